Context: an optimization exercise on an open-source flow, tuned for small area. The choices shown serve that exercise and are no tape-out recipe. RTL that was checked went through simulation tests only; none was proved equivalent to the original. Order is by start time. A run may have started before the one above it ended, and the first run may already hold edits. The series may have gaps, and a smaller design here may also do less where the tests do not look. The RTL of runs 3 and 4 was laid out without a check of its function. No driver is modelled on the clock port, so clock power and skew are understated where the tree is cut down; a real chip needs a root buffer or a tree. Power figures rest on the tool's default switching activity, not on a simulated workload.

==> design/flow/design.v <==
module smoothing (clk, reset, data, smooth);
	input logic clk, reset;
	input logic [11:0] data;
	output logic [11:0] smooth;
	logic [1535:0] hist;
	logic [6:0] count;
	logic full;
	logic [18:0] sum;
	logic [11:0] oldest;
	assign oldest = full ? hist[1535:1524] : 12'd0;
	assign smooth = sum[18:7];
	always_ff @(posedge clk) begin
		hist <= {hist[1523:0], data};
	end
	always_ff @(posedge clk) begin
		if (reset) begin
			count <= 0;
			full <= 0;
			sum <= 0;
		end
		else begin
			count <= count + 1'b1;
			if (&count) full <= 1'b1;
			sum <= sum + {7'd0, data} - {7'd0, oldest};
		end
	end
endmodule
==> design/flow/run.sh <==
#!/bin/bash
# synth_recipe.tcl (not shown) runs the flow's synth.tcl, then flattens the netlist and writes it again
# the make line also repeats each setting of config.mk as NAME=value (left out here)
make -C /OpenROAD-flow-scripts/flow DESIGN_CONFIG=/design/flow/config.mk WORK_HOME=/design/flow/orfs CLKGATE_MAP_FILE= SYNTH_SCRIPT=/design/flow/synth_recipe.tcl finish
==> design/flow/config.mk <==
export PLATFORM = sky130hd
export DESIGN_NAME = smoothing
export DESIGN_NICKNAME = smoothing
export VERILOG_FILES = /design/flow/design.v
export SDC_FILE = /design/flow/constraint.sdc
export NUM_CORES = 4
export LEC_CHECK = 0
export ABC_AREA = 1
export CAP_MARGIN = 20
export CORE_MARGIN = 2
export CORE_UTILIZATION = 25
export SLEW_MARGIN = 20
==> design/flow/constraint.sdc <==
create_clock -name core_clock -period 20.0 [get_ports {clk}]
set_input_delay 4.0000 -clock core_clock [delete_from_list [all_inputs] [get_ports {clk}]]
set_output_delay 4.0000 -clock core_clock [all_outputs]
set_load 0.01 [all_outputs]
==> metrics.csv, run 1 <==
stage,metric,value,unit
clocking,Max clock buf depth,3,
worst_setup_path,CP Data Required Time,16.00,ns
sta,Slew HR,58.8,%
drt,Residual DRC,0,
layout,Nets,2107,
layout,layout cells sized above 1,11.1,%
clocking,# Post-CTS Setup Buffers,0,
drt,Antenna Nets Post-Route,0,
floorplan,FP Rows,133,
clocking,H-Tree Level Count,4,
worst_hold_path,Worst Hold Class,flop to flop,
place,Detail Placement HPWL,17300,µm
place,RD Place Congestion,0.694,
synth,"Seq/Total Area, Yosys",94.2,%
sta,Final setup viols,0,
sta,final worst path period share,29.3,%
drt,drt pass-1 iters,4,
global_routing,total global-route track usage,5.36,%
synth,cell area after synthesis,33200,µm²
global_routing,initial antenna violation count,0,
worst_setup_path,worst-path cell chain,clkdlybuf4s50_1,
power_and_ir_drop,leakage power,0.0164,µW
worst_setup_path,crit-path max FO,3,
power_and_ir_drop,total chip power,6140,µW
drt,DR vias/cell,3.06,
floorplan,die area,136000,µm²
synth,Mean Syn Cell Area,17.3,µm²
power_and_ir_drop,pwr dens,153,nW/µm²
worst_setup_path,Crit. End Element,output port,
power_and_ir_drop,Peak VDD IR,115,µV
drt,routed len/inst,8.92,µm
worst_setup_path,top cell family by delay on the critical path,buffers and inverters,
floorplan,Die X,369,µm
clocking,TritonCTS clock tree,yes,
sta,Fin Clk Skew,0.0184,ns
synth,YS warnings,1,
synth,Yosys reg bits,1563,
global_routing,first-pass GRT wire length,59400,µm
worst_setup_path,Worst Setup Start Kind,flop,
drt,DR iter-0 viols,485,
place,Port-buffer cells,25,
worst_setup_path,slowest CP cell,clkdlybuf4s50_1,
layout,Syn-to-layout area delta,21.0,%
drt,via count,12000,
worst_setup_path,CP Buf/Inv Count,1,
global_routing,gr ovfl total,0,
worst_setup_path,largest stage delay on the critical path,0.77,ns
sta,Fin Setup TNS,0,ns
sta,Fin. Hold Viols,0,
synth,Syn Nets,1961,
layout,Antenna diodes,0,
sta,unrepaired setup endpoints after global routing,false,
sta,Worst-Margin Slew,0.617,ns
floorplan,core region area,132000,µm²
worst_setup_path,crit path DAT,1.85,ns
clocking,cts-stage hold buffer count,0,
clocking,Worst-path clk slew,0.07,ns
job,maxcap violations,0,
synth,"Distinct cells, synth",24,
sta,Slew Limit Fails,0,
status,status,finished clean,
sta,post-route worst setup slack,14.15,ns
global_routing,largest net degree at the start of global routing,19,
clocking,CTS Buf Count,134,
sta,final critical-path required period,5.85,ns
worst_setup_path,critical path type,flop to output port,
clocking,post-cts gate resize count,0,
clocking,total clock sinks,1563,
place,Place WS,13.55,ns
clocking,CTS root buffer,clkbuf_16,
synth,Post-Synthesis Cells,1915,
drt,Final Routed Wirelength,35000,µm
sta,Worst Hold Margin,0.308,ns
floorplan,Die Y,369,µm
global_routing,vias in the first global route,12000,
floorplan,Initial Utilization,25.2,%
clocking,"Clk Latency, worst-skew pair",0.70,ns
floorplan,Ports,26,
sta,Peak Freq,171,MHz
[cell type report]
type | count | area [µm²]
inverters | 105 | 394
clock buffers | 189 | 3930
fillers | 12800 | 91400
multi-input cells | 232 | 1430
well taps | 1755 | 2200
repair buffers | 25 | 250
flip-flops and latches | 1563 | 31300
clock inverters | 53 | 712
[metrics by stage]
step | std cells | utilization [%] | instance area (µm²)
floorplan | 1915 | - | 33200
global placement | 3680 | 27.0 | 35600
detailed placement | 3680 | 27.0 | 35600
CTS | 3922 | 30.5 | 40200
global route | 3922 | 30.5 | 40200
finish | 3922 | 30.5 | 40200
[state kept, by name (all words and copies together), names as in the netlist]
signal / cells
full: 1
sum: 19
hist: 1536
count: 7
[metal layers]
| metal | global-route usage (%) | part of all wire, % | routed length (µm) | up-vias |
|---|---|---|---|---|
| met2 | 6.78 | 36 | 12700 | 191 |
| met5 | 0 | 0 | 0 | - |
| met4 | 2.93 | 3.0 | 1050 | 0 |
| met3 | 2.00 | 5.2 | 1820 | 87 |
| met1 | 7.70 | 56 | 19400 | 5552 |
| li1 | - | - | - | 6165 |
[worst paths after layout]
kind	start	to	slack, ns	cells after the start
max	sum[12]	smooth[5]	14.15	1
min reg2reg	hist[1156]	hist[1168]	0.31	0
min	hist[1156]	hist[1168]	0.31	0
max reg2reg	full	sum[14]	17.46	13
[cells in the mapped netlist]
| library cell | n | area, µm² |
|---|---|---|
| buf_4 | 12 | 90.1 |
| buf_2 | 1 | 5.00 |
| clkbuf_1 | 1 | 3.75 |
| a21oi_1 | 30 | 150 |
| nor3_1 | 3 | 15.0 |
| buf_6 | 1 | 11.3 |
| fa_1 | 12 | 240 |
| o22ai_1 | 1 | 6.26 |
| a21oi_2 | 2 | 17.5 |
| o21bai_1 | 1 | 7.51 |
| nand2_2 | 8 | 50.1 |
| nor3_2 | 1 | 10.0 |
| nor2_1 | 34 | 128 |
| dfxtp_1 | 1563 | 31300 |
| nand2_1 | 85 | 319 |
| inv_1 | 105 | 394 |
| and2_1 | 2 | 12.5 |
| xor2_1 | 1 | 8.76 |
| nor2_2 | 2 | 12.5 |
| nand3_2 | 8 | 80.1 |
| o21a_1 | 3 | 22.5 |
| ha_1 | 20 | 250 |
| nand3_1 | 10 | 50.1 |
| o21ai_0 | 9 | 45.0 |
[placed cells by master, fill, tap and decap left out, types with 3 or more instances in the layout]
| cell | instances |
|---|---|
| dfxtp_1 | 1563 |
| clkbuf_16 | 138 |
| inv_1 | 105 |
| nand2_1 | 85 |
| nor2_1 | 34 |
| a21oi_1 | 30 |
| clkbuf_8 | 28 |
| clkdlybuf4s50_1 | 25 |
| clkbuf_1 | 23 |
| clkinv_2 | 22 |
| ha_1 | 20 |
| bufinv_16 | 14 |
| fa_1 | 12 |
| nand3_1 | 10 |
| o21ai_0 | 9 |
| nand3_2 | 8 |
| nand2_2 | 8 |
| inv_6 | 6 |
| clkinv_8 | 5 |
| clkinvlp_4 | 4 |
| o21a_1 | 3 |
| nor3_1 | 3 |
[cells by family (layout without fill, tap and decap cells)]
group | after synthesis | count (layout) | share of synthesized area (%)
AND/OR/NAND/NOR | 153 | 153 | 2.04
adder cells (fa/ha/maj) | 32 | 32 | 1.48
flip-flops | 1563 | 1563 | 94.2
AO/OA/AOI/OAI | 46 | 46 | 0.750
XOR/XNOR | 1 | 1 | 0.0264
buffers and inverters | 120 | 372 | 1.52
[where the power goes]
group	total, µW	leakage (µW)	switching, µW	internal, µW
logic	300	0.00131	189	111
clock network	2620	0.00228	1060	1560
registers	3220	0.0128	26.2	3190
==> run 2, diff against run 1 <==
--- a/design/flow/config.mk
+++ b/design/flow/config.mk
@@ -8,5 +8,5 @@
 export ABC_AREA = 1
 export CAP_MARGIN = 20
 export CORE_MARGIN = 2
-export CORE_UTILIZATION = 25
+export CORE_UTILIZATION = 70
 export SLEW_MARGIN = 20
==> metrics.csv, run 2 <==
stage,metric,value,unit,change
worst_setup_path,CP Buf/Inv Count,4,,was 1
global_routing,gr ovfl total,0,,unchanged
sta,post-route worst setup slack,14.11,ns,was 14.15 ns
drt,Final Routed Wirelength,52700,µm,was 35000 µm
layout,filler cell count,1987,,was 12800
worst_setup_path,critical path type,primary input to flop,,was flop to output port
sta,Worst-Margin Slew,0.702,ns,was 0.617 ns
power_and_ir_drop,total chip power,6190,µW,was 6140 µW
synth,Synth Flop Type,dfxtp_1,,unchanged
clocking,H-Tree Level Count,4,,unchanged
clocking,total clock sinks,1563,,unchanged
layout,Final Non-Filler Cells,2770,,was 3922
synth,largest area contributor in the netlist,dfxtp_1,,unchanged
synth,Syn Nets,1961,,unchanged
worst_setup_path,top cell family by delay on the critical path,adder cells,,was buffers and inverters
synth,Yosys reg bits,1563,,unchanged
worst_setup_path,slowest CP cell,fa_1,,was clkdlybuf4s50_1
clocking,CTS root buffer,clkbuf_16,,unchanged
worst_setup_path,FF-to-FF Start,full,,unchanged
layout,max reg flops,1536,,unchanged
layout,Largest regs,"hist (1536), sum (19), count (7)",,unchanged
worst_setup_path,crit-path max FO,5,,was 3
floorplan,core region area,46700,µm²,was 132000 µm²
place,RD Place Congestion,0.755,,was 0.694
synth,"count leader, synth",dfxtp_1,,unchanged
clocking,CTS Buf Count,133,,was 134
power_and_ir_drop,leakage power,0.0164,µW,about the same
place,Detail Placement HPWL,18400,µm,was 17300 µm
place,dpl cells,2532,,was 3680
synth,Post-Synthesis Cells,1915,,unchanged
synth,YS warnings,1,,unchanged
power_and_ir_drop,pwr dens,160,nW/µm²,was 153 nW/µm²
floorplan,die area,49200,µm²,was 136000 µm²
sta,Fin Setup TNS,0,ns,unchanged
global_routing,initial antenna violation count,1,,was 0
sta,Fin Clk Skew,0.0395,ns,was 0.0184 ns
worst_setup_path,R2R Setup Slk,17.19,ns,was 17.46 ns
clocking,Worst-path clk slew,0.10,ns,was 0.07 ns
synth,Mean Syn Cell Area,17.3,µm²,unchanged
worst_setup_path,Crit. End Element,flop,,was output port
sta,final critical-path required period,5.89,ns,was 5.85 ns
drt,Residual DRC,0,,unchanged
floorplan,FP Rows,79,,was 133
layout,Nets,2106,,was 2107
sta,Peak Freq,170,MHz,was 171 MHz
sta,unrepaired setup endpoints after global routing,false,,unchanged
floorplan,Die Y,222,µm,was 369 µm
clocking,post-cts gate resize count,0,,unchanged
sta,Fin. Hold Viols,0,,unchanged
layout,most frequent cells in the layout,"dfxtp_1, clkbuf_16, inv_1",,unchanged
clocking,"Clk Latency, worst-skew pair",0.73,ns,was 0.70 ns
drt,via count,12700,,was 12000
sta,Slew HR,53.2,%,was 58.8%
drt,drt pass-1 iters,4,,unchanged
worst_hold_path,Worst Hold Class,flop to flop,,unchanged
worst_hold_path,hold path start,hist[662],,was hist[1156]
global_routing,first-pass GRT wire length,84500,µm,was 59400 µm
worst_setup_path,Worst Setup SP,data[4],,was sum[12]
place,Place WS,13.55,ns,about the same
global_routing,total global-route track usage,22.9,%,was 5.36%
drt,Antenna Nets Post-Route,0,,unchanged
clocking,Max clock buf depth,3,,unchanged
synth,top post-synthesis cells by area,"dfxtp_1, inv_1, nand2_1, ha_1, fa_1",,unchanged
floorplan,Die X,222,µm,was 369 µm
worst_setup_path,Worst Setup Start Kind,primary input,,was flop
synth,"Async S/R FF share, synth",0,%,unchanged
layout,layout cells sized above 1,10.7,%,was 11.1%
clocking,cts-stage hold buffer count,0,,unchanged
sta,Final setup viols,0,,unchanged
worst_setup_path,CP Data Required Time,20.59,ns,was 16.00 ns
floorplan,Ports,26,,unchanged
global_routing,vias in the first global route,14600,,was 12000
worst_setup_path,"most used cell, CP",nand2_1,,
status,status,finished clean,,unchanged
layout,Antenna diodes,0,,unchanged
drt,routed len/inst,19.0,µm,was 8.92 µm
synth,"Seq/Total Area, Yosys",94.2,%,unchanged
layout,Syn-to-layout area delta,16.4,%,was 21.0%
synth,cell area after synthesis,33200,µm²,unchanged
global_routing,largest net degree at the start of global routing,19,,unchanged
layout,"commonest non-fill, non-tap cell in the layout",dfxtp_1,,unchanged
sta,final worst path period share,29.4,%,was 29.3%
power_and_ir_drop,Peak VDD IR,151,µV,was 115 µV
job,maxcap violations,0,,unchanged
synth,"Distinct cells, synth",24,,unchanged
place,Port-buffer cells,25,,unchanged
clocking,# Post-CTS Setup Buffers,0,,unchanged
synth,Synth top cells by count,"dfxtp_1, inv_1, nand2_1",,unchanged
worst_setup_path,largest stage delay on the critical path,0.58,ns,was 0.77 ns
worst_setup_path,worst-path cell chain,"clkdlybuf4s50_1, inv_1, fa_1, inv_1, ha_1, nand2_1, inv_1, nand2_1, nand2_1, nand2_1, nand3_2, nand2_2, nand3_2, nand2_1, nor2_1",,was clkdlybuf4s50_1
synth,Yosys top cell area share,94.2,%,unchanged
clocking,TritonCTS clock tree,yes,,unchanged
layout,"Most flops, register",hist,,unchanged
sta,Slew Limit Fails,0,,unchanged
worst_setup_path,crit path DAT,6.48,ns,was 1.85 ns
drt,DR vias/cell,4.57,,was 3.06
floorplan,Initial Utilization,71.2,%,was 25.2%
drt,DR iter-0 viols,731,,was 485
synth,Post-synth EDFFs,0,,unchanged
-- run 2: cell counts after synthesis --
Identical to the previous run, type by type.
-- run 2: report_power, final --
part	internal (µW)	switching (µW)	leakage (µW)
logic	114	197	0.00131
registers	3190	36.4	0.0128
clock network	1520	1130	0.00223
total	4820	1370	0.0164
-- run 2: path summary, 6_finish.rpt --
| kind | to | cells after the start |
|---|---|---|
| setup / recovery | sum[18] | 15 |
| hold / removal | hist[674] | 0 |
| setup reg to reg | sum[18] | 15 |
| hold reg to reg | hist[674] | 0 |
-- run 2: worst register-to-register path, delay by kind of cell (launching register included) --
family | cells | cell delay (ns)
buf+inv | 3 | 0.31
flops | 1 | 0.63
simple gates | 10 | 0.97
fa+ha+maj | 2 | 0.77
-- run 2: per-layer routing --
layer	track usage [%]	vias to the layer above	wire length, µm
met2	38.6	238	26600
met3	4.89	109	1690
met5	0	-	0
met1	28.7	6158	23000
met4	10.0	0	1410
li1	-	6154	-
-- run 2: stage by stage --
| stage | hold slack (ns) | instance area [µm²] | util [%] |
|---|---|---|---|
| global placement | 0.310 | 34100 | 73.1 |
| CTS | 0.293 | 38700 | 82.9 |
| finish | 0.293 | 38700 | 82.9 |
| floorplan | 0.310 | 33200 | - |
| detailed placement | 0.312 | 34100 | 73.1 |
| global route | 0.300 | 38700 | 82.9 |
-- run 2: logic make-up after synthesis --
| logic type | synth area share (%) |
|---|---|
| flops | 94.2 |
| compound gates | 0.750 |
| xor+xnor | 0.0264 |
| simple gates | 2.04 |
| buf+inv | 1.52 |
| fa+ha+maj | 1.48 |
-- run 2: layout make-up --
class	instances	area, µm²	area share [%]
clock inverter	33	420	1.09
clock buffer	205	4120	10.7
timing repair buffer	25	250	0.647
tap	607	759	1.96
sequential	1563	31300	80.9
inverter	105	394	1.02
multi-input combinational	232	1430	3.69
==> run 3, diff against run 2 <==
==> design/flow/design.v (replaced) <==
module smoothing (clk, reset, data, smooth);
	input logic clk, reset;
	input logic [11:0] data;
	output logic [11:0] smooth;
	logic [1523:0] hist;
	logic [11:0] nold;
	logic [6:0] count;
	logic full;
	logic full_next;
	logic [18:0] sum;
	assign smooth = sum[18:7];
	logic [7:0] cc;
	logic [6:0] count_inc;
	assign cc[0] = 1'b1;
	genvar g;
	generate
		for (g = 0; g < 7; g++) begin : inc
			assign count_inc[g] = count[g] ^ cc[g];
			assign cc[g+1] = count[g] & cc[g];
		end
	endgenerate
	assign full_next = ~reset & (full | cc[7]);
	logic [11:0] cs_s;
	logic [12:0] cs_c;
	logic [12:0] rc;
	logic [11:0] lo;
	assign cs_c[0] = 1'b1;
	assign rc[0] = 1'b0;
	generate
		for (g = 0; g < 12; g++) begin : csa
			assign cs_s[g] = sum[g] ^ data[g] ^ nold[g];
			assign cs_c[g+1] = (sum[g] & data[g]) | (sum[g] & nold[g]) | (data[g] & nold[g]);
			assign lo[g] = cs_s[g] ^ cs_c[g] ^ rc[g];
			assign rc[g+1] = (cs_s[g] & cs_c[g]) | (cs_s[g] & rc[g]) | (cs_c[g] & rc[g]);
		end
	endgenerate
	logic up, down;
	logic [7:0] uc;
	logic [6:0] hi;
	assign up = cs_c[12] & rc[12];
	assign down = ~(cs_c[12] | rc[12]);
	assign uc[0] = up;
	generate
		for (g = 0; g < 7; g++) begin : upd
			assign hi[g] = sum[12+g] ^ down ^ uc[g];
			assign uc[g+1] = (sum[12+g] & down) | (sum[12+g] & uc[g]) | (down & uc[g]);
		end
	endgenerate
	always_ff @(posedge clk) begin
		hist <= {hist[1511:0], data};
		nold <= ~(hist[1523:1512] & {12{full_next}});
		full <= full_next;
		if (reset) begin
			count <= 0;
			sum <= 0;
		end
		else begin
			count <= count_inc;
			sum <= {hi, lo};
		end
	end
endmodule
==> design/flow/flow/run.sh (new file) <==
#!/bin/bash
# Standard layout, with the clock tree built without dummy loads and with
# smaller port buffers. Each make step's log is under orfs/logs; make's own
# output goes to make.log here.
set -euo pipefail
export CTS_ARGS="-sink_clustering_enable -repair_clock_nets -dont_use_dummy_load -root_buf sky130_fd_sc_hd__clkbuf_16 -buf_list {sky130_fd_sc_hd__clkbuf_8 sky130_fd_sc_hd__clkbuf_16} -sink_clustering_size 20 -sink_clustering_max_diameter 50"
export BUFFER_PORTS_ARGS="-buffer_cell sky130_fd_sc_hd__buf_1"
bash standard.sh > make.log 2>&1
==> design/flow/standard.sh (new file) <==
#!/bin/bash
# synth_recipe.tcl (not shown) runs the flow's synth.tcl, then flattens the netlist and writes it again
# the make line also repeats each setting of config.mk as NAME=value (left out here)
make -C /OpenROAD-flow-scripts/flow DESIGN_CONFIG=/design/flow/config.mk WORK_HOME=/design/flow/orfs CLKGATE_MAP_FILE= SYNTH_SCRIPT=/design/flow/synth_recipe.tcl "${@:-finish}"
--- a/design/flow/config.mk
+++ b/design/flow/config.mk
@@ -8,5 +8,5 @@
 export ABC_AREA = 1
 export CAP_MARGIN = 20
 export CORE_MARGIN = 2
-export CORE_UTILIZATION = 70
+export CORE_UTILIZATION = 50
 export SLEW_MARGIN = 20
removed: design/flow/run.sh
==> metrics.csv, run 3 <==
stage,metric,value,unit,change
clocking,Max clock buf depth,3,,unchanged
floorplan,Initial Utilization,50.5,%,was 71.2%
global_routing,gr ovfl total,0,,unchanged
synth,Yosys top cell area share,96.4,%,was 94.2%
synth,largest area contributor in the netlist,dfxtp_1,,unchanged
drt,DR iter-0 viols,469,,was 731
layout,Antenna diodes,0,,unchanged
global_routing,first-pass GRT wire length,54600,µm,was 84500 µm
status,status,finished clean,,unchanged
synth,Synth top cells by count,"dfxtp_1, inv_1, nor2_1",,"was dfxtp_1, inv_1, nand2_1"
layout,layout cells sized above 1,6.31,%,was 10.7%
synth,"count leader, synth",dfxtp_1,,unchanged
clocking,cts-stage hold buffer count,0,,unchanged
clocking,H-Tree Level Count,3,,was 4
worst_setup_path,largest stage delay on the critical path,0.46,ns,was 0.58 ns
layout,max reg flops,1524,,was 1536
floorplan,Die Y,259,µm,was 222 µm
floorplan,Die X,259,µm,was 222 µm
worst_setup_path,Crit. End Element,flop,,unchanged
layout,Syn-to-layout area delta,11.2,%,was 16.4%
power_and_ir_drop,pwr dens,142,nW/µm²,was 160 nW/µm²
floorplan,FP Rows,93,,was 79
sta,Slew HR,41.3,%,was 53.2%
floorplan,core region area,64300,µm²,was 46700 µm²
drt,Final Routed Wirelength,31200,µm,was 52700 µm
clocking,CTS root buffer,clkbuf_16,,unchanged
global_routing,total global-route track usage,9.93,%,was 22.9%
drt,Antenna Nets Post-Route,0,,unchanged
synth,"Async S/R FF share, synth",0,%,unchanged
synth,Mean Syn Cell Area,18.8,µm²,was 17.3 µm²
sta,Fin. Hold Viols,0,,unchanged
synth,top post-synthesis cells by area,"dfxtp_1, fa_1, inv_1, nor2_1, buf_4",,"was dfxtp_1, inv_1, nand2_1, ha_1, fa_1"
clocking,TritonCTS clock tree,yes,,unchanged
place,Detail Placement HPWL,14700,µm,was 18400 µm
sta,Worst-Margin Slew,0.877,ns,was 0.702 ns
worst_setup_path,slowest CP cell,fa_1,,unchanged
sta,Final setup viols,0,,unchanged
place,Port-buffer cells,25,,unchanged
worst_setup_path,crit-path max FO,9,,was 5
synth,YS warnings,1,,unchanged
sta,Slew Limit Fails,0,,unchanged
layout,Nets,1882,,was 2106
synth,Synth Flop Type,dfxtp_1,,unchanged
layout,"Most flops, register",hist,,unchanged
sta,final worst path period share,48.9,%,was 29.4%
synth,Post-synth EDFFs,0,,unchanged
sta,Peak Freq,102,MHz,was 170 MHz
synth,Yosys reg bits,1563,,unchanged
layout,Largest regs,"hist (1524), sum (19), nold (12)",,"was hist (1536), sum (19), count (7)"
synth,"Seq/Total Area, Yosys",96.4,%,was 94.2%
drt,routed len/inst,11.6,µm,was 19.0 µm
synth,"Distinct cells, synth",22,,was 24
drt,Residual DRC,0,,unchanged
clocking,# Post-CTS Setup Buffers,0,,unchanged
sta,Fin Clk Skew,0.0540,ns,was 0.0395 ns
synth,cell area after synthesis,32500,µm²,was 33200 µm²
worst_setup_path,CP Data Required Time,20.50,ns,was 20.59 ns
floorplan,Ports,26,,unchanged
worst_setup_path,crit path DAT,10.29,ns,was 6.48 ns
synth,Post-Synthesis Cells,1724,,was 1915
place,Post-DP Area,33500,µm²,was 34100 µm²
power_and_ir_drop,leakage power,0.0147,µW,was 0.0164 µW
place,RD Place Congestion,0.722,,was 0.755
drt,DR vias/cell,3.94,,was 4.57
clocking,"Clk Latency, worst-skew pair",0.64,ns,was 0.73 ns
sta,unrepaired setup endpoints after global routing,false,,unchanged
clocking,post-cts gate resize count,0,,unchanged
job,maxcap violations,0,,unchanged
sta,Fin Setup TNS,0,ns,unchanged
floorplan,die area,67000,µm²,was 49200 µm²
global_routing,largest net degree at the start of global routing,24,,was 19
worst_setup_path,CP Buf/Inv Count,4,,unchanged
worst_hold_path,Worst Hold Class,flop to flop,,unchanged
power_and_ir_drop,Peak VDD IR,80.5,µV,was 151 µV
drt,drt pass-1 iters,4,,unchanged
worst_setup_path,critical path type,primary input to flop,,unchanged
layout,most frequent cells in the layout,"dfxtp_1, clkbuf_16, inv_1",,unchanged
layout,post-route cell area,36100,µm²,was 38700 µm²
clocking,CTS Buf Count,102,,was 133
global_routing,vias in the first global route,10900,,was 14600
sta,final critical-path required period,9.79,ns,was 5.89 ns
layout,"commonest non-fill, non-tap cell in the layout",dfxtp_1,,unchanged
clocking,Worst-path clk slew,0.07,ns,was 0.10 ns
worst_setup_path,"most used cell, CP",fa_1,,was nand2_1
clocking,total clock sinks,1563,,unchanged
synth,Syn Nets,1767,,was 1961
drt,via count,10600,,was 12700
global_routing,initial antenna violation count,0,,was 1
worst_setup_path,Worst Setup Start Kind,primary input,,unchanged
worst_setup_path,top cell family by delay on the critical path,adder cells,,unchanged
## run 3: kinds of logic after synthesis
kind of cell | after synthesis | share of synthesized area [%]
flip-flops | 1563 | 96.4
AND/OR/NAND/NOR | 66 | 0.990
adder cells (fa/ha/maj) | 29 | 1.65
AO/OA/AOI/OAI | 11 | 0.173
buffers and inverters | 53 | 0.752
XOR/XNOR | 2 | 0.0540
## run 3: report_power, final
group          leakage, µW  internal (µW)  total [µW]  switching, µW
combinational     0.000592           46.2         114           68.1
clock              0.00126            897        1780            884
sequential          0.0128           3190        3220           26.0
## run 3: per-stage QoR
stage / power (µW) / worst slack [ns] / std cells / hold slack [ns] / util (%)
2_1_floorplan: 3380 / 10.23 / 1724 / 0.310 / -
3_3_place_gp: 3390 / 9.69 / 2590 / 0.310 / 52.1
3_5_place_dp: 3400 / 9.56 / 2590 / 0.312 / 52.1
4_1_cts: 5190 / 10.21 / 2692 / 0.288 / 56.1
5_1_grt: 5330 / 9.88 / 2692 / 0.287 / 56.1
6_report: 5110 / 10.21 / 2692 / 0.287 / 56.1
## run 3: area by class of cell
| type | count | area [µm²] |
|---|---|---|
| multi-input combinational | 108 | 931 |
| sequential | 1563 | 31300 |
| timing repair buffer | 26 | 101 |
| tap | 855 | 1070 |
| fill | 4865 | 28300 |
| inverter | 38 | 143 |
| clock buffer | 102 | 2550 |
## run 3: metal layers
layer | part of all wire, % | vias up | global-route usage, %
li1 | - | 5398 | -
met1 | 56 | 4982 | 15.4
met2 | 36 | 149 | 12.3
met3 | 4.8 | 89 | 3.22
met4 | 3.7 | 0 | 4.51
met5 | 0 | - | 0
## run 3: path summary, 6_finish.rpt
path,depth (start not counted),slack [ns],endpoint,start
max reg2reg,26,13.55,sum[18],nold[0]
min,0,0.29,hist[1241],hist[1229]
max,27,10.21,sum[18],data[1]
min reg2reg,0,0.29,hist[1241],hist[1229]
==> run 4, diff against run 3 <==
==> design/flow/flow/run.sh (replaced) <==
#!/bin/bash
# Standard layout, with the clock tree built without dummy loads and with
# smaller port buffers. Each make step's log is under orfs/logs; make's own
# output goes to make.log here.
set -euo pipefail
export CTS_ARGS="-sink_clustering_enable -repair_clock_nets -dont_use_dummy_load -buf_list {sky130_fd_sc_hd__clkbuf_16} -sink_clustering_size 30 -sink_clustering_max_diameter 60"
export BUFFER_PORTS_ARGS="-buffer_cell sky130_fd_sc_hd__buf_1"
bash standard.sh > make.log 2>&1
==> metrics.csv, run 4 <==
stage,metric,value,unit,change
worst_hold_path,Hold EP,hist[1202],,was hist[1241]
sta,Slew HR,42.6,%,was 41.3%
layout,"Most flops, register",hist,,unchanged
clocking,Worst-path clk slew,0.10,ns,was 0.07 ns
floorplan,Die Y,259,µm,unchanged
floorplan,Initial Utilization,50.5,%,unchanged
sta,Final setup viols,0,,unchanged
worst_setup_path,Critical R2R Capture,sum[18],,unchanged
global_routing,largest net degree at the start of global routing,31,,was 24
power_and_ir_drop,combinational power share,2.4,%,was 2.2%
layout,most frequent cells in the layout,"dfxtp_1, clkbuf_16, inv_1",,unchanged
layout,final core occ,54.7,%,was 56.1%
worst_setup_path,FF-to-FF Start,nold[0],,unchanged
power_and_ir_drop,leakage power,0.0142,µW,was 0.0147 µW
floorplan,FP Rows,93,,unchanged
synth,Post-Synthesis Cells,1724,,unchanged
drt,routed len/inst,11.5,µm,was 11.6 µm
drt,Antenna Nets Post-Route,0,,unchanged
worst_setup_path,R2R cell count,26,,unchanged
synth,Synth top cells by count,"dfxtp_1, inv_1, nor2_1",,unchanged
layout,Nets,1846,,was 1882
global_routing,initial antenna violation count,0,,unchanged
synth,top post-synthesis cells by area,"dfxtp_1, fa_1, inv_1, nor2_1, buf_4",,unchanged
global_routing,total global-route track usage,9.69,%,was 9.93%
synth,Yosys top cell area share,96.4,%,unchanged
power_and_ir_drop,pwr dens,135,nW/µm²,was 142 nW/µm²
clocking,Max clock buf depth,3,,unchanged
sta,Fin. Hold Viols,0,,unchanged
worst_setup_path,R2R Setup Slk,13.59,ns,was 13.55 ns
synth,largest area contributor in the netlist,dfxtp_1,,unchanged
drt,via count,10400,,was 10600
synth,Syn Nets,1767,,unchanged
clocking,H-Tree Level Count,3,,unchanged
layout,Antenna diodes,0,,unchanged
worst_hold_path,Worst Hold Class,flop to flop,,unchanged
synth,"Distinct cells, synth",22,,unchanged
floorplan,Ports,26,,unchanged
clocking,post-cts gate resize count,0,,unchanged
clocking,TritonCTS clock tree,yes,,unchanged
synth,cell area after synthesis,32500,µm²,unchanged
layout,layout cells sized above 1,4.44,%,was 6.31%
drt,Final Routed Wirelength,30600,µm,was 31200 µm
sta,Peak Freq,102,MHz,about the same
sta,final worst path period share,48.9,%,about the same
worst_setup_path,crit-path max FO,9,,unchanged
sta,Fin Setup TNS,0,ns,unchanged
job,maxcap violations,0,,unchanged
clocking,CTS root buffer,clkbuf_16,,unchanged
synth,"Async S/R FF share, synth",0,%,unchanged
drt,DR vias/cell,3.92,,was 3.94
place,Detail Placement HPWL,14700,µm,unchanged
sta,Slew Limit Fails,0,,unchanged
power_and_ir_drop,Seq pwr share,67.7,%,was 62.9%
synth,"count leader, synth",dfxtp_1,,unchanged
power_and_ir_drop,Peak VDD IR,72.6,µV,was 80.5 µV
sta,Fin Clk Skew,0.0425,ns,was 0.0540 ns
global_routing,first-pass GRT wire length,53400,µm,was 54600 µm
layout,Syn-to-layout area delta,8.38,%,was 11.2%
drt,drt pass-1 iters,4,,unchanged
worst_setup_path,CP Data Required Time,20.48,ns,was 20.50 ns
worst_setup_path,Crit. End Element,flop,,unchanged
worst_hold_path,Hold Path Depth,0,,unchanged
power_and_ir_drop,Clock power frac,29.9,%,was 34.8%
floorplan,die area,67000,µm²,unchanged
status,status,finished clean,,unchanged
worst_hold_path,hold path start,hist[1190],,was hist[1229]
power_and_ir_drop,Int Pwr,3830,µW,was 4130 µW
place,RD Place Congestion,0.722,,unchanged
clocking,CTS Buf Count,66,,was 102
drt,DR iter-0 viols,521,,was 469
sta,final critical-path required period,9.78,ns,was 9.79 ns
clocking,"Clk Latency, worst-skew pair",0.61,ns,was 0.64 ns
clocking,# Post-CTS Setup Buffers,0,,unchanged
worst_setup_path,critical path type,primary input to flop,,unchanged
sta,Worst-Margin Slew,0.858,ns,was 0.877 ns
global_routing,vias in the first global route,10600,,was 10900
worst_setup_path,Worst Setup Start Kind,primary input,,unchanged
layout,Largest regs,"hist (1524), sum (19), nold (12)",,unchanged
layout,"commonest non-fill, non-tap cell in the layout",dfxtp_1,,unchanged
place,Port-buffer cells,25,,unchanged
synth,YS warnings,1,,unchanged
synth,"Seq/Total Area, Yosys",96.4,%,unchanged
power_and_ir_drop,Net Sw Frac,19.3,%,was 19.1%
synth,Yosys reg bits,1563,,unchanged
floorplan,Die X,259,µm,unchanged
power_and_ir_drop,Switch Pwr,918,µW,was 978 µW
synth,Mean Syn Cell Area,18.8,µm²,unchanged
global_routing,gr ovfl total,0,,unchanged
synth,Post-synth EDFFs,0,,unchanged
worst_setup_path,crit path DAT,10.26,ns,was 10.29 ns
drt,Residual DRC,0,,unchanged
clocking,cts-stage hold buffer count,0,,unchanged
layout,max reg flops,1524,,unchanged
sta,unrepaired setup endpoints after global routing,false,,unchanged
synth,Synth Flop Type,dfxtp_1,,unchanged
floorplan,core region area,64300,µm²,unchanged
clocking,total clock sinks,1563,,unchanged
-- run 4: cell families after synthesis --
logic type | Yosys count | share of synthesized area (%)
DFF | 1563 | 96.4
and+or+nand+nor | 66 | 0.990
buffers and inverters | 53 | 0.752
adders and majority gates | 29 | 1.65
AOI/OAI and AO/OA | 11 | 0.173
xor gates and xnor gates | 2 | 0.0540
-- run 4: per-stage QoR --
step	std cells	total power, µW	worst slack [ns]	hold slack (ns)	instance area (µm²)
floorplan	1724	3380	10.23	0.310	32500
global placement	2590	3390	9.69	0.310	33500
detailed placement	2590	3400	9.56	0.312	33500
CTS	2656	4820	10.19	0.293	35200
global route	2656	4950	9.85	0.285	35200
finish	2656	4750	10.22	0.282	35200
-- run 4: layout make-up --
type / count / area [µm²]
clock buffers: 66 / 1650
repair buffers: 26 / 101
fillers: 4942 / 29200
inverters: 38 / 143
flip-flops and latches: 1563 / 31300
well taps: 855 / 1070
multi-input cells: 108 / 931
-- run 4: worst max path at each step --
stage	startpoint	endpoint	depth (start not counted)
finish	data[1]	sum[18]	27
detailed placement	data[1]	sum[18]	27
floorplan	data[0]	sum[18]	26
global placement	data[1]	sum[18]	27
CTS	data[1]	sum[18]	27
global route	data[0]	sum[18]	25
-- run 4: worst max-delay path, stage by stage --
cell and delay (ns):
buf_1 0.33, fa_1 0.46, inv_1 0.08, fa_1 0.20, fa_1 0.17, inv_1 0.05, fa_1 0.44, fa_1 0.46
fa_1 0.46, fa_1 0.42, fa_1 0.39, fa_1 0.39, fa_1 0.38, fa_1 0.39, fa_1 0.47, nor2_4 0.24
inv_2 0.12, nand2_2 0.09, nand3_2 0.09, nand2_4 0.09, nand2_4 0.06, nand2_4 0.07, nand2_4 0.05, nand2_4 0.06
nand2_2 0.06, a21oi_1 0.15, nor2_1 0.07
-- run 4: power groups by stage --
stage / registers, µW / logic [µW] / clock network (µW)
finish: 3220 / 114 / 1420
global route: 3230 / 136 / 1590
CTS: 3220 / 117 / 1480
detailed placement: 3290 / 116 / 0
global placement: 3290 / 106 / 0
floorplan: 3280 / 101 / 0
-- run 4: routing by layer --
metal / vias up / track usage (%) / wire length [µm]
li1: 5328 / - / -
met1: 4892 / 15.4 / 17600
met2: 129 / 12.0 / 10700
met3: 72 / 2.43 / 1340
met4: 0 / 4.70 / 993
met5: - / 0 / 0
==> run 5, diff against run 4 <==
--- a/design/flow/design.v
+++ b/design/flow/design.v
@@ -20,26 +20,25 @@
 		end
 	endgenerate
 	assign full_next = ~reset & (full | cc[7]);
-	logic [11:0] cs_s;
-	logic [12:0] cs_c;
+	logic [12:0] tc;
+	logic [11:0] t;
 	logic [12:0] rc;
 	logic [11:0] lo;
-	assign cs_c[0] = 1'b1;
+	assign tc[0] = 1'b1;
 	assign rc[0] = 1'b0;
 	generate
-		for (g = 0; g < 12; g++) begin : csa
-			assign cs_s[g] = sum[g] ^ data[g] ^ nold[g];
-			assign cs_c[g+1] = (sum[g] & data[g]) | (sum[g] & nold[g]) | (data[g] & nold[g]);
-			assign lo[g] = cs_s[g] ^ cs_c[g] ^ rc[g];
-			assign rc[g+1] = (cs_s[g] & cs_c[g]) | (cs_s[g] & rc[g]) | (cs_c[g] & rc[g]);
+		for (g = 0; g < 12; g++) begin : sub
+			assign t[g] = data[g] ^ nold[g] ^ tc[g];
+			assign tc[g+1] = (data[g] & nold[g]) | (data[g] & tc[g]) | (nold[g] & tc[g]);
+			assign lo[g] = sum[g] ^ t[g] ^ rc[g];
+			assign rc[g+1] = (sum[g] & t[g]) | (sum[g] & rc[g]) | (t[g] & rc[g]);
 		end
 	endgenerate
-	logic up, down;
+	logic down;
 	logic [7:0] uc;
 	logic [6:0] hi;
-	assign up = cs_c[12] & rc[12];
-	assign down = ~(cs_c[12] | rc[12]);
-	assign uc[0] = up;
+	assign down = ~tc[12];
+	assign uc[0] = rc[12];
 	generate
 		for (g = 0; g < 7; g++) begin : upd
 			assign hi[g] = sum[12+g] ^ down ^ uc[g];
==> design/flow/flow/run.sh (replaced) <==
#!/bin/bash
# Standard layout, with the clock tree built without dummy loads and with
# smaller port buffers. Each make step's log is under orfs/logs; make's own
# output goes to make.log here.
set -euo pipefail
export CTS_ARGS="-sink_clustering_enable -repair_clock_nets -dont_use_dummy_load -buf_list {sky130_fd_sc_hd__clkbuf_16} -sink_clustering_size 40 -sink_clustering_max_diameter 50"
export BUFFER_PORTS_ARGS="-buffer_cell sky130_fd_sc_hd__buf_1"
bash standard.sh > make.log 2>&1
--- a/design/flow/config.mk
+++ b/design/flow/config.mk
@@ -8,5 +8,5 @@
 export ABC_AREA = 1
 export CAP_MARGIN = 20
 export CORE_MARGIN = 2
-export CORE_UTILIZATION = 50
+export CORE_UTILIZATION = 60
 export SLEW_MARGIN = 20
==> metrics.csv, run 5 <==
stage,metric,value,unit,change
synth,Yosys reg bits,1563,,unchanged
synth,YS warnings,1,,unchanged
worst_setup_path,FF-to-FF Start,nold[0],,unchanged
layout,"commonest non-fill, non-tap cell in the layout",dfxtp_1,,unchanged
layout,Largest regs,"hist (1524), sum (19), nold (12)",,unchanged
worst_setup_path,crit-path max FO,2,,was 9
layout,Antenna diodes,0,,unchanged
drt,DR vias/cell,4.12,,was 3.92
power_and_ir_drop,Net Sw Frac,18.5,%,was 19.3%
clocking,post-cts gate resize count,0,,unchanged
status,status,finished clean,,unchanged
place,RD Place Congestion,0.705,,was 0.722
drt,Final Routed Wirelength,30700,µm,was 30600 µm
sta,Worst Hold Margin,0.273,ns,was 0.282 ns
worst_setup_path,Worst Setup SP,data[0],,was data[1]
floorplan,Die X,236,µm,was 259 µm
power_and_ir_drop,total chip power,4810,µW,was 4750 µW
drt,routed len/inst,12.4,µm,was 11.5 µm
sta,Final setup viols,0,,unchanged
clocking,Worst-path clk slew,0.11,ns,was 0.10 ns
clocking,Max clock buf depth,3,,unchanged
synth,"count leader, synth",dfxtp_1,,unchanged
layout,Nets,1833,,was 1846
layout,max reg flops,1524,,unchanged
sta,post-route worst setup slack,8.55,ns,was 10.22 ns
clocking,CTS root buffer,clkbuf_16,,unchanged
power_and_ir_drop,pwr dens,136,nW/µm²,was 135 nW/µm²
layout,most frequent cells in the layout,"dfxtp_1, clkbuf_16, inv_1",,unchanged
place,Port-buffer cells,25,,unchanged
worst_setup_path,Crit. End Element,flop,,unchanged
drt,DR top layer,met4,,unchanged
layout,layout cells sized above 1,4.60,%,was 4.44%
floorplan,core region area,53600,µm²,was 64300 µm²
global_routing,largest net degree at the start of global routing,34,,was 31
synth,largest area contributor in the netlist,dfxtp_1,,unchanged
global_routing,total global-route track usage,11.7,%,was 9.69%
job,maxcap violations,0,,unchanged
floorplan,FP Rows,85,,was 93
floorplan,Initial Utilization,60.4,%,was 50.5%
synth,"Distinct cells, synth",12,,was 22
power_and_ir_drop,leakage power,0.0143,µW,was 0.0142 µW
worst_setup_path,R2R Setup Slk,11.74,ns,was 13.59 ns
clocking,# Post-CTS Setup Buffers,0,,unchanged
synth,Yosys top cell area share,96.7,%,was 96.4%
synth,Synth Flop Type,dfxtp_1,,unchanged
clocking,cts-stage hold buffer count,0,,unchanged
synth,"Seq/Total Area, Yosys",96.7,%,was 96.4%
worst_setup_path,critical path type,primary input to flop,,unchanged
sta,Peak Freq,87.3,MHz,was 102 MHz
synth,Post-Synthesis Cells,1691,,was 1724
drt,met3 wire length,1280,µm,was 1340 µm
layout,Syn-to-layout area delta,8.81,%,was 8.38%
synth,"Async S/R FF share, synth",0,%,unchanged
sta,Fin. Hold Viols,0,,unchanged
global_routing,initial antenna violation count,0,,unchanged
power_and_ir_drop,combinational power share,0.9,%,was 2.4%
sta,Fin Setup TNS,0,ns,unchanged
power_and_ir_drop,Clock power frac,32.3,%,was 29.9%
floorplan,die area,55800,µm²,was 67000 µm²
sta,Slew HR,74.1,%,was 42.6%
clocking,H-Tree Level Count,3,,unchanged
drt,drt pass-1 iters,4,,unchanged
drt,Residual DRC,0,,unchanged
layout,filler cell count,3759,,was 4942
global_routing,first-pass GRT wire length,52300,µm,was 53400 µm
place,Place WS,7.81,ns,was 9.56 ns
drt,Antenna Nets Post-Route,0,,unchanged
clocking,TritonCTS clock tree,yes,,unchanged
clocking,total clock sinks,1563,,unchanged
power_and_ir_drop,Switch Pwr,891,µW,was 918 µW
sta,unrepaired setup endpoints after global routing,false,,unchanged
clocking,"Clk Latency, worst-skew pair",0.62,ns,was 0.61 ns
synth,cell area after synthesis,32400,µm²,was 32500 µm²
global_routing,vias in the first global route,10200,,was 10600
layout,Final Non-Filler Cells,2477,,was 2656
sta,final worst path period share,57.3,%,was 48.9%
worst_setup_path,Critical R2R Capture,sum[18],,unchanged
sta,final critical-path required period,11.45,ns,was 9.78 ns
synth,Post-synth EDFFs,0,,unchanged
synth,Mean Syn Cell Area,19.1,µm²,was 18.8 µm²
worst_setup_path,R2R cell count,25,,was 26
global_routing,gr ovfl total,0,,unchanged
drt,via count,10200,,was 10400
sta,Fin Clk Skew,0.0530,ns,was 0.0425 ns
sta,Slew Limit Fails,0,,unchanged
worst_setup_path,Setup crit end,sum[18],,unchanged
place,dpl cells,2397,,was 2590
clocking,CTS Buf Count,80,,was 66
power_and_ir_drop,Int Pwr,3920,µW,was 3830 µW
sta,Worst-Margin Slew,0.390,ns,was 0.858 ns
drt,length of routed met2 wiring,10900,µm,was 10700 µm
floorplan,Die Y,236,µm,was 259 µm
drt,DR iter-0 viols,411,,was 521
synth,Synth top cells by count,"dfxtp_1, inv_1, fa_1",,"was dfxtp_1, inv_1, nor2_1"
worst_setup_path,Worst Setup Start Kind,primary input,,unchanged
worst_hold_path,Worst Hold Class,flop to flop,,unchanged
power_and_ir_drop,Seq pwr share,66.8,%,was 67.7%
synth,top post-synthesis cells by area,"dfxtp_1, fa_1, inv_1, nor2_1, ha_1",,"was dfxtp_1, fa_1, inv_1, nor2_1, buf_4"
worst_setup_path,CP Data Required Time,20.51,ns,was 20.48 ns
place,Detail Placement HPWL,15000,µm,was 14700 µm
layout,"Most flops, register",hist,,unchanged
drt,Post-Route M1 WL,17500,µm,was 17600 µm
synth,Syn Nets,1741,,was 1767
floorplan,Ports,26,,unchanged
power_and_ir_drop,Peak VDD IR,98.3,µV,was 72.6 µV
worst_setup_path,crit path DAT,11.96,ns,was 10.26 ns
-- run 5: cell types whose count changed after synthesis, moves of 4 or more --
cell	previous run	this run
fa_1	23	28
inv_1	36	31
nand2_4	5	0
nor2_1	33	27
a21oi_1	6	1
o21ai_1	4	0
-- run 5: worst min-delay path by stage --
stage                     startpoint         end  slack (ns)  cells after the start
final                     hist[1079]  hist[1091]        0.27                      0
after global routing      hist[1079]  hist[1091]        0.27                      0
after CTS                 hist[1079]  hist[1091]        0.28                      0
after detailed placement  hist[1109]  hist[1121]        0.31                      0
after global placement     hist[690]   hist[702]        0.31                      0
after floorplan            hist[988]  hist[1000]        0.31                      0
-- run 5: kinds of logic (layout without fill, tap and decap cells) --
logic type	after synthesis	after routing	synth area share, %
compound gates	1	1	0.0154
simple gates	44	44	0.537
buf+inv	47	137	0.738
flops	1563	1563	96.7
fa+ha+maj	36	36	2.04
-- run 5: per-layer routing --
| metal | vias to the layer above | track usage [%] |
|---|---|---|
| met5 | - | 0 |
| met4 | 0 | 5.64 |
| met3 | 78 | 2.93 |
| met2 | 112 | 14.6 |
| met1 | 4778 | 18.7 |
| li1 | 5248 | - |
-- run 5: critical path, cell delays in order --
cell	delay, ns
buf_1	0.09
inv_1	0.05
ha_1	0.20
inv_1	0.07
fa_1	0.43
fa_1	0.41
fa_1	0.43
fa_1	0.41
fa_1	0.45
fa_1	0.40
fa_1	0.39
fa_1	0.39
fa_1	0.40
fa_1	0.38
fa_1	0.38
fa_1	0.39
fa_1	0.39
fa_1	0.39
fa_1	0.39
fa_1	0.40
fa_1	0.39
fa_1	0.39
inv_1	0.06
nand2_1	0.06
a21oi_1	0.16
nor2_1	0.06
-- run 5: layout make-up --
type,instances,area [µm²],share of cell area [%]
Sequential cell,1563,31300,88.8
Clock buffer,80,2000,5.68
Tap cell,696,871,2.47
Multi-Input combinational cell,81,840,2.38
Inverter,31,116,0.330
Timing Repair Buffer,26,101,0.288
-- run 5: through the flow --
| step | instance area, µm² | util (%) |
|---|---|---|
| 2_1_floorplan | 32400 | - |
| 3_3_place_gp | 33200 | 62.0 |
| 3_5_place_dp | 33200 | 62.0 |
| 4_1_cts | 35200 | 65.7 |
| 5_1_grt | 35200 | 65.7 |
| 6_report | 35200 | 65.7 |
-- run 5: power by group through the flow --
stage	combinational (µW)	sequential, µW	clock, µW
CTS	45.3	3210	1610
detailed placement	45.2	3280	0
global placement	42.8	3280	0
floorplan	37.7	3270	0
global route	51.8	3220	1730
finish	43.2	3210	1550
==> run 6, diff against run 5 <==
==> design/flow/flow/run.sh (replaced) <==
#!/bin/bash
# Standard layout, with the clock tree built without dummy loads and with
# smaller port buffers. Each make step's log is under orfs/logs; make's own
# output goes to make.log here.
set -euo pipefail
export CTS_ARGS="-sink_clustering_enable -repair_clock_nets -dont_use_dummy_load -buf_list {sky130_fd_sc_hd__clkbuf_16} -sink_clustering_size 36 -sink_clustering_max_diameter 60"
export BUFFER_PORTS_ARGS="-buffer_cell sky130_fd_sc_hd__buf_1"
bash standard.sh > make.log 2>&1
--- a/design/flow/config.mk
+++ b/design/flow/config.mk
@@ -8,5 +8,5 @@
 export ABC_AREA = 1
 export CAP_MARGIN = 20
 export CORE_MARGIN = 2
-export CORE_UTILIZATION = 60
+export CORE_UTILIZATION = 50
 export SLEW_MARGIN = 20
==> metrics.csv, run 6 <==
stage,metric,value,unit,change
status,status,finished clean,,unchanged
synth,largest area contributor in the netlist,dfxtp_1,,unchanged
worst_setup_path,Worst Setup SP,data[0],,unchanged
layout,max reg flops,1524,,unchanged
clocking,TritonCTS clock tree,yes,,unchanged
drt,routed len/inst,11.6,µm,was 12.4 µm
worst_setup_path,R2R Setup Slk,11.68,ns,was 11.74 ns
worst_setup_path,crit-path max FO,2,,unchanged
synth,Yosys top cell area share,96.7,%,unchanged
power_and_ir_drop,leakage power,0.0141,µW,was 0.0143 µW
clocking,CTS Buf Count,58,,was 80
global_routing,gr ovfl total,0,,unchanged
worst_setup_path,CP Data Required Time,20.50,ns,was 20.51 ns
sta,unrepaired setup endpoints after global routing,false,,unchanged
global_routing,total global-route track usage,9.38,%,was 11.7%
drt,DR vias/cell,3.87,,was 4.12
drt,Antenna Nets Post-Route,0,,unchanged
clocking,# Post-CTS Setup Buffers,0,,unchanged
sta,post-route worst setup slack,8.50,ns,was 8.55 ns
layout,area of the multi-input gates,840,µm²,unchanged
layout,FF/Latch Area,31300,µm²,unchanged
floorplan,core region area,64200,µm²,was 53600 µm²
layout,Syn-to-layout area delta,7.72,%,was 8.81%
floorplan,Die Y,258,µm,was 236 µm
sta,Slew HR,74.9,%,was 74.1%
global_routing,initial antenna violation count,0,,unchanged
layout,"Most flops, register",hist,,unchanged
drt,via count,10100,,was 10200
synth,cell area after synthesis,32400,µm²,unchanged
drt,Residual DRC,0,,unchanged
sta,Worst-Margin Slew,0.376,ns,was 0.390 ns
synth,Post-synth EDFFs,0,,unchanged
sta,final worst path period share,57.5,%,was 57.3%
worst_setup_path,Critical R2R Capture,sum[18],,unchanged
layout,Antenna diodes,0,,unchanged
floorplan,Ports,26,,unchanged
power_and_ir_drop,pwr dens,131,nW/µm²,was 136 nW/µm²
worst_setup_path,Setup crit end,sum[18],,unchanged
worst_setup_path,crit path DAT,11.99,ns,was 11.96 ns
layout,Nets,1811,,was 1833
layout,layout cells sized above 1,3.41,%,was 4.60%
synth,Synth top cells by count,"dfxtp_1, inv_1, fa_1",,unchanged
place,RD Place Congestion,0.687,,was 0.705
global_routing,largest net degree at the start of global routing,37,,was 34
sta,Slew Limit Fails,0,,unchanged
synth,Mean Syn Cell Area,19.1,µm²,unchanged
worst_setup_path,critical path type,primary input to flop,,unchanged
sta,Fin Setup TNS,0,ns,unchanged
clocking,"Clk Latency, worst-skew pair",0.63,ns,was 0.62 ns
worst_setup_path,R2R cell count,25,,unchanged
clocking,cts-stage hold buffer count,0,,unchanged
clocking,Max clock buf depth,3,,unchanged
synth,Synth Flop Type,dfxtp_1,,unchanged
power_and_ir_drop,Peak VDD IR,88.5,µV,was 98.3 µV
floorplan,Die X,258,µm,was 236 µm
place,Place WS,7.81,ns,about the same
worst_hold_path,Worst Hold Class,flop to flop,,unchanged
global_routing,first-pass GRT wire length,51500,µm,was 52300 µm
layout,Largest regs,"hist (1524), sum (19), nold (12)",,unchanged
clocking,CTS root buffer,clkbuf_16,,unchanged
layout,"commonest non-fill, non-tap cell in the layout",dfxtp_1,,unchanged
place,Detail Placement HPWL,14400,µm,was 15000 µm
synth,"Async S/R FF share, synth",0,%,unchanged
synth,Yosys reg bits,1563,,unchanged
floorplan,Initial Utilization,50.4,%,was 60.4%
synth,Post-Synthesis Cells,1691,,unchanged
layout,most frequent cells in the layout,"dfxtp_1, clkbuf_16, inv_1",,unchanged
synth,"count leader, synth",dfxtp_1,,unchanged
drt,Final Routed Wirelength,30300,µm,was 30700 µm
job,maxcap violations,0,,unchanged
drt,DR iter-0 viols,428,,was 411
place,dpl cells,2556,,was 2397
floorplan,die area,66800,µm²,was 55800 µm²
sta,Peak Freq,87.0,MHz,was 87.3 MHz
synth,"Seq/Total Area, Yosys",96.7,%,unchanged
sta,Final setup viols,0,,unchanged
synth,top post-synthesis cells by area,"dfxtp_1, fa_1, inv_1, nor2_1, ha_1",,unchanged
floorplan,FP Rows,93,,was 85
layout,Final Non-Filler Cells,2614,,was 2477
sta,final critical-path required period,11.50,ns,was 11.45 ns
worst_setup_path,FF-to-FF Start,nold[0],,unchanged
drt,drt pass-1 iters,3,,was 4
sta,Fin. Hold Viols,0,,unchanged
synth,Syn Nets,1741,,unchanged
clocking,H-Tree Level Count,2,,was 3
clocking,total clock sinks,1563,,unchanged
synth,YS warnings,1,,unchanged
sta,Fin Clk Skew,0.0550,ns,was 0.0530 ns
worst_setup_path,Worst Setup Start Kind,primary input,,unchanged
layout,filler cell count,5014,,was 3759
clocking,Worst-path clk slew,0.10,ns,was 0.11 ns
global_routing,vias in the first global route,10100,,was 10200
clocking,post-cts gate resize count,0,,unchanged
place,Port-buffer cells,25,,unchanged
worst_setup_path,Crit. End Element,flop,,unchanged
synth,"Distinct cells, synth",12,,unchanged
[run 6: critical path, cell delays in order]
cell and delay, ns:
buf_1 0.09, inv_1 0.05, ha_1 0.18, inv_1 0.07
fa_1 0.42, fa_1 0.40, fa_1 0.44, fa_1 0.47
fa_1 0.42, fa_1 0.40, fa_1 0.40, fa_1 0.39
fa_1 0.39, fa_1 0.39, fa_1 0.39, fa_1 0.39
fa_1 0.39, fa_1 0.39, fa_1 0.41, fa_1 0.40
fa_1 0.39, fa_1 0.39, inv_1 0.06, nand2_1 0.06
a21oi_1 0.15, nor2_1 0.06
[run 6: per-stage QoR]
step	hold slack [ns]	area [µm²]	power, µW	util (%)
after floorplan	0.310	32400	3310	-
after global placement	0.310	33400	3320	52.0
after detailed placement	0.312	33400	3330	52.0
after CTS	0.269	34900	4650	54.3
after global routing	0.263	34900	4760	54.3
final	0.267	34900	4580	54.3
[run 6: layout make-up]
class / count / area share [%]
sequential: 1563 / 89.7
tap: 855 / 3.07
timing repair buffer: 26 / 0.291
inverter: 31 / 0.334
clock buffer: 58 / 4.16
multi-input combinational: 81 / 2.41
[run 6: report_power, final]
group          total (µW)  switching [µW]  internal, µW
clock                1330             813           521
combinational        42.9            24.5          18.4
sequential           3210            22.1          3190
[run 6: worst min path at each step]
stage	from	end	depth (start not counted)
floorplan	hist[988]	hist[1000]	0
global placement	hist[12]	hist[24]	0
detailed placement	hist[1001]	hist[1013]	0
CTS	hist[843]	hist[855]	0
global route	hist[843]	hist[855]	0
finish	hist[843]	hist[855]	0
[run 6: cell families (layout without fill, tap and decap cells)]
kind of cell    count (synthesis)  after routing  share of synthesized area [%]
compound gates                  1              1                         0.0154
fa+ha+maj                      36             36                           2.04
buf+inv                        47            115                          0.738
flops                        1563           1563                           96.7
simple gates                   44             44                          0.537
[run 6: per-layer routing]
layer  part of all wire [%]  GRT usage, %  wire length (µm)  up-vias
met1                     58          15.0             17400     4752
met3                    4.3          2.57              1300       69
met2                     35          11.8             10600       91
met5                      0             0                 0        -
met4                    3.1          3.73               931        0
li1                       -             -                 -     5209
==> run 7, diff against run 6 <==
==> design/flow/flow/run.sh (replaced) <==
#!/bin/bash
# Standard layout, with the clock tree built without dummy loads, leaf clock
# buffers downsized where slew allows (post_cts.tcl), power recovery sizing
# down non-critical gates, and smaller port buffers. Each make step's log is
# under orfs/logs; make's own output goes to make.log here.
set -euo pipefail
here=$(cd "$(dirname "$0")" && pwd)
export CTS_ARGS="-sink_clustering_enable -repair_clock_nets -dont_use_dummy_load -buf_list {sky130_fd_sc_hd__clkbuf_16} -sink_clustering_size 36 -sink_clustering_max_diameter 60"
export POST_CTS_TCL="$here/post_cts.tcl"
export BUFFER_PORTS_ARGS="-buffer_cell sky130_fd_sc_hd__buf_1"
export RECOVER_POWER=100
bash standard.sh > make.log 2>&1
==> design/flow/flow/post_cts.tcl (new file) <==
set limit 0.114
set max_sinks 44
set sizes {sky130_fd_sc_hd__clkbuf_2 sky130_fd_sc_hd__clkbuf_4 sky130_fd_sc_hd__clkbuf_8}
set block [ord::get_db_block]

proc net_sink_slew {net} {
  set worst 0
  foreach p [get_pins -of_objects $net -filter "direction==input"] {
    set s [get_property $p slew_max]
    if {$s > $worst} { set worst $s }
  }
  return $worst
}
proc leaf_nets {} {
  set r {}
  foreach n [[ord::get_db_block] getNets] {
    if {[string match "clknet_leaf*" [$n getName]]} { lappend r $n }
  }
  return $r
}
proc sinks_of {dbnet} {
  set r {}
  foreach it [$dbnet getITerms] { if {[$it isInputSignal]} { lappend r $it } }
  return $r
}
proc driver_inst {dbnet} {
  foreach it [$dbnet getITerms] { if {[$it isOutputSignal]} { return [$it getInst] } }
  return ""
}
proc inst_xy {inst} {
  set b [$inst getBBox]
  return [list [expr {([$b xMin] + [$b xMax]) / 2}] [expr {([$b yMin] + [$b yMax]) / 2}]]
}

estimate_parasitics -placement
set merged 0
set changed 1
while {$changed} {
  set changed 0
  # smallest leaf first
  set leaves {}
  foreach n [leaf_nets] { lappend leaves [list [llength [sinks_of $n]] [$n getName]] }
  set leaves [lsort -integer -index 0 $leaves]
  foreach entry $leaves {
    lassign $entry cnt name
    set net [$block findNet $name]
    if {$net eq "NULL" || $net eq ""} continue
    set drv [driver_inst $net]
    lassign [inst_xy $drv] x y
    # candidate targets by distance
    set cands {}
    foreach n2 [leaf_nets] {
      if {[$n2 getName] eq $name} continue
      set c2 [llength [sinks_of $n2]]
      if {$c2 + $cnt > $::max_sinks} continue
      lassign [inst_xy [driver_inst $n2]] x2 y2
      lappend cands [list [expr {abs($x2 - $x) + abs($y2 - $y)}] [$n2 getName]]
    }
    set cands [lsort -integer -index 0 $cands]
    foreach c [lrange $cands 0 2] {
      set target [$block findNet [lindex $c 1]]
      set moved [sinks_of $net]
      foreach it $moved { $it disconnect; $it connect $target }
      estimate_parasitics -placement
      set s [net_sink_slew [get_nets [$target getName]]]
      if {$s <= $limit} {
        puts "post_cts: merged $name ($cnt sinks) into [$target getName], slew [format %.3f $s]"
        set inpin [$drv findITerm A]
        $inpin disconnect
        odb::dbInst_destroy $drv
        odb::dbNet_destroy $net
        incr merged
        set changed 1
        break
      }
      foreach it $moved { $it disconnect; $it connect $net }
    }
    if {$changed} break
  }
}
estimate_parasitics -placement
puts "post_cts: merged $merged leaf clusters"

set saved 0
foreach net [leaf_nets] {
  set inst [driver_inst $net]
  set master [[$inst getMaster] getName]
  set sinst [get_cells [$inst getName]]
  foreach cand $sizes {
    replace_cell $sinst $cand
    if {[net_sink_slew [get_nets [$net getName]]] <= $limit} {
      puts "post_cts: [$inst getName] $master -> $cand ([llength [sinks_of $net]] sinks)"
      incr saved
      break
    }
    replace_cell $sinst $master
  }
}
puts "post_cts: downsized $saved leaf clock buffers"
detailed_placement
check_placement -verbose
estimate_parasitics -placement
report_clock_skew
==> metrics.csv, run 7 <==
stage,metric,value,unit,change
place,Detail Placement HPWL,14400,µm,unchanged
synth,Yosys top cell area share,96.7,%,unchanged
status,Stopped at,clock tree synthesis (4_1_cts),,
synth,Yosys reg bits,1563,,unchanged
status,status,did not finish,,was finished clean
place,Place WS,7.81,ns,unchanged
floorplan,Die Y,258,µm,unchanged
place,RD Place Congestion,0.687,,unchanged
synth,Post-Synthesis Cells,1691,,unchanged
synth,cell area after synthesis,32400,µm²,unchanged
synth,Mean Syn Cell Area,19.1,µm²,unchanged
synth,Post-synth EDFFs,0,,unchanged
synth,Synth Flop Type,dfxtp_1,,unchanged
synth,"Seq/Total Area, Yosys",96.7,%,unchanged
synth,Syn Nets,1741,,unchanged
synth,Synth top cells by count,"dfxtp_1, inv_1, fa_1",,unchanged
place,Port-buffer cells,25,,unchanged
synth,"Distinct cells, synth",12,,unchanged
synth,"count leader, synth",dfxtp_1,,unchanged
floorplan,Initial Utilization,50.4,%,unchanged
synth,top post-synthesis cells by area,"dfxtp_1, fa_1, inv_1, nor2_1, ha_1",,unchanged
floorplan,FP Rows,93,,unchanged
synth,"Async S/R FF share, synth",0,%,unchanged
status,stop err,"Error: cts.tcl, 90 can't read ""::max_sinks"": no such variable",,
clocking,total clock sinks,1563,,unchanged
floorplan,Die X,258,µm,unchanged
synth,YS warnings,1,,unchanged
floorplan,Ports,26,,unchanged
synth,largest area contributor in the netlist,dfxtp_1,,unchanged
[run 7: cell counts after synthesis]
No cell type changed its count.
[run 7: power by group through the flow]
stage                     Combinational [µW]  Sequential (µW)  Clock, µW
after floorplan                         37.7             3270          0
after global placement                  41.0             3280          0
after detailed placement                44.6             3280          0
[run 7: logic make-up after synthesis]
family                     Yosys count  share of synthesized area [%]
DFF                               1563                           96.7
AOI/OAI and AO/OA                    1                         0.0154
buffers and inverters               47                          0.738
and+or+nand+nor                     44                          0.537
adders and majority gates           36                           2.04
[run 7: worst max path at each step]
| stage | start | to |
|---|---|---|
| after floorplan | data[0] | sum[18] |
| after global placement | data[0] | sum[18] |
| after detailed placement | data[0] | sum[18] |
[run 7: per-stage QoR]
step | area (µm²) | std cells
after floorplan | 32400 | 1691
after global placement | 33400 | 2556
after detailed placement | 33400 | 2556
==> run 8, diff against run 7 <==
--- a/design/flow/flow/run.sh
+++ b/design/flow/flow/run.sh
@@ -5,7 +5,7 @@
 # under orfs/logs; make's own output goes to make.log here.
 set -euo pipefail
 here=$(cd "$(dirname "$0")" && pwd)
-export CTS_ARGS="-sink_clustering_enable -repair_clock_nets -dont_use_dummy_load -buf_list {sky130_fd_sc_hd__clkbuf_16} -sink_clustering_size 36 -sink_clustering_max_diameter 60"
+export CTS_ARGS="-sink_clustering_enable -repair_clock_nets -dont_use_dummy_load -buf_list {sky130_fd_sc_hd__clkbuf_16} -sink_clustering_size 36 -sink_clustering_max_diameter 50"
 export POST_CTS_TCL="$here/post_cts.tcl"
 export BUFFER_PORTS_ARGS="-buffer_cell sky130_fd_sc_hd__buf_1"
 export RECOVER_POWER=100
==> design/flow/flow/post_cts.tcl (replaced) <==
set limit 0.120
set max_sinks 44
set sizes {sky130_fd_sc_hd__clkbuf_2 sky130_fd_sc_hd__clkbuf_4 sky130_fd_sc_hd__clkbuf_8}
set block [ord::get_db_block]

proc net_sink_slew {net} {
  set worst 0
  foreach p [get_pins -of_objects $net -filter "direction==input"] {
    set s [get_property $p slew_max]
    if {$s > $worst} { set worst $s }
  }
  return $worst
}
proc leaf_nets {} {
  set r {}
  foreach n [[ord::get_db_block] getNets] {
    if {[string match "clknet_leaf*" [$n getName]]} { lappend r $n }
  }
  return $r
}
proc sinks_of {dbnet} {
  set r {}
  foreach it [$dbnet getITerms] { if {[$it isInputSignal]} { lappend r $it } }
  return $r
}
proc driver_inst {dbnet} {
  foreach it [$dbnet getITerms] { if {[$it isOutputSignal]} { return [$it getInst] } }
  return ""
}
proc inst_xy {inst} {
  set b [$inst getBBox]
  return [list [expr {([$b xMin] + [$b xMax]) / 2}] [expr {([$b yMin] + [$b yMax]) / 2}]]
}

estimate_parasitics -placement
# Dissolve leaf clusters, smallest first: hand each of its flip-flops to the
# nearest other leaf buffer that has room, and keep the change only if every
# leaf that took some stays under the slew limit.
set merged 0
set tried {}
while {1} {
  set leaves {}
  foreach n [leaf_nets] {
    if {[lsearch -exact $tried [$n getName]] >= 0} continue
    lappend leaves [list [llength [sinks_of $n]] [$n getName]]
  }
  if {[llength $leaves] == 0} break
  set leaves [lsort -integer -index 0 $leaves]
  lassign [lindex $leaves 0] cnt name
  lappend tried $name
  set net [$block findNet $name]
  set drv [driver_inst $net]
  set others {}
  foreach n2 [leaf_nets] {
    if {[$n2 getName] eq $name} continue
    lassign [inst_xy [driver_inst $n2]] x2 y2
    dict set others [$n2 getName] [list $x2 $y2 [llength [sinks_of $n2]]]
  }
  set moves {}
  set ok 1
  foreach it [sinks_of $net] {
    lassign [inst_xy [$it getInst]] x y
    set best ""; set bd 1e18
    dict for {n2 v} $others {
      lassign $v x2 y2 c2
      if {$c2 >= $max_sinks} continue
      set d [expr {abs($x2 - $x) + abs($y2 - $y)}]
      if {$d < $bd} { set bd $d; set best $n2 }
    }
    if {$best eq ""} { set ok 0; break }
    set v [dict get $others $best]
    dict set others $best [list [lindex $v 0] [lindex $v 1] [expr {[lindex $v 2] + 1}]]
    lappend moves [list $it $best]
  }
  if {!$ok} continue
  set touched {}
  foreach m $moves {
    lassign $m it t
    $it disconnect
    $it connect [$block findNet $t]
    if {[lsearch -exact $touched $t] < 0} { lappend touched $t }
  }
  estimate_parasitics -placement
  set worst 0
  foreach t $touched {
    set s [net_sink_slew [get_nets $t]]
    if {$s > $worst} { set worst $s }
  }
  if {$worst <= $limit} {
    puts "post_cts: dissolved $name ($cnt sinks) into [llength $touched] leaves, slew [format %.3f $worst]"
    set inpin [$drv findITerm A]
    $inpin disconnect
    odb::dbInst_destroy $drv
    odb::dbNet_destroy $net
    incr merged
    set tried {}
  } else {
    foreach m $moves {
      lassign $m it t
      $it disconnect
      $it connect $net
    }
    estimate_parasitics -placement
  }
}
estimate_parasitics -placement
puts "post_cts: merged $merged leaf clusters"

set saved 0
foreach net [leaf_nets] {
  set inst [driver_inst $net]
  set master [[$inst getMaster] getName]
  set sinst [get_cells [$inst getName]]
  foreach cand $sizes {
    replace_cell $sinst $cand
    if {[net_sink_slew [get_nets [$net getName]]] <= $limit} {
      puts "post_cts: [$inst getName] $master -> $cand ([llength [sinks_of $net]] sinks)"
      incr saved
      break
    }
    replace_cell $sinst $master
  }
}
puts "post_cts: downsized $saved leaf clock buffers"
detailed_placement
check_placement -verbose
estimate_parasitics -placement
report_clock_skew
--- a/design/flow/config.mk
+++ b/design/flow/config.mk
@@ -9,4 +9,5 @@
 export CAP_MARGIN = 20
 export CORE_MARGIN = 2
 export CORE_UTILIZATION = 50
+export PLACE_DENSITY = 0.85
 export SLEW_MARGIN = 20
==> metrics.csv, run 8 <==
stage,metric,value,unit,change
status,status,finished clean,,was did not finish
synth,Synth Flop Type,dfxtp_1,,unchanged
global_routing,largest net degree at the start of global routing,38,,
sta,Peak Freq,84.9,MHz,
drt,drt pass-1 iters,4,,
sta,Slew Limit Fails,0,,
sta,final critical-path required period,11.78,ns,
synth,Post-synth EDFFs,0,,unchanged
sta,Fin. Hold Viols,0,,
floorplan,FP Rows,93,,unchanged
global_routing,first-pass GRT wire length,61300,µm,
floorplan,die area,66800,µm²,
worst_setup_path,crit path DAT,12.29,ns,
worst_setup_path,crit-path max FO,2,,
drt,DR vias/cell,3.92,,
synth,Synth top cells by count,"dfxtp_1, inv_1, fa_1",,unchanged
drt,via count,10300,,
global_routing,gr ovfl total,0,,
power_and_ir_drop,Int Pwr,3720,µW,
power_and_ir_drop,leakage power,0.0140,µW,
worst_setup_path,Crit. End Element,flop,,
worst_setup_path,slowest CP cell,fa_1,,
worst_setup_path,critical path type,primary input to flop,,
synth,cell area after synthesis,32400,µm²,unchanged
layout,max reg flops,1524,,
worst_setup_path,R2R cell count,25,,
worst_hold_path,Hold Path Depth,0,,
synth,"count leader, synth",dfxtp_1,,unchanged
worst_setup_path,FF-to-FF Start,nold[0],,
synth,YS warnings,1,,unchanged
layout,Largest regs,"hist (1524), sum (19), nold (12)",,
synth,top post-synthesis cells by area,"dfxtp_1, fa_1, inv_1, nor2_1, ha_1",,unchanged
worst_setup_path,"most used cell, CP",fa_1,,
synth,"Distinct cells, synth",12,,unchanged
floorplan,Initial Utilization,50.4,%,unchanged
sta,Slew HR,4.33,%,
drt,DR iter-0 viols,514,,
drt,Final Routed Wirelength,37400,µm,
drt,routed len/inst,14.3,µm,
worst_setup_path,CP Data Required Time,20.50,ns,
layout,layout cells sized above 1,3.46,%,
clocking,total clock sinks,1563,,unchanged
layout,most frequent cells in the layout,"dfxtp_1, clkbuf_16, inv_1",,
sta,Fin Setup TNS,0,ns,
sta,Final setup viols,0,,
global_routing,vias in the first global route,11100,,
worst_setup_path,WP depth,26,,
power_and_ir_drop,total chip power,4610,µW,
power_and_ir_drop,pwr dens,132,nW/µm²,
worst_setup_path,Worst Setup Start Kind,primary input,,
power_and_ir_drop,Net Sw Frac,19.2,%,
worst_hold_path,Hold EP,hist[36],,
clocking,Worst-path clk slew,0.11,ns,
sta,Worst-Margin Slew,1.44,ns,
synth,"Seq/Total Area, Yosys",96.7,%,unchanged
power_and_ir_drop,Clock power frac,29.2,%,
sta,Fin Clk Skew,0.0436,ns,
sta,final worst path period share,58.9,%,
power_and_ir_drop,Seq pwr share,69.7,%,
floorplan,Die X,258,µm,unchanged
place,RD Place Congestion,0.719,,was 0.687
layout,Nets,1814,,
job,maxcap violations,0,,
synth,"Async S/R FF share, synth",0,%,unchanged
worst_setup_path,top cell family by delay on the critical path,adder cells,,
worst_setup_path,largest stage delay on the critical path,0.56,ns,
clocking,"Clk Latency, worst-skew pair",0.61,ns,
synth,Post-Synthesis Cells,1691,,unchanged
worst_setup_path,CP Buf/Inv Count,4,,
synth,Mean Syn Cell Area,19.1,µm²,unchanged
layout,"commonest non-fill, non-tap cell in the layout",dfxtp_1,,
floorplan,core region area,64200,µm²,
synth,Syn Nets,1741,,unchanged
layout,Antenna diodes,0,,
worst_setup_path,Critical R2R Capture,sum[18],,
layout,Syn-to-layout area delta,7.62,%,
synth,Yosys reg bits,1563,,unchanged
worst_hold_path,Worst Hold Class,flop to flop,,
drt,Antenna Nets Post-Route,0,,
synth,largest area contributor in the netlist,dfxtp_1,,unchanged
power_and_ir_drop,Peak VDD IR,92.8,µV,
synth,Yosys top cell area share,96.7,%,unchanged
global_routing,initial antenna violation count,0,,
drt,Residual DRC,0,,
global_routing,total global-route track usage,11.7,%,
place,Detail Placement HPWL,17400,µm,was 14400 µm
floorplan,Ports,26,,unchanged
layout,filler cell count,4718,,
worst_hold_path,hold path start,hist[24],,
worst_setup_path,R2R Setup Slk,11.48,ns,
sta,unrepaired setup endpoints after global routing,false,,
place,Port-buffer cells,25,,unchanged
power_and_ir_drop,Switch Pwr,883,µW,
power_and_ir_drop,combinational power share,1.1,%,
floorplan,Die Y,258,µm,unchanged
layout,"Most flops, register",hist,,
-- run 8: cell counts after synthesis --
Identical to the previous run, type by type.
-- run 8: power by group through the flow --
stage	logic [µW]	registers (µW)	clock network (µW)
detailed placement	46.8	3280	0
floorplan	37.7	3270	0
global placement	40.0	3280	0
finish	49.2	3210	1350
global route	55.1	3220	1480
-- run 8: kinds of logic (layout without fill, tap and decap cells) --
kind of cell	count (synthesis)	count (layout)	synth area share, %
compound gates	1	1	0.0154
fa+ha+maj	36	36	2.04
buf+inv	47	118	0.738
flops	1563	1563	96.7
simple gates	44	44	0.537
-- run 8: layout make-up --
type	instances	area (µm²)	share of cell area, %
flip-flops and latches	1563	31300	89.8
clock buffers	61	1430	4.11
well taps	855	1070	3.07
multi-input cells	81	832	2.39
inverters	31	116	0.334
repair buffers	26	97.6	0.280
-- run 8: per-stage QoR --
| step | instances | utilization, % | worst slack [ns] | hold slack (ns) | cell area, µm² |
|---|---|---|---|---|---|
| 6_report | 2617 | 54.2 | 8.22 | 0.294 | 34800 |
| 5_1_grt | 2617 | 54.2 | 7.96 | 0.285 | 34800 |
| 2_1_floorplan | 1691 | - | 8.40 | 0.310 | 32400 |
| 3_3_place_gp | 2556 | 52.0 | 7.93 | 0.311 | 33400 |
| 3_5_place_dp | 2556 | 52.0 | 7.69 | 0.312 | 33400 |
-- run 8: routing by layer --
metal | vias to the layer above | share of wire, % | wire length (µm) | global-route usage [%]
met1 | 4861 | 49 | 18300 | 16.0
li1 | 5205 | - | - | -
met2 | 119 | 45 | 16800 | 18.1
met4 | 0 | 2.7 | 1000 | 4.72
met5 | - | 0 | 0 | 0
met3 | 72 | 3.6 | 1350 | 2.66
-- run 8: worst register-to-register path, delay by kind of cell (launching register included) --
kind	cells	cell delay [ns]
buffers and inverters	3	0.19
adders and majority gates	19	7.68
AOI/OAI and AO/OA	1	0.15
DFF	1	0.32
and+or+nand+nor	2	0.12
-- run 8: how the worst max path moves through the flow --
stage	startpoint	slack, ns	endpoint
6_report	data[0]	8.22	sum[18]
5_1_grt	data[0]	7.96	sum[18]
3_5_place_dp	data[0]	7.69	sum[18]
3_3_place_gp	data[0]	7.93	sum[18]
2_1_floorplan	data[0]	8.40	sum[18]
==> run 9, diff against run 8 <==
--- a/design/flow/flow/run.sh
+++ b/design/flow/flow/run.sh
@@ -5,7 +5,7 @@
 # under orfs/logs; make's own output goes to make.log here.
 set -euo pipefail
 here=$(cd "$(dirname "$0")" && pwd)
-export CTS_ARGS="-sink_clustering_enable -repair_clock_nets -dont_use_dummy_load -buf_list {sky130_fd_sc_hd__clkbuf_16} -sink_clustering_size 36 -sink_clustering_max_diameter 50"
+export CTS_ARGS="-sink_clustering_enable -repair_clock_nets -dont_use_dummy_load -buf_list {sky130_fd_sc_hd__clkbuf_16} -sink_clustering_size 36 -sink_clustering_max_diameter 60"
 export POST_CTS_TCL="$here/post_cts.tcl"
 export BUFFER_PORTS_ARGS="-buffer_cell sky130_fd_sc_hd__buf_1"
 export RECOVER_POWER=100
==> design/flow/flow/post_cts.tcl (replaced) <==
set limit 0.112
set sizes {sky130_fd_sc_hd__clkbuf_2 sky130_fd_sc_hd__clkbuf_4 sky130_fd_sc_hd__clkbuf_8}
estimate_parasitics -placement
proc sink_slew {net} {
  set worst 0
  foreach p [get_pins -of_objects $net -filter "direction==input"] {
    set s [get_property $p slew_max]
    if {$s > $worst} { set worst $s }
  }
  return $worst
}
set saved 0
foreach inst [get_cells -hier *] {
  set master [get_property $inst ref_name]
  if {![string match "sky130_fd_sc_hd__clkbuf_16" $master]} continue
  set out [get_pins -of_objects $inst -filter "direction==output"]
  set net [get_nets -of_objects $out]
  if {![string match "clknet_leaf*" [get_name $net]]} continue
  foreach cand $sizes {
    replace_cell $inst $cand
    if {[sink_slew $net] <= $limit} {
      puts "post_cts: [get_name $inst] $master -> $cand ([llength [get_pins -of_objects $net -filter direction==input]] sinks)"
      incr saved
      break
    }
    replace_cell $inst $master
  }
}
puts "post_cts: downsized $saved leaf clock buffers"
detailed_placement
check_placement -verbose
--- a/design/flow/config.mk
+++ b/design/flow/config.mk
@@ -9,5 +9,4 @@
 export CAP_MARGIN = 20
 export CORE_MARGIN = 2
 export CORE_UTILIZATION = 50
-export PLACE_DENSITY = 0.85
 export SLEW_MARGIN = 20
==> metrics.csv, run 9 <==
stage,metric,value,unit,change
worst_setup_path,WP depth,26,,unchanged
job,maxcap violations,0,,unchanged
global_routing,first-pass GRT wire length,51500,µm,was 61300 µm
synth,top post-synthesis cells by area,"dfxtp_1, fa_1, inv_1, nor2_1, ha_1",,unchanged
layout,filler cell count,5025,,was 4718
sta,post-route worst setup slack,8.53,ns,was 8.22 ns
synth,Syn Nets,1741,,unchanged
drt,Final Routed Wirelength,30200,µm,was 37400 µm
clocking,Worst-path clk slew,0.12,ns,was 0.11 ns
layout,Antenna diodes,0,,unchanged
power_and_ir_drop,leakage power,0.0140,µW,about the same
sta,Fin. Hold Viols,0,,unchanged
synth,cell area after synthesis,32400,µm²,unchanged
layout,max reg flops,1524,,unchanged
floorplan,Ports,26,,unchanged
worst_setup_path,"most used cell, CP",fa_1,,unchanged
synth,largest area contributor in the netlist,dfxtp_1,,unchanged
floorplan,core region area,64200,µm²,unchanged
clocking,total clock sinks,1563,,unchanged
global_routing,met2 Use GR,11.7,%,was 18.1%
worst_setup_path,crit path DAT,12.00,ns,was 12.29 ns
synth,Yosys top cell area share,96.7,%,unchanged
worst_setup_path,largest stage delay on the critical path,0.47,ns,was 0.56 ns
layout,layout cells sized above 1,3.30,%,was 3.46%
drt,Antenna Nets Post-Route,0,,unchanged
clocking,TritonCTS clock tree,yes,,
place,Detail Placement HPWL,14400,µm,was 17400 µm
floorplan,Die X,258,µm,unchanged
floorplan,FP Rows,93,,unchanged
power_and_ir_drop,total chip power,4560,µW,was 4610 µW
worst_setup_path,CP Buf/Inv Count,4,,unchanged
synth,"count leader, synth",dfxtp_1,,unchanged
synth,"Distinct cells, synth",12,,unchanged
global_routing,largest net degree at the start of global routing,37,,was 38
layout,Largest regs,"hist (1524), sum (19), nold (12)",,unchanged
synth,Synth Flop Type,dfxtp_1,,unchanged
sta,Peak Freq,87.1,MHz,was 84.9 MHz
place,RD Place Congestion,0.687,,was 0.719
worst_setup_path,Worst Setup Start Kind,primary input,,unchanged
sta,Slew Limit Fails,0,,unchanged
drt,via count,10100,,was 10300
worst_setup_path,crit-path max FO,2,,unchanged
synth,"Seq/Total Area, Yosys",96.7,%,unchanged
sta,unrepaired setup endpoints after global routing,false,,unchanged
global_routing,total global-route track usage,9.38,%,was 11.7%
global_routing,initial antenna violation count,0,,unchanged
synth,Post-synth EDFFs,0,,unchanged
sta,Fin Clk Skew,0.0320,ns,was 0.0436 ns
layout,Syn-to-layout area delta,7.50,%,was 7.62%
synth,YS warnings,1,,unchanged
power_and_ir_drop,pwr dens,131,nW/µm²,was 132 nW/µm²
worst_hold_path,Worst Hold Class,flop to flop,,unchanged
global_routing,vias in the first global route,10100,,was 11100
global_routing,gr ovfl total,0,,unchanged
worst_setup_path,top cell family by delay on the critical path,adder cells,,unchanged
floorplan,Initial Utilization,50.4,%,unchanged
synth,"Async S/R FF share, synth",0,%,unchanged
layout,most frequent cells in the layout,"dfxtp_1, clkbuf_16, inv_1",,unchanged
sta,Final setup viols,0,,unchanged
synth,Synth top cells by count,"dfxtp_1, inv_1, fa_1",,unchanged
place,Place WS,7.81,ns,was 7.69 ns
global_routing,layer with the highest usage,met1,,was met2
sta,final critical-path required period,11.47,ns,was 11.78 ns
drt,DR iter-0 viols,419,,was 514
floorplan,Die Y,258,µm,unchanged
synth,Mean Syn Cell Area,19.1,µm²,unchanged
sta,Fin Setup TNS,0,ns,unchanged
worst_setup_path,slowest CP cell,fa_1,,unchanged
worst_setup_path,critical path type,primary input to flop,,unchanged
layout,area of the multi-input gates,832,µm²,unchanged
layout,"Most flops, register",hist,,unchanged
sta,final worst path period share,57.4,%,was 58.9%
global_routing,met1 usage,15.0,%,was 16.0%
sta,Worst-Margin Slew,1.28,ns,was 1.44 ns
worst_setup_path,R2R cell count,25,,unchanged
power_and_ir_drop,Peak VDD IR,88.5,µV,was 92.8 µV
clocking,"Clk Latency, worst-skew pair",0.62,ns,was 0.61 ns
drt,DR vias/cell,3.86,,was 3.92
worst_setup_path,CP Data Required Time,20.52,ns,was 20.50 ns
status,status,finished clean,,unchanged
drt,Residual DRC,0,,unchanged
sta,Slew HR,15.0,%,was 4.33%
worst_hold_path,Hold Path Depth,0,,unchanged
place,Port-buffer cells,25,,unchanged
drt,drt pass-1 iters,3,,was 4
global_routing,GR Util met3,2.57,%,was 2.66%
layout,"commonest non-fill, non-tap cell in the layout",dfxtp_1,,unchanged
synth,Post-Synthesis Cells,1691,,unchanged
synth,Yosys reg bits,1563,,unchanged
drt,routed len/inst,11.6,µm,was 14.3 µm
floorplan,die area,66800,µm²,unchanged
worst_setup_path,Crit. End Element,flop,,unchanged
layout,Nets,1811,,was 1814
layout,FF/Latch Area,31300,µm²,unchanged
## run 9: cell types whose count changed in the layout (fill, tap and decap cells not counted), sizes merged
| cell | before | now |
|---|---|---|
| clkbuf | 62 | 61 |
| buf | 25 | 23 |
## run 9: layout make-up
type	count	area share, %
Timing Repair Buffer	26	0.280
Multi-Input combinational cell	81	2.39
Clock buffer	58	3.99
Sequential cell	1563	89.9
Inverter	31	0.334
Tap cell	855	3.07
## run 9: worst reg2reg max path, cell delays in order, from the launching register on
cell	delay [ns]
dfxtp_1	0.33
inv_1	0.04
ha_1	0.16
inv_1	0.07
fa_1	0.42
fa_1	0.40
fa_1	0.44
fa_1	0.47
fa_1	0.42
fa_1	0.40
fa_1	0.40
fa_1	0.39
fa_1	0.39
fa_1	0.39
fa_1	0.39
fa_1	0.39
fa_1	0.39
fa_1	0.39
fa_1	0.41
fa_1	0.40
fa_1	0.39
fa_1	0.39
inv_1	0.06
nand2_1	0.06
a21oi_1	0.15
nor2_1	0.06
## run 9: where the power goes
| part | switching (µW) | leakage (µW) | internal [µW] |
|---|---|---|---|
| registers | 22.1 | 0.0128 | 3190 |
| clock network | 809 | 0.000686 | 498 |
| logic | 24.6 | 0.000513 | 18.3 |
| total | 856 | 0.0140 | 3700 |
## run 9: routing by layer
layer | routed length (µm) | vias up | share of wire [%]
li1 | - | 5206 | -
met1 | 17400 | 4736 | 58
met5 | 0 | - | 0
met3 | 1300 | 69 | 4.3
met2 | 10600 | 91 | 35
met4 | 931 | 0 | 3.1
## run 9: per-stage QoR
| stage | hold slack, ns | cells | instance area [µm²] | utilization [%] |
|---|---|---|---|---|
| 2_1_floorplan | 0.310 | 1691 | 32400 | - |
| 3_3_place_gp | 0.310 | 2556 | 33400 | 52.0 |
| 6_report | 0.305 | 2614 | 34800 | 54.2 |
| 3_5_place_dp | 0.312 | 2556 | 33400 | 52.0 |
| 5_1_grt | 0.307 | 2614 | 34800 | 54.2 |
## run 9: kinds of logic after synthesis
kind of cell               after synthesis  synth area share [%]
DFF                                   1563                  96.7
buffers and inverters                   47                 0.738
and+or+nand+nor                         44                 0.537
adders and majority gates               36                  2.04
AOI/OAI and AO/OA                        1                0.0154
## run 9: path summary, 6_finish.rpt
kind              startpoint    endpoint  slack, ns
setup / recovery     data[0]     sum[18]       8.53
hold / removal    hist[1256]  hist[1268]       0.30
setup reg to reg     nold[0]     sum[18]      11.71
hold reg to reg   hist[1256]  hist[1268]       0.30
==> run 10, diff against run 9 <==
--- a/design/flow/config.mk
+++ b/design/flow/config.mk
@@ -8,5 +8,5 @@
 export ABC_AREA = 1
 export CAP_MARGIN = 20
 export CORE_MARGIN = 2
-export CORE_UTILIZATION = 50
+export CORE_UTILIZATION = 70
 export SLEW_MARGIN = 20
==> metrics.csv, run 10 <==
stage,metric,value,unit,change
status,status,finished clean,,unchanged
sta,post-route worst setup slack,8.55,ns,was 8.53 ns
sta,Fin Clk Skew,0.0342,ns,was 0.0320 ns
synth,YS warnings,1,,unchanged
layout,Largest regs,"hist (1524), sum (19), nold (12)",,unchanged
layout,max reg flops,1524,,unchanged
global_routing,vias in the first global route,10600,,was 10100
global_routing,initial antenna violation count,1,,was 0
power_and_ir_drop,leakage power,0.0140,µW,about the same
floorplan,die area,48000,µm²,was 66800 µm²
synth,Yosys top cell area share,96.7,%,unchanged
clocking,total clock sinks,1563,,unchanged
synth,"Async S/R FF share, synth",0,%,unchanged
synth,"count leader, synth",dfxtp_1,,unchanged
floorplan,Die X,219,µm,was 258 µm
clocking,Worst-path clk slew,0.13,ns,was 0.12 ns
sta,Final setup viols,0,,unchanged
worst_setup_path,R2R Setup Slk,11.76,ns,was 11.71 ns
worst_hold_path,Worst Hold Class,flop to flop,,unchanged
layout,final core occ,75.6,%,was 54.2%
synth,Syn Nets,1741,,unchanged
place,dpl cells,2301,,was 2556
synth,compound-cell area share of the yosys netlist,0.0155,%,unchanged
synth,synthesized-area fraction occupied by adder cells,2.04,%,unchanged
layout,"Most flops, register",hist,,unchanged
global_routing,first-pass GRT wire length,56800,µm,was 51500 µm
synth,Post-synth EDFFs,0,,unchanged
floorplan,Ports,26,,unchanged
power_and_ir_drop,pwr dens,132,nW/µm²,was 131 nW/µm²
power_and_ir_drop,Peak VDD IR,126,µV,was 88.5 µV
synth,"Distinct cells, synth",12,,unchanged
drt,drt pass-1 iters,4,,was 3
sta,Worst-Margin Slew,1.17,ns,was 1.28 ns
layout,Antenna diodes,0,,unchanged
worst_setup_path,crit-path max FO,2,,unchanged
layout,most frequent cells in the layout,"dfxtp_1, clkbuf_16, inv_1",,unchanged
synth,Synth Flop Type,dfxtp_1,,unchanged
synth,"Seq/Total Area, Yosys",96.7,%,unchanged
layout,Final Non-Filler Cells,2354,,was 2614
place,RD Place Congestion,0.714,,was 0.687
drt,Residual DRC,0,,unchanged
place,Port-buffer cells,25,,unchanged
synth,cell area after synthesis,32400,µm²,unchanged
floorplan,Die Y,219,µm,was 258 µm
layout,Nets,1806,,was 1811
layout,"commonest non-fill, non-tap cell in the layout",dfxtp_1,,unchanged
drt,DR iter-0 viols,528,,was 419
place,Detail Placement HPWL,15300,µm,was 14400 µm
global_routing,total global-route track usage,15.2,%,was 9.38%
floorplan,Initial Utilization,71.2,%,was 50.4%
worst_setup_path,CP Data Required Time,20.49,ns,was 20.52 ns
layout,filler cell count,2550,,was 5025
drt,Antenna Nets Post-Route,0,,unchanged
worst_setup_path,Crit. End Element,flop,,unchanged
synth,Synth top cells by count,"dfxtp_1, inv_1, fa_1",,unchanged
sta,Peak Freq,87.3,MHz,was 87.1 MHz
worst_setup_path,Worst Setup Start Kind,primary input,,unchanged
worst_setup_path,crit path DAT,11.95,ns,was 12.00 ns
global_routing,gr ovfl total,0,,unchanged
sta,Slew HR,21.9,%,was 15.0%
place,Place WS,7.93,ns,was 7.81 ns
synth,Post-Synthesis Cells,1691,,unchanged
synth,Mean Syn Cell Area,19.1,µm²,unchanged
synth,simple-gate share of the synthesized area,0.537,%,unchanged
clocking,"Clk Latency, worst-skew pair",0.63,ns,was 0.62 ns
synth,Yosys reg bits,1563,,unchanged
clocking,TritonCTS clock tree,yes,,unchanged
drt,via count,10200,,was 10100
drt,DR vias/cell,4.32,,was 3.86
synth,largest area contributor in the netlist,dfxtp_1,,unchanged
layout,layout cells sized above 1,3.02,%,was 3.30%
worst_setup_path,critical path type,primary input to flop,,unchanged
global_routing,largest net degree at the start of global routing,37,,unchanged
synth,top post-synthesis cells by area,"dfxtp_1, fa_1, inv_1, nor2_1, ha_1",,unchanged
layout,Syn-to-layout area delta,6.23,%,was 7.50%
job,maxcap violations,0,,unchanged
floorplan,core region area,45500,µm²,was 64200 µm²
synth,largest family of logic cells by synthesized area,adder cells,,unchanged
sta,Fin. Hold Viols,0,,unchanged
synth,post-synthesis mux area share,0,%,unchanged
floorplan,FP Rows,78,,was 93
drt,Final Routed Wirelength,34100,µm,was 30200 µm
drt,routed len/inst,14.5,µm,was 11.6 µm
sta,unrepaired setup endpoints after global routing,false,,unchanged
synth,Synth Area in XOR/XNOR,0,%,unchanged
sta,Slew Limit Fails,0,,unchanged
sta,final worst path period share,57.3,%,was 57.4%
sta,Fin Setup TNS,0,ns,unchanged
sta,final critical-path required period,11.45,ns,was 11.47 ns
## run 10: critical path, cell delays in order
cell,delay [ns]
buf_1,0.09
inv_1,0.06
ha_1,0.20
inv_1,0.07
fa_1,0.42
fa_1,0.40
fa_1,0.43
fa_1,0.42
fa_1,0.40
fa_1,0.39
fa_1,0.40
fa_1,0.40
fa_1,0.38
fa_1,0.39
fa_1,0.39
fa_1,0.40
fa_1,0.40
fa_1,0.39
fa_1,0.40
fa_1,0.40
fa_1,0.39
fa_1,0.39
inv_1,0.06
nand2_1,0.06
a21oi_1,0.15
nor2_1,0.06
## run 10: report_power, final
group          internal [µW]  switching, µW
Sequential              3190           25.3
Combinational           18.3           25.9
Clock                    470            813
Total                   3670            865
## run 10: cell type report
class                   count  area [µm²]  area share, %
multi-input cells          81         832           2.42
repair buffers             26        97.6          0.284
flip-flops and latches   1563       31300           91.0
inverters                  31         116          0.338
well taps                 600         751           2.18
clock buffers              53        1300           3.77
## run 10: path summary, 6_finish.rpt
check | startpoint | cells past startpoint | to
worst max register to register | nold[0] | 25 | sum[18]
worst min register to register | hist[445] | 0 | hist[457]
worst min-delay path | hist[445] | 0 | hist[457]
worst max-delay path | data[0] | 26 | sum[18]
## run 10: layer usage
metal / vias up / wire (µm) / part of all wire (%) / track usage (%)
li1: 5196 / - / - / -
met2: 67 / 14000 / 41 / 21.6
met4: 0 / 873 / 2.6 / 4.55
met5: - / 0 / 0 / 0
met1: 4835 / 18100 / 53 / 23.8
met3: 68 / 1100 / 3.2 / 3.08
## run 10: kinds of logic after synthesis
group	Yosys count
buffers and inverters	47
flip-flops	1563
adder cells (fa/ha/maj)	36
AND/OR/NAND/NOR	44
AO/OA/AOI/OAI	1
## run 10: per-stage QoR
stage          hold slack [ns]  total power (µW)  instance area [µm²]
5_1_grt                  0.305              4700                34400
3_5_place_dp             0.312              3330                33100
3_3_place_gp             0.310              3320                33100
2_1_floorplan            0.310              3310                32400
6_report                 0.302              4540                34400
==> run 11, diff against run 10 <==
--- a/design/flow/config.mk
+++ b/design/flow/config.mk
@@ -5,8 +5,8 @@
 export SDC_FILE = /design/flow/constraint.sdc
 export NUM_CORES = 4
 export LEC_CHECK = 0
-export ABC_AREA = 1
+export ABC_AREA = 0
 export CAP_MARGIN = 20
 export CORE_MARGIN = 2
-export CORE_UTILIZATION = 70
+export CORE_UTILIZATION = 50
 export SLEW_MARGIN = 20
==> metrics.csv, run 11 <==
stage,metric,value,unit,change
status,status,finished clean,,unchanged
worst_hold_path,Worst Hold Class,flop to flop,,unchanged
layout,most frequent cells in the layout,"dfxtp_1, clkbuf_16, fa_1",,"was dfxtp_1, clkbuf_16, inv_1"
layout,Nets,1780,,was 1806
floorplan,FP Rows,93,,was 78
synth,"Distinct cells, synth",13,,was 12
sta,Fin Setup TNS,0,ns,unchanged
layout,Syn-to-layout area delta,7.50,%,was 6.23%
drt,Residual DRC,0,,unchanged
clocking,total clock sinks,1563,,unchanged
sta,final critical-path required period,11.53,ns,was 11.45 ns
synth,"Async S/R FF share, synth",0,%,unchanged
job,maxcap violations,0,,unchanged
place,RD Place Congestion,0.675,,was 0.714
worst_setup_path,Worst Setup Start Kind,primary input,,unchanged
global_routing,vias in the first global route,10000,,was 10600
worst_setup_path,Crit. End Element,flop,,unchanged
sta,Worst Hold Margin,0.288,ns,was 0.302 ns
synth,"Seq/Total Area, Yosys",96.8,%,was 96.7%
layout,Largest regs,"hist (1524), sum (19), nold (12)",,unchanged
drt,DR iter-0 viols,417,,was 528
global_routing,total global-route track usage,9.56,%,was 15.2%
synth,Synth Flop Type,dfxtp_1,,unchanged
drt,Final Routed Wirelength,30800,µm,was 34100 µm
clocking,Worst-path clk slew,0.10,ns,was 0.13 ns
synth,Post-Synthesis Cells,1659,,was 1691
synth,Yosys reg bits,1563,,unchanged
sta,Final setup viols,0,,unchanged
layout,Antenna diodes,0,,unchanged
floorplan,Die X,258,µm,was 219 µm
global_routing,largest net degree at the start of global routing,37,,unchanged
synth,Yosys top cell area share,96.8,%,was 96.7%
sta,Peak Freq,86.8,MHz,was 87.3 MHz
drt,DR vias/cell,3.85,,was 4.32
sta,Fin. Hold Viols,0,,unchanged
drt,via count,9936,,was 10200
worst_setup_path,crit path DAT,12.01,ns,was 11.95 ns
drt,routed len/inst,11.9,µm,was 14.5 µm
layout,"Most flops, register",hist,,unchanged
layout,layout cells sized above 1,3.41,%,was 3.02%
global_routing,initial antenna violation count,1,,unchanged
power_and_ir_drop,pwr dens,131,nW/µm²,was 132 nW/µm²
floorplan,Die Y,258,µm,was 219 µm
sta,final worst path period share,57.6,%,was 57.3%
synth,Syn Nets,1709,,was 1741
sta,Worst-Margin Slew,1.11,ns,was 1.17 ns
worst_setup_path,CP Data Required Time,20.48,ns,was 20.49 ns
synth,top post-synthesis cells by area,"dfxtp_1, fa_1, nor2b_1, ha_1, buf_4",,"was dfxtp_1, fa_1, inv_1, nor2_1, ha_1"
synth,Synth top cells by count,"dfxtp_1, fa_1, nor2b_1",,"was dfxtp_1, inv_1, fa_1"
floorplan,core region area,64200,µm²,was 45500 µm²
power_and_ir_drop,leakage power,0.0140,µW,about the same
layout,"commonest non-fill, non-tap cell in the layout",dfxtp_1,,unchanged
global_routing,gr ovfl total,0,,unchanged
global_routing,first-pass GRT wire length,51900,µm,was 56800 µm
synth,YS warnings,1,,unchanged
synth,cell area after synthesis,32300,µm²,was 32400 µm²
clocking,"Clk Latency, worst-skew pair",0.64,ns,was 0.63 ns
worst_setup_path,crit-path max FO,2,,unchanged
sta,Slew Limit Fails,0,,unchanged
synth,"count leader, synth",dfxtp_1,,unchanged
clocking,TritonCTS clock tree,yes,,unchanged
synth,largest area contributor in the netlist,dfxtp_1,,unchanged
worst_setup_path,critical path type,primary input to flop,,unchanged
place,Detail Placement HPWL,15200,µm,was 15300 µm
sta,unrepaired setup endpoints after global routing,false,,unchanged
layout,max reg flops,1524,,unchanged
sta,Slew HR,25.7,%,was 21.9%
drt,Antenna Nets Post-Route,0,,unchanged
drt,drt pass-1 iters,3,,was 4
floorplan,Ports,26,,unchanged
sta,Fin Clk Skew,0.0461,ns,was 0.0342 ns
floorplan,die area,66700,µm²,was 48000 µm²
power_and_ir_drop,Peak VDD IR,77.8,µV,was 126 µV
sta,post-route worst setup slack,8.47,ns,was 8.55 ns
place,Port-buffer cells,25,,unchanged
synth,Mean Syn Cell Area,19.5,µm²,was 19.1 µm²
synth,Post-synth EDFFs,0,,unchanged
floorplan,Initial Utilization,50.3,%,was 71.2%
place,Place WS,7.80,ns,was 7.93 ns
[run 11: cell types whose count changed in the layout (fill, tap and decap cells not counted), sizes merged, moves of 3 or more]
cell    previous run  this run
clkbuf            57        69
nor2              28         2
buf               22        15
nand2             15        12
inv               31         5
and2b              0         6
nor2b              0        18
[run 11: per-stage QoR]
| stage | utilization [%] | cells | power (µW) | area, µm² |
|---|---|---|---|---|
| global route | 54.1 | 2583 | 4730 | 34800 |
| floorplan | - | 1659 | 3300 | 32300 |
| global placement | 52.0 | 2524 | 3320 | 33400 |
| detailed placement | 52.0 | 2524 | 3320 | 33400 |
| finish | 54.1 | 2583 | 4550 | 34800 |
[run 11: critical path: stages]
cell    delay, ns
buf_1        0.09
inv_1        0.07
ha_1         0.20
inv_1        0.07
fa_1         0.42
fa_1         0.40
fa_1         0.45
fa_1         0.42
fa_1         0.39
fa_1         0.39
fa_1         0.38
fa_1         0.39
fa_1         0.39
fa_1         0.39
fa_1         0.39
fa_1         0.42
fa_1         0.39
fa_1         0.39
fa_1         0.40
fa_1         0.39
fa_1         0.39
fa_1         0.37
xor3_1       0.39
nor2_1       0.04
[run 11: worst paths after layout]
| path | slack [ns] | start | cells after the start | end |
|---|---|---|---|---|
| worst max-delay path | 8.47 | data[0] | 24 | sum[18] |
| worst min-delay path | 0.29 | hist[912] | 0 | hist[924] |
| worst max register to register | 11.69 | nold[0] | 23 | sum[18] |
| worst min register to register | 0.29 | hist[912] | 0 | hist[924] |
[run 11: power by group]
group / leakage [µW] / internal [µW] / switching [µW]
combinational: 0.000466 / 19.4 / 21.4
sequential: 0.0128 / 3190 / 21.0
clock: 0.000683 / 494 / 807
total: 0.0140 / 3700 / 849
[run 11: final cells by class]
class / instances / area [µm²]
Clock buffer: 59 / 1380
Tap cell: 855 / 1070
Multi-Input combinational cell: 76 / 905
Sequential cell: 1563 / 31300
Fill cell: 5016 / 29500
Timing Repair Buffer: 25 / 93.8
Inverter: 5 / 18.8
[run 11: logic make-up after synthesis]
| family | Yosys count | synth area share (%) |
|---|---|---|
| AOI/OAI and AO/OA | 1 | 0.0503 |
| DFF | 1563 | 96.8 |
| adders and majority gates | 36 | 2.04 |
| buffers and inverters | 20 | 0.402 |
| and+or+nand+nor | 38 | 0.650 |
| xor gates and xnor gates | 1 | 0.0735 |
[run 11: per-layer routing]
layer  vias up  GRT usage, %  routed length, µm
met5         -             0                  0
met4         0          3.18                805
met3        65          2.80               1420
met2        89          11.7              10500
met1      4644          15.7              18100
li1       5138             -                  -
==> run 12, diff against run 11 <==
--- a/design/flow/flow/run.sh
+++ b/design/flow/flow/run.sh
@@ -1,6 +1,6 @@
 #!/bin/bash
-# Standard layout, with the clock tree built without dummy loads, leaf clock
-# buffers downsized where slew allows (post_cts.tcl), power recovery sizing
+# Standard layout, with the clock tree built without dummy loads, its leaves
+# adjusted to the clock-pin slew limit (post_cts.tcl), power recovery sizing
 # down non-critical gates, and smaller port buffers. Each make step's log is
 # under orfs/logs; make's own output goes to make.log here.
 set -euo pipefail
==> design/flow/flow/post_cts.tcl (replaced) <==
set limit 0.121
set down_limit 0.112
set sizes {sky130_fd_sc_hd__clkbuf_2 sky130_fd_sc_hd__clkbuf_4 sky130_fd_sc_hd__clkbuf_8}
set block [ord::get_db_block]

proc net_sink_slew {net} {
  set worst 0
  foreach p [get_pins -of_objects $net -filter "direction==input"] {
    set s [get_property $p slew_max]
    if {$s > $worst} { set worst $s }
  }
  return $worst
}
proc leaf_nets {} {
  set r {}
  foreach n [[ord::get_db_block] getNets] {
    if {[string match "clknet_leaf*" [$n getName]]} { lappend r $n }
  }
  return $r
}
proc sinks_of {dbnet} {
  set r {}
  foreach it [$dbnet getITerms] { if {[$it isInputSignal]} { lappend r $it } }
  return $r
}
proc driver_inst {dbnet} {
  foreach it [$dbnet getITerms] { if {[$it isOutputSignal]} { return [$it getInst] } }
  return ""
}
proc inst_xy {inst} {
  set b [$inst getBBox]
  return [list [expr {([$b xMin] + [$b xMax]) / 2.0}] [expr {([$b yMin] + [$b yMax]) / 2.0}]]
}

set saved 0
foreach net [leaf_nets] {
  set inst [driver_inst $net]
  set master [[$inst getMaster] getName]
  set sinst [get_cells [$inst getName]]
  foreach cand $sizes {
    replace_cell $sinst $cand
    if {[net_sink_slew [get_nets [$net getName]]] <= $down_limit} {
      puts "post_cts: [$inst getName] $master -> $cand ([llength [sinks_of $net]] sinks)"
      incr saved
      break
    }
    replace_cell $sinst $master
  }
}
puts "post_cts: downsized $saved leaf clock buffers"
detailed_placement
estimate_parasitics -placement
# Offload: while a leaf's worst clock-pin slew is over the limit, hand its
# flip-flop farthest from its buffer to the nearest other leaf buffer whose
# slew stays under the limit with it.
proc leaf_slew {name} { return [net_sink_slew [get_nets $name]] }
set moves 0
set fails 0
set over 1
while {$over && $moves < 400} {
  set over 0
  foreach n [leaf_nets] {
    set name [$n getName]
    if {[leaf_slew $name] <= $limit} continue
    set over 1
    lassign [inst_xy [driver_inst $n]] bx by
    set far ""; set fd -1
    foreach it [sinks_of $n] {
      lassign [inst_xy [$it getInst]] x y
      set d [expr {abs($x - $bx) + abs($y - $by)}]
      if {$d > $fd} { set fd $d; set far $it }
    }
    lassign [inst_xy [$far getInst]] x y
    set cands {}
    foreach n2 [leaf_nets] {
      if {[$n2 getName] eq $name} continue
      lassign [inst_xy [driver_inst $n2]] x2 y2
      lappend cands [list [expr {abs($x2 - $x) + abs($y2 - $y)}] [$n2 getName]]
    }
    set done 0
    foreach c [lrange [lsort -real -index 0 $cands] 0 3] {
      set t [lindex $c 1]
      $far disconnect
      $far connect [$block findNet $t]
      estimate_parasitics -placement
      if {[leaf_slew $t] <= $limit} { set done 1; incr moves; break }
      $far disconnect
      $far connect $n
    }
    if {!$done} { incr fails; estimate_parasitics -placement }
    if {$fails > 50} { set over 0; break }
  }
}
set worst 0
foreach n [leaf_nets] { set s [leaf_slew [$n getName]]; if {$s > $worst} { set worst $s } }
puts "post_cts: moved $moves flip-flops between leaves ($fails failed tries), worst slew [format %.3f $worst]"
check_placement -verbose
--- a/design/flow/config.mk
+++ b/design/flow/config.mk
@@ -5,8 +5,8 @@
 export SDC_FILE = /design/flow/constraint.sdc
 export NUM_CORES = 4
 export LEC_CHECK = 0
-export ABC_AREA = 0
+export ABC_AREA = 1
 export CAP_MARGIN = 20
 export CORE_MARGIN = 2
-export CORE_UTILIZATION = 50
+export CORE_UTILIZATION = 70
 export SLEW_MARGIN = 20
==> metrics.csv, run 12 <==
stage,metric,value,unit,change
worst_setup_path,Worst Setup Start Kind,primary input,,unchanged
synth,"Distinct cells, synth",12,,was 13
layout,Nets,1806,,was 1780
drt,routed len/inst,14.4,µm,was 11.9 µm
worst_hold_path,Worst Hold Class,flop to flop,,unchanged
layout,Largest regs,"hist (1524), sum (19), nold (12)",,unchanged
layout,filler cell count,2550,,was 5016
global_routing,total global-route track usage,15.1,%,was 9.56%
place,RD Place Congestion,0.714,,was 0.675
floorplan,Die X,219,µm,was 258 µm
sta,final critical-path required period,11.45,ns,was 11.53 ns
sta,Worst-Margin Slew,1.17,ns,was 1.11 ns
synth,"Seq/Total Area, Yosys",96.7,%,was 96.8%
synth,Post-synth EDFFs,0,,unchanged
global_routing,vias in the first global route,10600,,was 10000
drt,via count,10200,,was 9936
synth,simple-gate share of the synthesized area,0.537,%,was 0.650%
power_and_ir_drop,total chip power,4540,µW,was 4550 µW
sta,Slew Limit Fails,0,,unchanged
sta,Final setup viols,0,,unchanged
drt,DR iter-0 viols,513,,was 417
status,status,finished clean,,unchanged
worst_setup_path,Crit. End Element,flop,,unchanged
synth,Post-Synthesis Cells,1691,,was 1659
worst_setup_path,CP Buf/Inv Count,4,,was 3
worst_setup_path,crit-path max FO,2,,unchanged
place,Post-DP Area,33100,µm²,was 33400 µm²
layout,FF/Latch Area,31300,µm²,unchanged
clocking,TritonCTS clock tree,yes,,unchanged
synth,YS warnings,1,,unchanged
synth,Yosys top cell area share,96.7,%,was 96.8%
clocking,total clock sinks,1563,,unchanged
layout,"Most flops, register",hist,,unchanged
floorplan,Initial Utilization,71.2,%,was 50.3%
drt,Antenna Nets Post-Route,0,,unchanged
floorplan,Ports,26,,unchanged
worst_setup_path,critical path type,primary input to flop,,unchanged
global_routing,initial antenna violation count,1,,unchanged
layout,area of the multi-input gates,832,µm²,was 905 µm²
drt,Final Routed Wirelength,34000,µm,was 30800 µm
synth,largest area contributor in the netlist,dfxtp_1,,unchanged
sta,Fin Setup TNS,0,ns,unchanged
sta,Peak Freq,87.3,MHz,was 86.8 MHz
drt,DR vias/cell,4.32,,was 3.85
worst_setup_path,crit path DAT,11.95,ns,was 12.01 ns
synth,Mean Syn Cell Area,19.1,µm²,was 19.5 µm²
layout,Antenna diodes,0,,unchanged
synth,compound-cell area share of the yosys netlist,0.0155,%,was 0.0503%
drt,drt pass-1 iters,4,,was 3
worst_setup_path,CP Data Required Time,20.49,ns,was 20.48 ns
worst_setup_path,slowest CP cell,fa_1,,unchanged
synth,cell area after synthesis,32400,µm²,was 32300 µm²
floorplan,core region area,45500,µm²,was 64200 µm²
sta,Fin. Hold Viols,0,,unchanged
layout,"commonest non-fill, non-tap cell in the layout",dfxtp_1,,unchanged
layout,Final Non-Filler Cells,2354,,was 2583
synth,post-synthesis mux area share,0,%,unchanged
sta,Worst Hold Margin,0.303,ns,was 0.288 ns
global_routing,largest net degree at the start of global routing,38,,was 37
sta,Slew HR,21.9,%,was 25.7%
place,dpl cells,2301,,was 2524
clocking,"Clk Latency, worst-skew pair",0.63,ns,was 0.64 ns
layout,max reg flops,1524,,unchanged
floorplan,Die Y,219,µm,was 258 µm
synth,"Async S/R FF share, synth",0,%,unchanged
job,maxcap violations,0,,unchanged
worst_setup_path,"most used cell, CP",fa_1,,unchanged
floorplan,FP Rows,78,,was 93
synth,synthesized-area fraction occupied by adder cells,2.04,%,about the same
synth,largest family of logic cells by synthesized area,adder cells,,unchanged
sta,unrepaired setup endpoints after global routing,false,,unchanged
layout,most frequent cells in the layout,"dfxtp_1, clkbuf_16, inv_1",,"was dfxtp_1, clkbuf_16, fa_1"
synth,Synth top cells by count,"dfxtp_1, inv_1, fa_1",,"was dfxtp_1, fa_1, nor2b_1"
drt,Residual DRC,0,,unchanged
power_and_ir_drop,Peak VDD IR,126,µV,was 77.8 µV
synth,Syn Nets,1741,,was 1709
layout,Syn-to-layout area delta,6.23,%,was 7.50%
worst_setup_path,top cell family by delay on the critical path,adder cells,,unchanged
synth,top post-synthesis cells by area,"dfxtp_1, fa_1, inv_1, nor2_1, ha_1",,"was dfxtp_1, fa_1, nor2b_1, ha_1, buf_4"
synth,Synth Flop Type,dfxtp_1,,unchanged
sta,Fin Clk Skew,0.0313,ns,was 0.0461 ns
synth,"count leader, synth",dfxtp_1,,unchanged
synth,Synth Area in XOR/XNOR,0,%,was 0.0735%
layout,layout cells sized above 1,3.02,%,was 3.41%
global_routing,gr ovfl total,0,,unchanged
synth,Yosys reg bits,1563,,unchanged
global_routing,first-pass GRT wire length,56700,µm,was 51900 µm
power_and_ir_drop,leakage power,0.0140,µW,about the same
clocking,Worst-path clk slew,0.12,ns,was 0.10 ns
sta,final worst path period share,57.3,%,was 57.6%
place,Port-buffer cells,25,,unchanged
worst_setup_path,largest stage delay on the critical path,0.43,ns,was 0.45 ns
power_and_ir_drop,pwr dens,132,nW/µm²,was 131 nW/µm²
floorplan,die area,48000,µm²,was 66700 µm²
layout,post-route cell area,34400,µm²,was 34800 µm²
place,Detail Placement HPWL,15300,µm,was 15200 µm
==> run 12: cell types whose count changed in the layout (fill, tap and decap cells not counted) <==
cell      change
clkbuf_8      -6
nand3_1       +1
nor2b_1      -18
xor3_1        -1
nor2_1       +26
o21ba_1       -1
and2b_1       -6
a21oi_1       +1
inv_1        +26
clkbuf_1      -6
nand2_1       +3
buf_1         +7
==> run 12: final timing paths <==
| check | start | endpoint | slack, ns | cells after the start |
|---|---|---|---|---|
| max | data[0] | sum[18] | 8.55 | 26 |
| max reg2reg | nold[0] | sum[18] | 11.76 | 25 |
| min reg2reg | hist[470] | hist[482] | 0.30 | 0 |
| min | hist[470] | hist[482] | 0.30 | 0 |
==> run 12: area by class of cell <==
class,instances,share of cell area (%)
tap,600,2.18
clock buffer,53,3.77
sequential,1563,91.0
timing repair buffer,26,0.284
multi-input combinational,81,2.42
inverter,31,0.338
==> run 12: through the flow <==
step	utilization [%]	setup slack, ns
after floorplan	-	8.40
after global placement	72.8	8.05
after detailed placement	72.8	7.93
after global routing	75.6	8.25
final	75.6	8.55
==> run 12: layer usage <==
| layer | up-vias | GRT usage (%) | share of wire (%) |
|---|---|---|---|
| met3 | 68 | 3.08 | 3.1 |
| met1 | 4840 | 23.7 | 53 |
| met4 | 0 | 4.55 | 2.6 |
| met5 | - | 0 | 0 |
| met2 | 68 | 21.5 | 41 |
| li1 | 5197 | - | - |
==> run 12: logic make-up after synthesis <==
kind of cell | after synthesis
AO/OA/AOI/OAI | 1
AND/OR/NAND/NOR | 44
flip-flops | 1563
adder cells (fa/ha/maj) | 36
buffers and inverters | 47
==> run 12: report_power, final <==
part / switching (µW) / internal [µW] / total, µW
combinational: 25.9 / 18.3 / 44.2
sequential: 25.3 / 3190 / 3210
clock: 810 / 470 / 1280
total: 862 / 3670 / 4540
==> run 13, diff against run 12 <==
--- a/design/flow/config.mk
+++ b/design/flow/config.mk
@@ -5,8 +5,8 @@
 export SDC_FILE = /design/flow/constraint.sdc
 export NUM_CORES = 4
 export LEC_CHECK = 0
-export ABC_AREA = 1
+export ABC_AREA = 0
 export CAP_MARGIN = 20
 export CORE_MARGIN = 2
-export CORE_UTILIZATION = 70
+export CORE_UTILIZATION = 85
 export SLEW_MARGIN = 20
==> metrics.csv, run 13 <==
stage,metric,value,unit,change
synth,"Seq/Total Area, Yosys",96.8,%,was 96.7%
synth,Yosys reg bits,1563,,unchanged
synth,cell area after synthesis,32300,µm²,was 32400 µm²
synth,Yosys top cell area share,96.8,%,was 96.7%
synth,Mean Syn Cell Area,19.5,µm²,was 19.1 µm²
floorplan,Die Y,199,µm,was 219 µm
synth,Post-Synthesis Cells,1659,,was 1691
floorplan,Die X,199,µm,was 219 µm
synth,YS warnings,1,,unchanged
floorplan,FP Rows,71,,was 78
synth,"Distinct cells, synth",13,,was 12
floorplan,Initial Utilization,86.0,%,was 71.2%
place,Port-buffer cells,25,,unchanged
synth,Synth Flop Type,dfxtp_1,,unchanged
status,stop err,"Error: detail_place.tcl, 38 bad optional access",,
synth,"count leader, synth",dfxtp_1,,unchanged
status,Stopped at,detailed placement (3_5_place_dp),,
status,status,did not finish,,was finished clean
synth,largest area contributor in the netlist,dfxtp_1,,unchanged
synth,"Async S/R FF share, synth",0,%,unchanged
synth,Post-synth EDFFs,0,,unchanged
synth,top post-synthesis cells by area,"dfxtp_1, fa_1, nor2b_1, ha_1, buf_4",,"was dfxtp_1, fa_1, inv_1, nor2_1, ha_1"
place,RD Place Congestion,0.723,,was 0.714
synth,Synth top cells by count,"dfxtp_1, fa_1, nor2b_1",,"was dfxtp_1, inv_1, fa_1"
floorplan,Ports,26,,unchanged
synth,Syn Nets,1709,,was 1741
-- run 13: per-stage QoR --
step              total power [µW]  instance area (µm²)  worst slack (ns)  hold slack, ns
global placement              3320                33000              7.80           0.311
floorplan                     3300                32300              8.31           0.310
-- run 13: how the worst min path moves through the flow --
stage                        from    endpoint  slack (ns)
after global placement   hist[28]    hist[40]        0.31
after floorplan         hist[988]  hist[1000]        0.31
-- run 13: cell families after synthesis --
group                    Yosys count  synth area share, %
flip-flops                      1563                 96.8
buffers and inverters             20                0.402
adder cells (fa/ha/maj)           36                 2.04
AND/OR/NAND/NOR                   38                0.650
AO/OA/AOI/OAI                      1               0.0503
XOR/XNOR                           1               0.0735
-- run 13: power groups by stage --
| stage | sequential (µW) | clock [µW] | combinational [µW] |
|---|---|---|---|
| 3_3_place_gp | 3280 | 0 | 42.5 |
| 2_1_floorplan | 3270 | 0 | 33.3 |
==> run 14, diff against run 13 <==
--- a/design/flow/design.v
+++ b/design/flow/design.v
@@ -4,28 +4,19 @@
 	output logic [11:0] smooth;
 	logic [1523:0] hist;
 	logic [11:0] nold;
-	logic [6:0] count;
-	logic full;
-	logic full_next;
 	logic [18:0] sum;
 	assign smooth = sum[18:7];
-	logic [7:0] cc;
-	logic [6:0] count_inc;
-	assign cc[0] = 1'b1;
-	genvar g;
-	generate
-		for (g = 0; g < 7; g++) begin : inc
-			assign count_inc[g] = count[g] ^ cc[g];
-			assign cc[g+1] = count[g] & cc[g];
-		end
-	endgenerate
-	assign full_next = ~reset & (full | cc[7]);
+	logic [6:0] lfsr;
+	logic late;
+	logic full_next;
+	assign full_next = late & ~reset;
 	logic [12:0] tc;
 	logic [11:0] t;
 	logic [12:0] rc;
 	logic [11:0] lo;
 	assign tc[0] = 1'b1;
 	assign rc[0] = 1'b0;
+	genvar g;
 	generate
 		for (g = 0; g < 12; g++) begin : sub
 			assign t[g] = data[g] ^ nold[g] ^ tc[g];
@@ -48,13 +39,14 @@
 	always_ff @(posedge clk) begin
 		hist <= {hist[1511:0], data};
 		nold <= ~(hist[1523:1512] & {12{full_next}});
-		full <= full_next;
 		if (reset) begin
-			count <= 0;
+			lfsr <= 0;
+			late <= 0;
 			sum <= 0;
 		end
 		else begin
-			count <= count_inc;
+			lfsr <= {lfsr[5:0], ~(lfsr[6] ^ lfsr[5])};
+			if (lfsr == 7'b1000000) late <= 1'b1;
 			sum <= {hi, lo};
 		end
 	end
==> design/flow/flow/run.sh (replaced) <==
#!/bin/bash
# Standard layout, with the clock tree built without dummy loads, its leaves
# adjusted to the clock-pin slew limit (post_cts.tcl), and smaller port
# buffers. Each make step's log is
# under orfs/logs; make's own output goes to make.log here.
set -euo pipefail
here=$(cd "$(dirname "$0")" && pwd)
export CTS_ARGS="-sink_clustering_enable -repair_clock_nets -dont_use_dummy_load -buf_list {sky130_fd_sc_hd__clkbuf_16} -sink_clustering_size 36 -sink_clustering_max_diameter 60"
export POST_CTS_TCL="$here/post_cts.tcl"
export BUFFER_PORTS_ARGS="-buffer_cell sky130_fd_sc_hd__buf_1"
bash standard.sh > make.log 2>&1
--- a/design/flow/config.mk
+++ b/design/flow/config.mk
@@ -8,5 +8,5 @@
 export ABC_AREA = 0
 export CAP_MARGIN = 20
 export CORE_MARGIN = 2
-export CORE_UTILIZATION = 85
+export CORE_UTILIZATION = 70
 export SLEW_MARGIN = 20
==> metrics.csv, run 14 <==
stage,metric,value,unit,change
synth,Synth Flop Type,dfxtp_1,,unchanged
sta,Fin. Hold Viols,0,,
layout,layout cells sized above 1,3.20,%,
power_and_ir_drop,total chip power,4530,µW,
drt,DR top layer,met4,,
place,Detail Placement HPWL,15500,µm,
synth,cell area after synthesis,32300,µm²,about the same
synth,Mean Syn Cell Area,19.5,µm²,about the same
layout,post-route cell area,34300,µm²,
floorplan,die area,47900,µm²,
worst_setup_path,largest stage delay on the critical path,0.43,ns,
power_and_ir_drop,Peak VDD IR,122,µV,
sta,final worst path period share,57.2,%,
synth,Yosys reg bits,1563,,unchanged
sta,unrepaired setup endpoints after global routing,false,,
worst_setup_path,"most used cell, CP",fa_1,,
drt,Antenna Nets Post-Route,0,,
status,status,finished clean,,was did not finish
synth,Synth top cells by count,"dfxtp_1, fa_1, nor2b_1",,unchanged
floorplan,Die Y,219,µm,was 199 µm
global_routing,vias in the first global route,10300,,
place,Post-DP Area,33000,µm²,
worst_setup_path,top cell family by delay on the critical path,adder cells,,
synth,Yosys top cell area share,96.9,%,was 96.8%
drt,via count,9891,,
place,RD Place Congestion,0.728,,was 0.723
global_routing,gr ovfl total,0,,
sta,Worst-Margin Slew,0.341,ns,
worst_setup_path,slowest CP cell,fa_1,,
synth,Post-synth EDFFs,0,,unchanged
worst_setup_path,Crit. End Element,flop,,
drt,met3 wire length,897,µm,
layout,Final Non-Filler Cells,2320,,
sta,Slew HR,77.3,%,
global_routing,initial antenna violation count,0,,
drt,drt pass-1 iters,4,,
worst_setup_path,CP Buf/Inv Count,3,,
synth,"Seq/Total Area, Yosys",96.9,%,was 96.8%
power_and_ir_drop,leakage power,0.0139,µW,
worst_setup_path,Worst Setup Start Kind,primary input,,
clocking,"Clk Latency, worst-skew pair",0.62,ns,
synth,Syn Nets,1702,,was 1709
drt,routed len/inst,14.5,µm,
job,maxcap violations,0,,
layout,filler cell count,2585,,
synth,top post-synthesis cells by area,"dfxtp_1, fa_1, nor2b_1, buf_4, and2b_1",,"was dfxtp_1, fa_1, nor2b_1, ha_1, buf_4"
sta,Final setup viols,0,,
drt,DR vias/cell,4.26,,
synth,"Distinct cells, synth",17,,was 13
global_routing,largest net degree at the start of global routing,37,,
floorplan,Ports,26,,unchanged
layout,Largest regs,"hist (1524), sum (19), nold (12)",,
sta,Fin Setup TNS,0,ns,
drt,DR iter-0 viols,495,,
synth,largest area contributor in the netlist,dfxtp_1,,unchanged
drt,length of routed met2 wiring,13700,µm,
layout,"commonest non-fill, non-tap cell in the layout",dfxtp_1,,
sta,Fin Clk Skew,0.0393,ns,
layout,Syn-to-layout area delta,6.30,%,
layout,"Most flops, register",hist,,
synth,YS warnings,1,,unchanged
layout,Antenna diodes,0,,
sta,Slew Limit Fails,0,,
drt,Post-Route M1 WL,18300,µm,
worst_hold_path,Worst Hold Class,flop to flop,,
floorplan,core region area,45500,µm²,
layout,Nets,1766,,
place,Port-buffer cells,25,,unchanged
floorplan,Die X,219,µm,was 199 µm
worst_setup_path,worst-path cell chain,"buf_1, inv_1, ha_1, inv_1, fa_1, fa_1, fa_1, fa_1, fa_1, fa_1, fa_1, fa_1, fa_1, fa_1, fa_1, fa_1, fa_1, fa_1, fa_1, fa_1, fa_1, fa_1, xor3_1, nor2_1",,
place,dpl cells,2268,,
worst_setup_path,CP Data Required Time,20.47,ns,
synth,"count leader, synth",dfxtp_1,,unchanged
sta,final critical-path required period,11.45,ns,
clocking,TritonCTS clock tree,yes,,
synth,"Async S/R FF share, synth",0,%,unchanged
global_routing,total global-route track usage,14.8,%,
clocking,total clock sinks,1563,,
floorplan,FP Rows,78,,was 71
worst_setup_path,critical path type,primary input to flop,,
clocking,Worst-path clk slew,0.12,ns,
synth,Post-Synthesis Cells,1658,,was 1659
power_and_ir_drop,pwr dens,132,nW/µm²,
layout,most frequent cells in the layout,"dfxtp_1, clkbuf_16, fa_1",,
global_routing,first-pass GRT wire length,55100,µm,
drt,Final Routed Wirelength,33700,µm,
worst_setup_path,crit-path max FO,2,,
sta,Peak Freq,87.3,MHz,
drt,Residual DRC,0,,
layout,max reg flops,1524,,
floorplan,Initial Utilization,71.0,%,was 86.0%
worst_setup_path,crit path DAT,11.92,ns,
[run 14: changes by cell type after synthesis]
cell     delta
nor2b_4     +1
o21ba_4     -1
nor4b_2     +1
ha_1        -6
nor4_1      +1
a21o_1      +1
xor2_1      +1
buf_4       +1
[run 14: path summary, 6_finish.rpt]
path / depth (start not counted) / start / to / slack [ns]
hold / removal: 0 / hist[322] / hist[334] / 0.29
setup / recovery: 24 / data[0] / sum[18] / 8.55
hold reg to reg: 0 / hist[322] / hist[334] / 0.29
setup reg to reg: 23 / nold[0] / sum[18] / 11.76
[run 14: cell families (layout without fill, tap and decap cells)]
| group | Yosys count | after routing | synth area share (%) |
|---|---|---|---|
| flops | 1563 | 1563 | 96.9 |
| buf+inv | 21 | 83 | 0.426 |
| compound gates | 1 | 1 | 0.0233 |
| fa+ha+maj | 30 | 30 | 1.81 |
| xor+xnor | 2 | 2 | 0.101 |
| simple gates | 41 | 41 | 0.759 |
[run 14: where the power goes]
group          internal [µW]  switching [µW]
Combinational           18.7            18.3
Sequential              3190            25.8
Clock                    472             809
[run 14: stage by stage]
stage / hold WS (ns) / setup WS [ns] / util (%)
finish: 0.290 / 8.55 / 75.5
global route: 0.288 / 8.28 / 75.5
detailed placement: 0.312 / 7.92 / 72.6
global placement: 0.310 / 8.01 / 72.6
floorplan: 0.310 / 8.31 / -
[run 14: layout make-up]
type	count	area, µm²	area share [%]
repair buffers	26	101	0.295
inverters	5	18.8	0.0547
well taps	600	751	2.19
multi-input cells	74	871	2.54
clock buffers	52	1300	3.79
flip-flops and latches	1563	31300	91.1
[run 14: per-layer routing]
| metal | global-route usage, % | up-vias |
|---|---|---|
| met3 | 2.66 | 57 |
| met5 | 0 | - |
| li1 | - | 5114 |
| met4 | 5.16 | 0 |
| met2 | 21.2 | 70 |
| met1 | 23.1 | 4650 |
==> run 15, diff against run 14 <==
--- a/design/flow/config.mk
+++ b/design/flow/config.mk
@@ -5,7 +5,7 @@
 export SDC_FILE = /design/flow/constraint.sdc
 export NUM_CORES = 4
 export LEC_CHECK = 0
-export ABC_AREA = 0
+export ABC_AREA = 1
 export CAP_MARGIN = 20
 export CORE_MARGIN = 2
 export CORE_UTILIZATION = 70
==> metrics.csv, run 15 <==
stage,metric,value,unit,change
global_routing,gr ovfl total,0,,unchanged
sta,Slew Limit Fails,0,,unchanged
drt,DR vias/cell,4.30,,was 4.26
drt,Post-Route M1 WL,18200,µm,was 18300 µm
sta,Fin Clk Skew,0.0267,ns,was 0.0393 ns
sta,Slew HR,77.8,%,was 77.3%
worst_setup_path,largest stage delay on the critical path,0.44,ns,was 0.43 ns
place,Place WS,7.83,ns,was 7.92 ns
floorplan,die area,47900,µm²,about the same
clocking,total clock sinks,1563,,unchanged
sta,Final setup viols,0,,unchanged
worst_setup_path,CP Data Required Time,20.51,ns,was 20.47 ns
drt,Residual DRC,0,,unchanged
worst_setup_path,Crit. End Element,flop,,unchanged
drt,DR iter-0 viols,502,,was 495
layout,FF/Latch Area,31300,µm²,unchanged
drt,drt pass-1 iters,4,,unchanged
global_routing,largest net degree at the start of global routing,38,,was 37
layout,Syn-to-layout area delta,6.19,%,was 6.30%
synth,YS warnings,1,,unchanged
synth,"Distinct cells, synth",14,,was 17
place,Port-buffer cells,25,,unchanged
worst_setup_path,Worst Setup Start Kind,primary input,,unchanged
place,dpl cells,2305,,was 2268
synth,Yosys top cell area share,96.8,%,was 96.9%
job,maxcap violations,0,,unchanged
power_and_ir_drop,leakage power,0.0139,µW,about the same
worst_setup_path,crit-path max FO,2,,unchanged
drt,routed len/inst,14.2,µm,was 14.5 µm
floorplan,FP Rows,78,,unchanged
layout,filler cell count,2620,,was 2585
clocking,TritonCTS clock tree,yes,,unchanged
drt,met3 wire length,1090,µm,was 897 µm
synth,largest area contributor in the netlist,dfxtp_1,,unchanged
global_routing,first-pass GRT wire length,55800,µm,was 55100 µm
layout,Nets,1803,,was 1766
global_routing,total global-route track usage,14.9,%,was 14.8%
worst_setup_path,crit path DAT,12.02,ns,was 11.92 ns
sta,Fin. Hold Viols,0,,unchanged
global_routing,initial antenna violation count,1,,was 0
synth,Mean Syn Cell Area,19.1,µm²,was 19.5 µm²
sta,final worst path period share,57.6,%,was 57.2%
layout,max reg flops,1524,,unchanged
drt,Final Routed Wirelength,33600,µm,was 33700 µm
floorplan,Initial Utilization,71.1,%,was 71.0%
drt,DR top layer,met4,,unchanged
sta,Fin Setup TNS,0,ns,unchanged
place,Detail Placement HPWL,15700,µm,was 15500 µm
sta,Worst-Margin Slew,0.332,ns,was 0.341 ns
sta,post-route worst setup slack,8.49,ns,was 8.55 ns
layout,Antenna diodes,0,,unchanged
layout,layout cells sized above 1,3.19,%,was 3.20%
synth,"count leader, synth",dfxtp_1,,unchanged
drt,via count,10100,,was 9891
worst_hold_path,Worst Hold Class,flop to flop,,unchanged
sta,final critical-path required period,11.51,ns,was 11.45 ns
sta,Peak Freq,86.8,MHz,was 87.3 MHz
drt,length of routed met2 wiring,13400,µm,was 13700 µm
floorplan,core region area,45500,µm²,unchanged
layout,"commonest non-fill, non-tap cell in the layout",dfxtp_1,,unchanged
synth,cell area after synthesis,32300,µm²,about the same
sta,unrepaired setup endpoints after global routing,false,,unchanged
synth,Syn Nets,1739,,was 1702
floorplan,Die Y,219,µm,about the same
synth,"Seq/Total Area, Yosys",96.8,%,was 96.9%
worst_setup_path,slowest CP cell,fa_1,,unchanged
power_and_ir_drop,Peak VDD IR,124,µV,was 122 µV
synth,"Async S/R FF share, synth",0,%,unchanged
worst_setup_path,top cell family by delay on the critical path,adder cells,,unchanged
layout,Largest regs,"hist (1524), sum (19), nold (12)",,unchanged
floorplan,Ports,26,,unchanged
power_and_ir_drop,pwr dens,132,nW/µm²,about the same
synth,top post-synthesis cells by area,"dfxtp_1, fa_1, inv_1, nor2_1, buf_4",,"was dfxtp_1, fa_1, nor2b_1, buf_4, and2b_1"
synth,Synth top cells by count,"dfxtp_1, inv_1, nor2_1",,"was dfxtp_1, fa_1, nor2b_1"
global_routing,vias in the first global route,10500,,was 10300
worst_setup_path,"most used cell, CP",fa_1,,unchanged
synth,Yosys reg bits,1563,,unchanged
layout,"Most flops, register",hist,,unchanged
clocking,Worst-path clk slew,0.11,ns,was 0.12 ns
power_and_ir_drop,total chip power,4520,µW,was 4530 µW
drt,Antenna Nets Post-Route,0,,unchanged
layout,Final Non-Filler Cells,2357,,was 2320
synth,Post-synth EDFFs,0,,unchanged
status,status,finished clean,,unchanged
worst_setup_path,CP Buf/Inv Count,4,,was 3
layout,most frequent cells in the layout,"dfxtp_1, clkbuf_16, inv_1",,"was dfxtp_1, clkbuf_16, fa_1"
worst_setup_path,critical path type,primary input to flop,,unchanged
place,RD Place Congestion,0.732,,was 0.728
layout,area of the multi-input gates,791,µm²,was 871 µm²
synth,Post-Synthesis Cells,1695,,was 1658
floorplan,Die X,219,µm,about the same
synth,Synth Flop Type,dfxtp_1,,unchanged
clocking,"Clk Latency, worst-skew pair",0.62,ns,about the same
==> run 15: changes by cell type after synthesis, sizes merged, moves of 2 or more <==
cell   previous run  this run
and2b             6         0
nand2            12        20
nor2              2        30
nor2b            19         0
inv               5        33
nand3             0         2
==> run 15: area by class of cell <==
| class | count | share of cell area (%) |
|---|---|---|
| flip-flops and latches | 1563 | 91.1 |
| repair buffers | 26 | 0.295 |
| inverters | 33 | 0.368 |
| well taps | 600 | 2.19 |
| clock buffers | 52 | 3.71 |
| multi-input cells | 83 | 2.30 |
==> run 15: where the power goes <==
| part | switching [µW] | internal, µW |
|---|---|---|
| Combinational | 25.2 | 18.1 |
| Clock | 805 | 462 |
| Sequential | 26.7 | 3190 |
| Total | 857 | 3670 |
==> run 15: metrics by stage <==
stage	utilization, %	area (µm²)	hold WS (ns)
finish	75.5	34300	0.311
detailed placement	72.7	33100	0.312
global placement	72.7	33100	0.310
global route	75.5	34300	0.310
floorplan	-	32300	0.310
==> run 15: cell families after synthesis <==
group           after synthesis  synth area share (%)
compound gates                1                0.0155
fa+ha+maj                    30                  1.81
buf+inv                      49                 0.770
flops                      1563                  96.8
simple gates                 52                 0.619
==> run 15: worst paths after layout <==
check	slack, ns	start	cells past startpoint	to
max	8.49	data[0]	26	sum[18]
min reg2reg	0.31	hist[662]	0	hist[674]
max reg2reg	11.82	nold[0]	25	sum[18]
min	0.31	hist[662]	0	hist[674]
==> run 15: per-layer routing <==
| layer | vias to the layer above | GRT usage (%) |
|---|---|---|
| met4 | 0 | 4.86 |
| li1 | 5193 | - |
| met5 | - | 0 |
| met2 | 79 | 20.9 |
| met3 | 70 | 3.08 |
| met1 | 4788 | 23.4 |
==> run 16, diff against run 15 <==
--- a/design/flow/flow/post_cts.tcl
+++ b/design/flow/flow/post_cts.tcl
@@ -1,4 +1,5 @@
 set limit 0.121
+set max_sinks 36
 set down_limit 0.112
 set sizes {sky130_fd_sc_hd__clkbuf_2 sky130_fd_sc_hd__clkbuf_4 sky130_fd_sc_hd__clkbuf_8}
 set block [ord::get_db_block]
@@ -30,6 +31,135 @@
 proc inst_xy {inst} {
   set b [$inst getBBox]
   return [list [expr {([$b xMin] + [$b xMax]) / 2.0}] [expr {([$b yMin] + [$b yMax]) / 2.0}]]
+}
+
+proc ckmeans {pts K C iters} {
+  set N [llength $pts]
+  set centres [list [lrange [lindex $pts 0] 0 1]]
+  set dmin [lrepeat $N 1e18]
+  while {[llength $centres] < $K} {
+    lassign [lindex $centres end] cx cy
+    set best -1; set bd -1
+    for {set i 0} {$i < $N} {incr i} {
+      lassign [lindex $pts $i] x y
+      set d [expr {abs($x - $cx) + abs($y - $cy)}]
+      if {$d < [lindex $dmin $i]} { lset dmin $i $d }
+      if {[lindex $dmin $i] > $bd} { set bd [lindex $dmin $i]; set best $i }
+    }
+    lappend centres [lrange [lindex $pts $best] 0 1]
+  }
+  for {set it 0} {$it < $iters} {incr it} {
+    set pairs {}
+    for {set i 0} {$i < $N} {incr i} {
+      lassign [lindex $pts $i] x y
+      for {set k 0} {$k < $K} {incr k} {
+        lassign [lindex $centres $k] cx cy
+        lappend pairs [list [expr {abs($x - $cx) + abs($y - $cy)}] $i $k]
+      }
+    }
+    set pairs [lsort -real -index 0 $pairs]
+    set asg [lrepeat $N -1]
+    set cnt [lrepeat $K 0]
+    set left $N
+    foreach pr $pairs {
+      lassign $pr d i k
+      if {[lindex $asg $i] >= 0} continue
+      if {[lindex $cnt $k] >= $C} continue
+      lset asg $i $k
+      lset cnt $k [expr {[lindex $cnt $k] + 1}]
+      incr left -1
+      if {$left == 0} break
+    }
+    set sx [lrepeat $K 0.0]; set sy [lrepeat $K 0.0]
+    for {set i 0} {$i < $N} {incr i} {
+      set k [lindex $asg $i]
+      lassign [lindex $pts $i] x y
+      lset sx $k [expr {[lindex $sx $k] + $x}]
+      lset sy $k [expr {[lindex $sy $k] + $y}]
+    }
+    set centres {}
+    for {set k 0} {$k < $K} {incr k} {
+      set c [lindex $cnt $k]
+      if {$c == 0} { set c 1 }
+      lappend centres [list [expr {[lindex $sx $k] / $c}] [expr {[lindex $sy $k] / $c}]]
+    }
+  }
+  return [list $centres $asg]
+}
+proc apply {centres asg} {
+  upvar its its bufs bufs
+  set used {}; set chosen {}
+  foreach c $centres {
+    lassign $c cx cy
+    set best ""; set bd 1e18
+    foreach b $bufs {
+      if {[lsearch -exact $used [$b getName]] >= 0} continue
+      lassign [inst_xy $b] x y
+      set d [expr {abs($x - $cx) + abs($y - $cy)}]
+      if {$d < $bd} { set bd $d; set best $b }
+    }
+    lappend used [$best getName]; lappend chosen $best
+    set w [[$best getMaster] getWidth]; set h [[$best getMaster] getHeight]
+    $best setLocation [expr {int($cx - $w / 2)}] [expr {int($cy - $h / 2)}]
+  }
+  set i 0
+  foreach it $its {
+    set net [[[lindex $chosen [lindex $asg $i]] findITerm X] getNet]
+    $it disconnect; $it connect $net; incr i
+  }
+  return $chosen
+}
+proc restore {} {
+  upvar its its orig_net orig_net bufs bufs orig_loc orig_loc
+  set i 0; foreach it $its { $it disconnect; $it connect [lindex $orig_net $i]; incr i }
+  set i 0; foreach b $bufs { lassign [lindex $orig_loc $i] x y; $b setLocation $x $y; incr i }
+}
+estimate_parasitics -placement
+set leaves [leaf_nets]
+set bufs {}
+foreach n $leaves { lappend bufs [driver_inst $n] }
+set pts {}; set its {}
+foreach n $leaves {
+  foreach it [sinks_of $n] {
+    lassign [inst_xy [$it getInst]] x y
+    lappend pts [list $x $y]; lappend its $it
+  }
+}
+set orig_net {}; foreach it $its { lappend orig_net [$it getNet] }
+set orig_loc {}; foreach b $bufs { lappend orig_loc [$b getLocation] }
+set N [llength $pts]
+set chosen ""
+for {set K [expr {($N + $max_sinks - 1) / $max_sinks}]} {$K < [llength $bufs]} {incr K} {
+  lassign [ckmeans $pts $K $max_sinks 15] centres asg
+  set chosen [apply $centres $asg]
+  detailed_placement
+  estimate_parasitics -placement
+  set worst 0
+  foreach b $chosen {
+    set s [net_sink_slew [get_nets [[[$b findITerm X] getNet] getName]]]
+    if {$s > $worst} { set worst $s }
+  }
+  puts "post_cts: $K leaf clusters of at most $max_sinks: worst slew [format %.3f $worst]"
+  if {$worst <= $limit + 0.004} break
+  restore
+  set chosen ""
+  if {$K >= [expr {($N + $max_sinks - 1) / $max_sinks}] + 4} break
+}
+if {$chosen ne ""} {
+  set removed 0
+  foreach b $bufs {
+    if {[lsearch -exact $chosen $b] >= 0} continue
+    set net [[$b findITerm X] getNet]
+    [$b findITerm A] disconnect
+    [$b findITerm X] disconnect
+    odb::dbInst_destroy $b
+    if {$net ne "NULL"} { odb::dbNet_destroy $net }
+    incr removed
+  }
+  puts "post_cts: removed $removed leaf buffers"
+} else {
+  detailed_placement
+  puts "post_cts: kept CTS's leaves"
 }
 
 set saved 0
==> metrics.csv, run 16 <==
stage,metric,value,unit,change
layout,"Most flops, register",hist,,unchanged
sta,Worst-Margin Slew,0.330,ns,was 0.332 ns
layout,max reg flops,1524,,unchanged
global_routing,gr ovfl total,0,,unchanged
synth,"Distinct cells, synth",14,,unchanged
synth,Synth top cells by count,"dfxtp_1, inv_1, nor2_1",,unchanged
synth,"Async S/R FF share, synth",0,%,unchanged
clocking,Worst-path clk slew,0.11,ns,about the same
clocking,"Clk Latency, worst-skew pair",0.63,ns,was 0.62 ns
layout,Syn-to-layout area delta,6.13,%,was 6.19%
worst_setup_path,Critical R2R Capture,sum[18],,unchanged
synth,Post-synth EDFFs,0,,unchanged
worst_hold_path,Hold Path Depth,0,,unchanged
sta,final worst path period share,57.5,%,was 57.6%
drt,routed len/inst,14.6,µm,was 14.2 µm
synth,YS warnings,1,,unchanged
worst_setup_path,crit-path max FO,2,,unchanged
global_routing,total global-route track usage,15.1,%,was 14.9%
global_routing,vias in the first global route,10400,,was 10500
worst_setup_path,Worst Setup Start Kind,primary input,,unchanged
worst_setup_path,"most used cell, CP",fa_1,,unchanged
synth,Syn Nets,1739,,unchanged
drt,Final Routed Wirelength,34300,µm,was 33600 µm
power_and_ir_drop,Peak VDD IR,123,µV,was 124 µV
worst_setup_path,R2R Setup Slk,11.84,ns,was 11.82 ns
layout,layout cells sized above 1,3.08,%,was 3.19%
synth,"count leader, synth",dfxtp_1,,unchanged
worst_hold_path,Worst Hold Class,flop to flop,,unchanged
drt,Antenna Nets Post-Route,0,,unchanged
worst_setup_path,FF-to-FF Start,nold[0],,unchanged
sta,Fin Setup TNS,0,ns,unchanged
place,Post-DP Area,33100,µm²,unchanged
worst_setup_path,critical path type,primary input to flop,,unchanged
layout,filler cell count,2590,,was 2620
floorplan,Die Y,219,µm,unchanged
synth,Yosys top cell area share,96.8,%,unchanged
worst_setup_path,crit path DAT,12.00,ns,was 12.02 ns
synth,Mean Syn Cell Area,19.1,µm²,unchanged
place,Detail Placement HPWL,15700,µm,unchanged
status,status,finished clean,,unchanged
synth,cell area after synthesis,32300,µm²,unchanged
sta,Fin. Hold Viols,0,,unchanged
place,Port-buffer cells,25,,unchanged
worst_setup_path,slowest CP cell,fa_1,,unchanged
sta,unrepaired setup endpoints after global routing,false,,unchanged
worst_hold_path,Hold EP,hist[993],,was hist[674]
layout,most frequent cells in the layout,"dfxtp_1, clkbuf_16, inv_1",,unchanged
layout,post-route cell area,34300,µm²,about the same
global_routing,first-pass GRT wire length,55900,µm,was 55800 µm
sta,post-route worst setup slack,8.51,ns,was 8.49 ns
sta,Slew HR,77.9,%,was 77.8%
floorplan,Die X,219,µm,unchanged
clocking,total clock sinks,1563,,unchanged
sta,Final setup viols,0,,unchanged
worst_hold_path,hold path start,hist[981],,was hist[662]
worst_setup_path,Crit. End Element,flop,,unchanged
worst_setup_path,largest stage delay on the critical path,0.44,ns,about the same
drt,drt pass-1 iters,4,,unchanged
synth,Post-Synthesis Cells,1695,,unchanged
global_routing,largest net degree at the start of global routing,38,,unchanged
sta,Peak Freq,87.0,MHz,was 86.8 MHz
sta,final critical-path required period,11.49,ns,was 11.51 ns
layout,Largest regs,"hist (1524), sum (19), nold (12)",,unchanged
drt,via count,10100,,about the same
global_routing,initial antenna violation count,1,,unchanged
synth,top post-synthesis cells by area,"dfxtp_1, fa_1, inv_1, nor2_1, buf_4",,unchanged
layout,"commonest non-fill, non-tap cell in the layout",dfxtp_1,,unchanged
synth,"Seq/Total Area, Yosys",96.8,%,unchanged
layout,Antenna diodes,0,,unchanged
synth,largest area contributor in the netlist,dfxtp_1,,unchanged
place,Place WS,7.83,ns,unchanged
place,RD Place Congestion,0.732,,unchanged
floorplan,Ports,26,,unchanged
power_and_ir_drop,pwr dens,131,nW/µm²,was 132 nW/µm²
floorplan,FP Rows,78,,unchanged
drt,DR vias/cell,4.30,,about the same
job,maxcap violations,0,,unchanged
sta,Slew Limit Fails,0,,unchanged
layout,Final Non-Filler Cells,2355,,was 2357
drt,Residual DRC,0,,unchanged
layout,final core occ,75.4,%,was 75.5%
floorplan,Initial Utilization,71.1,%,unchanged
drt,DR iter-0 viols,489,,was 502
worst_setup_path,R2R cell count,25,,unchanged
synth,Synth Flop Type,dfxtp_1,,unchanged
worst_setup_path,CP Data Required Time,20.51,ns,about the same
floorplan,die area,47900,µm²,unchanged
floorplan,core region area,45500,µm²,unchanged
power_and_ir_drop,leakage power,0.0139,µW,about the same
synth,Yosys reg bits,1563,,unchanged
place,dpl cells,2305,,unchanged
layout,Nets,1801,,was 1803
sta,Fin Clk Skew,0.0461,ns,was 0.0267 ns
==> run 16: changes by cell type in the layout (fill, tap and decap cells not counted), sizes merged <==
| cell | change |
|---|---|
| clkbuf | -2 |
==> run 16: kinds of logic after synthesis <==
group / count (synthesis) / synth area share [%]
DFF: 1563 / 96.8
and+or+nand+nor: 52 / 0.619
buffers and inverters: 49 / 0.770
adders and majority gates: 30 / 1.81
AOI/OAI and AO/OA: 1 / 0.0155
==> run 16: layer usage <==
metal | vias up | GRT usage, % | part of all wire [%]
met5 | - | 0 | 0
met4 | 0 | 4.57 | 2.3
met3 | 60 | 3.05 | 3.1
met2 | 72 | 22.2 | 42
met1 | 4793 | 23.1 | 52
li1 | 5195 | - | -
==> run 16: cell type report <==
| cell class | instances | area [µm²] | area share (%) |
|---|---|---|---|
| clock buffers | 50 | 1250 | 3.65 |
| inverters | 33 | 126 | 0.368 |
| multi-input cells | 83 | 791 | 2.30 |
| flip-flops and latches | 1563 | 31300 | 91.2 |
| well taps | 600 | 751 | 2.19 |
| repair buffers | 26 | 101 | 0.295 |
==> run 16: stage by stage <==
| step | hold WS, ns | power, µW |
|---|---|---|
| finish | 0.290 | 4510 |
| floorplan | 0.310 | 3310 |
| detailed placement | 0.312 | 3330 |
| global placement | 0.310 | 3320 |
| global route | 0.310 | 4650 |
==> run 16: worst max-delay path, delay by kind of cell <==
| family | cells | cell delay [ns] |
|---|---|---|
| fa+ha+maj | 19 | 7.40 |
| buf+inv | 4 | 0.35 |
| compound gates | 1 | 0.14 |
| simple gates | 2 | 0.12 |
==> run 16: how the worst max path moves through the flow <==
stage            start      end  slack, ns
2_1_floorplan  data[0]  sum[18]       8.40
3_3_place_gp   data[0]  sum[18]       7.89
3_5_place_dp   data[0]  sum[18]       7.83
5_1_grt        data[0]  sum[18]       8.22
6_report       data[0]  sum[18]       8.51
==> run 16: where the power goes <==
group / switching, µW / internal [µW]
Sequential: 27.5 / 3190
Clock: 793 / 455
Combinational: 25.5 / 18.3
Total: 846 / 3660
==> run 17, diff against run 16 <==
--- a/design/flow/config.mk
+++ b/design/flow/config.mk
@@ -8,5 +8,5 @@
 export ABC_AREA = 1
 export CAP_MARGIN = 20
 export CORE_MARGIN = 2
-export CORE_UTILIZATION = 70
+export CORE_UTILIZATION = 78
 export SLEW_MARGIN = 20
==> metrics.csv, run 17 <==
stage,metric,value,unit,change
synth,Post-synth EDFFs,0,,unchanged
synth,largest family of logic cells by synthesized area,adder cells,,unchanged
status,stop err,[ERROR DPL-0033] detailed placement checks failed during check placement.,,
place,Port-buffer cells,25,,unchanged
synth,Mean Syn Cell Area,19.1,µm²,unchanged
synth,top post-synthesis cells by area,"dfxtp_1, fa_1, inv_1, nor2_1, buf_4",,unchanged
place,Post-DP Area,33000,µm²,was 33100 µm²
synth,Synth top cells by count,"dfxtp_1, inv_1, nor2_1",,unchanged
synth,cell area after synthesis,32300,µm²,unchanged
floorplan,Initial Utilization,79.2,%,was 71.1%
synth,Post-Synthesis Cells,1695,,unchanged
clocking,total clock sinks,1563,,unchanged
synth,compound-cell area share of the yosys netlist,0.0155,%,unchanged
synth,Synth Flop Type,dfxtp_1,,unchanged
floorplan,Ports,26,,unchanged
synth,Syn Nets,1739,,unchanged
synth,"Async S/R FF share, synth",0,%,unchanged
synth,Yosys reg bits,1563,,unchanged
floorplan,Die Y,208,µm,was 219 µm
synth,simple-gate share of the synthesized area,0.619,%,unchanged
floorplan,FP Rows,74,,was 78
place,RD Place Congestion,0.723,,was 0.732
synth,Yosys top cell area share,96.8,%,unchanged
synth,YS warnings,1,,unchanged
place,Detail Placement HPWL,21100,µm,was 15700 µm
status,Stopped at,clock tree synthesis (4_1_cts),,
synth,post-synthesis mux area share,0,%,unchanged
synth,"Distinct cells, synth",14,,unchanged
synth,Synth Area in XOR/XNOR,0,%,unchanged
synth,"count leader, synth",dfxtp_1,,unchanged
floorplan,Die X,208,µm,was 219 µm
status,status,did not finish,,was finished clean
synth,synthesized-area fraction occupied by adder cells,1.81,%,unchanged
place,dpl cells,2237,,was 2305
synth,largest area contributor in the netlist,dfxtp_1,,unchanged
synth,"Seq/Total Area, Yosys",96.8,%,unchanged
run 17: cell counts after synthesis:
No cell type changed its count.
run 17: logic make-up after synthesis:
| group | Yosys count |
|---|---|
| adders and majority gates | 30 |
| DFF | 1563 |
| AOI/OAI and AO/OA | 1 |
| and+or+nand+nor | 52 |
| buffers and inverters | 49 |
run 17: worst min-delay path by stage:
stage          startpoint  cells after the start         end
3_5_place_dp   hist[1073]                      0  hist[1085]
3_3_place_gp      hist[2]                      0    hist[14]
2_1_floorplan   hist[988]                      0  hist[1000]
run 17: power groups by stage:
stage,Combinational (µW),Sequential [µW],Clock [µW]
global placement,41.5,3280,0
floorplan,37.6,3270,0
detailed placement,49.3,3280,0
run 17: per-stage QoR:
stage | hold slack, ns | total power [µW] | setup WS, ns
global placement | 0.310 | 3320 | 7.87
detailed placement | 0.312 | 3330 | 7.55
floorplan | 0.310 | 3310 | 8.40
==> run 18, diff against run 17 <==
--- a/design/flow/flow/post_cts.tcl
+++ b/design/flow/flow/post_cts.tcl
@@ -1,5 +1,5 @@
-set limit 0.121
-set max_sinks 36
+set limit 0.123
+set max_sinks 38
 set down_limit 0.112
 set sizes {sky130_fd_sc_hd__clkbuf_2 sky130_fd_sc_hd__clkbuf_4 sky130_fd_sc_hd__clkbuf_8}
 set block [ord::get_db_block]
--- a/design/flow/config.mk
+++ b/design/flow/config.mk
@@ -8,5 +8,5 @@
 export ABC_AREA = 1
 export CAP_MARGIN = 20
 export CORE_MARGIN = 2
-export CORE_UTILIZATION = 78
+export CORE_UTILIZATION = 70
 export SLEW_MARGIN = 20
==> metrics.csv, run 18 <==
stage,metric,value,unit,change
status,status,finished clean,,was did not finish
floorplan,FP Rows,78,,was 74
drt,drt pass-1 iters,4,,
global_routing,first-pass GRT wire length,54300,µm,
synth,"Seq/Total Area, Yosys",96.8,%,unchanged
sta,final worst path period share,57.5,%,
floorplan,Initial Utilization,71.1,%,was 79.2%
synth,cell area after synthesis,32300,µm²,unchanged
layout,final core occ,75.3,%,
worst_setup_path,Crit. End Element,flop,,
drt,via count,10100,,
worst_setup_path,R2R cell count,25,,
layout,max reg flops,1524,,
global_routing,vias in the first global route,10200,,
global_routing,initial antenna violation count,1,,
synth,Yosys reg bits,1563,,unchanged
drt,DR vias/cell,4.28,,
global_routing,gr ovfl total,0,,
worst_setup_path,largest stage delay on the critical path,0.44,ns,
sta,Final setup viols,0,,
floorplan,Ports,26,,unchanged
floorplan,Die X,219,µm,was 208 µm
worst_setup_path,Worst Setup Start Kind,primary input,,
synth,Post-synth EDFFs,0,,unchanged
worst_hold_path,Hold Path Depth,0,,
sta,unrepaired setup endpoints after global routing,false,,
drt,Final Routed Wirelength,33300,µm,
layout,Largest regs,"hist (1524), sum (19), nold (12)",,
job,maxcap violations,0,,
drt,routed len/inst,14.2,µm,
global_routing,largest net degree at the start of global routing,39,,
power_and_ir_drop,pwr dens,131,nW/µm²,
global_routing,total global-route track usage,14.6,%,
place,RD Place Congestion,0.732,,was 0.723
drt,Residual DRC,0,,
drt,DR iter-0 viols,484,,
synth,Post-Synthesis Cells,1695,,unchanged
place,Place WS,7.83,ns,was 7.55 ns
floorplan,Die Y,219,µm,was 208 µm
layout,most frequent cells in the layout,"dfxtp_1, clkbuf_16, inv_1",,
layout,Syn-to-layout area delta,5.89,%,
power_and_ir_drop,total chip power,4480,µW,
synth,Synth top cells by count,"dfxtp_1, inv_1, nor2_1",,unchanged
power_and_ir_drop,Peak VDD IR,117,µV,
place,Port-buffer cells,25,,unchanged
synth,"Distinct cells, synth",14,,unchanged
layout,post-route cell area,34200,µm²,
worst_setup_path,crit-path max FO,2,,
worst_setup_path,crit path DAT,12.02,ns,
synth,Yosys top cell area share,96.8,%,unchanged
synth,Syn Nets,1739,,unchanged
sta,final critical-path required period,11.51,ns,
worst_hold_path,Worst Hold Class,flop to flop,,
synth,"count leader, synth",dfxtp_1,,unchanged
sta,post-route worst setup slack,8.49,ns,
sta,Fin Clk Skew,0.0235,ns,
synth,largest area contributor in the netlist,dfxtp_1,,unchanged
sta,Fin. Hold Viols,0,,
layout,layout cells sized above 1,2.91,%,
layout,"Most flops, register",hist,,
place,Detail Placement HPWL,15700,µm,was 21100 µm
floorplan,core region area,45500,µm²,
sta,Slew Limit Fails,0,,
layout,Nets,1798,,
synth,Mean Syn Cell Area,19.1,µm²,unchanged
worst_setup_path,slowest CP cell,fa_1,,
clocking,"Clk Latency, worst-skew pair",0.62,ns,
synth,YS warnings,1,,unchanged
drt,Antenna Nets Post-Route,0,,
power_and_ir_drop,leakage power,0.0139,µW,
synth,top post-synthesis cells by area,"dfxtp_1, fa_1, inv_1, nor2_1, buf_4",,unchanged
sta,Slew HR,77.9,%,
worst_setup_path,CP Data Required Time,20.51,ns,
layout,"commonest non-fill, non-tap cell in the layout",dfxtp_1,,
worst_setup_path,"most used cell, CP",fa_1,,
clocking,total clock sinks,1563,,unchanged
sta,Worst-Margin Slew,0.330,ns,
synth,Synth Flop Type,dfxtp_1,,unchanged
worst_setup_path,critical path type,primary input to flop,,
sta,Peak Freq,86.9,MHz,
place,Post-DP Area,33100,µm²,was 33000 µm²
synth,"Async S/R FF share, synth",0,%,unchanged
clocking,Worst-path clk slew,0.12,ns,
sta,Fin Setup TNS,0,ns,
layout,Antenna diodes,0,,
floorplan,die area,47900,µm²,
## run 18: cell counts after synthesis
Identical to the previous run, type by type.
## run 18: kinds of logic (layout without fill, tap and decap cells)
logic type,count (synthesis),count (layout),share of synthesized area (%)
buf+inv,49,106,0.770
fa+ha+maj,30,30,1.81
simple gates,52,52,0.619
compound gates,1,1,0.0155
flops,1563,1563,96.8
## run 18: metrics by stage
| stage | hold slack, ns | std cells |
|---|---|---|
| after floorplan | 0.310 | 1695 |
| after global placement | 0.310 | 2305 |
| after detailed placement | 0.312 | 2305 |
| after global routing | 0.333 | 2352 |
| final | 0.321 | 2352 |
## run 18: worst paths after layout
check	startpoint	to	slack, ns
setup / recovery	data[0]	sum[18]	8.49
hold / removal	hist[450]	hist[462]	0.32
setup reg to reg	nold[0]	sum[18]	11.83
hold reg to reg	hist[450]	hist[462]	0.32
## run 18: critical path, delay by kind of cell
family                     cells  cell delay, ns
AOI/OAI and AO/OA              1            0.14
adders and majority gates     19            7.40
buffers and inverters          4            0.36
and+or+nand+nor                2            0.12
## run 18: layer usage
metal | vias up | global-route usage, % | share of wire (%)
li1 | 5185 | - | -
met1 | 4733 | 22.7 | 54
met2 | 80 | 20.8 | 40
met3 | 57 | 3.06 | 3.3
met4 | 0 | 4.26 | 2.4
met5 | - | 0 | 0
## run 18: layout make-up
cell class | instances | area [µm²]
flip-flops and latches | 1563 | 31300
well taps | 600 | 751
inverters | 33 | 126
fillers | 2617 | 11200
clock buffers | 47 | 1180
repair buffers | 26 | 101
multi-input cells | 83 | 791
## run 18: power by group
part | leakage [µW] | switching, µW | internal (µW) | total (µW)
combinational | 0.000484 | 25.3 | 18.0 | 43.3
sequential | 0.0128 | 26.7 | 3190 | 3210
clock | 0.000579 | 791 | 430 | 1220
==> run 19, diff against run 18 <==
==> design/flow/flow/run.sh (replaced) <==
#!/bin/bash
# Standard layout, with the clock tree built without dummy loads, its leaves
# adjusted to the clock-pin slew limit (post_cts.tcl), and smaller port
# buffers. Each make step's log is
# under orfs/logs; make's own output goes to make.log here.
set -euo pipefail
here=$(cd "$(dirname "$0")" && pwd)
export CTS_ARGS="-sink_clustering_enable -repair_clock_nets -dont_use_dummy_load -buf_list {sky130_fd_sc_hd__buf_4} -sink_clustering_size 13 -sink_clustering_max_diameter 40"
export POST_CTS_TCL="$here/post_cts.tcl"
export BUFFER_PORTS_ARGS="-buffer_cell sky130_fd_sc_hd__buf_1"
bash standard.sh > make.log 2>&1
==> design/flow/flow/post_cts.tcl (replaced) <==
set limit 0.121
set down_limit 0.112
set sizes {sky130_fd_sc_hd__buf_1 sky130_fd_sc_hd__buf_2 sky130_fd_sc_hd__buf_4 sky130_fd_sc_hd__clkbuf_8 sky130_fd_sc_hd__clkbuf_16}
set block [ord::get_db_block]

proc net_sink_slew {net} {
  set worst 0
  foreach p [get_pins -of_objects $net -filter "direction==input"] {
    set s [get_property $p slew_max]
    if {$s > $worst} { set worst $s }
  }
  return $worst
}
proc leaf_nets {} {
  set r {}
  foreach n [[ord::get_db_block] getNets] {
    if {[string match "clknet_leaf*" [$n getName]]} { lappend r $n }
  }
  return $r
}
proc sinks_of {dbnet} {
  set r {}
  foreach it [$dbnet getITerms] { if {[$it isInputSignal]} { lappend r $it } }
  return $r
}
proc driver_inst {dbnet} {
  foreach it [$dbnet getITerms] { if {[$it isOutputSignal]} { return [$it getInst] } }
  return ""
}
proc inst_xy {inst} {
  set b [$inst getBBox]
  return [list [expr {([$b xMin] + [$b xMax]) / 2.0}] [expr {([$b yMin] + [$b yMax]) / 2.0}]]
}

set saved 0
foreach net [leaf_nets] {
  set inst [driver_inst $net]
  set master [[$inst getMaster] getName]
  set sinst [get_cells [$inst getName]]
  set area [expr {[[$inst getMaster] getWidth] * [[$inst getMaster] getHeight]}]
  foreach cand $sizes {
    set cm [[ord::get_db] findMaster $cand]
    if {[$cm getWidth] * [$cm getHeight] >= $area} break
    replace_cell $sinst $cand
    if {[net_sink_slew [get_nets [$net getName]]] <= $down_limit} {
      puts "post_cts: [$inst getName] $master -> $cand ([llength [sinks_of $net]] sinks)"
      incr saved
      break
    }
    replace_cell $sinst $master
  }
}
puts "post_cts: downsized $saved leaf clock buffers"
detailed_placement
estimate_parasitics -placement
# Offload: while a leaf's worst clock-pin slew is over the limit, hand its
# flip-flop farthest from its buffer to the nearest other leaf buffer whose
# slew stays under the limit with it.
proc leaf_slew {name} { return [net_sink_slew [get_nets $name]] }
set moves 0
set fails 0
set over 1
while {$over && $moves < 400} {
  set over 0
  foreach n [leaf_nets] {
    set name [$n getName]
    if {[leaf_slew $name] <= $limit} continue
    set over 1
    lassign [inst_xy [driver_inst $n]] bx by
    set far ""; set fd -1
    foreach it [sinks_of $n] {
      lassign [inst_xy [$it getInst]] x y
      set d [expr {abs($x - $bx) + abs($y - $by)}]
      if {$d > $fd} { set fd $d; set far $it }
    }
    lassign [inst_xy [$far getInst]] x y
    set cands {}
    foreach n2 [leaf_nets] {
      if {[$n2 getName] eq $name} continue
      lassign [inst_xy [driver_inst $n2]] x2 y2
      lappend cands [list [expr {abs($x2 - $x) + abs($y2 - $y)}] [$n2 getName]]
    }
    set done 0
    foreach c [lrange [lsort -real -index 0 $cands] 0 3] {
      set t [lindex $c 1]
      $far disconnect
      $far connect [$block findNet $t]
      estimate_parasitics -placement
      if {[leaf_slew $t] <= $limit} { set done 1; incr moves; break }
      $far disconnect
      $far connect $n
    }
    if {!$done} { incr fails; estimate_parasitics -placement }
    if {$fails > 50} { set over 0; break }
  }
}
set worst 0
foreach n [leaf_nets] { set s [leaf_slew [$n getName]]; if {$s > $worst} { set worst $s } }
puts "post_cts: moved $moves flip-flops between leaves ($fails failed tries), worst slew [format %.3f $worst]"
check_placement -verbose
==> metrics.csv, run 19 <==
stage,metric,value,unit,change
sta,unrepaired setup endpoints after global routing,false,,unchanged
layout,Syn-to-layout area delta,5.54,%,was 5.89%
clocking,TritonCTS clock tree,yes,,
worst_setup_path,slowest CP cell,fa_1,,unchanged
synth,"Async S/R FF share, synth",0,%,unchanged
synth,post-synthesis mux area share,0,%,unchanged
layout,FF/Latch Area,31300,µm²,unchanged
layout,filler cell count,2743,,was 2617
layout,layout cells sized above 1,7.85,%,was 2.91%
sta,Fin Setup TNS,0,ns,unchanged
drt,Antenna Nets Post-Route,0,,unchanged
sta,final critical-path required period,11.33,ns,was 11.51 ns
power_and_ir_drop,leakage power,0.0140,µW,was 0.0139 µW
drt,via count,10500,,was 10100
synth,Mean Syn Cell Area,19.1,µm²,unchanged
synth,top post-synthesis cells by area,"dfxtp_1, fa_1, inv_1, nor2_1, buf_4",,unchanged
floorplan,Die Y,219,µm,unchanged
layout,Largest regs,"hist (1524), sum (19), nold (12)",,unchanged
worst_setup_path,Critical R2R Capture,sum[18],,unchanged
worst_setup_path,Crit. End Element,flop,,unchanged
synth,"Seq/Total Area, Yosys",96.8,%,unchanged
sta,Slew HR,72.2,%,was 77.9%
sta,Slew Limit Fails,0,,unchanged
power_and_ir_drop,Peak VDD IR,80.2,µV,was 117 µV
power_and_ir_drop,pwr dens,130,nW/µm²,was 131 nW/µm²
worst_setup_path,"most used cell, CP",fa_1,,unchanged
sta,Fin. Hold Viols,0,,unchanged
sta,Peak Freq,88.3,MHz,was 86.9 MHz
floorplan,Initial Utilization,71.1,%,unchanged
synth,compound-cell area share of the yosys netlist,0.0155,%,unchanged
sta,final worst path period share,56.6,%,was 57.5%
synth,"Distinct cells, synth",14,,unchanged
drt,DR iter-0 viols,413,,was 484
global_routing,gr ovfl total,0,,unchanged
global_routing,vias in the first global route,11200,,was 10200
synth,Syn Nets,1739,,unchanged
worst_setup_path,Setup crit end,sum[18],,unchanged
clocking,Worst-path clk slew,0.11,ns,was 0.12 ns
worst_setup_path,Worst Setup SP,data[0],,unchanged
clocking,"Clk Latency, worst-skew pair",0.82,ns,was 0.62 ns
power_and_ir_drop,total chip power,4430,µW,was 4480 µW
synth,Synth Flop Type,dfxtp_1,,unchanged
worst_setup_path,Worst Setup Start Kind,primary input,,unchanged
worst_setup_path,crit-path max FO,2,,unchanged
synth,Post-Synthesis Cells,1695,,unchanged
synth,simple-gate share of the synthesized area,0.619,%,unchanged
layout,"Most flops, register",hist,,unchanged
synth,Post-synth EDFFs,0,,unchanged
floorplan,FP Rows,78,,unchanged
synth,Synth top cells by count,"dfxtp_1, inv_1, nor2_1",,unchanged
layout,area of the multi-input gates,791,µm²,unchanged
worst_setup_path,FF-to-FF Start,nold[0],,unchanged
synth,largest family of logic cells by synthesized area,adder cells,,unchanged
synth,cell area after synthesis,32300,µm²,unchanged
drt,drt pass-1 iters,4,,unchanged
floorplan,core region area,45500,µm²,unchanged
place,Detail Placement HPWL,15700,µm,unchanged
layout,most frequent cells in the layout,"dfxtp_1, buf_4, inv_1",,"was dfxtp_1, clkbuf_16, inv_1"
layout,max reg flops,1524,,unchanged
synth,synthesized-area fraction occupied by adder cells,1.81,%,unchanged
global_routing,largest net degree at the start of global routing,26,,was 39
floorplan,die area,47900,µm²,unchanged
synth,Synth Area in XOR/XNOR,0,%,unchanged
clocking,total clock sinks,1563,,unchanged
global_routing,first-pass GRT wire length,54700,µm,was 54300 µm
job,maxcap violations,0,,unchanged
worst_setup_path,critical path type,primary input to flop,,unchanged
status,status,finished clean,,unchanged
sta,Worst-Margin Slew,0.417,ns,was 0.330 ns
worst_setup_path,largest stage delay on the critical path,0.44,ns,about the same
floorplan,Die X,219,µm,unchanged
global_routing,initial antenna violation count,1,,unchanged
drt,Final Routed Wirelength,31700,µm,was 33300 µm
synth,YS warnings,1,,unchanged
worst_setup_path,R2R Setup Slk,11.82,ns,was 11.83 ns
sta,post-route worst setup slack,8.67,ns,was 8.49 ns
drt,Residual DRC,0,,unchanged
layout,Nets,1892,,was 1798
synth,Yosys reg bits,1563,,unchanged
layout,"commonest non-fill, non-tap cell in the layout",dfxtp_1,,unchanged
worst_setup_path,crit path DAT,12.01,ns,was 12.02 ns
worst_setup_path,R2R cell count,25,,unchanged
floorplan,Ports,26,,unchanged
place,Place WS,7.83,ns,unchanged
synth,"count leader, synth",dfxtp_1,,unchanged
worst_setup_path,CP Data Required Time,20.69,ns,was 20.51 ns
place,RD Place Congestion,0.732,,unchanged
worst_hold_path,Worst Hold Class,flop to flop,,unchanged
synth,largest area contributor in the netlist,dfxtp_1,,unchanged
synth,Yosys top cell area share,96.8,%,unchanged
sta,Final setup viols,0,,unchanged
sta,Fin Clk Skew,0.0468,ns,was 0.0235 ns
global_routing,total global-route track usage,14.7,%,was 14.6%
place,Port-buffer cells,25,,unchanged
drt,routed len/inst,12.9,µm,was 14.2 µm
drt,DR vias/cell,4.29,,was 4.28
-- run 19: cell types whose count changed in the layout (fill, tap and decap cells not counted), sizes merged --
cell    before  now
diode        0    2
buf         26  167
clkbuf      47    0
-- run 19: how the worst min path moves through the flow --
stage | slack, ns | end | startpoint | depth (start not counted)
floorplan | 0.31 | hist[1000] | hist[988] | 0
global route | 0.29 | hist[59] | hist[47] | 0
global placement | 0.31 | hist[255] | hist[243] | 0
detailed placement | 0.31 | hist[1176] | hist[1164] | 0
finish | 0.28 | hist[215] | hist[203] | 0
-- run 19: worst max-delay path: cells and delay by family --
kind                     cells  cell delay [ns]
adder cells (fa/ha/maj)     19             7.40
AND/OR/NAND/NOR              2             0.12
buffers and inverters        4             0.36
AO/OA/AOI/OAI                1             0.14
-- run 19: power breakdown --
group	switching, µW	internal (µW)
registers	25.4	3180
clock network	813	359
logic	25.4	18.1
total	864	3560
-- run 19: kinds of logic (layout without fill, tap and decap cells) --
family / after synthesis / count (layout)
other: 0 / 2
and+or+nand+nor: 52 / 52
buffers and inverters: 49 / 200
DFF: 1563 / 1563
AOI/OAI and AO/OA: 1 / 1
adders and majority gates: 30 / 30
-- run 19: layer usage --
metal	global-route usage, %	wire (µm)	up-vias
met4	8.90	1070	0
met5	0	0	-
met1	22.5	17500	4913
met3	4.56	1350	83
met2	18.0	11800	154
li1	-	-	5351
-- run 19: cell type report --
| cell class | count | area share, % |
|---|---|---|
| flip-flops and latches | 1563 | 91.7 |
| multi-input cells | 83 | 2.32 |
| inverters | 33 | 0.370 |
| diodes | 2 | 0.0147 |
| clock buffers | 141 | 3.09 |
| repair buffers | 26 | 0.297 |
| well taps | 600 | 2.20 |
-- run 19: metrics by stage --
stage	area [µm²]	cells	hold WS (ns)	utilization [%]
2_1_floorplan	32300	1695	0.310	-
3_5_place_dp	33100	2305	0.312	72.7
5_1_grt	34100	2447	0.286	75.0
3_3_place_gp	33100	2305	0.310	72.7
6_report	34100	2448	0.283	75.0
==> run 20, diff against run 19 <==
==> design/flow/flow/run.sh (replaced) <==
#!/bin/bash
# Standard layout, with the clock tree built from small buffers without dummy
# loads, its leaves adjusted to the clock-pin slew limit (post_cts.tcl), and
# smaller port buffers. Each make step's log is under orfs/logs; make's own
# output goes to make.log here.
set -euo pipefail
here=$(cd "$(dirname "$0")" && pwd)
export CTS_ARGS="-sink_clustering_enable -repair_clock_nets -dont_use_dummy_load -buf_list {sky130_fd_sc_hd__buf_4} -sink_clustering_size 13 -sink_clustering_max_diameter 40"
export POST_CTS_TCL="$here/post_cts.tcl"
export BUFFER_PORTS_ARGS="-buffer_cell sky130_fd_sc_hd__buf_1"
bash standard.sh > make.log 2>&1
--- a/design/flow/flow/post_cts.tcl
+++ b/design/flow/flow/post_cts.tcl
@@ -51,6 +51,35 @@
   }
 }
 puts "post_cts: downsized $saved leaf clock buffers"
+
+# Upsize each leaf buffer whose slew is over the limit to the smallest
+# buffer that brings it under; legalize and repeat while that changes any.
+set up_sizes {sky130_fd_sc_hd__buf_6 sky130_fd_sc_hd__buf_8 sky130_fd_sc_hd__buf_12 sky130_fd_sc_hd__clkbuf_16}
+for {set pass 0} {$pass < 4} {incr pass} {
+  detailed_placement
+  estimate_parasitics -placement
+  set upsized 0
+  foreach net [leaf_nets] {
+    set sn [get_nets [$net getName]]
+    if {[net_sink_slew $sn] <= $limit} continue
+    set inst [driver_inst $net]
+    set master [[$inst getMaster] getName]
+    set sinst [get_cells [$inst getName]]
+    set area [expr {[[$inst getMaster] getWidth] * [[$inst getMaster] getHeight]}]
+    set best $master
+    foreach cand $up_sizes {
+      set cm [[ord::get_db] findMaster $cand]
+      if {[$cm getWidth] * [$cm getHeight] <= $area} continue
+      replace_cell $sinst $cand
+      set best $cand
+      if {[net_sink_slew $sn] <= $limit} break
+    }
+    if {$best ne $master} { incr upsized }
+  }
+  puts "post_cts: pass $pass upsized $upsized leaf clock buffers"
+  if {$upsized == 0} break
+}
+detailed_placement
 detailed_placement
 estimate_parasitics -placement
 # Offload: while a leaf's worst clock-pin slew is over the limit, hand its
==> metrics.csv, run 20 <==
stage,metric,value,unit,change
clocking,total clock sinks,1563,,unchanged
worst_hold_path,Hold EP,hist[215],,unchanged
layout,most frequent cells in the layout,"dfxtp_1, buf_4, inv_1",,unchanged
power_and_ir_drop,pwr dens,130,nW/µm²,unchanged
floorplan,die area,47900,µm²,unchanged
global_routing,gr ovfl total,0,,unchanged
synth,"Async S/R FF share, synth",0,%,unchanged
worst_setup_path,R2R Setup Slk,11.82,ns,about the same
synth,largest area contributor in the netlist,dfxtp_1,,unchanged
synth,Syn Nets,1739,,unchanged
clocking,Worst-path clk slew,0.11,ns,about the same
layout,"commonest non-fill, non-tap cell in the layout",dfxtp_1,,unchanged
synth,Synth top cells by count,"dfxtp_1, inv_1, nor2_1",,unchanged
layout,Final Non-Filler Cells,2448,,unchanged
status,status,finished clean,,unchanged
power_and_ir_drop,total chip power,4430,µW,unchanged
synth,Post-synth EDFFs,0,,unchanged
worst_hold_path,Worst Hold Class,flop to flop,,unchanged
drt,Antenna Nets Post-Route,0,,unchanged
global_routing,initial antenna violation count,1,,unchanged
sta,Fin. Hold Viols,0,,unchanged
power_and_ir_drop,leakage power,0.0140,µW,unchanged
worst_setup_path,"most used cell, CP",fa_1,,unchanged
synth,Yosys top cell area share,96.8,%,unchanged
sta,Final setup viols,0,,unchanged
synth,Post-Synthesis Cells,1695,,unchanged
synth,Mean Syn Cell Area,19.1,µm²,unchanged
layout,"Most flops, register",hist,,unchanged
place,RD Place Congestion,0.732,,unchanged
floorplan,FP Rows,78,,unchanged
layout,area of the multi-input gates,791,µm²,unchanged
worst_setup_path,R2R cell count,25,,unchanged
place,Detail Placement HPWL,15700,µm,unchanged
sta,Fin Clk Skew,0.0468,ns,unchanged
place,dpl cells,2305,,unchanged
worst_hold_path,hold path start,hist[203],,unchanged
synth,YS warnings,1,,unchanged
floorplan,Die Y,219,µm,unchanged
global_routing,first-pass GRT wire length,54700,µm,unchanged
worst_setup_path,Crit. End Element,flop,,unchanged
worst_setup_path,crit-path max FO,2,,unchanged
synth,"Distinct cells, synth",14,,unchanged
floorplan,Initial Utilization,71.1,%,unchanged
layout,layout cells sized above 1,7.85,%,unchanged
worst_setup_path,WP depth,26,,unchanged
power_and_ir_drop,Peak VDD IR,80.2,µV,unchanged
worst_setup_path,Critical R2R Capture,sum[18],,unchanged
job,maxcap violations,0,,unchanged
synth,"Seq/Total Area, Yosys",96.8,%,unchanged
layout,FF/Latch Area,31300,µm²,unchanged
clocking,TritonCTS clock tree,yes,,unchanged
synth,"count leader, synth",dfxtp_1,,unchanged
floorplan,Ports,26,,unchanged
sta,Worst-Margin Slew,0.417,ns,unchanged
drt,Residual DRC,0,,unchanged
synth,top post-synthesis cells by area,"dfxtp_1, fa_1, inv_1, nor2_1, buf_4",,unchanged
worst_setup_path,top cell family by delay on the critical path,adder cells,,unchanged
sta,Slew HR,72.2,%,unchanged
sta,Fin Setup TNS,0,ns,unchanged
drt,Final Routed Wirelength,31700,µm,unchanged
place,Post-DP Area,33100,µm²,unchanged
worst_setup_path,Worst Setup Start Kind,primary input,,unchanged
sta,final worst path period share,56.6,%,unchanged
worst_setup_path,CP Data Required Time,20.69,ns,about the same
layout,Nets,1892,,unchanged
sta,Slew Limit Fails,0,,unchanged
global_routing,largest net degree at the start of global routing,26,,unchanged
layout,filler cell count,2743,,unchanged
drt,drt pass-1 iters,4,,unchanged
synth,Synth Flop Type,dfxtp_1,,unchanged
synth,Yosys reg bits,1563,,unchanged
global_routing,total global-route track usage,14.7,%,unchanged
worst_setup_path,slowest CP cell,fa_1,,unchanged
layout,max reg flops,1524,,unchanged
clocking,"Clk Latency, worst-skew pair",0.82,ns,about the same
drt,DR iter-0 viols,413,,unchanged
sta,final critical-path required period,11.33,ns,unchanged
drt,DR vias/cell,4.29,,unchanged
worst_setup_path,FF-to-FF Start,nold[0],,unchanged
worst_setup_path,crit path DAT,12.01,ns,about the same
sta,Peak Freq,88.3,MHz,unchanged
worst_setup_path,largest stage delay on the critical path,0.44,ns,about the same
layout,Largest regs,"hist (1524), sum (19), nold (12)",,unchanged
synth,cell area after synthesis,32300,µm²,unchanged
worst_setup_path,critical path type,primary input to flop,,unchanged
layout,post-route cell area,34100,µm²,unchanged
drt,via count,10500,,unchanged
place,Port-buffer cells,25,,unchanged
layout,Syn-to-layout area delta,5.54,%,unchanged
floorplan,core region area,45500,µm²,unchanged
floorplan,Die X,219,µm,unchanged
worst_setup_path,CP Buf/Inv Count,4,,unchanged
sta,unrepaired setup endpoints after global routing,false,,unchanged
drt,routed len/inst,12.9,µm,unchanged
global_routing,vias in the first global route,11200,,unchanged
worst_hold_path,Hold Path Depth,0,,unchanged
==> run 20: worst max-delay path by stage <==
stage,slack [ns],from,to
after floorplan,8.40,data[0],sum[18]
after global placement,7.89,data[0],sum[18]
after detailed placement,7.83,data[0],sum[18]
after global routing,8.43,data[0],sum[18]
final,8.67,data[0],sum[18]
==> run 20: worst register-to-register path: cells and delay by family (launching register included) <==
family | cells | cell delay (ns)
adder cells (fa/ha/maj) | 19 | 7.36
flip-flops | 1 | 0.32
buffers and inverters | 3 | 0.15
AO/OA/AOI/OAI | 1 | 0.14
AND/OR/NAND/NOR | 2 | 0.12
==> run 20: per-stage QoR <==
step | setup slack (ns) | hold slack [ns] | util [%]
global route | 8.43 | 0.286 | 75.0
detailed placement | 7.83 | 0.312 | 72.7
floorplan | 8.40 | 0.310 | -
finish | 8.67 | 0.283 | 75.0
global placement | 7.89 | 0.310 | 72.7
==> run 20: power breakdown <==
part	internal [µW]	switching (µW)
sequential	3180	25.4
clock	359	813
combinational	18.1	25.4
==> run 20: cell type report <==
type	count	share of cell area [%]
Timing Repair Buffer	26	0.297
Multi-Input combinational cell	83	2.32
Sequential cell	1563	91.7
Clock buffer	141	3.09
Antenna cell	2	0.0147
Tap cell	600	2.20
Inverter	33	0.370
==> run 20: cell families after synthesis <==
family | after synthesis | synth area share [%]
AOI/OAI and AO/OA | 1 | 0.0155
DFF | 1563 | 96.8
adders and majority gates | 30 | 1.81
and+or+nand+nor | 52 | 0.619
buffers and inverters | 49 | 0.770
==> run 20: metal layers <==
metal / wire length [µm] / GRT usage, % / share of wire (%) / vias up
li1: - / - / - / 5351
met1: 17500 / 22.5 / 55 / 4913
met2: 11800 / 18.0 / 37 / 154
met3: 1350 / 4.56 / 4.3 / 83
met4: 1070 / 8.90 / 3.4 / 0
met5: 0 / 0 / 0 / -
==> run 21, diff against run 20 <==
==> design/flow/flow/run.sh (replaced) <==
#!/bin/bash
# Standard layout, with the clock tree built from small buffers without dummy
# loads, its leaves adjusted to the clock-pin slew limit (post_cts.tcl), and
# smaller port buffers. Each make step's log is under orfs/logs; make's own
# output goes to make.log here.
set -euo pipefail
here=$(cd "$(dirname "$0")" && pwd)
export CTS_ARGS="-sink_clustering_enable -repair_clock_nets -dont_use_dummy_load -buf_list {sky130_fd_sc_hd__buf_4} -sink_clustering_size 14 -sink_clustering_max_diameter 40"
export POST_CTS_TCL="$here/post_cts.tcl"
export BUFFER_PORTS_ARGS="-buffer_cell sky130_fd_sc_hd__buf_1"
bash standard.sh > make.log 2>&1
==> metrics.csv, run 21 <==
stage,metric,value,unit,change
status,status,finished clean,,unchanged
layout,filler cell count,2771,,was 2743
sta,final worst path period share,56.5,%,was 56.6%
layout,final core occ,74.9,%,was 75.0%
synth,"count leader, synth",dfxtp_1,,unchanged
clocking,"Clk Latency, worst-skew pair",0.81,ns,was 0.82 ns
worst_setup_path,CP Data Required Time,20.70,ns,was 20.69 ns
synth,"Async S/R FF share, synth",0,%,unchanged
global_routing,initial antenna violation count,1,,unchanged
synth,Yosys reg bits,1563,,unchanged
layout,Final Non-Filler Cells,2440,,was 2448
drt,drt pass-1 iters,4,,unchanged
sta,Worst-Margin Slew,0.419,ns,was 0.417 ns
floorplan,Die X,219,µm,unchanged
global_routing,vias in the first global route,11100,,was 11200
floorplan,Die Y,219,µm,unchanged
power_and_ir_drop,pwr dens,129,nW/µm²,was 130 nW/µm²
floorplan,FP Rows,78,,unchanged
drt,DR iter-0 viols,382,,was 413
place,Port-buffer cells,25,,unchanged
layout,Nets,1885,,was 1892
synth,largest area contributor in the netlist,dfxtp_1,,unchanged
drt,Antenna Nets Post-Route,0,,unchanged
layout,area of the multi-input gates,791,µm²,unchanged
power_and_ir_drop,leakage power,0.0140,µW,about the same
place,Detail Placement HPWL,15700,µm,unchanged
clocking,TritonCTS clock tree,yes,,unchanged
floorplan,Ports,26,,unchanged
synth,Mean Syn Cell Area,19.1,µm²,unchanged
floorplan,Initial Utilization,71.1,%,unchanged
floorplan,core region area,45500,µm²,unchanged
layout,most frequent cells in the layout,"dfxtp_1, buf_4, inv_1",,unchanged
layout,layout cells sized above 1,7.50,%,was 7.85%
global_routing,total global-route track usage,14.7,%,about the same
layout,Syn-to-layout area delta,5.40,%,was 5.54%
place,RD Place Congestion,0.732,,unchanged
worst_setup_path,Worst Setup Start Kind,primary input,,unchanged
clocking,Worst-path clk slew,0.11,ns,about the same
layout,Largest regs,"hist (1524), sum (19), nold (12)",,unchanged
synth,Post-synth EDFFs,0,,unchanged
floorplan,die area,47900,µm²,unchanged
sta,Fin Clk Skew,0.0480,ns,was 0.0468 ns
synth,YS warnings,1,,unchanged
synth,Syn Nets,1739,,unchanged
synth,Post-Synthesis Cells,1695,,unchanged
worst_hold_path,Worst Hold Class,flop to flop,,unchanged
drt,via count,10500,,about the same
synth,cell area after synthesis,32300,µm²,unchanged
worst_setup_path,critical path type,primary input to flop,,unchanged
synth,"Seq/Total Area, Yosys",96.8,%,unchanged
layout,"Most flops, register",hist,,unchanged
synth,Synth top cells by count,"dfxtp_1, inv_1, nor2_1",,unchanged
sta,Slew Limit Fails,0,,unchanged
sta,Slew HR,72.1,%,was 72.2%
clocking,total clock sinks,1563,,unchanged
sta,Fin. Hold Viols,0,,unchanged
sta,unrepaired setup endpoints after global routing,false,,unchanged
global_routing,largest net degree at the start of global routing,26,,unchanged
synth,Synth Flop Type,dfxtp_1,,unchanged
sta,Fin Setup TNS,0,ns,unchanged
sta,Final setup viols,0,,unchanged
global_routing,first-pass GRT wire length,54700,µm,about the same
sta,final critical-path required period,11.31,ns,was 11.33 ns
place,dpl cells,2305,,unchanged
layout,FF/Latch Area,31300,µm²,unchanged
synth,"Distinct cells, synth",14,,unchanged
worst_setup_path,crit path DAT,12.00,ns,was 12.01 ns
job,maxcap violations,0,,unchanged
layout,"commonest non-fill, non-tap cell in the layout",dfxtp_1,,unchanged
drt,Final Routed Wirelength,31600,µm,was 31700 µm
worst_setup_path,Crit. End Element,flop,,unchanged
synth,Yosys top cell area share,96.8,%,unchanged
sta,Peak Freq,88.4,MHz,was 88.3 MHz
drt,Residual DRC,0,,unchanged
power_and_ir_drop,Peak VDD IR,80.0,µV,was 80.2 µV
drt,DR vias/cell,4.29,,about the same
worst_setup_path,crit-path max FO,2,,unchanged
global_routing,gr ovfl total,0,,unchanged
synth,top post-synthesis cells by area,"dfxtp_1, fa_1, inv_1, nor2_1, buf_4",,unchanged
layout,max reg flops,1524,,unchanged
drt,routed len/inst,13.0,µm,was 12.9 µm
-- run 21: area by class of cell --
type	count	share of cell area (%)
inverter	33	0.371
tap	600	2.20
timing repair buffer	26	0.297
antenna	1	0.00734
clock buffer	134	2.98
multi-input combinational	83	2.32
sequential	1563	91.8
-- run 21: power by group --
part           leakage, µW  internal (µW)  total, µW  switching, µW
sequential          0.0128           3180       3210           25.5
clock             0.000647            346       1160            811
combinational     0.000484           18.1       43.5           25.4
total               0.0140           3550       4410            861
-- run 21: cells by family (layout without fill, tap and decap cells) --
group / Yosys count / in the layout / synth area share (%)
AOI/OAI and AO/OA: 1 / 1 / 0.0155
adders and majority gates: 30 / 30 / 1.81
buffers and inverters: 49 / 193 / 0.770
DFF: 1563 / 1563 / 96.8
other: 0 / 1 / 0
and+or+nand+nor: 52 / 52 / 0.619
-- run 21: critical path: stages --
cell     delay [ns]
buf_1          0.12
inv_1          0.11
ha_1           0.20
inv_1          0.06
fa_1           0.42
fa_1           0.41
fa_1           0.44
fa_1           0.42
fa_1           0.39
fa_1           0.42
fa_1           0.39
fa_1           0.39
fa_1           0.39
fa_1           0.38
fa_1           0.39
fa_1           0.40
fa_1           0.40
fa_1           0.40
fa_1           0.39
fa_1           0.39
fa_1           0.39
fa_1           0.39
inv_1          0.06
nand2_1        0.06
a21oi_1        0.14
nor2_1         0.06
-- run 21: through the flow --
stage	hold WS (ns)	instance area, µm²	power, µW	setup WS [ns]
global route	0.287	34100	4610	8.45
global placement	0.310	33100	3320	7.89
floorplan	0.310	32300	3310	8.40
finish	0.283	34100	4410	8.69
detailed placement	0.312	33100	3330	7.83
-- run 21: per-layer routing --
layer / track usage, % / up-vias / part of all wire [%]
li1: - / 5339 / -
met1: 22.6 / 4896 / 55
met2: 18.0 / 148 / 37
met3: 4.74 / 81 / 4.3
met4: 8.58 / 0 / 3.1
met5: 0 / - / 0
-- run 21: worst paths after layout --
path              startpoint  depth (start not counted)  slack, ns         end
setup / recovery     data[0]                         26       8.69     sum[18]
hold reg to reg   hist[1507]                          0       0.28  hist[1519]
hold / removal    hist[1507]                          0       0.28  hist[1519]
setup reg to reg     nold[0]                         25      11.82     sum[18]
==> run 22, diff against run 21 <==
--- a/design/flow/config.mk
+++ b/design/flow/config.mk
@@ -5,7 +5,7 @@
 export SDC_FILE = /design/flow/constraint.sdc
 export NUM_CORES = 4
 export LEC_CHECK = 0
-export ABC_AREA = 1
+export ABC_AREA = 0
 export CAP_MARGIN = 20
 export CORE_MARGIN = 2
 export CORE_UTILIZATION = 70
==> metrics.csv, run 22 <==
stage,metric,value,unit,change
status,status,finished clean,,unchanged
synth,Yosys reg bits,1563,,unchanged
worst_setup_path,"most used cell, CP",fa_1,,unchanged
global_routing,gr ovfl total,0,,unchanged
floorplan,Initial Utilization,71.0,%,was 71.1%
layout,Syn-to-layout area delta,5.49,%,was 5.40%
power_and_ir_drop,Int Pwr,3550,µW,about the same
sta,Fin. Hold Viols,0,,unchanged
power_and_ir_drop,combinational power share,0.8,%,was 1.0%
sta,Worst-Margin Slew,0.436,ns,was 0.419 ns
drt,Antenna Nets Post-Route,0,,unchanged
place,RD Place Congestion,0.728,,was 0.732
worst_setup_path,Setup crit end,sum[18],,unchanged
clocking,total clock sinks,1563,,unchanged
floorplan,core region area,45500,µm²,unchanged
worst_setup_path,WP depth,24,,was 26
worst_hold_path,Worst Hold Class,flop to flop,,unchanged
drt,DR vias/cell,4.27,,was 4.29
power_and_ir_drop,pwr dens,129,nW/µm²,about the same
place,Post-DP Area,33000,µm²,was 33100 µm²
power_and_ir_drop,Switch Pwr,855,µW,was 861 µW
clocking,"Clk Latency, worst-skew pair",0.82,ns,was 0.81 ns
clocking,TritonCTS clock tree,yes,,unchanged
worst_setup_path,Critical R2R Capture,sum[18],,unchanged
drt,drt pass-1 iters,4,,unchanged
layout,"commonest non-fill, non-tap cell in the layout",dfxtp_1,,unchanged
synth,Syn Nets,1702,,was 1739
synth,"count leader, synth",dfxtp_1,,unchanged
floorplan,Die X,219,µm,about the same
synth,YS warnings,1,,unchanged
drt,length of routed met2 wiring,11700,µm,was 11800 µm
synth,Yosys top cell area share,96.9,%,was 96.8%
sta,Slew Limit Fails,0,,unchanged
place,Detail Placement HPWL,15500,µm,was 15700 µm
drt,DR top layer,met4,,unchanged
place,Place WS,7.92,ns,was 7.83 ns
drt,DR iter-0 viols,352,,was 382
global_routing,vias in the first global route,10700,,was 11100
worst_setup_path,crit-path max FO,2,,unchanged
synth,Mean Syn Cell Area,19.5,µm²,was 19.1 µm²
worst_setup_path,R2R cell count,23,,was 25
worst_setup_path,CP Data Required Time,20.72,ns,was 20.70 ns
worst_hold_path,hold path start,hist[1207],,was hist[1507]
worst_setup_path,top cell family by delay on the critical path,adder cells,,unchanged
worst_setup_path,slowest CP cell,fa_1,,unchanged
synth,"Distinct cells, synth",17,,was 14
worst_setup_path,worst-path cell chain,"buf_1, inv_1, ha_1, inv_1, fa_1, fa_1, fa_1, fa_1, fa_1, fa_1, fa_1, fa_1, fa_1, fa_1, fa_1, fa_1, fa_1, fa_1, fa_1, fa_1, fa_1, fa_1, xor3_1, nor2_1",,
synth,Synth Flop Type,dfxtp_1,,unchanged
place,dpl cells,2268,,was 2305
power_and_ir_drop,Peak VDD IR,77.3,µV,was 80.0 µV
worst_setup_path,largest stage delay on the critical path,0.43,ns,was 0.44 ns
synth,Post-Synthesis Cells,1658,,was 1695
sta,final critical-path required period,11.20,ns,was 11.31 ns
global_routing,first-pass GRT wire length,53000,µm,was 54700 µm
drt,routed len/inst,13.0,µm,about the same
floorplan,die area,47900,µm²,about the same
drt,Residual DRC,0,,unchanged
sta,Final setup viols,0,,unchanged
global_routing,initial antenna violation count,2,,was 1
global_routing,total global-route track usage,14.4,%,was 14.7%
synth,top post-synthesis cells by area,"dfxtp_1, fa_1, nor2b_1, buf_4, and2b_1",,"was dfxtp_1, fa_1, inv_1, nor2_1, buf_4"
layout,Final Non-Filler Cells,2408,,was 2440
floorplan,Die Y,219,µm,about the same
sta,Slew HR,71.0,%,was 72.1%
power_and_ir_drop,Clock power frac,26.4,%,was 26.2%
sta,final worst path period share,56.0,%,was 56.5%
worst_setup_path,Worst Setup SP,data[0],,unchanged
layout,final core occ,74.9,%,about the same
synth,Synth top cells by count,"dfxtp_1, fa_1, nor2b_1",,"was dfxtp_1, inv_1, nor2_1"
job,maxcap violations,0,,unchanged
layout,Largest regs,"hist (1524), sum (19), nold (12)",,unchanged
drt,Final Routed Wirelength,31300,µm,was 31600 µm
worst_setup_path,critical path type,primary input to flop,,unchanged
drt,met3 wire length,1550,µm,was 1360 µm
layout,"Most flops, register",hist,,unchanged
worst_setup_path,CP Buf/Inv Count,3,,was 4
worst_setup_path,Worst Setup Start Kind,primary input,,unchanged
place,Port-buffer cells,25,,unchanged
sta,Fin Clk Skew,0.0574,ns,was 0.0480 ns
layout,post-route cell area,34100,µm²,about the same
layout,Nets,1851,,was 1885
clocking,Worst-path clk slew,0.11,ns,about the same
worst_setup_path,FF-to-FF Start,nold[0],,unchanged
power_and_ir_drop,Seq pwr share,72.8,%,about the same
drt,Post-Route M1 WL,17300,µm,was 17500 µm
layout,filler cell count,2696,,was 2771
worst_setup_path,crit path DAT,11.92,ns,was 12.00 ns
sta,Peak Freq,89.3,MHz,was 88.4 MHz
global_routing,largest net degree at the start of global routing,29,,was 26
layout,most frequent cells in the layout,"dfxtp_1, buf_4, fa_1",,"was dfxtp_1, buf_4, inv_1"
synth,largest area contributor in the netlist,dfxtp_1,,unchanged
sta,Fin Setup TNS,0,ns,unchanged
power_and_ir_drop,Net Sw Frac,19.4,%,was 19.5%
drt,via count,10300,,was 10500
sta,post-route worst setup slack,8.80,ns,was 8.69 ns
layout,layout cells sized above 1,7.76,%,was 7.50%
worst_setup_path,Crit. End Element,flop,,unchanged
synth,Post-synth EDFFs,0,,unchanged
floorplan,Ports,26,,unchanged
synth,"Async S/R FF share, synth",0,%,unchanged
synth,"Seq/Total Area, Yosys",96.9,%,was 96.8%
power_and_ir_drop,leakage power,0.0139,µW,was 0.0140 µW
worst_setup_path,R2R Setup Slk,11.77,ns,was 11.82 ns
sta,unrepaired setup endpoints after global routing,false,,unchanged
synth,cell area after synthesis,32300,µm²,about the same
floorplan,FP Rows,78,,unchanged
layout,max reg flops,1524,,unchanged
==> run 22: cells by family (layout without fill, tap and decap cells) <==
kind of cell / Yosys count / after routing / share of synthesized area [%]
XOR/XNOR: 2 / 2 / 0.101
AND/OR/NAND/NOR: 41 / 41 / 0.759
adder cells (fa/ha/maj): 30 / 30 / 1.81
buffers and inverters: 21 / 168 / 0.426
flip-flops: 1563 / 1563 / 96.9
AO/OA/AOI/OAI: 1 / 1 / 0.0233
other: 0 / 3 / 0
==> run 22: layer usage <==
| layer | global-route usage, % | vias to the layer above |
|---|---|---|
| met3 | 5.14 | 71 |
| met1 | 22.1 | 4792 |
| met5 | 0 | - |
| met4 | 7.61 | 0 |
| li1 | - | 5265 |
| met2 | 17.7 | 149 |
==> run 22: final cells by class <==
type	count	area, µm²	area share (%)
inverters	5	18.8	0.0551
diodes	3	7.51	0.0220
well taps	600	751	2.20
flip-flops and latches	1563	31300	91.8
clock buffers	137	1030	3.03
multi-input cells	74	871	2.56
repair buffers	26	101	0.297
==> run 22: per-stage QoR <==
| stage | power, µW | hold slack, ns |
|---|---|---|
| 3_3_place_gp | 3320 | 0.310 |
| 2_1_floorplan | 3300 | 0.310 |
| 5_1_grt | 4600 | 0.282 |
| 3_5_place_dp | 3320 | 0.312 |
| 6_report | 4410 | 0.292 |
==> run 22: how the worst min path moves through the flow <==
stage	cells after the start	to
after detailed placement	0	hist[1085]
final	0	hist[1219]
after global routing	0	hist[1171]
after floorplan	0	hist[1000]
after global placement	0	hist[60]
==> run 22: power groups by stage <==
stage	logic (µW)	registers, µW	clock network (µW)
after floorplan	33.2	3270	0
after global placement	35.4	3280	0
after detailed placement	38.0	3280	0
after global routing	44.0	3220	1340
final	37.3	3210	1160
==> run 23, diff against run 22 <==
--- a/design/flow/config.mk
+++ b/design/flow/config.mk
@@ -8,5 +8,5 @@
 export ABC_AREA = 0
 export CAP_MARGIN = 20
 export CORE_MARGIN = 2
-export CORE_UTILIZATION = 70
+export CORE_UTILIZATION = 74
 export SLEW_MARGIN = 20
==> metrics.csv, run 23 <==
stage,metric,value,unit,change
layout,layout cells sized above 1,7.56,%,was 7.76%
floorplan,Die Y,213,µm,was 219 µm
sta,post-route worst setup slack,8.61,ns,was 8.80 ns
worst_setup_path,crit path DAT,12.05,ns,was 11.92 ns
worst_setup_path,R2R Setup Slk,11.60,ns,was 11.77 ns
global_routing,largest net degree at the start of global routing,29,,unchanged
place,Detail Placement HPWL,16100,µm,was 15500 µm
synth,Mean Syn Cell Area,19.5,µm²,unchanged
worst_setup_path,FF-to-FF Start,nold[0],,unchanged
synth,Post-synth EDFFs,0,,unchanged
layout,"Most flops, register",hist,,unchanged
worst_setup_path,CP Buf/Inv Count,3,,unchanged
synth,Post-Synthesis Cells,1658,,unchanged
sta,Slew HR,65.5,%,was 71.0%
drt,Final Routed Wirelength,32000,µm,was 31300 µm
power_and_ir_drop,leakage power,0.0139,µW,about the same
synth,Yosys reg bits,1563,,unchanged
floorplan,Die X,213,µm,was 219 µm
worst_setup_path,Critical R2R Capture,sum[18],,unchanged
global_routing,vias in the first global route,10700,,about the same
worst_hold_path,Hold EP,hist[98],,was hist[1219]
floorplan,die area,45300,µm²,was 47900 µm²
worst_setup_path,slowest CP cell,fa_1,,unchanged
layout,Largest regs,"hist (1524), sum (19), nold (12)",,unchanged
synth,Synth top cells by count,"dfxtp_1, fa_1, nor2b_1",,unchanged
drt,Antenna Nets Post-Route,0,,unchanged
drt,drt pass-1 iters,4,,unchanged
sta,Worst-Margin Slew,0.518,ns,was 0.436 ns
layout,post-route cell area,34000,µm²,was 34100 µm²
clocking,Worst-path clk slew,0.11,ns,about the same
worst_setup_path,R2R cell count,23,,unchanged
layout,Nets,1846,,was 1851
place,Place WS,7.77,ns,was 7.92 ns
layout,Syn-to-layout area delta,5.34,%,was 5.49%
worst_setup_path,crit-path max FO,2,,unchanged
synth,Yosys top cell area share,96.9,%,unchanged
drt,routed len/inst,13.4,µm,was 13.0 µm
worst_hold_path,Hold Path Depth,0,,unchanged
floorplan,core region area,43100,µm²,was 45500 µm²
worst_setup_path,worst-path cell chain,"buf_1, inv_1, ha_1, inv_1, fa_1, fa_1, fa_1, fa_1, fa_1, fa_1, fa_1, fa_1, fa_1, fa_1, fa_1, fa_1, fa_1, fa_1, fa_1, fa_1, fa_1, fa_1, xor3_1, nor2_1",,unchanged
drt,Residual DRC,0,,unchanged
global_routing,gr ovfl total,0,,unchanged
status,status,finished clean,,unchanged
global_routing,initial antenna violation count,1,,was 2
sta,Fin Setup TNS,0,ns,unchanged
layout,Final Non-Filler Cells,2386,,was 2408
floorplan,Initial Utilization,75.0,%,was 71.0%
worst_setup_path,Worst Setup Start Kind,primary input,,unchanged
synth,cell area after synthesis,32300,µm²,unchanged
synth,"Async S/R FF share, synth",0,%,unchanged
job,maxcap violations,0,,unchanged
layout,most frequent cells in the layout,"dfxtp_1, buf_4, fa_1",,unchanged
layout,max reg flops,1524,,unchanged
sta,Slew Limit Fails,0,,unchanged
worst_setup_path,Crit. End Element,flop,,unchanged
clocking,total clock sinks,1563,,unchanged
floorplan,Ports,26,,unchanged
worst_setup_path,top cell family by delay on the critical path,adder cells,,unchanged
clocking,TritonCTS clock tree,yes,,unchanged
worst_hold_path,Worst Hold Class,flop to flop,,unchanged
synth,"Seq/Total Area, Yosys",96.9,%,unchanged
sta,Worst Hold Margin,0.281,ns,was 0.292 ns
place,dpl cells,2252,,was 2268
power_and_ir_drop,pwr dens,129,nW/µm²,about the same
sta,Peak Freq,87.8,MHz,was 89.3 MHz
synth,largest area contributor in the netlist,dfxtp_1,,unchanged
layout,"commonest non-fill, non-tap cell in the layout",dfxtp_1,,unchanged
worst_setup_path,WP depth,24,,unchanged
sta,unrepaired setup endpoints after global routing,false,,unchanged
sta,Final setup viols,0,,unchanged
worst_setup_path,largest stage delay on the critical path,0.46,ns,was 0.43 ns
place,RD Place Congestion,0.761,,was 0.728
layout,filler cell count,2265,,was 2696
sta,final critical-path required period,11.39,ns,was 11.20 ns
worst_setup_path,CP Data Required Time,20.67,ns,was 20.72 ns
synth,YS warnings,1,,unchanged
clocking,"Clk Latency, worst-skew pair",0.83,ns,was 0.82 ns
synth,"Distinct cells, synth",17,,unchanged
sta,final worst path period share,56.9,%,was 56.0%
drt,DR iter-0 viols,413,,was 352
power_and_ir_drop,Peak VDD IR,81.5,µV,was 77.3 µV
worst_setup_path,"most used cell, CP",fa_1,,unchanged
global_routing,total global-route track usage,15.3,%,was 14.4%
synth,Syn Nets,1702,,unchanged
worst_setup_path,critical path type,primary input to flop,,unchanged
place,Port-buffer cells,25,,unchanged
global_routing,first-pass GRT wire length,53000,µm,about the same
synth,"count leader, synth",dfxtp_1,,unchanged
drt,DR vias/cell,4.29,,was 4.27
place,Post-DP Area,33000,µm²,about the same
worst_hold_path,hold path start,hist[86],,was hist[1207]
synth,Synth Flop Type,dfxtp_1,,unchanged
synth,top post-synthesis cells by area,"dfxtp_1, fa_1, nor2b_1, buf_4, and2b_1",,unchanged
drt,via count,10200,,was 10300
sta,Fin Clk Skew,0.0577,ns,was 0.0574 ns
floorplan,FP Rows,76,,was 78
sta,Fin. Hold Viols,0,,unchanged
-- run 23: area by class of cell --
class                   instances  area [µm²]  area share (%)
clock buffers                 133        1010            2.98
flip-flops and latches       1563       31300            92.0
repair buffers                 25        95.1           0.279
diodes                          1        2.50         0.00736
multi-input cells              74         871            2.56
inverters                       5        18.8          0.0552
well taps                     585         732            2.15
-- run 23: worst max-delay path by stage --
stage | from | endpoint | slack, ns
6_report | data[0] | sum[18] | 8.61
5_1_grt | data[0] | sum[18] | 8.47
3_5_place_dp | data[0] | sum[18] | 7.77
3_3_place_gp | data[0] | sum[18] | 7.97
2_1_floorplan | data[0] | sum[18] | 8.31
-- run 23: cell families after synthesis --
group,count (synthesis),share of synthesized area [%]
compound gates,1,0.0233
xor+xnor,2,0.101
flops,1563,96.9
buf+inv,21,0.426
fa+ha+maj,30,1.81
simple gates,41,0.759
-- run 23: power breakdown --
group | switching, µW | internal (µW) | total, µW | leakage [µW]
logic | 18.9 | 18.9 | 37.8 | 0.000419
registers | 25.3 | 3190 | 3210 | 0.0128
clock network | 806 | 346 | 1150 | 0.000644
total | 851 | 3550 | 4400 | 0.0139
-- run 23: routing by layer --
metal  global-route usage, %  up-vias  share of wire [%]
met1                    23.2     4770                 55
met2                    19.4      140                 38
met4                    8.37        0                2.8
li1                        -     5259                  -
met5                       0        -                  0
met3                    5.12       77                4.0
-- run 23: stage by stage --
stage | util, % | total power (µW)
detailed placement | 76.6 | 3320
global placement | 76.6 | 3320
finish | 79.0 | 4400
floorplan | - | 3300
global route | 79.0 | 4580

separate check: timing with driven ports:
Ports are ideal in the flow. The routed layouts listed here were re-timed in OpenROAD. Step 1 (the two cells are an assumption about what drives the block):
set clk [get_ports {clk}]
set_driving_cell -lib_cell sky130_fd_sc_hd__clkbuf_16 $clk
set_driving_cell -lib_cell sky130_fd_sc_hd__buf_2 [delete_from_list [all_inputs] $clk]
Step 2 also shifts input and output timing later by t, the mid clock arrival at the registers, as if the neighbouring blocks saw the same clock. Three values: ideal ports, drivers, drivers and shift; two values: the first two.
run	t (ns)	setup WS [ns]	clock arrival spread, ns	worst register clock-pin slew, ns	worst data-port slew with drivers (ns)
run 1	0.746	14.150 / 14.094 / 13.566	0.021 / 0.021	0.07 / 0.07	0.03
run 2	0.768	14.111 / 14.138 / 13.370	0.045 / 0.045	0.10 / 0.10	0.05
run 3	0.653	10.211 / 10.232 / 9.578	0.096 / 0.097	0.08 / 0.08	0.04
run 4	0.634	10.218 / 10.240 / 9.606	0.064 / 0.064	0.10 / 0.10	0.04
run 5	0.655	8.548 / 8.581 / 7.926	0.066 / 0.066	0.11 / 0.11	0.03
run 6	0.668	8.503 / 8.537 / 7.869	0.068 / 0.067	0.12 / 0.12	0.06
run 8	0.648	8.216 / 8.231 / 7.583	0.062 / 0.062	0.12 / 0.12	0.05
run 9	0.670	8.525 / 8.559 / 7.888	0.055 / 0.055	0.12 / 0.12	0.05
run 10	0.665	8.548 / 8.575 / 7.910	0.041 / 0.040	0.13 / 0.13	0.05
run 11	0.666	8.474 / 8.509 / 7.842	0.062 / 0.063	0.12 / 0.12	0.18
run 12	0.663	8.548 / 8.575 / 7.911	0.037 / 0.037	0.12 / 0.12	0.05
run 14	0.657	8.550 / 8.583 / 7.925	0.051 / 0.051	0.12 / 0.12	0.04
run 15	0.667	8.486 / 8.518 / 7.851	0.039 / 0.040	0.12 / 0.12	0.05
run 16	0.662	8.509 / 8.541 / 7.879	0.056 / 0.056	0.12 / 0.12	0.04
run 18	0.659	8.494 / 8.526 / 7.866	0.027 / 0.027	0.13 / 0.13	0.05
run 19	0.828	8.673 / 8.698 / 7.870	0.087 / 0.088	0.11 / 0.11	0.04
run 20	0.828	8.673 / 8.698 / 7.870	0.087 / 0.088	0.11 / 0.11	0.04
run 21	0.833	8.692 / 8.718 / 7.885	0.086 / 0.086	0.12 / 0.12	0.04
run 22	0.852	8.803 / 8.827 / 7.975	0.078 / 0.078	0.12 / 0.12	0.04
run 23	0.850	8.615 / 8.621 / 7.771	0.058 / 0.058	0.12 / 0.12	0.05
After both steps every run listed still meets setup and hold. The setup slack of run 23, which loses most, moves by +0.006 ns with the drivers and by -0.844 ns with both steps.
